From an optimization exercise on the open Yosys and OpenROAD flow, aimed at small area, a short achievable clock period and few clock cycles per item; shortcuts taken in it are not production practice. Where RTL was checked, it was by simulation tests only, not by an equivalence proof against the original. Order is by start time. A run may have started before the one above it ended, and the first run may already hold edits. Not every run is shown, and edits may drop behaviour that the tests do not exercise. The RTL of runs 8, 9 and 12 to 15 was laid out without a check of its function. Power and IR drop assume default switching activity.

--- config.mk ---
export PLATFORM = sky130hd
export DESIGN_NAME = boothsalgo
export DESIGN_NICKNAME = boothsalgo
export VERILOG_FILES = /design/flow/design.v
export SDC_FILE = /design/flow/constraint.sdc
export NUM_CORES = 4
export LEC_CHECK = 0
export CAP_MARGIN = 20
export CORE_MARGIN = 2
export CORE_UTILIZATION = 40
export SLEW_MARGIN = 20
--- constraint.sdc ---
create_clock -name core_clock -period 6.5 [get_ports {clock}]
set_input_delay 1.3000 -clock core_clock [delete_from_list [all_inputs] [get_ports {clock}]]
set_output_delay 1.3000 -clock core_clock [all_outputs]
set_load 0.01 [all_outputs]
--- design.v ---
module boothsalgo(clock, reset, signal_in, mcand, mplier, product, done_signal, addOP, subOP);
    input clock, reset, signal_in;
    input signed [31:0] mcand;   
    input signed [31:0] mplier;  
    output reg signed [63:0] product;   
    output reg done_signal;             
    output reg [4:0] addOP;             
    output reg [4:0] subOP;             
    reg signed [31:0] mcand_q;        
    reg signed [31:0] mplier_q;       
    reg busy;                         
    reg [4:0] current_index;          
    reg previous_mplier_bit;          
    wire current_mplier_bit = mplier_q[current_index];                
    wire signed [63:0] mcand_ext = {{32{mcand_q[31]}}, mcand_q};
    wire signed [63:0] shifted_mcand = mcand_ext << current_index;     
    wire signed [32:0] temp_mplier = $signed({mplier_q[31], mplier_q}) >>> current_index;  
    wire rest_equal = current_mplier_bit ? (temp_mplier[32:1] == -32'sd1) : (temp_mplier[32:1] == 32'sd0);
    always @(posedge clock) begin
        if (reset) begin
            busy <= 1'b0;
            done_signal <= 1'b0;
        end
        else if (signal_in) begin
            mcand_q <= mcand;
            mplier_q <= mplier;
            busy <= 1'b1;
            done_signal <= 1'b0;        
            addOP <= 5'd0;              
            subOP <= 5'd0;              
            product <= 64'sd0;          
            previous_mplier_bit <= 1'b0;  
            current_index <= 5'd0;      
        end
        else if (busy) begin
            if (previous_mplier_bit != current_mplier_bit) begin
                if (current_mplier_bit != 1'b1) begin
                    product <= product + shifted_mcand;
                    addOP <= addOP + 5'd1;
                end
                else begin
                    product <= product - shifted_mcand;
                    subOP <= subOP + 5'd1;
                end
            end
            if (current_index == 5'd31 || rest_equal) begin
                done_signal <= 1'b1;
                busy <= 1'b0;
            end
            current_index <= current_index + 5'd1;
            previous_mplier_bit <= current_mplier_bit;
        end
    end
endmodule
--- run.sh ---
#!/bin/bash
# synth_recipe.tcl (not shown) runs the flow's synth.tcl, then flattens the netlist and writes it again
# the make line also repeats each setting of config.mk as NAME=value (left out here)
make -C /OpenROAD-flow-scripts/flow DESIGN_CONFIG=/design/flow/config.mk WORK_HOME=/design/flow/orfs CLKGATE_MAP_FILE= SYNTH_SCRIPT=/design/flow/synth_recipe.tcl finish
==> summary.txt, run 1 <==
worst hold path depth 2; antenna cells 0; via count 15.1k; Hold Startpoint done_signal; number of distinct standard cells referenced by the synthesized netlist between 80 and 90; number of antenna violations at the first check in global routing 0; overflow left after global routing 0; synthesized cell area 16000 um2; depth of the worst register-to-register path 21; last weighted congestion value of the routability-driven placer between 0.9 and 1; delay contributed by the slowest stage of the critical path between 600 and 700 ps; Worst Path Class, Setup reg2reg; Buffers on Ports about 140; first-pass GRT wire length ~81 mm; length of the first detailed-routing pass in iterations 5; die height slightly above 200 um; drt via density between 6 and 7; element type at the critical path start register; Achievable Freq approximately 160 MHz; portion of the post-synthesis area used by sequential elements 0.272; power per unit of standard cell area approximately 300 nW/um2; maximum vdd drop roughly 0.00022 V; WHS roughly 520 ps; warnings from Yosys 1; Lkg Pwr approximately 7.2 nW; r2r setup slk 240 ps; CP Capture Type register; DRC violation count after routing 0; final clock period utilization by the worst path 0.963; ports placed on the boundary ~140; Bufs on Longest Clock Path 2; Synth-to-Final Area Change 19.0%; overall routed net length 52.0 mm; total net switching power 0.00250 W; arrival time of the worst setup path approximately 6500 ps; number of buffers created by CTS 17; Clock Skew between 15 and 20 ps; CTS H-tree depth 4; number of hold buffers added after cts 0; via count of the first global-routing pass 14.4k; hold path endpoint done_signal; synthesized instance count approximately 1.8k; placed wire-length estimate between 40 and 50 mm; row count 73; run status timing/DRC/antenna clean; most common flop cell mapped by yosys sky130_fd_sc_hd__edfxtp_1; Hold/Removal Path Class reg2reg; area of the placeable core between 30000 and 40000 um2; most frequent standard cell in the layout excluding fill and tap cells sky130_fd_sc_hd__nor2_1; switch share 0.433; Max Slew Vio Count 0; time the final worst path needs with I/O delays and setup between 6000 and 7000 ps; critical path data required time 6720 ps; CTS tree yes; worst path setup slack after routing between 200 and 250 ps; number of sinks handled by clock tree synthesis 146; slowest stage cell on the critical path sky130_fd_sc_hd__or4_4; clock insertion delay at the later pin of the skew report between 400 and 500 ps; setup repair after global routing missed its margin no; CTS Root Cell sky130_fd_sc_hd__clkbuf_16; Final TNS setup 0 ps; number of enable-type register cells in the synthesized netlist 144; final net count between 2k and 2.5k; Clock transition at path regs roughly 70 ps; total chip power 0.00577 W; Final Setup Violations 0; initial cell density of the core 0.404; commonest cells after routing, fill and taps aside 181 x sky130_fd_sc_hd__nor2_1, 167 x sky130_fd_sc_hd__nand2_1, 144 x sky130_fd_sc_hd__edfxtp_1; proportion of layout cells with a drive suffix above 1 0.149; combined global-route utilization of all metal layers 0.249; Die Footprint 41700 um2; endpoint of the worst-slack reg-to-reg timing path product[63]; worst slew slack as a fraction of its limit 0.324; Horiz. Die Dim between 200 and 250 um; part of the total power dissipated in sequential elements 0.234; First DRT Iteration DRCs about 1.5k; flip-flop and latch count after synthesis about 150; internal portion of total power roughly 0.0033 W; cells along the critical path clkbuf_16 -> mux4_2 -> mux2i_1 -> o22ai_1 -> a311oi_1 -> and3_1 -> nand2_1 -> or4_4 -> o21ai_1 -> xor2_1 -> ha_1 -> a21o_1 -> a21o_1 -> a21o_1 -> a21oi_1 -> o21bai_1 -> a311o_1 -> a211oi_1 -> o21ai_0 -> and2_1 -> mux2_2; share of synthesized registers carrying an async set or reset 0; remaining antenna violation count 0; most common cell type on the critical path sky130_fd_sc_hd__a21o_1; post-synthesis area per instance 8.93 um2; syn_nets around 1.9k; Reg-to-Reg Start current_index[0]; top fanout value on the critical path 28; worst slack after detailed placement roughly 78 ps; number of maximum-capacitance constraint violations 0; Final Hold Violating Endpoints 0; transition at the pin with the smallest max-transition slack 1010 ps; relative contribution of combinational cells to total power 0.596; average detailed-routed wire length per instance 21.1 um; largest net degree at the start of global routing just over 80; portion of total power attributed to the clock network 0.169
metal layers:
metal	vias up	track usage	wire [um]
li1	7117	-	-
met4	0	0.0753	976
met1	7315	0.354	24000
met5	-	0	0
met3	65	0.0423	3460
met2	604	0.388	23500
per-stage QoR:
stage	util	area, um2	std cells
2_1_floorplan	-	16000	1795
3_3_place_gp	0.463	18300	2430
3_5_place_dp	0.463	18300	2430
4_1_cts	0.477	18900	2462
5_1_grt	0.481	19100	2471
6_report	0.481	19100	2471
synth_stat cells (6+ instances only):
master / n / area share
sky130_fd_sc_hd__nor2_1: 183 / 0.043
sky130_fd_sc_hd__nand2_1: 167 / 0.039
sky130_fd_sc_hd__edfxtp_1: 144 / 0.27
sky130_fd_sc_hd__a21oi_1: 127 / 0.040
sky130_fd_sc_hd__o21ai_0: 104 / 0.032
sky130_fd_sc_hd__clkbuf_1: 74 / 0.017
sky130_fd_sc_hd__ha_1: 68 / 0.053
sky130_fd_sc_hd__xnor2_1: 63 / 0.034
sky130_fd_sc_hd__mux4_2: 60 / 0.084
sky130_fd_sc_hd__xor2_1: 59 / 0.032
sky130_fd_sc_hd__a21o_1: 58 / 0.027
sky130_fd_sc_hd__mux2i_1: 55 / 0.034
sky130_fd_sc_hd__nand3_1: 48 / 0.015
sky130_fd_sc_hd__mux2_2: 46 / 0.032
sky130_fd_sc_hd__nor3_1: 42 / 0.013
sky130_fd_sc_hd__nor2b_1: 34 / 0.013
sky130_fd_sc_hd__a31oi_1: 32 / 0.012
sky130_fd_sc_hd__inv_1: 32 / 0.0075
sky130_fd_sc_hd__nand2b_1: 25 / 0.0098
sky130_fd_sc_hd__a211oi_1: 24 / 0.011
sky130_fd_sc_hd__nand4_1: 24 / 0.0094
sky130_fd_sc_hd__buf_1: 22 / 0.0052
sky130_fd_sc_hd__buf_2: 22 / 0.0069
sky130_fd_sc_hd__and2_1: 17 / 0.0066
sky130_fd_sc_hd__o211ai_1: 17 / 0.0080
sky130_fd_sc_hd__a211o_1: 15 / 0.0082
sky130_fd_sc_hd__nor4_1: 14 / 0.0055
sky130_fd_sc_hd__o31ai_1: 14 / 0.0066
sky130_fd_sc_hd__o21bai_1: 13 / 0.0061
sky130_fd_sc_hd__and3_1: 12 / 0.0047
sky130_fd_sc_hd__or3_1: 12 / 0.0047
sky130_fd_sc_hd__a31o_2: 9 / 0.0049
sky130_fd_sc_hd__a41oi_1: 9 / 0.0049
sky130_fd_sc_hd__mux4_1: 9 / 0.015
sky130_fd_sc_hd__o21a_1: 9 / 0.0042
sky130_fd_sc_hd__a2111oi_0: 8 / 0.0044
sky130_fd_sc_hd__a22oi_1: 8 / 0.0037
sky130_fd_sc_hd__or2_2: 8 / 0.0031
sky130_fd_sc_hd__buf_6: 7 / 0.0049
sky130_fd_sc_hd__o221ai_1: 6 / 0.0033
sky130_fd_sc_hd__o22ai_1: 6 / 0.0023
worst max path at each step:
stage | from | end
detailed placement | current_index[0] | product[62]
global route | current_index[0] | product[63]
finish | current_index[0] | product[63]
floorplan | current_index[2] | product[56]
global placement | current_index[2] | product[62]
CTS | current_index[0] | product[62]
area by class of cell:
type	instances	area, um2
multi-input cells	1489	11100
flip-flops and latches	146	4360
fillers	3856	20600
well taps	525	657
inverters	33	124
clock inverters	15	144
repair buffers	246	2300
clock buffers	17	425
critical path, delay by kind of cell, from the launching register on:
| kind | cells | cell delay [ps] |
|---|---|---|
| fa+ha+maj | 1 | 270 |
| xor+xnor | 1 | 200 |
| simple gates | 4 | 1240 |
| mux | 3 | 1210 |
| flops | 1 | 500 |
| compound gates | 11 | 2280 |
| buf+inv | 1 | 300 |
power by group through the flow:
stage	Sequential (W)	Clock (W)	Combinational, W
global route	0.00137	0.00104	0.00378
floorplan	0.00137	0	0.00231
CTS	0.00135	0.00101	0.00338
global placement	0.00137	0	0.00336
detailed placement	0.00137	0	0.00336
finish	0.00135	0.000977	0.00344
state kept, by name, indices dropped and copies added (netlist names):
signal / count
mplier_q: 32
subOP: 5
addOP: 5
product: 64
done_signal: 1
mcand_q: 32
previous_mplier_bit: 1
current_index: 5
busy: 1
kinds of logic after synthesis:
kind of cell | Yosys count | synth area share
simple gates | 611 | 0.181
compound gates | 514 | 0.213
mux | 173 | 0.169
buf+inv | 160 | 0.0437
flops | 146 | 0.272
xor+xnor | 122 | 0.0667
fa+ha+maj | 69 | 0.0543
repair_timing:
action                     4_1_cts  5_1_grt
setup endpoints to repair        0       16
gates resized for setup          0       22
setup buffers                    0        7
Testbench counts, summed over its fixed seeds: cycles 54,726, mults 3,200.
==> inputs of run 2 (changes only) <==
==> design.v (replaced) <==
module boothsalgo(clock, reset, signal_in, mcand, mplier, product, done_signal, addOP, subOP);
    input clock, reset, signal_in;
    input signed [31:0] mcand;
    input signed [31:0] mplier;
    output reg signed [63:0] product;
    output reg done_signal;
    output reg [4:0] addOP;
    reg m31;              
    output reg [4:0] subOP;
    reg [31:0] X;         
    reg [31:0] L;         
    reg [31:0] H;         
    reg        p;         
    reg        busy;
    reg [1:0] nch;   
    reg [1:0] idx;   
    wire mcand_fit1 = (~|mcand[31:7]) | (&mcand[31:7]);
    wire mcand_fit2 = (~|mcand[31:15]) | (&mcand[31:15]);
    wire mcand_fit3 = (~|mcand[31:23]) | (&mcand[31:23]);
    wire [1:0] n_mcand = mcand_fit1 ? 2'd0 : (mcand_fit2 ? 2'd1 : (mcand_fit3 ? 2'd2 : (3)));
    wire mplier_fit1 = (~|mplier[31:7]) | (&mplier[31:7]);
    wire mplier_fit2 = (~|mplier[31:15]) | (&mplier[31:15]);
    wire mplier_fit3 = (~|mplier[31:23]) | (&mplier[31:23]);
    wire [1:0] n_mplier = mplier_fit1 ? 2'd0 : (mplier_fit2 ? 2'd1 : (mplier_fit3 ? 2'd2 : (3)));
    wire swap = n_mcand < n_mplier;
    wire [8:0] yb = {L[7:0], p};
    wire [33:0] xe = {{2{X[31]}}, X};
    wire [33:0] x2 = {X[31], X, 1'b0};
    wire one0 = yb[0] ^ yb[1];
    wire two0 = (yb[2] & ~yb[1] & ~yb[0]) | (~yb[2] & yb[1] & yb[0]);
    wire neg0 = yb[2];
    wire [33:0] pp0 = (({34{one0}} & xe) | ({34{two0}} & x2)) ^ {34{neg0}};
    wire one1 = yb[2] ^ yb[3];
    wire two1 = (yb[4] & ~yb[3] & ~yb[2]) | (~yb[4] & yb[3] & yb[2]);
    wire neg1 = yb[4];
    wire [33:0] pp1 = (({34{one1}} & xe) | ({34{two1}} & x2)) ^ {34{neg1}};
    wire one2 = yb[4] ^ yb[5];
    wire two2 = (yb[6] & ~yb[5] & ~yb[4]) | (~yb[6] & yb[5] & yb[4]);
    wire neg2 = yb[6];
    wire [33:0] pp2 = (({34{one2}} & xe) | ({34{two2}} & x2)) ^ {34{neg2}};
    wire one3 = yb[6] ^ yb[7];
    wire two3 = (yb[8] & ~yb[7] & ~yb[6]) | (~yb[8] & yb[7] & yb[6]);
    wire neg3 = yb[8];
    wire [33:0] pp3 = (({34{one3}} & xe) | ({34{two3}} & x2)) ^ {34{neg3}};
    wire cs1;
    wire cs2;
    wire cs3;
    wire cs4;
    wire cs5;
    wire cs6;
    wire cs7;
    wire cs8;
    wire cs9;
    wire cs10;
    wire cs11;
    wire cs12;
    wire cs13;
    wire cs14;
    wire cs15;
    wire cs16;
    wire cs17;
    wire cs18;
    wire cs19;
    wire cs20;
    wire cs21;
    wire cs22;
    wire cs23;
    wire cs24;
    wire cs25;
    wire cs26;
    wire cs27;
    wire cs28;
    wire cs29;
    wire cs30;
    wire cs31;
    wire cs32;
    wire cs33;
    wire cs34;
    wire cs35;
    wire cs36;
    wire cs37;
    wire cs38;
    wire cs39;
    wire cs40;
    wire cs41;
    wire cs42;
    wire cs43;
    wire cs44;
    wire cs45;
    wire cs46;
    wire cs47;
    wire cs48;
    wire cs49;
    wire cs50;
    wire cs51;
    wire cs52;
    wire cs53;
    wire cs54;
    wire cs55;
    wire cs56;
    wire cs57;
    wire cs58;
    wire cs59;
    wire cs60;
    wire cs61;
    wire cs62;
    wire cs63;
    wire cs64;
    wire cs65;
    wire cs66;
    wire cs67;
    wire cs68;
    wire cs69;
    wire cs70;
    wire cs71;
    wire cs72;
    wire cs73;
    wire cs74;
    wire cs75;
    wire cs76;
    wire cs77;
    wire cs78;
    wire cs79;
    wire cs80;
    wire cs81;
    wire cs82;
    wire cs83;
    wire cs84;
    wire cs85;
    wire cs86;
    wire cs87;
    wire cs88;
    wire cs89;
    wire cs90;
    wire cs91;
    wire cs92;
    wire cs93;
    wire cs94;
    wire cs95;
    wire cs96;
    wire cs97;
    wire cs98;
    wire cs99;
    wire cs100;
    wire cs101;
    wire cs102;
    wire cs103;
    wire cs104;
    wire cs105;
    wire cs106;
    wire cs107;
    wire cs108;
    wire cs109;
    wire cs110;
    wire cs111;
    wire cs112;
    wire cs113;
    wire cs114;
    wire cs115;
    wire cs116;
    wire cs117;
    wire cs118;
    wire cs119;
    wire cs120;
    wire cs121;
    wire cs122;
    wire cs123;
    wire cs124;
    wire cs125;
    wire cs126;
    wire cs127;
    wire cs128;
    wire cs129;
    wire cs130;
    wire cs131;
    wire cs132;
    wire cs133;
    wire cs134;
    wire cs135;
    wire cs136;
    wire cs137;
    wire cs138;
    wire cs139;
    wire cs140;
    wire cs141;
    wire cs142;
    wire cs143;
    wire cs144;
    wire cs145;
    wire cs146;
    wire cs147;
    wire cs148;
    wire cs149;
    wire cs150;
    wire cs151;
    wire cs152;
    wire cs153;
    wire cs154;
    wire cs155;
    wire cs156;
    wire cs157;
    wire cs158;
    wire cs159;
    wire cs160;
    wire cs161;
    wire cs162;
    wire cs163;
    wire cs164;
    wire cs165;
    wire cs166;
    wire cs167;
    wire cs168;
    wire cs169;
    wire cs170;
    wire cs171;
    wire cs172;
    wire cs173;
    wire cs174;
    wire cs175;
    wire cs176;
    wire cs177;
    wire cs178;
    wire cs179;
    wire cs180;
    wire cs181;
    wire cs182;
    wire cs183;
    wire cs184;
    wire cs185;
    wire cs186;
    wire cs187;
    wire cs188;
    wire cs189;
    wire cs190;
    wire cs191;
    wire cs192;
    wire cs193;
    wire cs194;
    wire cs195;
    wire cs196;
    wire cs197;
    wire cs198;
    wire cs199;
    wire cs200;
    wire cs201;
    wire cs202;
    wire cs203;
    wire cs204;
    wire cs205;
    wire cs206;
    wire cs207;
    wire cs208;
    wire cs209;
    wire cs210;
    wire cs211;
    wire cs212;
    wire cs213;
    wire cs214;
    wire cs215;
    wire cs216;
    wire cs217;
    wire cs218;
    wire cs219;
    wire cs220;
    wire cs221;
    wire cs222;
    wire cs223;
    wire cs224;
    wire cs225;
    wire cs226;
    wire cs227;
    wire cs228;
    wire cs229;
    wire cs230;
    wire cs231;
    wire cs232;
    wire cs233;
    wire cs234;
    wire cs235;
    wire cs236;
    wire cs237;
    wire cs238;
    wire cs239;
    wire cs240;
    wire cs241;
    wire cs242;
    wire cs243;
    wire cs244;
    wire cs245;
    wire cs246;
    wire cs247;
    wire cs248;
    wire cs249;
    wire cs250;
    wire cs251;
    wire cs252;
    wire cs253;
    wire cs254;
    wire cs255;
    wire cs256;
    wire cs257;
    wire cs258;
    wire cs259;
    wire cs260;
    wire cs261;
    wire cs262;
    wire cs263;
    wire cs264;
    assign cs1 = H[4] ^ pp0[4];
    assign cs2 = H[4] & pp0[4];
    assign cs3 = H[5] ^ pp0[5];
    assign cs4 = H[5] & pp0[5];
    assign cs5 = H[6] ^ pp0[6] ^ pp1[4];
    assign cs6 = (H[6] & pp0[6]) | (H[6] & pp1[4]) | (pp0[6] & pp1[4]);
    assign cs7 = pp2[2] ^ pp3[0];
    assign cs8 = pp2[2] & pp3[0];
    assign cs9 = H[7] ^ pp0[7] ^ pp1[5];
    assign cs10 = (H[7] & pp0[7]) | (H[7] & pp1[5]) | (pp0[7] & pp1[5]);
    assign cs11 = pp2[3] ^ pp3[1];
    assign cs12 = pp2[3] & pp3[1];
    assign cs13 = H[8] ^ pp0[8] ^ pp1[6];
    assign cs14 = (H[8] & pp0[8]) | (H[8] & pp1[6]) | (pp0[8] & pp1[6]);
    assign cs15 = pp2[4] ^ pp3[2];
    assign cs16 = pp2[4] & pp3[2];
    assign cs17 = H[9] ^ pp0[9] ^ pp1[7];
    assign cs18 = (H[9] & pp0[9]) | (H[9] & pp1[7]) | (pp0[9] & pp1[7]);
    assign cs19 = pp2[5] ^ pp3[3];
    assign cs20 = pp2[5] & pp3[3];
    assign cs21 = H[10] ^ pp0[10] ^ pp1[8];
    assign cs22 = (H[10] & pp0[10]) | (H[10] & pp1[8]) | (pp0[10] & pp1[8]);
    assign cs23 = pp2[6] ^ pp3[4];
    assign cs24 = pp2[6] & pp3[4];
    assign cs25 = H[11] ^ pp0[11] ^ pp1[9];
    assign cs26 = (H[11] & pp0[11]) | (H[11] & pp1[9]) | (pp0[11] & pp1[9]);
    assign cs27 = pp2[7] ^ pp3[5];
    assign cs28 = pp2[7] & pp3[5];
    assign cs29 = H[12] ^ pp0[12] ^ pp1[10];
    assign cs30 = (H[12] & pp0[12]) | (H[12] & pp1[10]) | (pp0[12] & pp1[10]);
    assign cs31 = pp2[8] ^ pp3[6];
    assign cs32 = pp2[8] & pp3[6];
    assign cs33 = H[13] ^ pp0[13] ^ pp1[11];
    assign cs34 = (H[13] & pp0[13]) | (H[13] & pp1[11]) | (pp0[13] & pp1[11]);
    assign cs35 = pp2[9] ^ pp3[7];
    assign cs36 = pp2[9] & pp3[7];
    assign cs37 = H[14] ^ pp0[14] ^ pp1[12];
    assign cs38 = (H[14] & pp0[14]) | (H[14] & pp1[12]) | (pp0[14] & pp1[12]);
    assign cs39 = pp2[10] ^ pp3[8];
    assign cs40 = pp2[10] & pp3[8];
    assign cs41 = H[15] ^ pp0[15] ^ pp1[13];
    assign cs42 = (H[15] & pp0[15]) | (H[15] & pp1[13]) | (pp0[15] & pp1[13]);
    assign cs43 = pp2[11] ^ pp3[9];
    assign cs44 = pp2[11] & pp3[9];
    assign cs45 = H[16] ^ pp0[16] ^ pp1[14];
    assign cs46 = (H[16] & pp0[16]) | (H[16] & pp1[14]) | (pp0[16] & pp1[14]);
    assign cs47 = pp2[12] ^ pp3[10];
    assign cs48 = pp2[12] & pp3[10];
    assign cs49 = H[17] ^ pp0[17] ^ pp1[15];
    assign cs50 = (H[17] & pp0[17]) | (H[17] & pp1[15]) | (pp0[17] & pp1[15]);
    assign cs51 = pp2[13] ^ pp3[11];
    assign cs52 = pp2[13] & pp3[11];
    assign cs53 = H[18] ^ pp0[18] ^ pp1[16];
    assign cs54 = (H[18] & pp0[18]) | (H[18] & pp1[16]) | (pp0[18] & pp1[16]);
    assign cs55 = pp2[14] ^ pp3[12];
    assign cs56 = pp2[14] & pp3[12];
    assign cs57 = H[19] ^ pp0[19] ^ pp1[17];
    assign cs58 = (H[19] & pp0[19]) | (H[19] & pp1[17]) | (pp0[19] & pp1[17]);
    assign cs59 = pp2[15] ^ pp3[13];
    assign cs60 = pp2[15] & pp3[13];
    assign cs61 = H[20] ^ pp0[20] ^ pp1[18];
    assign cs62 = (H[20] & pp0[20]) | (H[20] & pp1[18]) | (pp0[20] & pp1[18]);
    assign cs63 = pp2[16] ^ pp3[14];
    assign cs64 = pp2[16] & pp3[14];
    assign cs65 = H[21] ^ pp0[21] ^ pp1[19];
    assign cs66 = (H[21] & pp0[21]) | (H[21] & pp1[19]) | (pp0[21] & pp1[19]);
    assign cs67 = pp2[17] ^ pp3[15];
    assign cs68 = pp2[17] & pp3[15];
    assign cs69 = H[22] ^ pp0[22] ^ pp1[20];
    assign cs70 = (H[22] & pp0[22]) | (H[22] & pp1[20]) | (pp0[22] & pp1[20]);
    assign cs71 = pp2[18] ^ pp3[16];
    assign cs72 = pp2[18] & pp3[16];
    assign cs73 = H[23] ^ pp0[23] ^ pp1[21];
    assign cs74 = (H[23] & pp0[23]) | (H[23] & pp1[21]) | (pp0[23] & pp1[21]);
    assign cs75 = pp2[19] ^ pp3[17];
    assign cs76 = pp2[19] & pp3[17];
    assign cs77 = H[24] ^ pp0[24] ^ pp1[22];
    assign cs78 = (H[24] & pp0[24]) | (H[24] & pp1[22]) | (pp0[24] & pp1[22]);
    assign cs79 = pp2[20] ^ pp3[18];
    assign cs80 = pp2[20] & pp3[18];
    assign cs81 = H[25] ^ pp0[25] ^ pp1[23];
    assign cs82 = (H[25] & pp0[25]) | (H[25] & pp1[23]) | (pp0[25] & pp1[23]);
    assign cs83 = pp2[21] ^ pp3[19];
    assign cs84 = pp2[21] & pp3[19];
    assign cs85 = H[26] ^ pp0[26] ^ pp1[24];
    assign cs86 = (H[26] & pp0[26]) | (H[26] & pp1[24]) | (pp0[26] & pp1[24]);
    assign cs87 = pp2[22] ^ pp3[20];
    assign cs88 = pp2[22] & pp3[20];
    assign cs89 = H[27] ^ pp0[27] ^ pp1[25];
    assign cs90 = (H[27] & pp0[27]) | (H[27] & pp1[25]) | (pp0[27] & pp1[25]);
    assign cs91 = pp2[23] ^ pp3[21];
    assign cs92 = pp2[23] & pp3[21];
    assign cs93 = H[28] ^ pp0[28] ^ pp1[26];
    assign cs94 = (H[28] & pp0[28]) | (H[28] & pp1[26]) | (pp0[28] & pp1[26]);
    assign cs95 = pp2[24] ^ pp3[22];
    assign cs96 = pp2[24] & pp3[22];
    assign cs97 = H[29] ^ pp0[29] ^ pp1[27];
    assign cs98 = (H[29] & pp0[29]) | (H[29] & pp1[27]) | (pp0[29] & pp1[27]);
    assign cs99 = pp2[25] ^ pp3[23];
    assign cs100 = pp2[25] & pp3[23];
    assign cs101 = H[30] ^ pp0[30] ^ pp1[28];
    assign cs102 = (H[30] & pp0[30]) | (H[30] & pp1[28]) | (pp0[30] & pp1[28]);
    assign cs103 = pp2[26] ^ pp3[24];
    assign cs104 = pp2[26] & pp3[24];
    assign cs105 = ~H[31] ^ pp0[31] ^ pp1[29];
    assign cs106 = (~H[31] & pp0[31]) | (~H[31] & pp1[29]) | (pp0[31] & pp1[29]);
    assign cs107 = pp2[27] ^ pp3[25] ^ 1'b1;
    assign cs108 = (pp2[27] & pp3[25]) | (pp2[27] & 1'b1) | (pp3[25] & 1'b1);
    assign cs109 = pp0[32] ^ pp1[30] ^ pp2[28];
    assign cs110 = (pp0[32] & pp1[30]) | (pp0[32] & pp2[28]) | (pp1[30] & pp2[28]);
    assign cs111 = pp3[26] ^ 1'b1;
    assign cs112 = pp3[26] & 1'b1;
    assign cs113 = ~pp0[33] ^ pp1[31] ^ pp2[29];
    assign cs114 = (~pp0[33] & pp1[31]) | (~pp0[33] & pp2[29]) | (pp1[31] & pp2[29]);
    assign cs115 = pp1[32] ^ pp2[30];
    assign cs116 = pp1[32] & pp2[30];
    assign cs117 = H[2] ^ pp0[2];
    assign cs118 = H[2] & pp0[2];
    assign cs119 = H[3] ^ pp0[3];
    assign cs120 = H[3] & pp0[3];
    assign cs121 = cs1 ^ pp1[2] ^ pp2[0];
    assign cs122 = (cs1 & pp1[2]) | (cs1 & pp2[0]) | (pp1[2] & pp2[0]);
    assign cs123 = cs2 ^ cs3 ^ pp1[3];
    assign cs124 = (cs2 & cs3) | (cs2 & pp1[3]) | (cs3 & pp1[3]);
    assign cs125 = cs4 ^ cs5 ^ cs7;
    assign cs126 = (cs4 & cs5) | (cs4 & cs7) | (cs5 & cs7);
    assign cs127 = cs6 ^ cs8 ^ cs9;
    assign cs128 = (cs6 & cs8) | (cs6 & cs9) | (cs8 & cs9);
    assign cs129 = cs10 ^ cs12 ^ cs13;
    assign cs130 = (cs10 & cs12) | (cs10 & cs13) | (cs12 & cs13);
    assign cs131 = cs14 ^ cs16 ^ cs17;
    assign cs132 = (cs14 & cs16) | (cs14 & cs17) | (cs16 & cs17);
    assign cs133 = cs18 ^ cs20 ^ cs21;
    assign cs134 = (cs18 & cs20) | (cs18 & cs21) | (cs20 & cs21);
    assign cs135 = cs22 ^ cs24 ^ cs25;
    assign cs136 = (cs22 & cs24) | (cs22 & cs25) | (cs24 & cs25);
    assign cs137 = cs26 ^ cs28 ^ cs29;
    assign cs138 = (cs26 & cs28) | (cs26 & cs29) | (cs28 & cs29);
    assign cs139 = cs30 ^ cs32 ^ cs33;
    assign cs140 = (cs30 & cs32) | (cs30 & cs33) | (cs32 & cs33);
    assign cs141 = cs34 ^ cs36 ^ cs37;
    assign cs142 = (cs34 & cs36) | (cs34 & cs37) | (cs36 & cs37);
    assign cs143 = cs38 ^ cs40 ^ cs41;
    assign cs144 = (cs38 & cs40) | (cs38 & cs41) | (cs40 & cs41);
    assign cs145 = cs42 ^ cs44 ^ cs45;
    assign cs146 = (cs42 & cs44) | (cs42 & cs45) | (cs44 & cs45);
    assign cs147 = cs46 ^ cs48 ^ cs49;
    assign cs148 = (cs46 & cs48) | (cs46 & cs49) | (cs48 & cs49);
    assign cs149 = cs50 ^ cs52 ^ cs53;
    assign cs150 = (cs50 & cs52) | (cs50 & cs53) | (cs52 & cs53);
    assign cs151 = cs54 ^ cs56 ^ cs57;
    assign cs152 = (cs54 & cs56) | (cs54 & cs57) | (cs56 & cs57);
    assign cs153 = cs58 ^ cs60 ^ cs61;
    assign cs154 = (cs58 & cs60) | (cs58 & cs61) | (cs60 & cs61);
    assign cs155 = cs62 ^ cs64 ^ cs65;
    assign cs156 = (cs62 & cs64) | (cs62 & cs65) | (cs64 & cs65);
    assign cs157 = cs66 ^ cs68 ^ cs69;
    assign cs158 = (cs66 & cs68) | (cs66 & cs69) | (cs68 & cs69);
    assign cs159 = cs70 ^ cs72 ^ cs73;
    assign cs160 = (cs70 & cs72) | (cs70 & cs73) | (cs72 & cs73);
    assign cs161 = cs74 ^ cs76 ^ cs77;
    assign cs162 = (cs74 & cs76) | (cs74 & cs77) | (cs76 & cs77);
    assign cs163 = cs78 ^ cs80 ^ cs81;
    assign cs164 = (cs78 & cs80) | (cs78 & cs81) | (cs80 & cs81);
    assign cs165 = cs82 ^ cs84 ^ cs85;
    assign cs166 = (cs82 & cs84) | (cs82 & cs85) | (cs84 & cs85);
    assign cs167 = cs86 ^ cs88 ^ cs89;
    assign cs168 = (cs86 & cs88) | (cs86 & cs89) | (cs88 & cs89);
    assign cs169 = cs90 ^ cs92 ^ cs93;
    assign cs170 = (cs90 & cs92) | (cs90 & cs93) | (cs92 & cs93);
    assign cs171 = cs94 ^ cs96 ^ cs97;
    assign cs172 = (cs94 & cs96) | (cs94 & cs97) | (cs96 & cs97);
    assign cs173 = cs98 ^ cs100 ^ cs101;
    assign cs174 = (cs98 & cs100) | (cs98 & cs101) | (cs100 & cs101);
    assign cs175 = cs102 ^ cs104 ^ cs105;
    assign cs176 = (cs102 & cs104) | (cs102 & cs105) | (cs104 & cs105);
    assign cs177 = cs106 ^ cs108 ^ cs109;
    assign cs178 = (cs106 & cs108) | (cs106 & cs109) | (cs108 & cs109);
    assign cs179 = cs110 ^ cs112 ^ cs113;
    assign cs180 = (cs110 & cs112) | (cs110 & cs113) | (cs112 & cs113);
    assign cs181 = cs114 ^ cs115 ^ pp3[28];
    assign cs182 = (cs114 & cs115) | (cs114 & pp3[28]) | (cs115 & pp3[28]);
    assign cs183 = cs116 ^ ~pp1[33] ^ pp2[31];
    assign cs184 = (cs116 & ~pp1[33]) | (cs116 & pp2[31]) | (~pp1[33] & pp2[31]);
    assign cs185 = pp2[32] ^ pp3[30];
    assign cs186 = pp2[32] & pp3[30];
    assign cs187 = H[0] ^ pp0[0];
    assign cs188 = H[0] & pp0[0];
    assign cs189 = H[1] ^ pp0[1];
    assign cs190 = H[1] & pp0[1];
    assign cs191 = cs117 ^ pp1[0] ^ neg1;
    assign cs192 = (cs117 & pp1[0]) | (cs117 & neg1) | (pp1[0] & neg1);
    assign cs193 = cs118 ^ cs119 ^ pp1[1];
    assign cs194 = (cs118 & cs119) | (cs118 & pp1[1]) | (cs119 & pp1[1]);
    assign cs195 = cs120 ^ cs121 ^ neg2;
    assign cs196 = (cs120 & cs121) | (cs120 & neg2) | (cs121 & neg2);
    assign cs197 = cs122 ^ cs123 ^ pp2[1];
    assign cs198 = (cs122 & cs123) | (cs122 & pp2[1]) | (cs123 & pp2[1]);
    assign cs199 = cs124 ^ cs125 ^ neg3;
    assign cs200 = (cs124 & cs125) | (cs124 & neg3) | (cs125 & neg3);
    assign cs201 = cs126 ^ cs127 ^ cs11;
    assign cs202 = (cs126 & cs127) | (cs126 & cs11) | (cs127 & cs11);
    assign cs203 = cs128 ^ cs129 ^ cs15;
    assign cs204 = (cs128 & cs129) | (cs128 & cs15) | (cs129 & cs15);
    assign cs205 = cs130 ^ cs131 ^ cs19;
    assign cs206 = (cs130 & cs131) | (cs130 & cs19) | (cs131 & cs19);
    assign cs207 = cs132 ^ cs133 ^ cs23;
    assign cs208 = (cs132 & cs133) | (cs132 & cs23) | (cs133 & cs23);
    assign cs209 = cs134 ^ cs135 ^ cs27;
    assign cs210 = (cs134 & cs135) | (cs134 & cs27) | (cs135 & cs27);
    assign cs211 = cs136 ^ cs137 ^ cs31;
    assign cs212 = (cs136 & cs137) | (cs136 & cs31) | (cs137 & cs31);
    assign cs213 = cs138 ^ cs139 ^ cs35;
    assign cs214 = (cs138 & cs139) | (cs138 & cs35) | (cs139 & cs35);
    assign cs215 = cs140 ^ cs141 ^ cs39;
    assign cs216 = (cs140 & cs141) | (cs140 & cs39) | (cs141 & cs39);
    assign cs217 = cs142 ^ cs143 ^ cs43;
    assign cs218 = (cs142 & cs143) | (cs142 & cs43) | (cs143 & cs43);
    assign cs219 = cs144 ^ cs145 ^ cs47;
    assign cs220 = (cs144 & cs145) | (cs144 & cs47) | (cs145 & cs47);
    assign cs221 = cs146 ^ cs147 ^ cs51;
    assign cs222 = (cs146 & cs147) | (cs146 & cs51) | (cs147 & cs51);
    assign cs223 = cs148 ^ cs149 ^ cs55;
    assign cs224 = (cs148 & cs149) | (cs148 & cs55) | (cs149 & cs55);
    assign cs225 = cs150 ^ cs151 ^ cs59;
    assign cs226 = (cs150 & cs151) | (cs150 & cs59) | (cs151 & cs59);
    assign cs227 = cs152 ^ cs153 ^ cs63;
    assign cs228 = (cs152 & cs153) | (cs152 & cs63) | (cs153 & cs63);
    assign cs229 = cs154 ^ cs155 ^ cs67;
    assign cs230 = (cs154 & cs155) | (cs154 & cs67) | (cs155 & cs67);
    assign cs231 = cs156 ^ cs157 ^ cs71;
    assign cs232 = (cs156 & cs157) | (cs156 & cs71) | (cs157 & cs71);
    assign cs233 = cs158 ^ cs159 ^ cs75;
    assign cs234 = (cs158 & cs159) | (cs158 & cs75) | (cs159 & cs75);
    assign cs235 = cs160 ^ cs161 ^ cs79;
    assign cs236 = (cs160 & cs161) | (cs160 & cs79) | (cs161 & cs79);
    assign cs237 = cs162 ^ cs163 ^ cs83;
    assign cs238 = (cs162 & cs163) | (cs162 & cs83) | (cs163 & cs83);
    assign cs239 = cs164 ^ cs165 ^ cs87;
    assign cs240 = (cs164 & cs165) | (cs164 & cs87) | (cs165 & cs87);
    assign cs241 = cs166 ^ cs167 ^ cs91;
    assign cs242 = (cs166 & cs167) | (cs166 & cs91) | (cs167 & cs91);
    assign cs243 = cs168 ^ cs169 ^ cs95;
    assign cs244 = (cs168 & cs169) | (cs168 & cs95) | (cs169 & cs95);
    assign cs245 = cs170 ^ cs171 ^ cs99;
    assign cs246 = (cs170 & cs171) | (cs170 & cs99) | (cs171 & cs99);
    assign cs247 = cs172 ^ cs173 ^ cs103;
    assign cs248 = (cs172 & cs173) | (cs172 & cs103) | (cs173 & cs103);
    assign cs249 = cs174 ^ cs175 ^ cs107;
    assign cs250 = (cs174 & cs175) | (cs174 & cs107) | (cs175 & cs107);
    assign cs251 = cs176 ^ cs177 ^ cs111;
    assign cs252 = (cs176 & cs177) | (cs176 & cs111) | (cs177 & cs111);
    assign cs253 = cs178 ^ cs179 ^ pp3[27];
    assign cs254 = (cs178 & cs179) | (cs178 & pp3[27]) | (cs179 & pp3[27]);
    assign cs255 = cs180 ^ cs181 ^ 1'b1;
    assign cs256 = (cs180 & cs181) | (cs180 & 1'b1) | (cs181 & 1'b1);
    assign cs257 = cs182 ^ cs183 ^ pp3[29];
    assign cs258 = (cs182 & cs183) | (cs182 & pp3[29]) | (cs183 & pp3[29]);
    assign cs259 = cs184 ^ cs185 ^ 1'b1;
    assign cs260 = (cs184 & cs185) | (cs184 & 1'b1) | (cs185 & 1'b1);
    assign cs261 = cs186 ^ ~pp2[33] ^ pp3[31];
    assign cs262 = (cs186 & ~pp2[33]) | (cs186 & pp3[31]) | (~pp2[33] & pp3[31]);
    assign cs263 = pp3[32] ^ 1'b1;
    assign cs264 = pp3[32] & 1'b1;
    wire [39:0] sum = {cs264, cs262, cs260, cs258, cs256, cs254, cs252, cs250, cs248, cs246, cs244, cs242, cs240, cs238, cs236, cs234, cs232, cs230, cs228, cs226, cs224, cs222, cs220, cs218, cs216, cs214, cs212, cs210, cs208, cs206, cs204, cs202, cs200, cs198, cs196, cs194, cs192, cs190, cs188, cs187} + {~pp3[33], cs263, cs261, cs259, cs257, cs255, cs253, cs251, cs249, cs247, cs245, cs243, cs241, cs239, cs237, cs235, cs233, cs231, cs229, cs227, cs225, cs223, cs221, cs219, cs217, cs215, cs213, cs211, cs209, cs207, cs205, cs203, cs201, cs199, cs197, cs195, cs193, cs191, cs189, neg0};
    wire [31:0] rises = mplier & ~{mplier[30:0], 1'b0};
    wire gp0a = rises[0] | rises[1];
    wire gp0b = rises[2] | rises[3];
    wire gs0 = gp0a ^ gp0b;
    wire gc0 = gp0a & gp0b;
    wire gp1a = rises[4] | rises[5];
    wire gp1b = rises[6] | rises[7];
    wire gs1 = gp1a ^ gp1b;
    wire gc1 = gp1a & gp1b;
    wire gp2a = rises[8] | rises[9];
    wire gp2b = rises[10] | rises[11];
    wire gs2 = gp2a ^ gp2b;
    wire gc2 = gp2a & gp2b;
    wire gp3a = rises[12] | rises[13];
    wire gp3b = rises[14] | rises[15];
    wire gs3 = gp3a ^ gp3b;
    wire gc3 = gp3a & gp3b;
    wire gp4a = rises[16] | rises[17];
    wire gp4b = rises[18] | rises[19];
    wire gs4 = gp4a ^ gp4b;
    wire gc4 = gp4a & gp4b;
    wire gp5a = rises[20] | rises[21];
    wire gp5b = rises[22] | rises[23];
    wire gs5 = gp5a ^ gp5b;
    wire gc5 = gp5a & gp5b;
    wire gp6a = rises[24] | rises[25];
    wire gp6b = rises[26] | rises[27];
    wire gs6 = gp6a ^ gp6b;
    wire gc6 = gp6a & gp6b;
    wire gp7a = rises[28] | rises[29];
    wire gp7b = rises[30] | rises[31];
    wire gs7 = gp7a ^ gp7b;
    wire gc7 = gp7a & gp7b;
    wire pc1;
    wire pc2;
    wire pc3;
    wire pc4;
    wire pc5;
    wire pc6;
    wire pc7;
    wire pc8;
    wire pc9;
    wire pc10;
    wire pc11;
    wire pc12;
    wire pc13;
    wire pc14;
    wire pc15;
    wire pc16;
    wire pc17;
    wire pc18;
    wire pc19;
    wire pc20;
    wire pc21;
    wire pc22;
    wire pc23;
    wire pc24;
    assign pc1 = gs0 ^ gs1 ^ gs2;
    assign pc2 = (gs0 & gs1) | (gs0 & gs2) | (gs1 & gs2);
    assign pc3 = gc0 ^ gc1 ^ gc2;
    assign pc4 = (gc0 & gc1) | (gc0 & gc2) | (gc1 & gc2);
    assign pc5 = gc3 ^ gc4;
    assign pc6 = gc3 & gc4;
    assign pc7 = pc1 ^ gs3 ^ gs4;
    assign pc8 = (pc1 & gs3) | (pc1 & gs4) | (gs3 & gs4);
    assign pc9 = pc2 ^ pc3 ^ pc5;
    assign pc10 = (pc2 & pc3) | (pc2 & pc5) | (pc3 & pc5);
    assign pc11 = gc5 ^ gc6;
    assign pc12 = gc5 & gc6;
    assign pc13 = pc7 ^ gs5;
    assign pc14 = pc7 & gs5;
    assign pc15 = pc8 ^ pc9 ^ pc11;
    assign pc16 = (pc8 & pc9) | (pc8 & pc11) | (pc9 & pc11);
    assign pc17 = pc10 ^ pc12 ^ pc4;
    assign pc18 = (pc10 & pc12) | (pc10 & pc4) | (pc12 & pc4);
    assign pc19 = pc13 ^ gs6;
    assign pc20 = pc13 & gs6;
    assign pc21 = pc14 ^ pc15 ^ gc7;
    assign pc22 = (pc14 & pc15) | (pc14 & gc7) | (pc15 & gc7);
    assign pc23 = pc16 ^ pc17 ^ pc6;
    assign pc24 = (pc16 & pc17) | (pc16 & pc6) | (pc17 & pc6);
    wire [4:0] nsub = {1'b0, pc24, pc22, pc20, pc19} + {1'b0, pc18, pc23, pc21, gs7};
    always @(posedge clock) begin
        if (reset) begin
            busy <= 1'b0;
            done_signal <= 1'b0;
        end else if (signal_in) begin
            X <= swap ? mplier : mcand;
            L <= swap ? mcand : mplier;
            nch <= swap ? n_mcand : n_mplier;
            H <= 32'd0;
            p <= 1'b0;
            idx <= 2'd0;
            busy <= 1'b1;
            done_signal <= 1'b0;
            subOP <= nsub;
            m31 <= mplier[31];
        end else if (busy) begin
            H <= sum[39:8];
            L <= {sum[7:0], L[31:8]};
            p <= L[7];
            idx <= idx + 1'b1;
            if (idx == nch) begin
                busy <= 1'b0;
                done_signal <= 1'b1;
            end
        end
    end
    always @(*) begin
        addOP = subOP - {4'd0, m31};
        case (nch)
            2'd0: product = $signed({H, L}) >>> 24;
            2'd1: product = $signed({H, L}) >>> 16;
            2'd2: product = $signed({H, L}) >>> 8;
            2'd3: product = $signed({H, L}) >>> 0;
            default: product = 64'sd0;
        endcase
    end
endmodule
--- a/config.mk
+++ b/config.mk
@@ -5,6 +5,7 @@
 export SDC_FILE = /design/flow/constraint.sdc
 export NUM_CORES = 4
 export LEC_CHECK = 0
+export ABC_AREA = 1
 export CAP_MARGIN = 20
 export CORE_MARGIN = 2
 export CORE_UTILIZATION = 40
==> run 2 against run 1 <==
Net effect:
- register-to-register slack got worse by 50 ps
- clock skew shrank 1.9 ps
- flip-flop and latch count decreased by 37
- sequential share of layout area decreased by 3.9 points
- via count is 0.71% lower
- non-clock buffer count down 78
- utilization down 1.4 points
- critical path depth decreased by 1
- hold slack got worse by 58 ps
- design area decreased by 10%
- maximum frequency shrank 0.79%
- synthesized cell count rose by 14%
- critical path type unchanged
- largest cell class unchanged
==> summary.txt, run 2 <==
run status timing/DRC/antenna clean; overflow left after global routing 0; last weighted congestion value of the routability-driven placer between 1 and 1.5; DRC violation count after routing 0; Max Slew Vio Count 0; number of buffers created by CTS 9; count leader, synth sky130_fd_sc_hd__inv_1; CTS tree yes; remaining antenna violation count 0; element type at the critical path start register; Final TNS setup 0 ps; top fanout value on the critical path 19; critical path data required time between 6000 and 7000 ps; Buffers on Ports about 140; worst slew slack as a fraction of its limit 0.242; Bufs and invs on worst path 4; flip-flop and latch count after synthesis between 100 and 150; via count of the first global-routing pass 14.6k; Achievable Freq about 160 MHz; Worst Path Class, Setup reg2reg; number of sinks handled by clock tree synthesis 109; row count 70; Horiz. Die Dim 197 um; first-pass GRT wire length around 90 mm; worst slack after detailed placement between 200 and 300 ps; number of maximum-capacitance constraint violations 0; Clock Skew 16.3 ps; commonest cells in the netlist 405 x sky130_fd_sc_hd__inv_1, 386 x sky130_fd_sc_hd__nand2_1, 136 x sky130_fd_sc_hd__nor2_1, 134 x sky130_fd_sc_hd__xor2_1, 129 x sky130_fd_sc_hd__o22ai_1; area of the placeable core between 30000 and 40000 um2; initial cell density of the core 0.408; average detailed-routed wire length per instance between 20 and 25 um; area fraction of the dominant cell type after synthesis 0.215; commonest cells after routing, fill and taps aside 405 x sky130_fd_sc_hd__inv_1, 386 x sky130_fd_sc_hd__nand2_1, 141 x sky130_fd_sc_hd__clkdlybuf4s50_1; final clock period utilization by the worst path 0.970; post-synth top area cell sky130_fd_sc_hd__edfxtp_1; placed instance count 2602; antenna cells 0; CTS Root Cell sky130_fd_sc_hd__clkbuf_16; cells along the critical path nor2_1 -> o21ai_2 -> buf_4 -> o22ai_1 -> xor2_1 -> fa_1 -> inv_1 -> fa_1 -> inv_1 -> fa_1 -> inv_1 -> ha_1 -> a21oi_1 -> o21ai_0 -> a21oi_1 -> nand3_1 -> a21boi_0 -> nand2_1 -> nand2_1 -> nor2_1; number of enable-type register cells in the synthesized netlist between 100 and 150; CTS H-tree depth 3; Final Setup Violations 0; synthesized cell area 15000 um2; Largest regs H (32), L (32), X (32); CP Capture Type register; warnings from Yosys 1; length of the first detailed-routing pass in iterations 6; share of synthesized registers carrying an async set or reset 0; Die Footprint between 30000 and 40000 um2; combined global-route utilization of all metal layers 0.309; syn_nets between 2k and 2.5k; arrival time of the worst setup path about 6500 ps; final net count roughly 2.4k; count of non-filler cells in the finished layout approximately 2.6k; synthesized instance count between 2k and 2.5k; drt via density 5.73; Hold/Removal Path Class reg2reg; First DRT Iteration DRCs about 1.7k; Clock transition at path regs around 90 ps; number of distinct standard cells referenced by the synthesized netlist 45; overall routed net length 59.1 mm; post-CTS setup buffer count 0; portion of the post-synthesis area used by sequential elements 0.217; transition at the pin with the smallest max-transition slack 1140 ps; number of antenna violations at the first check in global routing 1; most common flop cell mapped by yosys sky130_fd_sc_hd__edfxtp_1; most frequent standard cell in the layout excluding fill and tap cells sky130_fd_sc_hd__inv_1; final core utilization 0.468; Final Hold Violating Endpoints 0; delay contributed by the slowest stage of the critical path just under 800 ps; worst path setup slack after routing approximately 190 ps; time the final worst path needs with I/O delays and setup around 6300 ps; via count about 15k; setup repair after global routing missed its margin yes; placed wire-length estimate approximately 49 mm; top post-synthesis cells by area sky130_fd_sc_hd__edfxtp_1 21%, sky130_fd_sc_hd__fa_1 14%, sky130_fd_sc_hd__inv_1 10%; Bufs on Longest Clock Path 2; clock insertion delay at the later pin of the skew report 400 ps; die height just under 200 um; largest net degree at the start of global routing 67; Synth-to-Final Area Change 14.7%; ports placed on the boundary about 140; post-synthesis area per instance ~7.3 um2; slowest stage cell on the critical path sky130_fd_sc_hd__o21ai_2; proportion of layout cells with a drive suffix above 1 0.0307; Crit path max-delay family compound AO/OA/AOI/OAI gates
-- run 2: changes by cell type after synthesis, moves of 54 or more --
| cell | previous run | this run |
|---|---|---|
| sky130_fd_sc_hd__inv_1 | 32 | 405 |
| sky130_fd_sc_hd__nand2_1 | 167 | 386 |
| sky130_fd_sc_hd__o22ai_1 | 6 | 129 |
| sky130_fd_sc_hd__fa_1 | 1 | 101 |
| sky130_fd_sc_hd__xor2_1 | 59 | 134 |
| sky130_fd_sc_hd__nand3_1 | 48 | 113 |
| sky130_fd_sc_hd__mux4_2 | 60 | 0 |
| sky130_fd_sc_hd__xnor2_1 | 63 | 5 |
| sky130_fd_sc_hd__mux2i_1 | 55 | 0 |
| sky130_fd_sc_hd__a21o_1 | 58 | 4 |
-- run 2: layout make-up --
type,instances,area [um2]
repair buffers,168,1640
clock inverters,7,73.8
flip-flops and latches,109,3250
multi-input cells,1446,9840
fillers,3736,19500
well taps,468,586
inverters,411,1540
clock buffers,9,225
-- run 2: worst min-delay path: cells and delay by family (launching register included) --
kind / cells / cell delay (ps)
flip-flops: 1 / 320
buffers and inverters: 1 / 50
AO/OA/AOI/OAI: 1 / 50
-- run 2: logic make-up after synthesis --
group,Yosys count,synth area share
fa+ha+maj,200,0.218
compound gates,438,0.173
buf+inv,496,0.128
xor+xnor,139,0.0813
flops,109,0.217
simple gates,669,0.183
-- run 2: timing repair --
| action | CTS | global route |
|---|---|---|
| gates resized for setup | 0 | 0 |
| endpoints found under the setup margin | 0 | 1 |
| endpoints found under the hold margin | 0 | 0 |
| hold buffers | 0 | 0 |
-- run 2: final timing paths --
kind,startpoint,slack (ps),endpoint,cells after the start
worst min-delay path,done_signal,460,done_signal,2
worst min register to register,done_signal,460,done_signal,2
worst max register to register,L[1],190,H[20],20
worst max-delay path,L[1],190,H[20],20
-- run 2: metal layers --
| layer | part of all wire | up-vias | GRT usage |
|---|---|---|---|
| met2 | 0.44 | 818 | 0.482 |
| met3 | 0.091 | 161 | 0.0606 |
| li1 | - | 6910 | - |
| met5 | 0.00022 | - | 0 |
| met1 | 0.42 | 7103 | 0.412 |
| met4 | 0.050 | 2 | 0.147 |
-- run 2: per-stage QoR --
stage	instance area [um2]	hold WS, ps
5_1_grt	17200	505
4_1_cts	17200	470
3_5_place_dp	16900	456
3_3_place_gp	16900	453
6_report	17200	464
2_1_floorplan	15000	457
Testbench counts for the RTL of run 2, summed over its fixed seeds: cycles 8,914, mults 3,200.
Power of run 2 is left out: the tool's default activity adds up to more than one toggle a clock period on the data nets, which glitch-free logic cannot reach.
==> inputs of run 3 (changes only) <==
--- a/config.mk
+++ b/config.mk
@@ -5,8 +5,9 @@
 export SDC_FILE = /design/flow/constraint.sdc
 export NUM_CORES = 4
 export LEC_CHECK = 0
-export ABC_AREA = 1
+export ABC_AREA = 0
 export CAP_MARGIN = 20
 export CORE_MARGIN = 2
 export CORE_UTILIZATION = 40
+export SETUP_SLACK_MARGIN = 2.0
 export SLEW_MARGIN = 20
==> run 3 against run 2 <==
Net effect:
- utilization up 4.6 points
- non-clock buffer count up 147
- design area up 22%
- clock-buffer cell count unchanged
- worst setup slack better by 920 ps
- die area up 11%
- via count up 12%
- area after synthesis up 11%
- critical endpoint is now H[22]
==> summary.txt, run 3 <==
run status timing/DRC/antenna clean; number of buffers created by CTS 9; average detailed-routed wire length per instance about 25 um; Die Footprint 43200 um2; Achievable Freq roughly 190 MHz; most common cell type on the critical path sky130_fd_sc_hd__buf_6; row count 74; area of the placeable core about 41000 um2; Final TNS setup 0 ps; CTS H-tree depth 3; commonest cells in the netlist 262 x sky130_fd_sc_hd__inv_1, 260 x sky130_fd_sc_hd__nor2_1, 213 x sky130_fd_sc_hd__a21oi_1, 170 x sky130_fd_sc_hd__clkbuf_1, 110 x sky130_fd_sc_hd__nand2_1; Horiz. Die Dim between 200 and 250 um; number of distinct standard cells referenced by the synthesized netlist 68; die height 208 um; critical path data required time approximately 6600 ps; final standard cell area without fillers around 21000 um2; post-synthesis area per instance about 8.1 um2; warnings from Yosys 1; CTS tree yes; number of antenna violations at the first check in global routing 0; synthesized instance count 2053; first-pass GRT wire length around 100 mm; Synth-to-Final Area Change 26.5%; count leader, synth sky130_fd_sc_hd__inv_1; Clock Skew around 14 ps; remaining antenna violation count 0; Buffers on Ports 141; area fraction of the dominant cell type after synthesis 0.193; placed inst area 18400 um2; drt via density 6.20; top post-synthesis cells by area sky130_fd_sc_hd__edfxtp_1 19%, sky130_fd_sc_hd__fa_1 12%, sky130_fd_sc_hd__ha_1 7.3%; Hold/Removal Path Class reg2reg; clock insertion delay at the later pin of the skew report about 400 ps; delay contributed by the slowest stage of the critical path 550 ps; largest net degree at the start of global routing just over 80; setup repair after global routing missed its margin yes; First DRT Iteration DRCs between 2k and 2.5k; final clock period utilization by the worst path 0.829; post-synth top area cell sky130_fd_sc_hd__edfxtp_1; time the final worst path needs with I/O delays and setup ~5400 ps; cells along the critical path buf_6 -> buf_6 -> buf_6 -> nor2_4 -> buf_12 -> a22oi_2 -> o21ai_2 -> fa_1 -> inv_2 -> fa_1 -> inv_1 -> fa_1 -> inv_2 -> ha_4 -> o2111ai_4 -> or2_4 -> o211ai_1 -> buf_4 -> o41a_1 -> buf_6 -> o211ai_1 -> a21oi_2 -> o21a_1 -> nor3_2; Final Hold Violating Endpoints 0; via count between 15k and 20k; WHS approximately 530 ps; syn_nets roughly 2.3k; number of sinks handled by clock tree synthesis 109; portion of the post-synthesis area used by sequential elements 0.196; length of the first detailed-routing pass in iterations 8; Worst setup startpoint L[1]; share of synthesized registers carrying an async set or reset 0; Worst Path Class, Setup reg2reg; Largest regs H (32), L (32), X (32); flip-flop and latch count after synthesis 109; synthesized cell area around 17000 um2; DRC violation count after routing 0; Bufs and invs on worst path 9; via count of the first global-routing pass about 16k; slowest stage cell on the critical path sky130_fd_sc_hd__fa_1; worst slew slack as a fraction of its limit 0.371; number of enable-type register cells in the synthesized netlist between 100 and 150; CP Capture Type register; Hold Startpoint done_signal; number of maximum-capacitance constraint violations 0; Crit path max-delay family adder cells; most frequent standard cell in the layout excluding fill and tap cells sky130_fd_sc_hd__nor2_1; element type at the critical path start register; Max Slew Vio Count 0; most common flop cell mapped by yosys sky130_fd_sc_hd__edfxtp_1; combined global-route utilization of all metal layers 0.304; commonest cells after routing, fill and taps aside 248 x sky130_fd_sc_hd__nor2_1, 243 x sky130_fd_sc_hd__inv_1, 193 x sky130_fd_sc_hd__a21oi_1; top fanout value on the critical path 5; arrival time of the worst setup path around 5500 ps; Bufs on Longest Clock Path 2; CTS Root Cell sky130_fd_sc_hd__clkbuf_16; number of hold buffers added after cts 0; overflow left after global routing 0; overall routed net length around 68 mm; ports placed on the boundary about 140; Clock transition at path regs 90 ps; Final Setup Violations 0; last weighted congestion value of the routability-driven placer 0.970; proportion of layout cells with a drive suffix above 1 0.217; initial cell density of the core 0.406; Reg-to-Reg Start L[1]; final net count around 2.4k; transition at the pin with the smallest max-transition slack about 940 ps; placed wire-length estimate roughly 48 mm
==> run 3: cell types whose count changed after synthesis, moves of 31 or more <==
cell,delta
sky130_fd_sc_hd__a221oi_1,+62
sky130_fd_sc_hd__clkbuf_1,+121
sky130_fd_sc_hd__nand2_1,-276
sky130_fd_sc_hd__inv_1,-143
sky130_fd_sc_hd__nor2_1,+124
sky130_fd_sc_hd__mux4_2,+31
sky130_fd_sc_hd__o22ai_1,-35
sky130_fd_sc_hd__nand3_1,-93
sky130_fd_sc_hd__a22oi_1,+57
sky130_fd_sc_hd__a21oi_1,+103
sky130_fd_sc_hd__xor2_1,-113
sky130_fd_sc_hd__mux2i_1,+80
==> run 3: layout make-up <==
type	count	area, um2
antenna	1	2.50
timing repair buffer	315	3130
fill	3812	19900
clock buffer	9	225
inverter	263	987
sequential	109	3250
clock inverter	7	78.8
tap	532	666
multi-input combinational	1478	12700
==> run 3: layer usage <==
metal / wire length, um / vias to the layer above / track usage
met5: 0 / - / 0
met4: 3330 / 0 / 0.126
met3: 7160 / 204 / 0.0687
met2: 30000 / 993 / 0.467
met1: 27700 / 8144 / 0.413
li1: - / 7488 / -
==> run 3: repair_timing <==
action / CTS / global route
gates resized for setup: 210 / 142
buffers inserted: 73 / 44
cloned: 5 / 5
pin swaps: 56 / 90
endpoints found under the setup margin: 45 / 34
==> run 3: worst paths after layout <==
check | to | slack [ps] | cells past startpoint
worst max-delay path | H[22] | 1110 | 24
worst min-delay path | done_signal | 530 | 2
worst max register to register | H[22] | 1110 | 24
worst min register to register | done_signal | 530 | 2
==> run 3: cells by family (layout without fill, tap and decap cells) <==
logic type	after synthesis	count (layout)	share of synthesized area
compound gates	616	616	0.233
xor+xnor	41	41	0.0216
fa+ha+maj	199	199	0.195
buf+inv	468	594	0.113
flops	109	109	0.196
mux	149	149	0.121
other cells	0	1	0
simple gates	471	473	0.120
==> run 3: metrics by stage <==
| stage | std cells | utilization | worst slack [ps] |
|---|---|---|---|
| floorplan | 2053 | - | 1350 |
| global placement | 2570 | 0.450 | 721 |
| detailed placement | 2570 | 0.450 | 653 |
| CTS | 2664 | 0.490 | 1230 |
| global route | 2713 | 0.513 | 949 |
| finish | 2714 | 0.513 | 1110 |
==> run 3: worst register-to-register path: stages (launching register included) <==
cell and delay, ps:
sky130_fd_sc_hd__edfxtp_1 450, sky130_fd_sc_hd__buf_6 130, sky130_fd_sc_hd__buf_6 100, sky130_fd_sc_hd__buf_6 100, sky130_fd_sc_hd__nor2_4 50, sky130_fd_sc_hd__buf_12 130, sky130_fd_sc_hd__a22oi_2 200, sky130_fd_sc_hd__o21ai_2 140
sky130_fd_sc_hd__fa_1 550, sky130_fd_sc_hd__inv_2 40, sky130_fd_sc_hd__fa_1 470, sky130_fd_sc_hd__inv_1 50, sky130_fd_sc_hd__fa_1 530, sky130_fd_sc_hd__inv_2 60, sky130_fd_sc_hd__ha_4 300, sky130_fd_sc_hd__o2111ai_4 130
sky130_fd_sc_hd__or2_4 260, sky130_fd_sc_hd__o211ai_1 320, sky130_fd_sc_hd__buf_4 190, sky130_fd_sc_hd__o41a_1 150, sky130_fd_sc_hd__buf_6 140, sky130_fd_sc_hd__o211ai_1 160, sky130_fd_sc_hd__a21oi_2 270, sky130_fd_sc_hd__o21a_1 180
sky130_fd_sc_hd__nor3_2 40
Power of run 3 is not shown: the default activity estimate is doubtful for this run.
==> inputs of run 4 (changes only) <==
--- a/config.mk
+++ b/config.mk
@@ -5,7 +5,7 @@
 export SDC_FILE = /design/flow/constraint.sdc
 export NUM_CORES = 4
 export LEC_CHECK = 0
-export ABC_AREA = 0
+export ABC_AREA = 1
 export CAP_MARGIN = 20
 export CORE_MARGIN = 2
 export CORE_UTILIZATION = 40
==> run 4 against run 3 <==
Net effect:
- still clean
- clock skew grew 7.2 ps
- via count shrank 6.9%
- clock-buffer cell count is the same
- global-route usage grew 2.7 points
- area after synthesis shrank 9.9%
- sequential share of layout area grew 0.98 points
- hold slack lost 60 ps
- die area shrank 9.7%
==> summary.txt, run 4 <==
most frequent standard cell in the layout excluding fill and tap cells sky130_fd_sc_hd__inv_1; element type at the critical path start register; number of hold buffers added after cts 0; number of enable-type register cells in the synthesized netlist 107; length of the first detailed-routing pass in iterations 19; number of sinks handled by clock tree synthesis 109; flip-flop and latch count after synthesis ~110; met3 usage 0.0721; time the final worst path needs with I/O delays and setup 4860 ps; post-synthesis area per instance 7.30 um2; final clock period utilization by the worst path 0.748; clock insertion delay at the later pin of the skew report around 400 ps; last weighted congestion value of the routability-driven placer slightly below 1; average detailed-routed wire length per instance between 20 and 25 um; transition at the pin with the smallest max-transition slack 1010 ps; Largest regs H (32), L (32), X (32); Achievable Freq approximately 210 MHz; Die Footprint about 40000 um2; Final Hold Violating Endpoints 0; commonest cells in the netlist 405 x sky130_fd_sc_hd__inv_1, 386 x sky130_fd_sc_hd__nand2_1, 136 x sky130_fd_sc_hd__nor2_1, 134 x sky130_fd_sc_hd__xor2_1, 129 x sky130_fd_sc_hd__o22ai_1; Bufs on Longest Clock Path 2; Horiz. Die Dim ~200 um; remaining antenna violation count 0; die height between 150 and 200 um; arrival time of the worst setup path 5020 ps; share of synthesized registers carrying an async set or reset 0; fill cell instance count of the final layout 3517; proportion of layout cells with a drive suffix above 1 0.207; Worst Path Class, Setup reg2reg; Buffers on Ports around 140; largest net degree at the start of global routing 66; area of the placeable core around 37000 um2; count leader, synth sky130_fd_sc_hd__inv_1; Synth-to-Final Area Change 32.0%; CTS Root Cell sky130_fd_sc_hd__clkbuf_16; synthesized instance count 2051; number of buffers created by CTS 9; CTS tree yes; run status timing/DRC/antenna clean; WHS about 470 ps; Final TNS setup 0 ps; number of antenna violations at the first check in global routing 1; top fanout value on the critical path 8; Clock Skew roughly 21 ps; first-pass GRT wire length roughly 95 mm; Max Slew Vio Count 0; worst slew slack as a fraction of its limit 0.327; post-synth top area cell sky130_fd_sc_hd__edfxtp_1; Hold/Removal Path Class reg2reg; drt via density between 5 and 6; overall routed net length around 64 mm; First DRT Iteration DRCs approximately 1.6k; setup repair after global routing missed its margin yes; Clock transition at path regs 90 ps; portion of the post-synthesis area used by sequential elements 0.217; commonest cells after routing, fill and taps aside 366 x sky130_fd_sc_hd__inv_1, 330 x sky130_fd_sc_hd__nand2_1, 126 x sky130_fd_sc_hd__xor2_1; number of distinct standard cells referenced by the synthesized netlist 45; total area of multi-input combinational cells ~12000 um2; synthesized cell area 15000 um2; most common flop cell mapped by yosys sky130_fd_sc_hd__edfxtp_1; via count of the first global-routing pass roughly 16k; number of maximum-capacitance constraint violations 0; GRT busiest layer met2; GR Layer Usage met1 0.419; warnings from Yosys 1; Final Setup Violations 0; final net count 2501; top post-synthesis cells by area sky130_fd_sc_hd__edfxtp_1 21%, sky130_fd_sc_hd__fa_1 14%, sky130_fd_sc_hd__inv_1 10%; area taken by flip-flops and latches ~3300 um2; DRC violation count after routing 0; CP Capture Type register; ports placed on the boundary 142; placed wire-length estimate slightly below 50 mm; via count 15.7k; initial cell density of the core 0.408; area fraction of the dominant cell type after synthesis 0.215; CTS H-tree depth 3; row count 70; syn_nets around 2.3k; combined global-route utilization of all metal layers 0.331; met2 track demand over resource in global routing 0.546; critical path data required time 6660 ps; overflow left after global routing 0
## run 4: cell types whose count changed in the layout (fill, tap and decap cells not counted), moves of 31 or more
cell | before | now
sky130_fd_sc_hd__mux4_2 | 31 | 0
sky130_fd_sc_hd__a221oi_1 | 56 | 5
sky130_fd_sc_hd__nand2_1 | 100 | 330
sky130_fd_sc_hd__xor2_1 | 19 | 126
sky130_fd_sc_hd__nor2_1 | 248 | 94
sky130_fd_sc_hd__nand3_1 | 16 | 102
sky130_fd_sc_hd__a22oi_1 | 48 | 0
sky130_fd_sc_hd__a21oi_1 | 193 | 58
sky130_fd_sc_hd__inv_1 | 243 | 366
sky130_fd_sc_hd__mux2i_1 | 76 | 0
sky130_fd_sc_hd__o2111ai_1 | 0 | 31
## run 4: through the flow
step	worst slack [ps]	std cells	cell area (um2)	util
after global routing	1480	2709	19800	0.538
final	1640	2711	19800	0.538
after floorplan	2000	2051	15000	-
after detailed placement	818	2604	16900	0.461
after CTS	1740	2682	19300	0.525
after global placement	860	2603	16900	0.460
## run 4: path summary, 6_finish.rpt
path,endpoint,from,cells past startpoint,slack [ps]
worst max-delay path,H[26],L[1],24,1640
worst min-delay path,done_signal,done_signal,2,470
worst max register to register,H[26],L[1],24,1640
worst min register to register,done_signal,done_signal,2,470
## run 4: final cells by class
cell class | count | area share
multi-input combinational | 1449 | 0.588
sequential | 109 | 0.165
timing repair buffer | 255 | 0.123
inverter | 411 | 0.0791
tap | 468 | 0.0296
clock buffer | 9 | 0.0114
clock inverter | 7 | 0.00456
timing repair inverter | 1 | 0.000253
antenna | 2 | 0.000253
## run 4: per-layer routing
metal  routed length [um]  up-vias
met5                    0        -
met4                 2650        0
met3                 6020      135
met2                29900      775
met1                25200     7653
li1                     -     7112
## run 4: cell families (layout without fill, tap and decap cells)
kind of cell,count (synthesis),count (layout),synth area share
simple gates,669,669,0.183
buf+inv,496,683,0.128
compound gates,438,441,0.173
fa+ha+maj,200,200,0.218
xor+xnor,139,139,0.0813
flops,109,109,0.217
other cells,0,2,0
## run 4: worst max-delay path, stage by stage, from the launching register on
cell,delay [ps]
sky130_fd_sc_hd__edfxtp_1,440
sky130_fd_sc_hd__buf_12,160
sky130_fd_sc_hd__nand2_4,60
sky130_fd_sc_hd__inv_4,40
sky130_fd_sc_hd__nor2_4,160
sky130_fd_sc_hd__clkinv_4,170
sky130_fd_sc_hd__buf_16,200
sky130_fd_sc_hd__o22ai_4,190
sky130_fd_sc_hd__xor2_2,100
sky130_fd_sc_hd__fa_1,550
sky130_fd_sc_hd__inv_2,50
sky130_fd_sc_hd__fa_1,540
sky130_fd_sc_hd__inv_1,50
sky130_fd_sc_hd__fa_1,490
sky130_fd_sc_hd__inv_2,50
sky130_fd_sc_hd__ha_4,320
sky130_fd_sc_hd__nand2_4,80
sky130_fd_sc_hd__nor2_4,130
sky130_fd_sc_hd__nand4_1,240
sky130_fd_sc_hd__nor2_2,190
sky130_fd_sc_hd__nand3_2,120
sky130_fd_sc_hd__nand3_2,90
sky130_fd_sc_hd__nand2_1,60
sky130_fd_sc_hd__nand2_1,60
sky130_fd_sc_hd__nor2_1,50
## run 4: repair_timing
item	in CTS	in global routing
pin swaps	82	74
gates cloned	7	0
resized for setup	391	106
setup buffers	55	27
endpoints found under the setup margin	49	43
Power of run 4 is not shown: default switching activity piles up to over one toggle a cycle in this logic, so the estimate is an artifact.
==> inputs of run 5 (changes only) <==
--- a/design.v
+++ b/design.v
@@ -10,7 +10,6 @@
     reg [31:0] X;         
     reg [31:0] L;         
     reg [31:0] H;         
-    reg        p;         
     reg        busy;
     reg [1:0] nch;   
     reg [1:0] idx;   
@@ -23,25 +22,48 @@
     wire mplier_fit3 = (~|mplier[31:23]) | (&mplier[31:23]);
     wire [1:0] n_mplier = mplier_fit1 ? 2'd0 : (mplier_fit2 ? 2'd1 : (mplier_fit3 ? 2'd2 : (3)));
     wire swap = n_mcand < n_mplier;
-    wire [8:0] yb = {L[7:0], p};
+    wire [8:0] ys = {swap ? mcand[7:0] : mplier[7:0], 1'b0};
+    wire [8:0] yn = L[15:7];
     wire [33:0] xe = {{2{X[31]}}, X};
     wire [33:0] x2 = {X[31], X, 1'b0};
-    wire one0 = yb[0] ^ yb[1];
-    wire two0 = (yb[2] & ~yb[1] & ~yb[0]) | (~yb[2] & yb[1] & yb[0]);
-    wire neg0 = yb[2];
+    reg one0, two0, neg0;
+    wire ones0 = ys[0] ^ ys[1];
+    wire twos0 = (ys[2] & ~ys[1] & ~ys[0]) | (~ys[2] & ys[1] & ys[0]);
+    wire onen0 = yn[0] ^ yn[1];
+    wire twon0 = (yn[2] & ~yn[1] & ~yn[0]) | (~yn[2] & yn[1] & yn[0]);
     wire [33:0] pp0 = (({34{one0}} & xe) | ({34{two0}} & x2)) ^ {34{neg0}};
-    wire one1 = yb[2] ^ yb[3];
-    wire two1 = (yb[4] & ~yb[3] & ~yb[2]) | (~yb[4] & yb[3] & yb[2]);
-    wire neg1 = yb[4];
+    reg one1, two1, neg1;
+    wire ones1 = ys[2] ^ ys[3];
+    wire twos1 = (ys[4] & ~ys[3] & ~ys[2]) | (~ys[4] & ys[3] & ys[2]);
+    wire onen1 = yn[2] ^ yn[3];
+    wire twon1 = (yn[4] & ~yn[3] & ~yn[2]) | (~yn[4] & yn[3] & yn[2]);
     wire [33:0] pp1 = (({34{one1}} & xe) | ({34{two1}} & x2)) ^ {34{neg1}};
-    wire one2 = yb[4] ^ yb[5];
-    wire two2 = (yb[6] & ~yb[5] & ~yb[4]) | (~yb[6] & yb[5] & yb[4]);
-    wire neg2 = yb[6];
+    reg one2, two2, neg2;
+    wire ones2 = ys[4] ^ ys[5];
+    wire twos2 = (ys[6] & ~ys[5] & ~ys[4]) | (~ys[6] & ys[5] & ys[4]);
+    wire onen2 = yn[4] ^ yn[5];
+    wire twon2 = (yn[6] & ~yn[5] & ~yn[4]) | (~yn[6] & yn[5] & yn[4]);
     wire [33:0] pp2 = (({34{one2}} & xe) | ({34{two2}} & x2)) ^ {34{neg2}};
-    wire one3 = yb[6] ^ yb[7];
-    wire two3 = (yb[8] & ~yb[7] & ~yb[6]) | (~yb[8] & yb[7] & yb[6]);
-    wire neg3 = yb[8];
+    reg one3, two3, neg3;
+    wire ones3 = ys[6] ^ ys[7];
+    wire twos3 = (ys[8] & ~ys[7] & ~ys[6]) | (~ys[8] & ys[7] & ys[6]);
+    wire onen3 = yn[6] ^ yn[7];
+    wire twon3 = (yn[8] & ~yn[7] & ~yn[6]) | (~yn[8] & yn[7] & yn[6]);
     wire [33:0] pp3 = (({34{one3}} & xe) | ({34{two3}} & x2)) ^ {34{neg3}};
+    always @(posedge clock) begin
+        one0 <= signal_in ? ones0 : onen0;
+        two0 <= signal_in ? twos0 : twon0;
+        neg0 <= signal_in ? ys[2] : yn[2];
+        one1 <= signal_in ? ones1 : onen1;
+        two1 <= signal_in ? twos1 : twon1;
+        neg1 <= signal_in ? ys[4] : yn[4];
+        one2 <= signal_in ? ones2 : onen2;
+        two2 <= signal_in ? twos2 : twon2;
+        neg2 <= signal_in ? ys[6] : yn[6];
+        one3 <= signal_in ? ones3 : onen3;
+        two3 <= signal_in ? twos3 : twon3;
+        neg3 <= signal_in ? ys[8] : yn[8];
+    end
     wire cs1;
     wire cs2;
     wire cs3;
@@ -572,38 +594,48 @@
     assign cs264 = pp3[32] & 1'b1;
     wire [39:0] sum = {cs264, cs262, cs260, cs258, cs256, cs254, cs252, cs250, cs248, cs246, cs244, cs242, cs240, cs238, cs236, cs234, cs232, cs230, cs228, cs226, cs224, cs222, cs220, cs218, cs216, cs214, cs212, cs210, cs208, cs206, cs204, cs202, cs200, cs198, cs196, cs194, cs192, cs190, cs188, cs187} + {~pp3[33], cs263, cs261, cs259, cs257, cs255, cs253, cs251, cs249, cs247, cs245, cs243, cs241, cs239, cs237, cs235, cs233, cs231, cs229, cs227, cs225, cs223, cs221, cs219, cs217, cs215, cs213, cs211, cs209, cs207, cs205, cs203, cs201, cs199, cs197, cs195, cs193, cs191, cs189, neg0};
     wire [31:0] rises = mplier & ~{mplier[30:0], 1'b0};
-    wire gp0a = rises[0] | rises[1];
-    wire gp0b = rises[2] | rises[3];
-    wire gs0 = gp0a ^ gp0b;
-    wire gc0 = gp0a & gp0b;
-    wire gp1a = rises[4] | rises[5];
-    wire gp1b = rises[6] | rises[7];
-    wire gs1 = gp1a ^ gp1b;
-    wire gc1 = gp1a & gp1b;
-    wire gp2a = rises[8] | rises[9];
-    wire gp2b = rises[10] | rises[11];
-    wire gs2 = gp2a ^ gp2b;
-    wire gc2 = gp2a & gp2b;
-    wire gp3a = rises[12] | rises[13];
-    wire gp3b = rises[14] | rises[15];
-    wire gs3 = gp3a ^ gp3b;
-    wire gc3 = gp3a & gp3b;
-    wire gp4a = rises[16] | rises[17];
-    wire gp4b = rises[18] | rises[19];
-    wire gs4 = gp4a ^ gp4b;
-    wire gc4 = gp4a & gp4b;
-    wire gp5a = rises[20] | rises[21];
-    wire gp5b = rises[22] | rises[23];
-    wire gs5 = gp5a ^ gp5b;
-    wire gc5 = gp5a & gp5b;
-    wire gp6a = rises[24] | rises[25];
-    wire gp6b = rises[26] | rises[27];
-    wire gs6 = gp6a ^ gp6b;
-    wire gc6 = gp6a & gp6b;
-    wire gp7a = rises[28] | rises[29];
-    wire gp7b = rises[30] | rises[31];
-    wire gs7 = gp7a ^ gp7b;
-    wire gc7 = gp7a & gp7b;
+    reg [11:0] gcnt;      
+    wire [2:0] gn0;
+    wire [2:0] gn1;
+    wire [2:0] gn2;
+    wire [2:0] gn3;
+    wire gq1;
+    wire gq2;
+    wire gq3;
+    wire gq4;
+    wire gq5;
+    wire gq6;
+    wire gq7;
+    wire gq8;
+    wire gq9;
+    wire gq10;
+    wire gq11;
+    wire gq12;
+    wire gq13;
+    wire gq14;
+    wire gq15;
+    wire gq16;
+    assign gq1 = (rises[0] | rises[1]) ^ (rises[2] | rises[3]);
+    assign gq2 = (rises[0] | rises[1]) & (rises[2] | rises[3]);
+    assign gq3 = gq1 ^ (rises[4] | rises[5]);
+    assign gq4 = gq1 & (rises[4] | rises[5]);
+    assign gn0 = {1'b0, gq4, gq3} + {1'b0, gq2, (rises[6] | rises[7])};
+    assign gq5 = (rises[8] | rises[9]) ^ (rises[10] | rises[11]);
+    assign gq6 = (rises[8] | rises[9]) & (rises[10] | rises[11]);
+    assign gq7 = gq5 ^ (rises[12] | rises[13]);
+    assign gq8 = gq5 & (rises[12] | rises[13]);
+    assign gn1 = {1'b0, gq8, gq7} + {1'b0, gq6, (rises[14] | rises[15])};
+    assign gq9 = (rises[16] | rises[17]) ^ (rises[18] | rises[19]);
+    assign gq10 = (rises[16] | rises[17]) & (rises[18] | rises[19]);
+    assign gq11 = gq9 ^ (rises[20] | rises[21]);
+    assign gq12 = gq9 & (rises[20] | rises[21]);
+    assign gn2 = {1'b0, gq12, gq11} + {1'b0, gq10, (rises[22] | rises[23])};
+    assign gq13 = (rises[24] | rises[25]) ^ (rises[26] | rises[27]);
+    assign gq14 = (rises[24] | rises[25]) & (rises[26] | rises[27]);
+    assign gq15 = gq13 ^ (rises[28] | rises[29]);
+    assign gq16 = gq13 & (rises[28] | rises[29]);
+    assign gn3 = {1'b0, gq16, gq15} + {1'b0, gq14, (rises[30] | rises[31])};
+    always @(posedge clock) gcnt <= {gn3, gn2, gn1, gn0};
     wire pc1;
     wire pc2;
     wire pc3;
@@ -616,43 +648,19 @@
     wire pc10;
     wire pc11;
     wire pc12;
-    wire pc13;
-    wire pc14;
-    wire pc15;
-    wire pc16;
-    wire pc17;
-    wire pc18;
-    wire pc19;
-    wire pc20;
-    wire pc21;
-    wire pc22;
-    wire pc23;
-    wire pc24;
-    assign pc1 = gs0 ^ gs1 ^ gs2;
-    assign pc2 = (gs0 & gs1) | (gs0 & gs2) | (gs1 & gs2);
-    assign pc3 = gc0 ^ gc1 ^ gc2;
-    assign pc4 = (gc0 & gc1) | (gc0 & gc2) | (gc1 & gc2);
-    assign pc5 = gc3 ^ gc4;
-    assign pc6 = gc3 & gc4;
-    assign pc7 = pc1 ^ gs3 ^ gs4;
-    assign pc8 = (pc1 & gs3) | (pc1 & gs4) | (gs3 & gs4);
-    assign pc9 = pc2 ^ pc3 ^ pc5;
-    assign pc10 = (pc2 & pc3) | (pc2 & pc5) | (pc3 & pc5);
-    assign pc11 = gc5 ^ gc6;
-    assign pc12 = gc5 & gc6;
-    assign pc13 = pc7 ^ gs5;
-    assign pc14 = pc7 & gs5;
-    assign pc15 = pc8 ^ pc9 ^ pc11;
-    assign pc16 = (pc8 & pc9) | (pc8 & pc11) | (pc9 & pc11);
-    assign pc17 = pc10 ^ pc12 ^ pc4;
-    assign pc18 = (pc10 & pc12) | (pc10 & pc4) | (pc12 & pc4);
-    assign pc19 = pc13 ^ gs6;
-    assign pc20 = pc13 & gs6;
-    assign pc21 = pc14 ^ pc15 ^ gc7;
-    assign pc22 = (pc14 & pc15) | (pc14 & gc7) | (pc15 & gc7);
-    assign pc23 = pc16 ^ pc17 ^ pc6;
-    assign pc24 = (pc16 & pc17) | (pc16 & pc6) | (pc17 & pc6);
-    wire [4:0] nsub = {1'b0, pc24, pc22, pc20, pc19} + {1'b0, pc18, pc23, pc21, gs7};
+    assign pc1 = gcnt[0] ^ gcnt[3];
+    assign pc2 = gcnt[0] & gcnt[3];
+    assign pc3 = gcnt[1] ^ gcnt[4] ^ gcnt[7];
+    assign pc4 = (gcnt[1] & gcnt[4]) | (gcnt[1] & gcnt[7]) | (gcnt[4] & gcnt[7]);
+    assign pc5 = gcnt[2] ^ gcnt[5] ^ gcnt[8];
+    assign pc6 = (gcnt[2] & gcnt[5]) | (gcnt[2] & gcnt[8]) | (gcnt[5] & gcnt[8]);
+    assign pc7 = pc1 ^ gcnt[6];
+    assign pc8 = pc1 & gcnt[6];
+    assign pc9 = pc2 ^ pc3 ^ gcnt[10];
+    assign pc10 = (pc2 & pc3) | (pc2 & gcnt[10]) | (pc3 & gcnt[10]);
+    assign pc11 = pc4 ^ pc5 ^ gcnt[11];
+    assign pc12 = (pc4 & pc5) | (pc4 & gcnt[11]) | (pc5 & gcnt[11]);
+    wire [4:0] nsub = {1'b0, pc12, pc10, pc8, pc7} + {1'b0, pc6, pc11, pc9, gcnt[9]};
     always @(posedge clock) begin
         if (reset) begin
             busy <= 1'b0;
@@ -662,16 +670,14 @@
             L <= swap ? mcand : mplier;
             nch <= swap ? n_mcand : n_mplier;
             H <= 32'd0;
-            p <= 1'b0;
             idx <= 2'd0;
             busy <= 1'b1;
             done_signal <= 1'b0;
-            subOP <= nsub;
             m31 <= mplier[31];
         end else if (busy) begin
+            if (idx == 2'd0) subOP <= nsub;
             H <= sum[39:8];
             L <= {sum[7:0], L[31:8]};
-            p <= L[7];
             idx <= idx + 1'b1;
             if (idx == nch) begin
                 busy <= 1'b0;
--- a/config.mk
+++ b/config.mk
@@ -9,5 +9,5 @@
 export CAP_MARGIN = 20
 export CORE_MARGIN = 2
 export CORE_UTILIZATION = 40
-export SETUP_SLACK_MARGIN = 2.0
+export SETUP_SLACK_MARGIN = 3.0
 export SLEW_MARGIN = 20
==> run 5 against run 4 <==
Net effect:
- still clean
- area after synthesis rose by 5.2%
- worst setup slack improved by 290 ps
- global-route usage rose by 0.76 points
- non-clock buffer count rose by 90
- sequential share of layout area rose by 0.076 points
- first-iteration DRC count rose by 32%
- design area rose by 14%
- critical path depth fell by 4
- clock-buffer cell count rose by 8
- clock skew fell by 6.1 ps
- via count rose by 11%
- hold slack improved by 51 ps
- critical endpoint is now H[16]
==> summary.txt, run 5 <==
largest family of logic cells by synthesized area adder cells; initial cell density of the core 0.407; depth of the worst register-to-register path 20; final net count approximately 2.7k; r2r setup slk a little under 2000 ps; ports placed on the boundary 142; number of buffers created by CTS 17; synthesized cell area roughly 16000 um2; First DRT Iteration DRCs 2139; area fraction of the dominant cell type after synthesis 0.202; top fanout value on the critical path 6; run status timing/DRC/antenna clean; most common flop cell mapped by yosys sky130_fd_sc_hd__edfxtp_1; DRC violation count after routing 0; first-pass GRT wire length around 100 mm; combined global-route utilization of all metal layers 0.339; last weighted congestion value of the routability-driven placer between 1 and 1.5; largest net degree at the start of global routing between 60 and 70; Final TNS setup 0 ps; remaining antenna violation count 0; xor and xnor fraction of the mapped netlist area 0.0790; number of sinks handled by clock tree synthesis about 130; post-synthesis area per instance between 7 and 8 um2; Largest regs H (32), L (32), X (32); element type at the critical path start register; post-synth top area cell sky130_fd_sc_hd__edfxtp_1; Achievable Freq around 220 MHz; top post-synthesis cells by area sky130_fd_sc_hd__edfxtp_1 20%, sky130_fd_sc_hd__fa_1 13%, sky130_fd_sc_hd__inv_1 9.9%; CTS tree yes; proportion of layout cells with a drive suffix above 1 0.322; CTS H-tree depth 4; via count of the first global-routing pass ~16k; syn_nets about 2.4k; time the final worst path needs with I/O delays and setup 4570 ps; CP Capture Type register; worst hold path depth 2; Hold/Removal Path Class reg2reg; Die Footprint between 40000 and 50000 um2; antenna cells 0; share of synthesized registers carrying an async set or reset 0; Hold Startpoint done_signal; drt via density between 5 and 6; overflow left after global routing 0; clock insertion delay at the later pin of the skew report roughly 440 ps; arrival time of the worst setup path between 4000 and 5000 ps; Worst Path Class, Setup reg2reg; Clock Skew ~15 ps; overall routed net length about 72 mm; simple-gate share of the synthesized area 0.154; area of the placeable core roughly 39000 um2; Final Hold Violating Endpoints 0; Bufs on Longest Clock Path 2; placed wire-length estimate 51.8 mm; Compound-Gate Fraction of Synth Area 0.194; share of synthesized cell area in full adder, half adder and majority cells 0.214; synthesized instance count 2114; commonest cells after routing, fill and taps aside 326 x sky130_fd_sc_hd__inv_1, 300 x sky130_fd_sc_hd__nand2_1, 152 x sky130_fd_sc_hd__buf_4; Final Setup Violations 0; critical path data required time 6750 ps; Reg-to-Reg Start two0; transition at the pin with the smallest max-transition slack ~1000 ps; number of maximum-capacitance constraint violations 0; count leader, synth sky130_fd_sc_hd__inv_1; via count around 17k; Clock transition at path regs approximately 70 ps; Horiz. Die Dim roughly 200 um; number of distinct standard cells referenced by the synthesized netlist 47; portion of the post-synthesis area used by sequential elements 0.235; setup repair after global routing missed its margin yes; hold path endpoint done_signal; final clock period utilization by the worst path 0.704; worst slew slack as a fraction of its limit 0.322; post-synthesis mux area share 0; number of enable-type register cells in the synthesized netlist around 110; endpoint of the worst-slack reg-to-reg timing path H[16]; number of antenna violations at the first check in global routing 0; die height ~200 um; row count 72; most frequent standard cell in the layout excluding fill and tap cells sky130_fd_sc_hd__inv_1; number of hold buffers added after cts 0; commonest cells in the netlist 416 x sky130_fd_sc_hd__inv_1, 360 x sky130_fd_sc_hd__nand2_1, 160 x sky130_fd_sc_hd__nor2_1, 157 x sky130_fd_sc_hd__o21ai_0, 140 x sky130_fd_sc_hd__xor2_1; CTS Root Cell sky130_fd_sc_hd__clkbuf_16; flip-flop and latch count after synthesis around 130; warnings from Yosys 1; average detailed-routed wire length per instance approximately 25 um; Synth-to-Final Area Change 43.3%; length of the first detailed-routing pass in iterations 6; Buffers on Ports 141; Max Slew Vio Count 0
==> run 5: cell families (layout without fill, tap and decap cells) <==
logic type	count (synthesis)	count (layout)
AO/OA/AOI/OAI	524	524
AND/OR/NAND/NOR	604	607
flip-flops	132	132
buffers and inverters	506	811
adder cells (fa/ha/maj)	206	206
XOR/XNOR	142	142
==> run 5: final cells by class <==
type                    instances  area, um2
clock buffers                  17        425
clock inverters                15        175
fillers                      3509      16200
inverters                     422       1750
multi-input cells            1479      12600
flip-flops and latches        132       3730
well taps                     518        648
repair buffers                345       3160
repair inverters               12       98.8
==> run 5: how the worst max path moves through the flow <==
stage | start | end | slack (ps)
5_1_grt | two0 | H[20] | 1860
3_3_place_gp | two0 | H[22] | 1310
3_5_place_dp | two0 | H[22] | 1390
2_1_floorplan | neg1 | H[24] | 2610
4_1_cts | two0 | H[26] | 2060
6_report | two0 | H[16] | 1930
==> run 5: metrics by stage <==
step           instance area (um2)  utilization  setup slack (ps)  std cells  hold slack, ps
5_1_grt                      22600        0.583              1860       2940             582
6_report                     22600        0.583              1930       2940             521
4_1_cts                      21100        0.544              2060       2875             529
3_3_place_gp                 18300        0.472              1310       2707             502
2_1_floorplan                16600            -              2610       2114             503
3_5_place_dp                 18300        0.472              1390       2707             507
==> run 5: critical path, cell delays in order, from the launching register on <==
cell and delay, ps:
sky130_fd_sc_hd__dfxtp_4 380, sky130_fd_sc_hd__clkinvlp_4 230, sky130_fd_sc_hd__buf_4 210, sky130_fd_sc_hd__o22ai_2 120
sky130_fd_sc_hd__xor2_1 100, sky130_fd_sc_hd__fa_1 490, sky130_fd_sc_hd__inv_1 50, sky130_fd_sc_hd__fa_1 550
sky130_fd_sc_hd__inv_1 50, sky130_fd_sc_hd__fa_1 510, sky130_fd_sc_hd__inv_2 60, sky130_fd_sc_hd__ha_4 250
sky130_fd_sc_hd__inv_2 120, sky130_fd_sc_hd__o21bai_4 90, sky130_fd_sc_hd__nor2_2 140, sky130_fd_sc_hd__nand2_1 110
sky130_fd_sc_hd__a21oi_2 220, sky130_fd_sc_hd__o21ai_2 110, sky130_fd_sc_hd__a21oi_2 220, sky130_fd_sc_hd__o21ai_1 100
sky130_fd_sc_hd__a21oi_2 270
==> run 5: metal layers <==
| layer | up-vias | GRT usage | share of wire |
|---|---|---|---|
| li1 | 7543 | - | - |
| met1 | 8316 | 0.493 | 0.42 |
| met2 | 1260 | 0.501 | 0.42 |
| met3 | 233 | 0.0677 | 0.11 |
| met4 | 0 | 0.113 | 0.046 |
| met5 | - | 0 | 0 |
==> run 5: repair_timing <==
item	in CTS	in global routing
buffers inserted	122	57
setup endpoints to repair	165	162
pin swaps	115	89
gates resized for setup	514	330
cloned	14	7
Testbench counts for the RTL of run 5, summed over its fixed seeds: cycles 8,914, mults 3,200.
Power of run 5 is left out for the same reason.
==> inputs of run 6 (changes only) <==
--- a/config.mk
+++ b/config.mk
@@ -9,5 +9,5 @@
 export CAP_MARGIN = 20
 export CORE_MARGIN = 2
 export CORE_UTILIZATION = 40
-export SETUP_SLACK_MARGIN = 3.0
+export SETUP_SLACK_MARGIN = 2.0
 export SLEW_MARGIN = 20
==> run 6 against run 5 <==
Net effect:
- still clean on timing, DRC and antenna
- flip-flop and latch count did not move
- sequential share of layout area rose by 1.2 points
- first-iteration DRC count fell by 8.1%
- design area fell by 7.0%
- via count fell by 5.0%
- global-route usage fell by 0.57 points
- maximum frequency fell by 0.52%
- highest routed layer unchanged
==> summary.txt, run 6 <==
arrival time of the worst setup path between 4000 and 5000 ps; cells along the critical path clkinvlp_4 -> buf_6 -> o22ai_2 -> xor2_1 -> fa_1 -> inv_1 -> fa_1 -> inv_1 -> fa_1 -> inv_1 -> ha_4 -> nand2_4 -> nor2_4 -> inv_4 -> nor4_4 -> nand4_1 -> nand4_1 -> o21ai_1 -> a21oi_2; Final Hold Violating Endpoints 0; flip-flop and latch count after synthesis approximately 130; number of antenna violations at the first check in global routing 4; portion of the post-synthesis area used by sequential elements 0.235; via count 16.5k; Synth-to-Final Area Change 33.3%; Buffers on Ports approximately 140; CP Capture Type register; total met3 wirelength after detailed routing 6.93 mm; syn_nets approximately 2.4k; Worst Path Class, Setup reg2reg; Final TNS setup 0 ps; average detailed-routed wire length per instance about 24 um; Achievable Freq between 200 and 250 MHz; synthesized instance count between 2k and 2.5k; top fanout value on the critical path 5; slowest stage cell on the critical path sky130_fd_sc_hd__fa_1; post-synthesis area per instance around 7.5 um2; final clock period utilization by the worst path 0.707; synthesized cell area 15800 um2; CTS Root Cell sky130_fd_sc_hd__clkbuf_16; delay contributed by the slowest stage of the critical path around 530 ps; first-pass GRT wire length just over 100 mm; area fraction of the dominant cell type after synthesis 0.202; overflow left after global routing 0; count leader, synth sky130_fd_sc_hd__inv_1; Max Slew Vio Count 0; Reg-to-Reg Start two1; fill cell instance count of the final layout around 3.7k; proportion of layout cells with a drive suffix above 1 0.210; met2 routed WL 28.9 mm; largest net degree at the start of global routing 72; CTS H-tree depth 4; top post-synthesis cells by area sky130_fd_sc_hd__edfxtp_1 20%, sky130_fd_sc_hd__fa_1 13%, sky130_fd_sc_hd__inv_1 9.9%; die height roughly 200 um; element type at the critical path start register; drt via density about 5.8; Bufs and invs on worst path 6; First DRT Iteration DRCs 1965; Hold/Removal Path Class reg2reg; number of sinks handled by clock tree synthesis ~130; length of the first detailed-routing pass in iterations 8; last weighted congestion value of the routability-driven placer 0.988; DRC violation count after routing 0; Bufs on Longest Clock Path 2; Largest regs H (32), L (32), X (32); time the final worst path needs with I/O delays and setup 4600 ps; run status timing/DRC/antenna clean; share of synthesized registers carrying an async set or reset 0; overall routed net length 68.9 mm; critical path data required time roughly 6800 ps; number of buffers created by CTS 17; Hold Startpoint done_signal; Crit path max-delay family adder cells; warnings from Yosys 1; final net count 2583; Clock transition at path regs about 70 ps; commonest cells in the netlist 416 x sky130_fd_sc_hd__inv_1, 360 x sky130_fd_sc_hd__nand2_1, 160 x sky130_fd_sc_hd__nor2_1, 157 x sky130_fd_sc_hd__o21ai_0, 140 x sky130_fd_sc_hd__xor2_1; most frequent standard cell in the layout excluding fill and tap cells sky130_fd_sc_hd__inv_1; top layer in use met4; CTS tree yes; Horiz. Die Dim about 200 um; post-synth top area cell sky130_fd_sc_hd__edfxtp_1; number of hold buffers added after cts 0; worst slew slack as a fraction of its limit 0.303; endpoint of the worst-slack reg-to-reg timing path H[26]; remaining antenna violation count 0; combined global-route utilization of all metal layers 0.333; commonest cells after routing, fill and taps aside 365 x sky130_fd_sc_hd__inv_1, 325 x sky130_fd_sc_hd__nand2_1, 140 x sky130_fd_sc_hd__clkdlybuf4s50_1; number of distinct standard cells referenced by the synthesized netlist 47; wl on met1 ~31 mm; ports placed on the boundary between 100 and 150; clock insertion delay at the later pin of the skew report approximately 450 ps; Clock Skew 16.6 ps; antenna cells 0; transition at the pin with the smallest max-transition slack around 1000 ps; Die Footprint between 40000 and 50000 um2; depth of the worst register-to-register path 19; row count between 70 and 80; hold path endpoint done_signal; initial cell density of the core 0.407; number of enable-type register cells in the synthesized netlist approximately 110; placed wire-length estimate between 50 and 60 mm; Final Setup Violations 0; setup repair after global routing missed its margin yes; area of the placeable core just under 40000 um2; via count of the first global-routing pass approximately 16k; worst hold path depth 2; number of maximum-capacitance constraint violations 0; r2r setup slk approximately 1900 ps; most common flop cell mapped by yosys sky130_fd_sc_hd__edfxtp_1
==> run 6: cell count changes in the layout (fill, tap and decap cells not counted), moves of 25 or more <==
cell | previous run | this run
sky130_fd_sc_hd__inv_1 | 326 | 365
sky130_fd_sc_hd__buf_4 | 152 | 95
sky130_fd_sc_hd__nand2_1 | 300 | 325
sky130_fd_sc_hd__o21ai_1 | 78 | 45
sky130_fd_sc_hd__o21ai_0 | 74 | 126
sky130_fd_sc_hd__clkdlybuf4s50_1 | 58 | 140
sky130_fd_sc_hd__inv_2 | 63 | 26
sky130_fd_sc_hd__buf_2 | 34 | 1
==> run 6: through the flow <==
stage | cell area, um2 | util | setup slack, ps | instances | hold WS, ps
global route | 21000 | 0.542 | 1770 | 2842 | 571
detailed placement | 17600 | 0.455 | 726 | 2712 | 516
CTS | 20000 | 0.515 | 1940 | 2805 | 550
global placement | 17600 | 0.455 | 624 | 2712 | 503
floorplan | 15800 | - | 2070 | 2114 | 503
finish | 21000 | 0.542 | 1900 | 2842 | 543
==> run 6: cell families (layout without fill, tap and decap cells) <==
| family | Yosys count | in the layout | share of synthesized area |
|---|---|---|---|
| xor gates and xnor gates | 142 | 142 | 0.0790 |
| and+or+nand+nor | 604 | 604 | 0.154 |
| DFF | 132 | 132 | 0.235 |
| AOI/OAI and AO/OA | 524 | 524 | 0.194 |
| adders and majority gates | 206 | 206 | 0.214 |
| buffers and inverters | 506 | 716 | 0.124 |
==> run 6: worst max path at each step <==
| stage | from | endpoint | cells after the start |
|---|---|---|---|
| 3_3_place_gp | two0 | H[16] | 19 |
| 4_1_cts | two0 | H[22] | 22 |
| 6_report | two1 | H[26] | 19 |
| 5_1_grt | two1 | H[26] | 21 |
| 3_5_place_dp | one0 | H[16] | 20 |
| 2_1_floorplan | neg0 | H[19] | 18 |
==> run 6: area by class of cell <==
class                   instances  area (um2)  area share
repair inverters               11        75.1     0.00358
repair buffers                251        2310       0.110
inverters                     422        1690      0.0803
clock buffers                  17         425      0.0203
well taps                     518         648      0.0309
clock inverters                15         139     0.00662
multi-input cells            1476       12000       0.571
flip-flops and latches        132        3730       0.178
==> run 6: per-layer routing <==
| layer | GRT usage | vias up |
|---|---|---|
| met5 | 0 | - |
| li1 | - | 7339 |
| met2 | 0.483 | 1002 |
| met1 | 0.496 | 7990 |
| met4 | 0.113 | 0 |
| met3 | 0.0595 | 152 |
==> run 6: timing repair <==
action	in CTS	in global routing
setup buffers	52	35
resized for setup	310	182
endpoints found under the setup margin	62	42
cloned	9	2
pin swaps	68	66
==> run 6: worst register-to-register path, cell delays in order (launching register included) <==
cell                         delay (ps)
sky130_fd_sc_hd__dfxtp_4            390
sky130_fd_sc_hd__clkinvlp_4         180
sky130_fd_sc_hd__buf_6              190
sky130_fd_sc_hd__o22ai_2            200
sky130_fd_sc_hd__xor2_1             120
sky130_fd_sc_hd__fa_1               530
sky130_fd_sc_hd__inv_1               70
sky130_fd_sc_hd__fa_1               540
sky130_fd_sc_hd__inv_1               50
sky130_fd_sc_hd__fa_1               520
sky130_fd_sc_hd__inv_1               70
sky130_fd_sc_hd__ha_4               330
sky130_fd_sc_hd__nand2_4             90
sky130_fd_sc_hd__nor2_4             150
sky130_fd_sc_hd__inv_4               80
sky130_fd_sc_hd__nor4_4             300
sky130_fd_sc_hd__nand4_1            180
sky130_fd_sc_hd__nand4_1            150
sky130_fd_sc_hd__o21ai_1             80
sky130_fd_sc_hd__a21oi_2            210
Power of run 6 is left out for the same reason.
==> inputs of run 7 (changes only) <==
--- a/config.mk
+++ b/config.mk
@@ -9,5 +9,5 @@
 export CAP_MARGIN = 20
 export CORE_MARGIN = 2
 export CORE_UTILIZATION = 40
-export SETUP_SLACK_MARGIN = 2.0
+export SETUP_SLACK_MARGIN = 1.3
 export SLEW_MARGIN = 20
==> run 7 against run 6 <==
Net effect:
- sequential share of layout area rose by 2.2 points
- area after synthesis did not move
- non-clock buffer count fell by 74
- die area did not move
- highest routed layer is now met5
==> summary.txt, run 7 <==
commonest cells in the netlist 416 x sky130_fd_sc_hd__inv_1, 360 x sky130_fd_sc_hd__nand2_1, 160 x sky130_fd_sc_hd__nor2_1, 157 x sky130_fd_sc_hd__o21ai_0, 140 x sky130_fd_sc_hd__xor2_1; Final Setup Violations 0; syn_nets between 2k and 2.5k; critical path data required time between 6000 and 7000 ps; Largest regs H (32), L (32), X (32); largest family of logic cells by synthesized area adder cells; most common flop cell mapped by yosys sky130_fd_sc_hd__edfxtp_1; CTS Root Cell sky130_fd_sc_hd__clkbuf_16; Clock transition at path regs roughly 80 ps; commonest cells after routing, fill and taps aside 409 x sky130_fd_sc_hd__inv_1, 360 x sky130_fd_sc_hd__nand2_1, 152 x sky130_fd_sc_hd__nor2_1; Compound-Gate Fraction of Synth Area 0.194; Reg-to-Reg Start two0; Final TNS setup 0 ps; overall routed net length 65.7 mm; placed wire-length estimate roughly 53 mm; warnings from Yosys 1; Synth-to-Final Area Change 17.9%; via count 15.8k; length of the first detailed-routing pass in iterations 7; clock insertion delay at the later pin of the skew report approximately 460 ps; top fanout value on the critical path 7; total area of multi-input combinational cells approximately 10000 um2; overflow left after global routing 0; worst slew slack as a fraction of its limit 0.270; Hold Startpoint done_signal; last weighted congestion value of the routability-driven placer roughly 1.0; Clock Skew approximately 21 ps; Final Hold Violating Endpoints 0; Max Slew Vio Count 0; number of buffers created by CTS 17; simple-gate share of the synthesized area 0.154; Worst setup startpoint two0; synthesized instance count approximately 2.1k; First DRT Iteration DRCs a little over 2k; Bufs on Longest Clock Path 2; number of enable-type register cells in the synthesized netlist approximately 110; final clock period utilization by the worst path 0.797; post-synthesis mux area share 0; largest net degree at the start of global routing 59; Achievable Freq slightly below 200 MHz; post-synthesis area per instance 7.45 um2; Worst Path Class, Setup reg2reg; DRC violation count after routing 0; drt via density ~5.7; hold path endpoint done_signal; combined global-route utilization of all metal layers 0.320; share of synthesized registers carrying an async set or reset 0; initial cell density of the core 0.407; endpoint of the worst-slack reg-to-reg timing path H[15]; worst hold path depth 2; average detailed-routed wire length per instance about 24 um; transition at the pin with the smallest max-transition slack between 1000 and 1500 ps; placed instance count around 2.7k; die height just over 200 um; final net count between 2k and 3k; setup repair after global routing missed its margin yes; fill cell instance count of the final layout 3898; CTS tree yes; xor and xnor fraction of the mapped netlist area 0.0790; synthesized cell area between 15000 and 20000 um2; depth of the worst register-to-register path 18; top post-synthesis cells by area sky130_fd_sc_hd__edfxtp_1 20%, sky130_fd_sc_hd__fa_1 13%, sky130_fd_sc_hd__inv_1 9.9%; final core utilization 0.480; via count of the first global-routing pass around 15k; number of sinks handled by clock tree synthesis roughly 130; CP Capture Type register; portion of the post-synthesis area used by sequential elements 0.235; Hold/Removal Path Class reg2reg; Horiz. Die Dim between 200 and 250 um; share of synthesized cell area in full adder, half adder and majority cells 0.214; area taken by flip-flops and latches between 3000 and 4000 um2; number of distinct standard cells referenced by the synthesized netlist 47; post-synth top area cell sky130_fd_sc_hd__edfxtp_1; time the final worst path needs with I/O delays and setup 5180 ps; ports placed on the boundary roughly 140; most frequent standard cell in the layout excluding fill and tap cells sky130_fd_sc_hd__inv_1; count leader, synth sky130_fd_sc_hd__inv_1; proportion of layout cells with a drive suffix above 1 0.0593; number of hold buffers added after cts 0; area fraction of the dominant cell type after synthesis 0.202; Die Footprint slightly above 40000 um2; number of antenna violations at the first check in global routing 4; CTS H-tree depth 4; first-pass GRT wire length 96.6 mm; flip-flop and latch count after synthesis 132; count of non-filler cells in the finished layout roughly 2.8k; row count ~70; remaining antenna violation count 0; number of maximum-capacitance constraint violations 0; r2r setup slk ~1300 ps; area of the placeable core roughly 39000 um2; element type at the critical path start register; arrival time of the worst setup path roughly 5400 ps; Buffers on Ports between 100 and 150; run status timing/DRC/antenna clean
## run 7: cell types whose count changed in the layout (fill, tap and decap cells not counted), moves of 28 or more
| cell | delta |
|---|---|
| sky130_fd_sc_hd__inv_1 | +44 |
| sky130_fd_sc_hd__o22ai_1 | +41 |
| sky130_fd_sc_hd__buf_4 | -61 |
| sky130_fd_sc_hd__ha_4 | -30 |
| sky130_fd_sc_hd__nor2_1 | +41 |
| sky130_fd_sc_hd__a21oi_1 | +32 |
| sky130_fd_sc_hd__o22ai_2 | -29 |
| sky130_fd_sc_hd__ha_1 | +28 |
| sky130_fd_sc_hd__nand2_1 | +35 |
## run 7: worst max path at each step
stage | end | slack (ps)
after global placement | H[17] | 590
after detailed placement | H[17] | 700
after CTS | H[22] | 1310
final | H[15] | 1320
after floorplan | H[19] | 2000
after global routing | H[27] | 1240
## run 7: routing by layer
metal	share of wire	wire [um]	track usage	up-vias
met2	0.42	27300	0.470	904
met5	0.00011	7	0	-
met3	0.10	6890	0.0724	111
li1	-	-	-	7164
met1	0.45	29400	0.466	7625
met4	0.032	2100	0.0991	2
## run 7: cell families (layout without fill, tap and decap cells)
group / after synthesis / after routing
AO/OA/AOI/OAI: 524 / 524
XOR/XNOR: 142 / 142
adder cells (fa/ha/maj): 206 / 206
buffers and inverters: 506 / 634
flip-flops: 132 / 132
other: 0 / 1
AND/OR/NAND/NOR: 604 / 604
## run 7: final cells by class
| type | count | area share |
|---|---|---|
| Timing Repair Buffer | 177 | 0.0911 |
| Multi-Input combinational cell | 1476 | 0.553 |
| Timing Repair inverter | 3 | 0.00121 |
| Sequential cell | 132 | 0.200 |
| Clock inverter | 13 | 0.00802 |
| Tap cell | 518 | 0.0349 |
| Antenna cell | 1 | 0.000135 |
| Clock buffer | 19 | 0.0256 |
| Inverter | 422 | 0.0868 |
## run 7: metrics by stage
stage,hold slack (ps),area (um2),setup WS [ps]
finish,528,18600,1320
global route,599,18600,1240
CTS,525,18400,1310
detailed placement,503,17700,700
global placement,506,17700,590
floorplan,503,15800,2000
## run 7: timing repair
item                       4_1_cts  5_1_grt
cloned                           2        1
setup buffers                    6        2
setup endpoints to repair       17       23
pin swaps                        1        1
resized for setup               26       36
## run 7: worst max-delay path: stages (launching register included)
cell                         delay (ps)
sky130_fd_sc_hd__dfxtp_2            410
sky130_fd_sc_hd__clkinvlp_4         200
sky130_fd_sc_hd__buf_4              190
sky130_fd_sc_hd__o22ai_1            170
sky130_fd_sc_hd__xor2_1             220
sky130_fd_sc_hd__fa_1               470
sky130_fd_sc_hd__fa_1               510
sky130_fd_sc_hd__fa_1               530
sky130_fd_sc_hd__ha_1               400
sky130_fd_sc_hd__nand2_1            210
sky130_fd_sc_hd__nor2_1              80
sky130_fd_sc_hd__nor2_1             270
sky130_fd_sc_hd__nand2_1            210
sky130_fd_sc_hd__nand2_1            110
sky130_fd_sc_hd__nand2_1            140
sky130_fd_sc_hd__a21oi_1            290
sky130_fd_sc_hd__inv_1              120
sky130_fd_sc_hd__o21ai_0            220
sky130_fd_sc_hd__a21oi_2            130
Power of run 7 is left out for the same reason.
==> inputs of run 8 (changes only) <==
--- a/design.v
+++ b/design.v
@@ -27,42 +27,62 @@
     wire [33:0] xe = {{2{X[31]}}, X};
     wire [33:0] x2 = {X[31], X, 1'b0};
     reg one0, two0, neg0;
+    reg one0_n, two0_n, neg0_n;    
     wire ones0 = ys[0] ^ ys[1];
     wire twos0 = (ys[2] & ~ys[1] & ~ys[0]) | (~ys[2] & ys[1] & ys[0]);
     wire onen0 = yn[0] ^ yn[1];
     wire twon0 = (yn[2] & ~yn[1] & ~yn[0]) | (~yn[2] & yn[1] & yn[0]);
-    wire [33:0] pp0 = (({34{one0}} & xe) | ({34{two0}} & x2)) ^ {34{neg0}};
+    wire [33:0] pp0 = {(({17{~one0_n}} & xe[33:17]) | ({17{~two0_n}} & x2[33:17])) ^ {17{~neg0_n}},
+                         (({17{one0}} & xe[16:0]) | ({17{two0}} & x2[16:0])) ^ {17{neg0}}};
     reg one1, two1, neg1;
+    reg one1_n, two1_n, neg1_n;    
     wire ones1 = ys[2] ^ ys[3];
     wire twos1 = (ys[4] & ~ys[3] & ~ys[2]) | (~ys[4] & ys[3] & ys[2]);
     wire onen1 = yn[2] ^ yn[3];
     wire twon1 = (yn[4] & ~yn[3] & ~yn[2]) | (~yn[4] & yn[3] & yn[2]);
-    wire [33:0] pp1 = (({34{one1}} & xe) | ({34{two1}} & x2)) ^ {34{neg1}};
+    wire [33:0] pp1 = {(({17{~one1_n}} & xe[33:17]) | ({17{~two1_n}} & x2[33:17])) ^ {17{~neg1_n}},
+                         (({17{one1}} & xe[16:0]) | ({17{two1}} & x2[16:0])) ^ {17{neg1}}};
     reg one2, two2, neg2;
+    reg one2_n, two2_n, neg2_n;    
     wire ones2 = ys[4] ^ ys[5];
     wire twos2 = (ys[6] & ~ys[5] & ~ys[4]) | (~ys[6] & ys[5] & ys[4]);
     wire onen2 = yn[4] ^ yn[5];
     wire twon2 = (yn[6] & ~yn[5] & ~yn[4]) | (~yn[6] & yn[5] & yn[4]);
-    wire [33:0] pp2 = (({34{one2}} & xe) | ({34{two2}} & x2)) ^ {34{neg2}};
+    wire [33:0] pp2 = {(({17{~one2_n}} & xe[33:17]) | ({17{~two2_n}} & x2[33:17])) ^ {17{~neg2_n}},
+                         (({17{one2}} & xe[16:0]) | ({17{two2}} & x2[16:0])) ^ {17{neg2}}};
     reg one3, two3, neg3;
+    reg one3_n, two3_n, neg3_n;    
     wire ones3 = ys[6] ^ ys[7];
     wire twos3 = (ys[8] & ~ys[7] & ~ys[6]) | (~ys[8] & ys[7] & ys[6]);
     wire onen3 = yn[6] ^ yn[7];
     wire twon3 = (yn[8] & ~yn[7] & ~yn[6]) | (~yn[8] & yn[7] & yn[6]);
-    wire [33:0] pp3 = (({34{one3}} & xe) | ({34{two3}} & x2)) ^ {34{neg3}};
+    wire [33:0] pp3 = {(({17{~one3_n}} & xe[33:17]) | ({17{~two3_n}} & x2[33:17])) ^ {17{~neg3_n}},
+                         (({17{one3}} & xe[16:0]) | ({17{two3}} & x2[16:0])) ^ {17{neg3}}};
     always @(posedge clock) begin
         one0 <= signal_in ? ones0 : onen0;
         two0 <= signal_in ? twos0 : twon0;
         neg0 <= signal_in ? ys[2] : yn[2];
+        one0_n <= ~(signal_in ? ones0 : onen0);
+        two0_n <= ~(signal_in ? twos0 : twon0);
+        neg0_n <= ~(signal_in ? ys[2] : yn[2]);
         one1 <= signal_in ? ones1 : onen1;
         two1 <= signal_in ? twos1 : twon1;
         neg1 <= signal_in ? ys[4] : yn[4];
+        one1_n <= ~(signal_in ? ones1 : onen1);
+        two1_n <= ~(signal_in ? twos1 : twon1);
+        neg1_n <= ~(signal_in ? ys[4] : yn[4]);
         one2 <= signal_in ? ones2 : onen2;
         two2 <= signal_in ? twos2 : twon2;
         neg2 <= signal_in ? ys[6] : yn[6];
+        one2_n <= ~(signal_in ? ones2 : onen2);
+        two2_n <= ~(signal_in ? twos2 : twon2);
+        neg2_n <= ~(signal_in ? ys[6] : yn[6]);
         one3 <= signal_in ? ones3 : onen3;
         two3 <= signal_in ? twos3 : twon3;
         neg3 <= signal_in ? ys[8] : yn[8];
+        one3_n <= ~(signal_in ? ones3 : onen3);
+        two3_n <= ~(signal_in ? twos3 : twon3);
+        neg3_n <= ~(signal_in ? ys[8] : yn[8]);
     end
     wire cs1;
     wire cs2;
--- a/config.mk
+++ b/config.mk
@@ -9,5 +9,5 @@
 export CAP_MARGIN = 20
 export CORE_MARGIN = 2
 export CORE_UTILIZATION = 40
-export SETUP_SLACK_MARGIN = 1.3
+export SETUP_SLACK_MARGIN = 2.0
 export SLEW_MARGIN = 20
==> run 8 against run 7 <==
Net effect:
- critical endpoint is now product[32]
- still clean
- first-iteration DRC count is 17% lower
- critical path type is now reg2out
- design area up 7.7%
- global-route usage fell by 1.8 points
- largest cell class unchanged
- register-to-register slack gained 690 ps
- via count decreased by 1.9%
==> summary.txt, run 8 <==
element type at the critical path start register; via count of the first global-routing pass 15.1k; Die Footprint between 40000 and 50000 um2; number of buffers created by CTS 17; warnings from Yosys 1; remaining antenna violation count 0; Final TNS setup 0 ps; antenna cells 0; post-synthesis area per instance between 7 and 8 um2; First DRT Iteration DRCs roughly 1.7k; average detailed-routed wire length per instance around 23 um; most common flop cell mapped by yosys sky130_fd_sc_hd__edfxtp_1; area fraction of the dominant cell type after synthesis 0.198; Final Hold Violating Endpoints 0; proportion of layout cells with a drive suffix above 1 0.149; DRC violation count after routing 0; overall routed net length 63.1 mm; length of the first detailed-routing pass in iterations 6; overflow left after global routing 0; number of enable-type register cells in the synthesized netlist around 110; number of hold buffers added after cts 0; synthesized instance count 2136; placed inst area between 15000 and 20000 um2; arrival time of the worst setup path 3200 ps; time the final worst path needs with I/O delays and setup approximately 4500 ps; post-synth top area cell sky130_fd_sc_hd__edfxtp_1; final standard cell area without fillers ~20000 um2; drt via density 5.55; cells along the critical path buf_4 -> nor2_1 -> buf_4 -> inv_1 -> o21ai_0 -> clkdlybuf4s50_1; Bufs on Longest Clock Path 2; number of antenna violations at the first check in global routing 1; Max Slew Vio Count 0; CTS tree yes; initial cell density of the core 0.405; fill cell instance count of the final layout about 4k; CTS H-tree depth 4; top fanout value on the critical path 29; CP Capture Type output pin; Largest regs H (32), L (32), X (32); final clock period utilization by the worst path 0.693; Buffers on Ports 141; placed instance count about 2.7k; critical path data required time ~5200 ps; Achievable Freq roughly 220 MHz; Horiz. Die Dim around 200 um; Final Setup Violations 0; worst slew slack as a fraction of its limit 0.262; Clock transition at path regs around 60 ps; top post-synthesis cells by area sky130_fd_sc_hd__edfxtp_1 20%, sky130_fd_sc_hd__fa_1 13%, sky130_fd_sc_hd__inv_1 10%; run status timing/DRC/antenna clean; area of the placeable core approximately 40000 um2; CTS Root Cell sky130_fd_sc_hd__clkbuf_16; final net count around 2.5k; Worst Path Class, Setup reg2out; number of sinks handled by clock tree synthesis about 140; commonest cells after routing, fill and taps aside 402 x sky130_fd_sc_hd__inv_1, 306 x sky130_fd_sc_hd__nand2_1, 140 x sky130_fd_sc_hd__clkdlybuf4s50_1; number of maximum-capacitance constraint violations 0; largest net degree at the start of global routing 110; delay contributed by the slowest stage of the critical path between 600 and 700 ps; last weighted congestion value of the routability-driven placer 1.01; transition at the pin with the smallest max-transition slack 1110 ps; Clock Skew roughly 12 ps; combined global-route utilization of all metal layers 0.302; commonest cells in the netlist 446 x sky130_fd_sc_hd__inv_1, 327 x sky130_fd_sc_hd__nand2_1, 155 x sky130_fd_sc_hd__nor2_1, 150 x sky130_fd_sc_hd__o21ai_0, 135 x sky130_fd_sc_hd__xor2_1; clock insertion delay at the later pin of the skew report approximately 450 ps; row count 73; portion of the post-synthesis area used by sequential elements 0.246; setup repair after global routing missed its margin yes; share of synthesized registers carrying an async set or reset 0; count of non-filler cells in the finished layout around 2.8k; ports placed on the boundary ~140; syn_nets 2408; most frequent standard cell in the layout excluding fill and tap cells sky130_fd_sc_hd__inv_1; Hold/Removal Path Class reg2reg; most common cell type on the critical path sky130_fd_sc_hd__buf_4; via count 15.5k; Synth-to-Final Area Change 24.6%; number of distinct standard cells referenced by the synthesized netlist between 40 and 50; slowest stage cell on the critical path sky130_fd_sc_hd__o21ai_0; synthesized cell area approximately 16000 um2; WHS between 500 and 600 ps; die height 204 um; placed wire-length estimate a little under 50 mm; count leader, synth sky130_fd_sc_hd__inv_1; flip-flop and latch count after synthesis roughly 140; first-pass GRT wire length 93.4 mm
-- run 8: layout make-up --
class                      count  area [um2]  area share
clock buffer                  20         489      0.0244
clock inverter                11         138     0.00688
inverter                     455        1760      0.0879
multi-input combinational   1454       11200       0.558
sequential                   144        3980       0.199
tap                          525         657      0.0328
timing repair buffer         186        1820      0.0909
timing repair inverter         1        7.51    0.000375
-- run 8: timing repair --
| action | 4_1_cts | 5_1_grt |
|---|---|---|
| resized for setup | 96 | 235 |
| endpoints found under the setup margin | 58 | 58 |
| pin swaps | 5 | 44 |
| buffers inserted | 14 | 17 |
| cloned | 2 | 0 |
-- run 8: cell families after synthesis --
logic type / share of synthesized area
AOI/OAI and AO/OA: 0.191
xor gates and xnor gates: 0.0758
adders and majority gates: 0.210
buffers and inverters: 0.129
DFF: 0.246
and+or+nand+nor: 0.149
-- run 8: critical path, delay by kind of cell, from the launching register on --
kind                   cells  cell delay (ps)
AOI/OAI and AO/OA          1              640
buffers and inverters      4             1590
DFF                        1              420
and+or+nand+nor            1               80
-- run 8: path summary, 6_finish.rpt --
check | from | slack [ps] | to | depth (start not counted)
worst min register to register | gcnt[9] | 540 | subOP[0] | 1
worst max register to register | one0 | 2010 | H[20] | 21
worst max-delay path | nch[1] | 2000 | product[32] | 6
worst min-delay path | gcnt[9] | 540 | subOP[0] | 1
-- run 8: metrics by stage --
step                      worst slack (ps)  utilization
after floorplan                       2030            -
after global placement                1290        0.451
after detailed placement              1350        0.451
after CTS                             1870        0.479
after global routing                  1820        0.505
final                                 2000        0.505
-- run 8: metal layers --
layer,vias up,share of wire,GRT usage
li1,7232,-,-
met1,7394,0.43,0.411
met2,753,0.45,0.476
met3,123,0.076,0.0478
met4,2,0.046,0.131
met5,-,0.00029,0
Power of run 8 is left out for the same reason.
==> inputs of run 9 (changes only) <==
==> flow/run.sh (new file) <==
#!/bin/bash
set -e
cp standard.sh standard_sh_copy.log
export ADDER_MAP_FILE=
bash standard.sh > standard.log 2>&1
==> standard.sh (new file) <==
#!/bin/bash
# synth_recipe.tcl (not shown) runs the flow's synth.tcl, then flattens the netlist and writes it again
# the make line also repeats each setting of config.mk as NAME=value (left out here)
make -C /OpenROAD-flow-scripts/flow DESIGN_CONFIG=/design/flow/config.mk WORK_HOME=/design/flow/orfs CLKGATE_MAP_FILE= SYNTH_SCRIPT=/design/flow/synth_recipe.tcl "${@:-finish}"
removed: run.sh
==> run 9 against run 8 <==
Net effect:
- utilization decreased by 5.0 points
- clock skew increased by 4.9 ps
- non-clock buffer count decreased by 33
- largest cell class unchanged
==> summary.txt, run 9 <==
Achievable Freq around 220 MHz; synthesized instance count about 3.5k; Die Footprint 48800 um2; top fanout value on the critical path 24; Synth-to-Final Area Change 12.2%; Clock transition at path regs 80 ps; post-synth top area cell sky130_fd_sc_hd__nand2_1; combined global-route utilization of all metal layers 0.304; largest net degree at the start of global routing 74; syn_nets 3582; number of buffers created by CTS 17; Final TNS setup 0 ps; number of distinct standard cells referenced by the synthesized netlist 48; share of synthesized registers carrying an async set or reset 0; most common flop cell mapped by yosys sky130_fd_sc_hd__edfxtp_1; First DRT Iteration DRCs roughly 2.4k; clock insertion delay at the later pin of the skew report a little under 500 ps; number of sinks handled by clock tree synthesis around 140; Bufs on Longest Clock Path 2; die height 221 um; final net count approximately 3.6k; post-synthesis area per instance approximately 5.4 um2; arrival time of the worst setup path around 3200 ps; Clock Skew 16.6 ps; remaining antenna violation count 0; Worst Path Class, Setup reg2out; setup repair after global routing missed its margin yes; Worst setup startpoint nch[0]; placed wire-length estimate 60.2 mm; run status timing/DRC/antenna clean; number of hold buffers added after cts 0; transition at the pin with the smallest max-transition slack roughly 850 ps; synthesized cell area roughly 19000 um2; DRC violation count after routing 0; commonest cells after routing, fill and taps aside 1657 x sky130_fd_sc_hd__nand2_1, 412 x sky130_fd_sc_hd__inv_1, 386 x sky130_fd_sc_hd__nand3_1; time the final worst path needs with I/O delays and setup ~4500 ps; CTS Root Cell sky130_fd_sc_hd__clkbuf_16; number of maximum-capacitance constraint violations 0; proportion of layout cells with a drive suffix above 1 0.0396; critical path data required time around 5200 ps; worst slew slack as a fraction of its limit 0.434; drt via density between 5 and 6; Max Slew Vio Count 0; area fraction of the dominant cell type after synthesis 0.331; average detailed-routed wire length per instance 17.9 um; final clock period utilization by the worst path 0.693; length of the first detailed-routing pass in iterations 6; count leader, synth sky130_fd_sc_hd__nand2_1; row count 79; number of antenna violations at the first check in global routing 1; area of the placeable core roughly 46000 um2; Final Setup Violations 0; overflow left after global routing 0; overall routed net length roughly 75 mm; CTS H-tree depth 4; top post-synthesis cells by area sky130_fd_sc_hd__nand2_1 33%, sky130_fd_sc_hd__edfxtp_1 17%, sky130_fd_sc_hd__nand3_1 10%; commonest cells in the netlist 1661 x sky130_fd_sc_hd__nand2_1, 414 x sky130_fd_sc_hd__inv_1, 386 x sky130_fd_sc_hd__nand3_1, 183 x sky130_fd_sc_hd__nor2_1, 150 x sky130_fd_sc_hd__o21ai_0; Horiz. Die Dim ~220 um; number of enable-type register cells in the synthesized netlist 106; ports placed on the boundary between 100 and 150; element type at the critical path start register; CTS tree yes; most frequent standard cell in the layout excluding fill and tap cells sky130_fd_sc_hd__nand2_1; last weighted congestion value of the routability-driven placer between 0.9 and 1; portion of the post-synthesis area used by sequential elements 0.210; Hold/Removal Path Class reg2reg; Buffers on Ports 141; via count between 20k and 25k; Largest regs H (32), L (32), X (32); CP Capture Type output pin; flip-flop and latch count after synthesis 144; via count of the first global-routing pass approximately 20k; Hold Startpoint busy; initial cell density of the core 0.405; warnings from Yosys 1; Final Hold Violating Endpoints 0; first-pass GRT wire length roughly 110 mm; Reg-to-Reg Start two0
==> run 9: cell types whose count changed in the layout (fill, tap and decap cells not counted), moves of 17 or more <==
cell | before | now
sky130_fd_sc_hd__a21oi_2 | 35 | 2
sky130_fd_sc_hd__buf_4 | 39 | 12
sky130_fd_sc_hd__fa_1 | 105 | 0
sky130_fd_sc_hd__ha_1 | 74 | 0
sky130_fd_sc_hd__ha_4 | 17 | 0
sky130_fd_sc_hd__nand2_1 | 306 | 1657
sky130_fd_sc_hd__nand3_1 | 45 | 386
sky130_fd_sc_hd__nor2_1 | 130 | 179
sky130_fd_sc_hd__o211ai_1 | 0 | 18
sky130_fd_sc_hd__o21ai_0 | 113 | 147
sky130_fd_sc_hd__o21ai_1 | 49 | 18
sky130_fd_sc_hd__o22ai_1 | 113 | 29
sky130_fd_sc_hd__o22ai_2 | 18 | 1
sky130_fd_sc_hd__xor2_1 | 130 | 69
==> run 9: final timing paths <==
| check | to | slack, ps | cells past startpoint |
|---|---|---|---|
| max | product[49] | 2000 | 5 |
| min | done_signal | 490 | 2 |
| max reg2reg | H[30] | 2440 | 25 |
| min reg2reg | done_signal | 490 | 2 |
==> run 9: layout make-up <==
cell class	count	area (um2)
Multi-Input combinational cell	2810	12600
Tap cell	607	759
Clock inverter	15	189
Timing Repair inverter	1	7.51
Fill cell	5126	25300
Clock buffer	17	425
Inverter	448	1690
Timing Repair Buffer	153	1500
Sequential cell	144	3950
Antenna cell	1	2.50
==> run 9: logic make-up after synthesis <==
group,share of synthesized area
AOI/OAI and AO/OA,0.114
xor gates and xnor gates,0.0409
adders and majority gates,0.000532
buffers and inverters,0.124
DFF,0.210
and+or+nand+nor,0.510
==> run 9: metrics by stage <==
| stage | hold slack [ps] | util | instance area [um2] | cells | worst slack (ps) |
|---|---|---|---|---|---|
| after global routing | 509 | 0.454 | 21100 | 4195 | 1950 |
| after floorplan | 453 | - | 18800 | 3515 | 2550 |
| final | 494 | 0.454 | 21100 | 4196 | 2000 |
| after CTS | 493 | 0.453 | 21100 | 4192 | 1880 |
| after global placement | 475 | 0.440 | 20400 | 4160 | 1480 |
| after detailed placement | 473 | 0.440 | 20400 | 4160 | 1450 |
==> run 9: critical path, stage by stage, from the launching register on <==
cell and delay, ps:
sky130_fd_sc_hd__edfxtp_1 550, sky130_fd_sc_hd__inv_1 130, sky130_fd_sc_hd__nor2_4 510, sky130_fd_sc_hd__nand2_1 450, sky130_fd_sc_hd__o2111ai_1 410, sky130_fd_sc_hd__clkdlybuf4s50_1 650
==> run 9: what timing repair did <==
action | in CTS | in global routing
gates resized for setup | 7 | 13
buffers inserted | 0 | 2
setup endpoints to repair | 46 | 102
cloned | 0 | 1
==> run 9: metal layers <==
metal	global-route usage	vias to the layer above	part of all wire
met2	0.469	889	0.43
met3	0.0644	148	0.090
met5	0	-	0.000093
li1	-	11270	-
met1	0.413	9919	0.44
met4	0.123	2	0.042
Power of run 9 is not shown: the default activity estimate is doubtful for this run.
==> inputs of run 10 (changes only) <==
--- a/design.v
+++ b/design.v
@@ -11,7 +11,8 @@
     reg [31:0] L;         
     reg [31:0] H;         
     reg        busy;
-    reg [1:0] nch;   
+    reg [3:0] sel;    
+    reg [3:0] sel_n;  
     reg [1:0] idx;   
     wire mcand_fit1 = (~|mcand[31:7]) | (&mcand[31:7]);
     wire mcand_fit2 = (~|mcand[31:15]) | (&mcand[31:15]);
@@ -681,6 +682,10 @@
     assign pc11 = pc4 ^ pc5 ^ gcnt[11];
     assign pc12 = (pc4 & pc5) | (pc4 & gcnt[11]) | (pc5 & gcnt[11]);
     wire [4:0] nsub = {1'b0, pc12, pc10, pc8, pc7} + {1'b0, pc6, pc11, pc9, gcnt[9]};
+    wire [63:0] al0 = $signed({H, L}) >>> 24;
+    wire [63:0] al1 = $signed({H, L}) >>> 16;
+    wire [63:0] al2 = $signed({H, L}) >>> 8;
+    wire [63:0] al3 = $signed({H, L}) >>> 0;
     always @(posedge clock) begin
         if (reset) begin
             busy <= 1'b0;
@@ -688,7 +693,8 @@
         end else if (signal_in) begin
             X <= swap ? mplier : mcand;
             L <= swap ? mcand : mplier;
-            nch <= swap ? n_mcand : n_mplier;
+            sel <= 4'd1 << (swap ? n_mcand : n_mplier);
+            sel_n <= ~(4'd1 << (swap ? n_mcand : n_mplier));
             H <= 32'd0;
             idx <= 2'd0;
             busy <= 1'b1;
@@ -699,7 +705,7 @@
             H <= sum[39:8];
             L <= {sum[7:0], L[31:8]};
             idx <= idx + 1'b1;
-            if (idx == nch) begin
+            if (sel[idx]) begin
                 busy <= 1'b0;
                 done_signal <= 1'b1;
             end
@@ -707,12 +713,14 @@
     end
     always @(*) begin
         addOP = subOP - {4'd0, m31};
-        case (nch)
-            2'd0: product = $signed({H, L}) >>> 24;
-            2'd1: product = $signed({H, L}) >>> 16;
-            2'd2: product = $signed({H, L}) >>> 8;
-            2'd3: product = $signed({H, L}) >>> 0;
-            default: product = 64'sd0;
-        endcase
+        product = 64'd0;
+        product[31:0] = product[31:0] | ({32{sel[0]}} & al0[31:0]);
+        product[63:32] = product[63:32] | ({32{~sel_n[0]}} & al0[63:32]);
+        product[31:0] = product[31:0] | ({32{sel[1]}} & al1[31:0]);
+        product[63:32] = product[63:32] | ({32{~sel_n[1]}} & al1[63:32]);
+        product[31:0] = product[31:0] | ({32{sel[2]}} & al2[31:0]);
+        product[63:32] = product[63:32] | ({32{~sel_n[2]}} & al2[63:32]);
+        product[31:0] = product[31:0] | ({32{sel[3]}} & al3[31:0]);
+        product[63:32] = product[63:32] | ({32{~sel_n[3]}} & al3[63:32]);
     end
 endmodule
==> run.sh (new file) <==
#!/bin/bash
# synth_recipe.tcl (not shown) runs the flow's synth.tcl, then flattens the netlist and writes it again
# the make line also repeats each setting of config.mk as NAME=value (left out here)
make -C /OpenROAD-flow-scripts/flow DESIGN_CONFIG=/design/flow/config.mk WORK_HOME=/design/flow/orfs CLKGATE_MAP_FILE= SYNTH_SCRIPT=/design/flow/synth_recipe.tcl finish
--- a/config.mk
+++ b/config.mk
@@ -9,5 +9,6 @@
 export CAP_MARGIN = 20
 export CORE_MARGIN = 2
 export CORE_UTILIZATION = 40
+export PLACE_DENSITY = 0.75
 export SETUP_SLACK_MARGIN = 2.0
 export SLEW_MARGIN = 20
removed: flow/run.sh
removed: standard.sh
==> run 10 against run 9 <==
Net effect:
- hold slack gained 52 ps
- clock skew grew 5.3 ps
- first-iteration DRC count shrank 26%
- critical endpoint is now H[23]
- wire length shrank 20%
- design area shrank 8.7%
- non-clock buffer count grew 20
- via count shrank 29%
==> summary.txt, run 10 <==
Achievable Freq ~220 MHz; area taken by flip-flops and latches between 4000 and 5000 um2; Bufs and invs on worst path 5; syn_nets 2358; delay contributed by the slowest stage of the critical path roughly 530 ps; post-synth top area cell sky130_fd_sc_hd__edfxtp_1; total area of multi-input combinational cells 10500 um2; Bufs on Longest Clock Path 2; last weighted congestion value of the routability-driven placer between 1 and 1.5; count of non-filler cells in the finished layout ~2.7k; area fraction of the dominant cell type after synthesis 0.211; CP Capture Type register; Clock Skew 21.9 ps; overflow left after global routing 0; number of sinks handled by clock tree synthesis 150; ports placed on the boundary about 140; number of maximum-capacitance constraint violations 0; die height around 200 um; Final Hold Violating Endpoints 0; number of hold buffers added after cts 0; initial cell density of the core 0.403; CTS H-tree depth 4; Max Slew Vio Count 0; transition at the pin with the smallest max-transition slack ~1100 ps; First DRT Iteration DRCs ~1.8k; most common flop cell mapped by yosys sky130_fd_sc_hd__edfxtp_1; slowest stage cell on the critical path sky130_fd_sc_hd__fa_1; element type at the critical path start register; number of antenna violations at the first check in global routing 1; commonest cells in the netlist 428 x sky130_fd_sc_hd__inv_1, 264 x sky130_fd_sc_hd__nand2_1, 167 x sky130_fd_sc_hd__o22ai_1, 158 x sky130_fd_sc_hd__a21oi_1, 153 x sky130_fd_sc_hd__o21ai_0; DRC violation count after routing 0; Clock transition at path regs ~90 ps; synthesized instance count between 2k and 2.5k; run status timing/DRC/antenna clean; flip-flop and latch count after synthesis 150; synthesized cell area ~16000 um2; portion of the post-synthesis area used by sequential elements 0.258; Buffers on Ports between 100 and 150; arrival time of the worst setup path between 4000 and 5000 ps; remaining antenna violation count 0; top post-synthesis cells by area sky130_fd_sc_hd__edfxtp_1 21%, sky130_fd_sc_hd__fa_1 13%, sky130_fd_sc_hd__inv_1 10%; row count 73; Die Footprint slightly above 40000 um2; length of the first detailed-routing pass in iterations 6; proportion of layout cells with a drive suffix above 1 0.104; cells along the critical path clkinvlp_4 -> buf_6 -> o22ai_2 -> xor2_2 -> fa_1 -> inv_1 -> fa_1 -> inv_1 -> fa_1 -> inv_1 -> ha_4 -> a21o_1 -> a21oi_4 -> nor2_1 -> nor2_1 -> nand2_2 -> a21oi_4 -> o21bai_1 -> o21ai_1 -> a21oi_2; count leader, synth sky130_fd_sc_hd__inv_1; clock insertion delay at the later pin of the skew report around 460 ps; final clock period utilization by the worst path 0.692; Horiz. Die Dim 204 um; via count of the first global-routing pass 15.3k; commonest cells after routing, fill and taps aside 398 x sky130_fd_sc_hd__inv_1, 250 x sky130_fd_sc_hd__nand2_1, 157 x sky130_fd_sc_hd__o22ai_1; Hold/Removal Path Class reg2reg; CTS Root Cell sky130_fd_sc_hd__clkbuf_16; Final Setup Violations 0; combined global-route utilization of all metal layers 0.286; top fanout value on the critical path 7; Worst Path Class, Setup reg2reg; Final TNS setup 0 ps; via count around 16k; antenna cells 0; Synth-to-Final Area Change 20.8%; warnings from Yosys 1; worst slew slack as a fraction of its limit 0.296; largest net degree at the start of global routing 66; first-pass GRT wire length ~90 mm; Crit path max-delay family adder cells; setup repair after global routing missed its margin yes; number of distinct standard cells referenced by the synthesized netlist between 40 and 50; final net count between 2k and 2.5k; Largest regs H (32), L (32), X (32); post-synthesis area per instance between 7 and 8 um2; area of the placeable core approximately 40000 um2; CTS tree yes; time the final worst path needs with I/O delays and setup between 4000 and 5000 ps; drt via density 5.77; average detailed-routed wire length per instance 21.9 um; placed instance count about 2.7k; fill cell instance count of the final layout 3741; number of enable-type register cells in the synthesized netlist roughly 110; most frequent standard cell in the layout excluding fill and tap cells sky130_fd_sc_hd__inv_1; overall routed net length around 60 mm; share of synthesized registers carrying an async set or reset 0; critical path data required time ~6700 ps; placed wire-length estimate between 40 and 50 mm; number of buffers created by CTS 17
## run 10: cell types whose count changed after synthesis, moves of 66 or more
cell                      before  now
sky130_fd_sc_hd__o22ai_1      30  167
sky130_fd_sc_hd__nand2_1    1661  264
sky130_fd_sc_hd__ha_1          0  100
sky130_fd_sc_hd__fa_1          0  105
sky130_fd_sc_hd__nand3_1     386   43
sky130_fd_sc_hd__xor2_1       69  135
## run 10: worst reg2reg max path: cells and delay by family, from the launching register on
kind / cells / cell delay, ps
compound gates: 7 / 1190
buf+inv: 5 / 530
simple gates: 3 / 280
xor+xnor: 1 / 120
flops: 1 / 370
fa+ha+maj: 4 / 1770
## run 10: cell type report
class	instances	share of cell area
multi-input cells	1417	0.544
flip-flops and latches	150	0.216
inverters	434	0.0863
repair buffers	173	0.0859
well taps	525	0.0341
clock buffers	21	0.0256
clock inverters	11	0.00695
repair inverters	2	0.000649
## run 10: logic make-up after synthesis
kind of cell,after synthesis,share of synthesized area
buffers and inverters,519,0.124
flip-flops,150,0.258
AND/OR/NAND/NOR,492,0.125
AO/OA/AOI/OAI,577,0.204
adder cells (fa/ha/maj),207,0.211
XOR/XNOR,141,0.0774
## run 10: metrics by stage
| stage | util | area [um2] | setup slack [ps] | hold WS [ps] |
|---|---|---|---|---|
| 3_3_place_gp | 0.449 | 17800 | 1170 | 528 |
| 5_1_grt | 0.487 | 19300 | 1850 | 606 |
| 4_1_cts | 0.475 | 18800 | 2000 | 568 |
| 2_1_floorplan | - | 16000 | 2040 | 491 |
| 6_report | 0.487 | 19300 | 2000 | 545 |
| 3_5_place_dp | 0.449 | 17800 | 1170 | 546 |
## run 10: timing repair
item / in CTS / in global routing
gates cloned: 2 / 0
setup endpoints to repair: 32 / 54
gates resized for setup: 87 / 116
endpoints found under the hold margin: 0 / 0
pin swaps: 4 / 14
buffers inserted: 16 / 8
## run 10: routing by layer
layer,up-vias,track usage,wire [um],part of all wire
met5,-,0,0,0
met4,0,0.119,2830,0.047
met3,160,0.0505,6230,0.10
met2,1036,0.454,26900,0.45
met1,7469,0.385,24000,0.40
li1,7102,-,-,-
## run 10: path summary, 6_finish.rpt
kind	slack, ps	end	depth (start not counted)	startpoint
max	2000	H[23]	20	one0
min	550	done_signal	2	done_signal
max reg2reg	2000	H[23]	20	one0
min reg2reg	550	done_signal	2	done_signal
Testbench counts for the RTL of run 10, summed over its fixed seeds: cycles 8,914, mults 3,200.
Power of run 10 is left out: the tool's default activity adds up to more than one toggle a clock period on the data nets, which glitch-free logic cannot reach.
==> inputs of run 11 (changes only) <==
--- a/config.mk
+++ b/config.mk
@@ -9,6 +9,5 @@
 export CAP_MARGIN = 20
 export CORE_MARGIN = 2
 export CORE_UTILIZATION = 40
-export PLACE_DENSITY = 0.75
 export SETUP_SLACK_MARGIN = 2.0
 export SLEW_MARGIN = 20
==> run 11 against run 10 <==
Net effect:
- clock-buffer cell count down 3
- non-clock buffer count is 13 higher
- global-route usage grew 0.35 points
- first-iteration DRC count fell by 11%
- worst setup slack gained 110 ps
- critical path depth fell by 1
- maximum frequency increased by 2.6%
- sequential share of layout area is 0.55 points lower
- area after synthesis stayed put
- hold slack got worse by 29 ps
- synthesized cell count stayed put
- utilization rose by 1.2 points
- critical path type unchanged
- critical endpoint unchanged
==> summary.txt, run 11 <==
Synth-to-Final Area Change 23.8%; syn_nets around 2.4k; met2 track demand over resource in global routing 0.459; Bufs on Longest Clock Path 2; via count approximately 16k; area of the placeable core between 30000 and 40000 um2; warnings from Yosys 1; Clock Skew between 30 and 40 ps; most common flop cell mapped by yosys sky130_fd_sc_hd__edfxtp_1; ports placed on the boundary roughly 140; placed inst area about 18000 um2; drt via density approximately 5.7; synthesized cell area between 15000 and 20000 um2; Final Setup Violations 0; clock insertion delay at the later pin of the skew report around 480 ps; worst slew slack as a fraction of its limit 0.276; row count 73; element type at the critical path start register; average detailed-routed wire length per instance ~22 um; commonest cells after routing, fill and taps aside 386 x sky130_fd_sc_hd__inv_1, 242 x sky130_fd_sc_hd__nand2_1, 143 x sky130_fd_sc_hd__o22ai_1; remaining antenna violation count 0; final clock period utilization by the worst path 0.674; combined global-route utilization of all metal layers 0.290; First DRT Iteration DRCs approximately 1.6k; count leader, synth sky130_fd_sc_hd__inv_1; number of distinct standard cells referenced by the synthesized netlist 41; final net count 2484; Final TNS setup 0 ps; time the final worst path needs with I/O delays and setup roughly 4400 ps; Final Hold Violating Endpoints 0; number of maximum-capacitance constraint violations 0; fill cell instance count of the final layout around 3.8k; placed instance count 2676; proportion of layout cells with a drive suffix above 1 0.134; Buffers on Ports 141; critical path data required time 6700 ps; via count of the first global-routing pass roughly 15k; number of enable-type register cells in the synthesized netlist around 110; number of antenna violations at the first check in global routing 0; r2r setup slk around 2100 ps; top post-synthesis cells by area sky130_fd_sc_hd__edfxtp_1 21%, sky130_fd_sc_hd__fa_1 13%, sky130_fd_sc_hd__inv_1 10%; Achievable Freq ~230 MHz; Die Footprint 41500 um2; initial cell density of the core 0.403; length of the first detailed-routing pass in iterations 6; die height between 200 and 250 um; placed wire-length estimate between 40 and 50 mm; final standard cell area without fillers around 20000 um2; portion of the post-synthesis area used by sequential elements 0.258; count of non-filler cells in the finished layout ~2.8k; Hold/Removal Path Class reg2reg; largest net degree at the start of global routing 87; CTS H-tree depth 4; post-synth top area cell sky130_fd_sc_hd__edfxtp_1; DRC violation count after routing 0; number of sinks handled by clock tree synthesis 150; commonest cells in the netlist 428 x sky130_fd_sc_hd__inv_1, 264 x sky130_fd_sc_hd__nand2_1, 167 x sky130_fd_sc_hd__o22ai_1, 158 x sky130_fd_sc_hd__a21oi_1, 153 x sky130_fd_sc_hd__o21ai_0; Max Slew Vio Count 0; number of buffers created by CTS 17; CP Capture Type register; share of synthesized registers carrying an async set or reset 0; post-synthesis area per instance about 7.6 um2; overall routed net length 61.4 mm; run status timing/DRC/antenna clean; area fraction of the dominant cell type after synthesis 0.211; top fanout value on the critical path 8; Clock transition at path regs 100 ps; transition at the pin with the smallest max-transition slack about 1100 ps; GRT busiest layer met2; met3 usage 0.0355; most frequent standard cell in the layout excluding fill and tap cells sky130_fd_sc_hd__inv_1; Largest regs H (32), L (32), X (32); Horiz. Die Dim 204 um; synthesized instance count 2086; CTS Root Cell sky130_fd_sc_hd__clkbuf_16; flip-flop and latch count after synthesis 150; last weighted congestion value of the routability-driven placer 0.993; CTS tree yes; GR Layer Usage met1 0.404; number of hold buffers added after cts 0; setup repair after global routing missed its margin yes; overflow left after global routing 0; Worst Path Class, Setup reg2reg; arrival time of the worst setup path 4580 ps; first-pass GRT wire length between 80 and 90 mm
## run 11: final cells by class
class / count / area (um2) / area share
Sequential cell: 150 / 4170 / 0.211
Inverter: 434 / 1720 / 0.0871
Multi-Input combinational cell: 1418 / 10800 / 0.544
Clock buffer: 18 / 439 / 0.0222
Clock inverter: 14 / 161 / 0.00817
Timing Repair Buffer: 186 / 1820 / 0.0921
Timing Repair inverter: 5 / 35.0 / 0.00177
Tap cell: 525 / 657 / 0.0333
Antenna cell: 2 / 5.00 / 0.000253
## run 11: cell families (layout without fill, tap and decap cells)
family                     after synthesis  in the layout  share of synthesized area
AOI/OAI and AO/OA                      577            577                      0.204
xor gates and xnor gates               141            141                     0.0774
adders and majority gates              207            207                      0.211
buffers and inverters                  519            657                      0.124
DFF                                    150            150                      0.258
other                                    0              2                          0
and+or+nand+nor                        492            493                      0.125
## run 11: repair_timing
action                                  in CTS  in global routing
setup buffers                                5                 31
endpoints found under the setup margin      46                 33
gates cloned                                 4                  2
resized for setup                           94                195
pin swaps                                    4                 39
## run 11: metrics by stage
stage | setup slack [ps] | hold slack [ps] | util
floorplan | 2040 | 491 | -
CTS | 1990 | 537 | 0.472
global placement | 1200 | 501 | 0.449
finish | 2120 | 517 | 0.500
detailed placement | 1190 | 520 | 0.449
global route | 1950 | 556 | 0.499
## run 11: routing by layer
| layer | up-vias | part of all wire |
|---|---|---|
| met4 | 0 | 0.039 |
| met5 | - | 0 |
| met2 | 804 | 0.45 |
| met3 | 119 | 0.082 |
| li1 | 7140 | - |
| met1 | 7513 | 0.43 |
## run 11: worst max-delay path: stages (launching register included)
cell and delay (ps):
sky130_fd_sc_hd__dfxtp_4 400, sky130_fd_sc_hd__clkinvlp_4 240, sky130_fd_sc_hd__o22ai_2 240, sky130_fd_sc_hd__xor2_1 110, sky130_fd_sc_hd__fa_1 500, sky130_fd_sc_hd__inv_1 60, sky130_fd_sc_hd__fa_1 530, sky130_fd_sc_hd__inv_1 50
sky130_fd_sc_hd__fa_1 490, sky130_fd_sc_hd__inv_1 60, sky130_fd_sc_hd__ha_4 240, sky130_fd_sc_hd__a21o_1 200, sky130_fd_sc_hd__a21oi_2 180, sky130_fd_sc_hd__nor2_1 60, sky130_fd_sc_hd__nor2_1 110, sky130_fd_sc_hd__nand2_2 110
sky130_fd_sc_hd__a21oi_4 190, sky130_fd_sc_hd__o21bai_1 110, sky130_fd_sc_hd__o21ai_1 130, sky130_fd_sc_hd__a21oi_1 60
## run 11: final timing paths
path / startpoint / to / cells past startpoint
setup / recovery: two0 / H[23] / 19
hold / removal: done_signal / done_signal / 2
setup reg to reg: two0 / H[23] / 19
hold reg to reg: done_signal / done_signal / 2
Power of run 11 is left out for the same reason.
==> inputs of run 12 (changes only) <==
--- a/design.v
+++ b/design.v
@@ -85,6 +85,7 @@
         two3_n <= ~(signal_in ? twos3 : twon3);
         neg3_n <= ~(signal_in ? ys[8] : yn[8]);
     end
+    wire [31:0] Hg = H & {32{idx != 2'd0}};    
     wire cs1;
     wire cs2;
     wire cs3;
@@ -349,112 +350,112 @@
     wire cs262;
     wire cs263;
     wire cs264;
-    assign cs1 = H[4] ^ pp0[4];
-    assign cs2 = H[4] & pp0[4];
-    assign cs3 = H[5] ^ pp0[5];
-    assign cs4 = H[5] & pp0[5];
-    assign cs5 = H[6] ^ pp0[6] ^ pp1[4];
-    assign cs6 = (H[6] & pp0[6]) | (H[6] & pp1[4]) | (pp0[6] & pp1[4]);
+    assign cs1 = Hg[4] ^ pp0[4];
+    assign cs2 = Hg[4] & pp0[4];
+    assign cs3 = Hg[5] ^ pp0[5];
+    assign cs4 = Hg[5] & pp0[5];
+    assign cs5 = Hg[6] ^ pp0[6] ^ pp1[4];
+    assign cs6 = (Hg[6] & pp0[6]) | (Hg[6] & pp1[4]) | (pp0[6] & pp1[4]);
     assign cs7 = pp2[2] ^ pp3[0];
     assign cs8 = pp2[2] & pp3[0];
-    assign cs9 = H[7] ^ pp0[7] ^ pp1[5];
-    assign cs10 = (H[7] & pp0[7]) | (H[7] & pp1[5]) | (pp0[7] & pp1[5]);
+    assign cs9 = Hg[7] ^ pp0[7] ^ pp1[5];
+    assign cs10 = (Hg[7] & pp0[7]) | (Hg[7] & pp1[5]) | (pp0[7] & pp1[5]);
     assign cs11 = pp2[3] ^ pp3[1];
     assign cs12 = pp2[3] & pp3[1];
-    assign cs13 = H[8] ^ pp0[8] ^ pp1[6];
-    assign cs14 = (H[8] & pp0[8]) | (H[8] & pp1[6]) | (pp0[8] & pp1[6]);
+    assign cs13 = Hg[8] ^ pp0[8] ^ pp1[6];
+    assign cs14 = (Hg[8] & pp0[8]) | (Hg[8] & pp1[6]) | (pp0[8] & pp1[6]);
     assign cs15 = pp2[4] ^ pp3[2];
     assign cs16 = pp2[4] & pp3[2];
-    assign cs17 = H[9] ^ pp0[9] ^ pp1[7];
-    assign cs18 = (H[9] & pp0[9]) | (H[9] & pp1[7]) | (pp0[9] & pp1[7]);
+    assign cs17 = Hg[9] ^ pp0[9] ^ pp1[7];
+    assign cs18 = (Hg[9] & pp0[9]) | (Hg[9] & pp1[7]) | (pp0[9] & pp1[7]);
     assign cs19 = pp2[5] ^ pp3[3];
     assign cs20 = pp2[5] & pp3[3];
-    assign cs21 = H[10] ^ pp0[10] ^ pp1[8];
-    assign cs22 = (H[10] & pp0[10]) | (H[10] & pp1[8]) | (pp0[10] & pp1[8]);
+    assign cs21 = Hg[10] ^ pp0[10] ^ pp1[8];
+    assign cs22 = (Hg[10] & pp0[10]) | (Hg[10] & pp1[8]) | (pp0[10] & pp1[8]);
     assign cs23 = pp2[6] ^ pp3[4];
     assign cs24 = pp2[6] & pp3[4];
-    assign cs25 = H[11] ^ pp0[11] ^ pp1[9];
-    assign cs26 = (H[11] & pp0[11]) | (H[11] & pp1[9]) | (pp0[11] & pp1[9]);
+    assign cs25 = Hg[11] ^ pp0[11] ^ pp1[9];
+    assign cs26 = (Hg[11] & pp0[11]) | (Hg[11] & pp1[9]) | (pp0[11] & pp1[9]);
     assign cs27 = pp2[7] ^ pp3[5];
     assign cs28 = pp2[7] & pp3[5];
-    assign cs29 = H[12] ^ pp0[12] ^ pp1[10];
-    assign cs30 = (H[12] & pp0[12]) | (H[12] & pp1[10]) | (pp0[12] & pp1[10]);
+    assign cs29 = Hg[12] ^ pp0[12] ^ pp1[10];
+    assign cs30 = (Hg[12] & pp0[12]) | (Hg[12] & pp1[10]) | (pp0[12] & pp1[10]);
     assign cs31 = pp2[8] ^ pp3[6];
     assign cs32 = pp2[8] & pp3[6];
-    assign cs33 = H[13] ^ pp0[13] ^ pp1[11];
-    assign cs34 = (H[13] & pp0[13]) | (H[13] & pp1[11]) | (pp0[13] & pp1[11]);
+    assign cs33 = Hg[13] ^ pp0[13] ^ pp1[11];
+    assign cs34 = (Hg[13] & pp0[13]) | (Hg[13] & pp1[11]) | (pp0[13] & pp1[11]);
     assign cs35 = pp2[9] ^ pp3[7];
     assign cs36 = pp2[9] & pp3[7];
-    assign cs37 = H[14] ^ pp0[14] ^ pp1[12];
-    assign cs38 = (H[14] & pp0[14]) | (H[14] & pp1[12]) | (pp0[14] & pp1[12]);
+    assign cs37 = Hg[14] ^ pp0[14] ^ pp1[12];
+    assign cs38 = (Hg[14] & pp0[14]) | (Hg[14] & pp1[12]) | (pp0[14] & pp1[12]);
     assign cs39 = pp2[10] ^ pp3[8];
     assign cs40 = pp2[10] & pp3[8];
-    assign cs41 = H[15] ^ pp0[15] ^ pp1[13];
-    assign cs42 = (H[15] & pp0[15]) | (H[15] & pp1[13]) | (pp0[15] & pp1[13]);
+    assign cs41 = Hg[15] ^ pp0[15] ^ pp1[13];
+    assign cs42 = (Hg[15] & pp0[15]) | (Hg[15] & pp1[13]) | (pp0[15] & pp1[13]);
     assign cs43 = pp2[11] ^ pp3[9];
     assign cs44 = pp2[11] & pp3[9];
-    assign cs45 = H[16] ^ pp0[16] ^ pp1[14];
-    assign cs46 = (H[16] & pp0[16]) | (H[16] & pp1[14]) | (pp0[16] & pp1[14]);
+    assign cs45 = Hg[16] ^ pp0[16] ^ pp1[14];
+    assign cs46 = (Hg[16] & pp0[16]) | (Hg[16] & pp1[14]) | (pp0[16] & pp1[14]);
     assign cs47 = pp2[12] ^ pp3[10];
     assign cs48 = pp2[12] & pp3[10];
-    assign cs49 = H[17] ^ pp0[17] ^ pp1[15];
-    assign cs50 = (H[17] & pp0[17]) | (H[17] & pp1[15]) | (pp0[17] & pp1[15]);
+    assign cs49 = Hg[17] ^ pp0[17] ^ pp1[15];
+    assign cs50 = (Hg[17] & pp0[17]) | (Hg[17] & pp1[15]) | (pp0[17] & pp1[15]);
     assign cs51 = pp2[13] ^ pp3[11];
     assign cs52 = pp2[13] & pp3[11];
-    assign cs53 = H[18] ^ pp0[18] ^ pp1[16];
-    assign cs54 = (H[18] & pp0[18]) | (H[18] & pp1[16]) | (pp0[18] & pp1[16]);
+    assign cs53 = Hg[18] ^ pp0[18] ^ pp1[16];
+    assign cs54 = (Hg[18] & pp0[18]) | (Hg[18] & pp1[16]) | (pp0[18] & pp1[16]);
     assign cs55 = pp2[14] ^ pp3[12];
     assign cs56 = pp2[14] & pp3[12];
-    assign cs57 = H[19] ^ pp0[19] ^ pp1[17];
-    assign cs58 = (H[19] & pp0[19]) | (H[19] & pp1[17]) | (pp0[19] & pp1[17]);
+    assign cs57 = Hg[19] ^ pp0[19] ^ pp1[17];
+    assign cs58 = (Hg[19] & pp0[19]) | (Hg[19] & pp1[17]) | (pp0[19] & pp1[17]);
     assign cs59 = pp2[15] ^ pp3[13];
     assign cs60 = pp2[15] & pp3[13];
-    assign cs61 = H[20] ^ pp0[20] ^ pp1[18];
-    assign cs62 = (H[20] & pp0[20]) | (H[20] & pp1[18]) | (pp0[20] & pp1[18]);
+    assign cs61 = Hg[20] ^ pp0[20] ^ pp1[18];
+    assign cs62 = (Hg[20] & pp0[20]) | (Hg[20] & pp1[18]) | (pp0[20] & pp1[18]);
     assign cs63 = pp2[16] ^ pp3[14];
     assign cs64 = pp2[16] & pp3[14];
-    assign cs65 = H[21] ^ pp0[21] ^ pp1[19];
-    assign cs66 = (H[21] & pp0[21]) | (H[21] & pp1[19]) | (pp0[21] & pp1[19]);
+    assign cs65 = Hg[21] ^ pp0[21] ^ pp1[19];
+    assign cs66 = (Hg[21] & pp0[21]) | (Hg[21] & pp1[19]) | (pp0[21] & pp1[19]);
     assign cs67 = pp2[17] ^ pp3[15];
     assign cs68 = pp2[17] & pp3[15];
-    assign cs69 = H[22] ^ pp0[22] ^ pp1[20];
-    assign cs70 = (H[22] & pp0[22]) | (H[22] & pp1[20]) | (pp0[22] & pp1[20]);
+    assign cs69 = Hg[22] ^ pp0[22] ^ pp1[20];
+    assign cs70 = (Hg[22] & pp0[22]) | (Hg[22] & pp1[20]) | (pp0[22] & pp1[20]);
     assign cs71 = pp2[18] ^ pp3[16];
     assign cs72 = pp2[18] & pp3[16];
-    assign cs73 = H[23] ^ pp0[23] ^ pp1[21];
-    assign cs74 = (H[23] & pp0[23]) | (H[23] & pp1[21]) | (pp0[23] & pp1[21]);
+    assign cs73 = Hg[23] ^ pp0[23] ^ pp1[21];
+    assign cs74 = (Hg[23] & pp0[23]) | (Hg[23] & pp1[21]) | (pp0[23] & pp1[21]);
     assign cs75 = pp2[19] ^ pp3[17];
     assign cs76 = pp2[19] & pp3[17];
-    assign cs77 = H[24] ^ pp0[24] ^ pp1[22];
-    assign cs78 = (H[24] & pp0[24]) | (H[24] & pp1[22]) | (pp0[24] & pp1[22]);
+    assign cs77 = Hg[24] ^ pp0[24] ^ pp1[22];
+    assign cs78 = (Hg[24] & pp0[24]) | (Hg[24] & pp1[22]) | (pp0[24] & pp1[22]);
     assign cs79 = pp2[20] ^ pp3[18];
     assign cs80 = pp2[20] & pp3[18];
-    assign cs81 = H[25] ^ pp0[25] ^ pp1[23];
-    assign cs82 = (H[25] & pp0[25]) | (H[25] & pp1[23]) | (pp0[25] & pp1[23]);
+    assign cs81 = Hg[25] ^ pp0[25] ^ pp1[23];
+    assign cs82 = (Hg[25] & pp0[25]) | (Hg[25] & pp1[23]) | (pp0[25] & pp1[23]);
     assign cs83 = pp2[21] ^ pp3[19];
     assign cs84 = pp2[21] & pp3[19];
-    assign cs85 = H[26] ^ pp0[26] ^ pp1[24];
-    assign cs86 = (H[26] & pp0[26]) | (H[26] & pp1[24]) | (pp0[26] & pp1[24]);
+    assign cs85 = Hg[26] ^ pp0[26] ^ pp1[24];
+    assign cs86 = (Hg[26] & pp0[26]) | (Hg[26] & pp1[24]) | (pp0[26] & pp1[24]);
     assign cs87 = pp2[22] ^ pp3[20];
     assign cs88 = pp2[22] & pp3[20];
-    assign cs89 = H[27] ^ pp0[27] ^ pp1[25];
-    assign cs90 = (H[27] & pp0[27]) | (H[27] & pp1[25]) | (pp0[27] & pp1[25]);
+    assign cs89 = Hg[27] ^ pp0[27] ^ pp1[25];
+    assign cs90 = (Hg[27] & pp0[27]) | (Hg[27] & pp1[25]) | (pp0[27] & pp1[25]);
     assign cs91 = pp2[23] ^ pp3[21];
     assign cs92 = pp2[23] & pp3[21];
-    assign cs93 = H[28] ^ pp0[28] ^ pp1[26];
-    assign cs94 = (H[28] & pp0[28]) | (H[28] & pp1[26]) | (pp0[28] & pp1[26]);
+    assign cs93 = Hg[28] ^ pp0[28] ^ pp1[26];
+    assign cs94 = (Hg[28] & pp0[28]) | (Hg[28] & pp1[26]) | (pp0[28] & pp1[26]);
     assign cs95 = pp2[24] ^ pp3[22];
     assign cs96 = pp2[24] & pp3[22];
-    assign cs97 = H[29] ^ pp0[29] ^ pp1[27];
-    assign cs98 = (H[29] & pp0[29]) | (H[29] & pp1[27]) | (pp0[29] & pp1[27]);
+    assign cs97 = Hg[29] ^ pp0[29] ^ pp1[27];
+    assign cs98 = (Hg[29] & pp0[29]) | (Hg[29] & pp1[27]) | (pp0[29] & pp1[27]);
     assign cs99 = pp2[25] ^ pp3[23];
     assign cs100 = pp2[25] & pp3[23];
-    assign cs101 = H[30] ^ pp0[30] ^ pp1[28];
-    assign cs102 = (H[30] & pp0[30]) | (H[30] & pp1[28]) | (pp0[30] & pp1[28]);
+    assign cs101 = Hg[30] ^ pp0[30] ^ pp1[28];
+    assign cs102 = (Hg[30] & pp0[30]) | (Hg[30] & pp1[28]) | (pp0[30] & pp1[28]);
     assign cs103 = pp2[26] ^ pp3[24];
     assign cs104 = pp2[26] & pp3[24];
-    assign cs105 = ~H[31] ^ pp0[31] ^ pp1[29];
-    assign cs106 = (~H[31] & pp0[31]) | (~H[31] & pp1[29]) | (pp0[31] & pp1[29]);
+    assign cs105 = ~Hg[31] ^ pp0[31] ^ pp1[29];
+    assign cs106 = (~Hg[31] & pp0[31]) | (~Hg[31] & pp1[29]) | (pp0[31] & pp1[29]);
     assign cs107 = pp2[27] ^ pp3[25] ^ 1'b1;
     assign cs108 = (pp2[27] & pp3[25]) | (pp2[27] & 1'b1) | (pp3[25] & 1'b1);
     assign cs109 = pp0[32] ^ pp1[30] ^ pp2[28];
@@ -465,10 +466,10 @@
     assign cs114 = (~pp0[33] & pp1[31]) | (~pp0[33] & pp2[29]) | (pp1[31] & pp2[29]);
     assign cs115 = pp1[32] ^ pp2[30];
     assign cs116 = pp1[32] & pp2[30];
-    assign cs117 = H[2] ^ pp0[2];
-    assign cs118 = H[2] & pp0[2];
-    assign cs119 = H[3] ^ pp0[3];
-    assign cs120 = H[3] & pp0[3];
+    assign cs117 = Hg[2] ^ pp0[2];
+    assign cs118 = Hg[2] & pp0[2];
+    assign cs119 = Hg[3] ^ pp0[3];
+    assign cs120 = Hg[3] & pp0[3];
     assign cs121 = cs1 ^ pp1[2] ^ pp2[0];
     assign cs122 = (cs1 & pp1[2]) | (cs1 & pp2[0]) | (pp1[2] & pp2[0]);
     assign cs123 = cs2 ^ cs3 ^ pp1[3];
@@ -535,10 +536,10 @@
     assign cs184 = (cs116 & ~pp1[33]) | (cs116 & pp2[31]) | (~pp1[33] & pp2[31]);
     assign cs185 = pp2[32] ^ pp3[30];
     assign cs186 = pp2[32] & pp3[30];
-    assign cs187 = H[0] ^ pp0[0];
-    assign cs188 = H[0] & pp0[0];
-    assign cs189 = H[1] ^ pp0[1];
-    assign cs190 = H[1] & pp0[1];
+    assign cs187 = Hg[0] ^ pp0[0];
+    assign cs188 = Hg[0] & pp0[0];
+    assign cs189 = Hg[1] ^ pp0[1];
+    assign cs190 = Hg[1] & pp0[1];
     assign cs191 = cs117 ^ pp1[0] ^ neg1;
     assign cs192 = (cs117 & pp1[0]) | (cs117 & neg1) | (pp1[0] & neg1);
     assign cs193 = cs118 ^ cs119 ^ pp1[1];
@@ -695,7 +696,6 @@
             L <= swap ? mcand : mplier;
             sel <= 4'd1 << (swap ? n_mcand : n_mplier);
             sel_n <= ~(4'd1 << (swap ? n_mcand : n_mplier));
-            H <= 32'd0;
             idx <= 2'd0;
             busy <= 1'b1;
             done_signal <= 1'b0;
==> run 12 against run 11 <==
Net effect:
- worst setup slack lost 120 ps
- wire length up 0.65%
- still clean
- utilization is 0.22 points higher
- critical path depth decreased by 5
==> summary.txt, run 12 <==
run status timing/DRC/antenna clean; syn_nets 2355; Worst Path Class, Setup reg2reg; final net count 2493; largest family of logic cells by synthesized area adder cells; Clock transition at path regs 80 ps; CTS Root Cell sky130_fd_sc_hd__clkbuf_16; Clock Skew around 28 ps; post-synthesis area per instance 7.71 um2; count leader, synth sky130_fd_sc_hd__inv_1; area of the placeable core ~40000 um2; average detailed-routed wire length per instance 22.4 um; fill cell instance count of the final layout between 3k and 4k; Max Slew Vio Count 0; endpoint of the worst-slack reg-to-reg timing path H[5]; most common flop cell mapped by yosys sky130_fd_sc_hd__edfxtp_1; die height slightly above 200 um; commonest cells after routing, fill and taps aside 374 x sky130_fd_sc_hd__inv_1, 272 x sky130_fd_sc_hd__nand2_1, 154 x sky130_fd_sc_hd__o22ai_1; combined global-route utilization of all metal layers 0.295; number of distinct standard cells referenced by the synthesized netlist 45; via count 15.5k; row count 73; first-pass GRT wire length 91.0 mm; setup repair after global routing missed its margin yes; clock insertion delay at the later pin of the skew report 470 ps; WHS approximately 550 ps; number of antenna violations at the first check in global routing 1; warnings from Yosys 1; number of maximum-capacitance constraint violations 0; CP Capture Type register; Largest regs H (32), L (32), X (32); post-synthesis mux area share 0; DRC violation count after routing 0; length of the first detailed-routing pass in iterations 10; post-synth top area cell sky130_fd_sc_hd__edfxtp_1; placed wire-length estimate between 40 and 50 mm; arrival time of the worst setup path approximately 4700 ps; Reg-to-Reg Start two1; top fanout value on the critical path 7; overflow left after global routing 0; Final TNS setup 0 ps; Worst setup startpoint two1; CTS tree yes; Final Setup Violations 0; Achievable Freq 222 MHz; last weighted congestion value of the routability-driven placer 0.988; flip-flop and latch count after synthesis 150; transition at the pin with the smallest max-transition slack 1050 ps; Horiz. Die Dim 204 um; time the final worst path needs with I/O delays and setup around 4500 ps; Die Footprint approximately 42000 um2; ports placed on the boundary between 100 and 150; First DRT Iteration DRCs 1664; CTS H-tree depth 4; synthesized cell area 16100 um2; Bufs on Longest Clock Path 2; Synth-to-Final Area Change 23.9%; via count of the first global-routing pass between 10k and 15k; Final Hold Violating Endpoints 0; most frequent standard cell in the layout excluding fill and tap cells sky130_fd_sc_hd__inv_1; depth of the worst register-to-register path 14; element type at the critical path start register; number of enable-type register cells in the synthesized netlist between 100 and 150; xor and xnor fraction of the mapped netlist area 0.0928; synthesized instance count 2083; worst slew slack as a fraction of its limit 0.296; proportion of layout cells with a drive suffix above 1 0.131; critical path capture point H[5]; top post-synthesis cells by area sky130_fd_sc_hd__edfxtp_1 21%, sky130_fd_sc_hd__fa_1 13%, sky130_fd_sc_hd__inv_1 9.8%; commonest cells in the netlist 418 x sky130_fd_sc_hd__inv_1, 296 x sky130_fd_sc_hd__nand2_1, 165 x sky130_fd_sc_hd__o22ai_1, 153 x sky130_fd_sc_hd__xor2_1, 147 x sky130_fd_sc_hd__o21ai_0; largest net degree at the start of global routing 84; Hold/Removal Path Class reg2reg; remaining antenna violation count 0; area fraction of the dominant cell type after synthesis 0.210; r2r setup slk 2000 ps; final clock period utilization by the worst path 0.692; number of hold buffers added after cts 0; critical path data required time approximately 6700 ps; share of synthesized cell area in full adder, half adder and majority cells 0.210; simple-gate share of the synthesized area 0.132; portion of the post-synthesis area used by sequential elements 0.257; number of sinks handled by clock tree synthesis 150; overall routed net length 61.8 mm; share of synthesized registers carrying an async set or reset 0; Buffers on Ports approximately 140; drt via density ~5.6; number of buffers created by CTS 17; initial cell density of the core 0.405; Compound-Gate Fraction of Synth Area 0.187
## run 12: cell count changes after synthesis, moves of 3 or more
cell	change
sky130_fd_sc_hd__a21boi_0	-3
sky130_fd_sc_hd__a21oi_1	-32
sky130_fd_sc_hd__a31oi_1	+3
sky130_fd_sc_hd__inv_1	-10
sky130_fd_sc_hd__nand2_1	+32
sky130_fd_sc_hd__nand3_1	+3
sky130_fd_sc_hd__nand4_1	+3
sky130_fd_sc_hd__nor2_1	-6
sky130_fd_sc_hd__o21ai_0	-6
sky130_fd_sc_hd__o21ai_1	-19
sky130_fd_sc_hd__xnor2_1	+11
sky130_fd_sc_hd__xor2_1	+18
## run 12: kinds of logic after synthesis
logic type / after synthesis
buffers and inverters: 508
DFF: 150
adders and majority gates: 207
and+or+nand+nor: 523
xor gates and xnor gates: 170
AOI/OAI and AO/OA: 525
## run 12: area by class of cell
| type | instances | area, um2 | area share |
|---|---|---|---|
| clock inverter | 14 | 176 | 0.00887 |
| timing repair buffer | 201 | 1920 | 0.0963 |
| tap | 525 | 657 | 0.0330 |
| inverter | 423 | 1630 | 0.0818 |
| multi-input combinational | 1425 | 10900 | 0.547 |
| antenna | 1 | 2.50 | 0.000126 |
| clock buffer | 18 | 450 | 0.0226 |
| sequential | 150 | 4160 | 0.209 |
| timing repair inverter | 3 | 22.5 | 0.00113 |
## run 12: timing repair
item / CTS / global route
pin swaps: 8 / 28
cloned: 2 / 1
setup buffers: 24 / 26
gates resized for setup: 97 / 174
endpoints found under the setup margin: 33 / 60
## run 12: critical path, cell delays in order, from the launching register on
cell and delay, ps:
sky130_fd_sc_hd__dfxtp_4 380, sky130_fd_sc_hd__clkinvlp_4 210, sky130_fd_sc_hd__o22ai_1 280, sky130_fd_sc_hd__xor2_1 250
sky130_fd_sc_hd__fa_1 490, sky130_fd_sc_hd__fa_1 520, sky130_fd_sc_hd__fa_1 430, sky130_fd_sc_hd__ha_2 390
sky130_fd_sc_hd__nand2_2 100, sky130_fd_sc_hd__buf_4 160, sky130_fd_sc_hd__nor2_1 180, sky130_fd_sc_hd__nand2_1 110
sky130_fd_sc_hd__nand3_1 70, sky130_fd_sc_hd__o21ai_0 170, sky130_fd_sc_hd__xnor2_1 490
## run 12: how the worst min path moves through the flow
stage | slack, ps | to | depth (start not counted) | from
finish | 550 | subOP[0] | 1 | gcnt[9]
global route | 560 | subOP[0] | 1 | gcnt[9]
CTS | 550 | subOP[0] | 1 | gcnt[9]
global placement | 540 | subOP[0] | 1 | gcnt[9]
floorplan | 490 | neg3_n | 1 | L[15]
detailed placement | 520 | subOP[0] | 1 | gcnt[9]
## run 12: layer usage
layer / GRT usage / wire length (um) / vias to the layer above
met4: 0.112 / 2710 / 0
met3: 0.0501 / 5220 / 127
met5: 0 / 0 / -
met2: 0.474 / 28200 / 805
li1: - / - / 7125
met1: 0.396 / 25700 / 7421
## run 12: per-stage QoR
step                      instance area (um2)   util  setup WS [ps]  std cells
after detailed placement                17900  0.451            716       2673
after CTS                               19000  0.480           1960       2731
after global routing                    19900  0.502           1910       2759
after global placement                  17900  0.451            677       2673
after floorplan                         16100      -           1940       2083
final                                   19900  0.502           2000       2760
Power of run 12 is left out for the same reason.
==> inputs of run 13 (changes only) <==
==> design.v (replaced) <==
module boothsalgo(clock, reset, signal_in, mcand, mplier, product, done_signal, addOP, subOP);
    input clock, reset, signal_in;
    input signed [31:0] mcand;
    input signed [31:0] mplier;
    output reg signed [63:0] product;
    output reg done_signal;
    output reg [4:0] addOP;
    reg m31;              
    output reg [4:0] subOP;
    reg [31:0] X;         
    reg [31:0] L;         
    reg [31:0] H;         
    reg [3:0] cp;        
    reg        busy;
    reg [3:0] sel;    
    reg [3:0] sel_n;  
    reg [1:0] idx;   
    wire mcand_fit1 = (~|mcand[31:7]) | (&mcand[31:7]);
    wire mcand_fit2 = (~|mcand[31:15]) | (&mcand[31:15]);
    wire mcand_fit3 = (~|mcand[31:23]) | (&mcand[31:23]);
    wire [1:0] n_mcand = mcand_fit1 ? 2'd0 : (mcand_fit2 ? 2'd1 : (mcand_fit3 ? 2'd2 : (3)));
    wire mplier_fit1 = (~|mplier[31:7]) | (&mplier[31:7]);
    wire mplier_fit2 = (~|mplier[31:15]) | (&mplier[31:15]);
    wire mplier_fit3 = (~|mplier[31:23]) | (&mplier[31:23]);
    wire [1:0] n_mplier = mplier_fit1 ? 2'd0 : (mplier_fit2 ? 2'd1 : (mplier_fit3 ? 2'd2 : (3)));
    wire swap = n_mcand < n_mplier;
    wire [8:0] ys = {swap ? mcand[7:0] : mplier[7:0], 1'b0};
    wire [8:0] yn = L[15:7];
    wire [33:0] xe = {{2{X[31]}}, X};
    wire [33:0] x2 = {X[31], X, 1'b0};
    reg one0, two0, neg0;
    reg one0_n, two0_n, neg0_n;    
    wire ones0 = ys[0] ^ ys[1];
    wire twos0 = (ys[2] & ~ys[1] & ~ys[0]) | (~ys[2] & ys[1] & ys[0]);
    wire onen0 = yn[0] ^ yn[1];
    wire twon0 = (yn[2] & ~yn[1] & ~yn[0]) | (~yn[2] & yn[1] & yn[0]);
    wire [33:0] pp0 = {(({17{~one0_n}} & xe[33:17]) | ({17{~two0_n}} & x2[33:17])) ^ {17{~neg0_n}},
                         (({17{one0}} & xe[16:0]) | ({17{two0}} & x2[16:0])) ^ {17{neg0}}};
    reg one1, two1, neg1;
    reg one1_n, two1_n, neg1_n;    
    wire ones1 = ys[2] ^ ys[3];
    wire twos1 = (ys[4] & ~ys[3] & ~ys[2]) | (~ys[4] & ys[3] & ys[2]);
    wire onen1 = yn[2] ^ yn[3];
    wire twon1 = (yn[4] & ~yn[3] & ~yn[2]) | (~yn[4] & yn[3] & yn[2]);
    wire [33:0] pp1 = {(({17{~one1_n}} & xe[33:17]) | ({17{~two1_n}} & x2[33:17])) ^ {17{~neg1_n}},
                         (({17{one1}} & xe[16:0]) | ({17{two1}} & x2[16:0])) ^ {17{neg1}}};
    reg one2, two2, neg2;
    reg one2_n, two2_n, neg2_n;    
    wire ones2 = ys[4] ^ ys[5];
    wire twos2 = (ys[6] & ~ys[5] & ~ys[4]) | (~ys[6] & ys[5] & ys[4]);
    wire onen2 = yn[4] ^ yn[5];
    wire twon2 = (yn[6] & ~yn[5] & ~yn[4]) | (~yn[6] & yn[5] & yn[4]);
    wire [33:0] pp2 = {(({17{~one2_n}} & xe[33:17]) | ({17{~two2_n}} & x2[33:17])) ^ {17{~neg2_n}},
                         (({17{one2}} & xe[16:0]) | ({17{two2}} & x2[16:0])) ^ {17{neg2}}};
    reg one3, two3, neg3;
    reg one3_n, two3_n, neg3_n;    
    wire ones3 = ys[6] ^ ys[7];
    wire twos3 = (ys[8] & ~ys[7] & ~ys[6]) | (~ys[8] & ys[7] & ys[6]);
    wire onen3 = yn[6] ^ yn[7];
    wire twon3 = (yn[8] & ~yn[7] & ~yn[6]) | (~yn[8] & yn[7] & yn[6]);
    wire [33:0] pp3 = {(({17{~one3_n}} & xe[33:17]) | ({17{~two3_n}} & x2[33:17])) ^ {17{~neg3_n}},
                         (({17{one3}} & xe[16:0]) | ({17{two3}} & x2[16:0])) ^ {17{neg3}}};
    always @(posedge clock) begin
        one0 <= signal_in ? ones0 : onen0;
        two0 <= signal_in ? twos0 : twon0;
        neg0 <= signal_in ? ys[2] : yn[2];
        one0_n <= ~(signal_in ? ones0 : onen0);
        two0_n <= ~(signal_in ? twos0 : twon0);
        neg0_n <= ~(signal_in ? ys[2] : yn[2]);
        one1 <= signal_in ? ones1 : onen1;
        two1 <= signal_in ? twos1 : twon1;
        neg1 <= signal_in ? ys[4] : yn[4];
        one1_n <= ~(signal_in ? ones1 : onen1);
        two1_n <= ~(signal_in ? twos1 : twon1);
        neg1_n <= ~(signal_in ? ys[4] : yn[4]);
        one2 <= signal_in ? ones2 : onen2;
        two2 <= signal_in ? twos2 : twon2;
        neg2 <= signal_in ? ys[6] : yn[6];
        one2_n <= ~(signal_in ? ones2 : onen2);
        two2_n <= ~(signal_in ? twos2 : twon2);
        neg2_n <= ~(signal_in ? ys[6] : yn[6]);
        one3 <= signal_in ? ones3 : onen3;
        two3 <= signal_in ? twos3 : twon3;
        neg3 <= signal_in ? ys[8] : yn[8];
        one3_n <= ~(signal_in ? ones3 : onen3);
        two3_n <= ~(signal_in ? twos3 : twon3);
        neg3_n <= ~(signal_in ? ys[8] : yn[8]);
    end
    wire cs1;
    wire cs2;
    wire cs3;
    wire cs4;
    wire cs5;
    wire cs6;
    wire cs7;
    wire cs8;
    wire cs9;
    wire cs10;
    wire cs11;
    wire cs12;
    wire cs13;
    wire cs14;
    wire cs15;
    wire cs16;
    wire cs17;
    wire cs18;
    wire cs19;
    wire cs20;
    wire cs21;
    wire cs22;
    wire cs23;
    wire cs24;
    wire cs25;
    wire cs26;
    wire cs27;
    wire cs28;
    wire cs29;
    wire cs30;
    wire cs31;
    wire cs32;
    wire cs33;
    wire cs34;
    wire cs35;
    wire cs36;
    wire cs37;
    wire cs38;
    wire cs39;
    wire cs40;
    wire cs41;
    wire cs42;
    wire cs43;
    wire cs44;
    wire cs45;
    wire cs46;
    wire cs47;
    wire cs48;
    wire cs49;
    wire cs50;
    wire cs51;
    wire cs52;
    wire cs53;
    wire cs54;
    wire cs55;
    wire cs56;
    wire cs57;
    wire cs58;
    wire cs59;
    wire cs60;
    wire cs61;
    wire cs62;
    wire cs63;
    wire cs64;
    wire cs65;
    wire cs66;
    wire cs67;
    wire cs68;
    wire cs69;
    wire cs70;
    wire cs71;
    wire cs72;
    wire cs73;
    wire cs74;
    wire cs75;
    wire cs76;
    wire cs77;
    wire cs78;
    wire cs79;
    wire cs80;
    wire cs81;
    wire cs82;
    wire cs83;
    wire cs84;
    wire cs85;
    wire cs86;
    wire cs87;
    wire cs88;
    wire cs89;
    wire cs90;
    wire cs91;
    wire cs92;
    wire cs93;
    wire cs94;
    wire cs95;
    wire cs96;
    wire cs97;
    wire cs98;
    wire cs99;
    wire cs100;
    wire cs101;
    wire cs102;
    wire cs103;
    wire cs104;
    wire cs105;
    wire cs106;
    wire cs107;
    wire cs108;
    wire cs109;
    wire cs110;
    wire cs111;
    wire cs112;
    wire cs113;
    wire cs114;
    wire cs115;
    wire cs116;
    wire cs117;
    wire cs118;
    wire cs119;
    wire cs120;
    wire cs121;
    wire cs122;
    wire cs123;
    wire cs124;
    wire cs125;
    wire cs126;
    wire cs127;
    wire cs128;
    wire cs129;
    wire cs130;
    wire cs131;
    wire cs132;
    wire cs133;
    wire cs134;
    wire cs135;
    wire cs136;
    wire cs137;
    wire cs138;
    wire cs139;
    wire cs140;
    wire cs141;
    wire cs142;
    wire cs143;
    wire cs144;
    wire cs145;
    wire cs146;
    wire cs147;
    wire cs148;
    wire cs149;
    wire cs150;
    wire cs151;
    wire cs152;
    wire cs153;
    wire cs154;
    wire cs155;
    wire cs156;
    wire cs157;
    wire cs158;
    wire cs159;
    wire cs160;
    wire cs161;
    wire cs162;
    wire cs163;
    wire cs164;
    wire cs165;
    wire cs166;
    wire cs167;
    wire cs168;
    wire cs169;
    wire cs170;
    wire cs171;
    wire cs172;
    wire cs173;
    wire cs174;
    wire cs175;
    wire cs176;
    wire cs177;
    wire cs178;
    wire cs179;
    wire cs180;
    wire cs181;
    wire cs182;
    wire cs183;
    wire cs184;
    wire cs185;
    wire cs186;
    wire cs187;
    wire cs188;
    wire cs189;
    wire cs190;
    wire cs191;
    wire cs192;
    wire cs193;
    wire cs194;
    wire cs195;
    wire cs196;
    wire cs197;
    wire cs198;
    wire cs199;
    wire cs200;
    wire cs201;
    wire cs202;
    wire cs203;
    wire cs204;
    wire cs205;
    wire cs206;
    wire cs207;
    wire cs208;
    wire cs209;
    wire cs210;
    wire cs211;
    wire cs212;
    wire cs213;
    wire cs214;
    wire cs215;
    wire cs216;
    wire cs217;
    wire cs218;
    wire cs219;
    wire cs220;
    wire cs221;
    wire cs222;
    wire cs223;
    wire cs224;
    wire cs225;
    wire cs226;
    wire cs227;
    wire cs228;
    wire cs229;
    wire cs230;
    wire cs231;
    wire cs232;
    wire cs233;
    wire cs234;
    wire cs235;
    wire cs236;
    wire cs237;
    wire cs238;
    wire cs239;
    wire cs240;
    wire cs241;
    wire cs242;
    wire cs243;
    wire cs244;
    wire cs245;
    wire cs246;
    wire cs247;
    wire cs248;
    wire cs249;
    wire cs250;
    wire cs251;
    wire cs252;
    wire cs253;
    wire cs254;
    wire cs255;
    wire cs256;
    wire cs257;
    wire cs258;
    wire cs259;
    wire cs260;
    wire cs261;
    wire cs262;
    wire cs263;
    wire cs264;
    wire cs265;
    wire cs266;
    assign cs1 = H[4] ^ pp0[4];
    assign cs2 = H[4] & pp0[4];
    assign cs3 = H[5] ^ pp0[5];
    assign cs4 = H[5] & pp0[5];
    assign cs5 = H[6] ^ pp0[6] ^ pp1[4];
    assign cs6 = (H[6] & pp0[6]) | (H[6] & pp1[4]) | (pp0[6] & pp1[4]);
    assign cs7 = pp2[2] ^ pp3[0];
    assign cs8 = pp2[2] & pp3[0];
    assign cs9 = H[7] ^ pp0[7] ^ pp1[5];
    assign cs10 = (H[7] & pp0[7]) | (H[7] & pp1[5]) | (pp0[7] & pp1[5]);
    assign cs11 = pp2[3] ^ pp3[1];
    assign cs12 = pp2[3] & pp3[1];
    assign cs13 = H[8] ^ cp[1] ^ pp0[8];
    assign cs14 = (H[8] & cp[1]) | (H[8] & pp0[8]) | (cp[1] & pp0[8]);
    assign cs15 = pp1[6] ^ pp2[4] ^ pp3[2];
    assign cs16 = (pp1[6] & pp2[4]) | (pp1[6] & pp3[2]) | (pp2[4] & pp3[2]);
    assign cs17 = H[9] ^ pp0[9] ^ pp1[7];
    assign cs18 = (H[9] & pp0[9]) | (H[9] & pp1[7]) | (pp0[9] & pp1[7]);
    assign cs19 = pp2[5] ^ pp3[3];
    assign cs20 = pp2[5] & pp3[3];
    assign cs21 = H[10] ^ pp0[10] ^ pp1[8];
    assign cs22 = (H[10] & pp0[10]) | (H[10] & pp1[8]) | (pp0[10] & pp1[8]);
    assign cs23 = pp2[6] ^ pp3[4];
    assign cs24 = pp2[6] & pp3[4];
    assign cs25 = H[11] ^ pp0[11] ^ pp1[9];
    assign cs26 = (H[11] & pp0[11]) | (H[11] & pp1[9]) | (pp0[11] & pp1[9]);
    assign cs27 = pp2[7] ^ pp3[5];
    assign cs28 = pp2[7] & pp3[5];
    assign cs29 = H[12] ^ pp0[12] ^ pp1[10];
    assign cs30 = (H[12] & pp0[12]) | (H[12] & pp1[10]) | (pp0[12] & pp1[10]);
    assign cs31 = pp2[8] ^ pp3[6];
    assign cs32 = pp2[8] & pp3[6];
    assign cs33 = H[13] ^ pp0[13] ^ pp1[11];
    assign cs34 = (H[13] & pp0[13]) | (H[13] & pp1[11]) | (pp0[13] & pp1[11]);
    assign cs35 = pp2[9] ^ pp3[7];
    assign cs36 = pp2[9] & pp3[7];
    assign cs37 = H[14] ^ pp0[14] ^ pp1[12];
    assign cs38 = (H[14] & pp0[14]) | (H[14] & pp1[12]) | (pp0[14] & pp1[12]);
    assign cs39 = pp2[10] ^ pp3[8];
    assign cs40 = pp2[10] & pp3[8];
    assign cs41 = H[15] ^ pp0[15] ^ pp1[13];
    assign cs42 = (H[15] & pp0[15]) | (H[15] & pp1[13]) | (pp0[15] & pp1[13]);
    assign cs43 = pp2[11] ^ pp3[9];
    assign cs44 = pp2[11] & pp3[9];
    assign cs45 = H[16] ^ cp[2] ^ pp0[16];
    assign cs46 = (H[16] & cp[2]) | (H[16] & pp0[16]) | (cp[2] & pp0[16]);
    assign cs47 = pp1[14] ^ pp2[12] ^ pp3[10];
    assign cs48 = (pp1[14] & pp2[12]) | (pp1[14] & pp3[10]) | (pp2[12] & pp3[10]);
    assign cs49 = H[17] ^ pp0[17] ^ pp1[15];
    assign cs50 = (H[17] & pp0[17]) | (H[17] & pp1[15]) | (pp0[17] & pp1[15]);
    assign cs51 = pp2[13] ^ pp3[11];
    assign cs52 = pp2[13] & pp3[11];
    assign cs53 = H[18] ^ pp0[18] ^ pp1[16];
    assign cs54 = (H[18] & pp0[18]) | (H[18] & pp1[16]) | (pp0[18] & pp1[16]);
    assign cs55 = pp2[14] ^ pp3[12];
    assign cs56 = pp2[14] & pp3[12];
    assign cs57 = H[19] ^ pp0[19] ^ pp1[17];
    assign cs58 = (H[19] & pp0[19]) | (H[19] & pp1[17]) | (pp0[19] & pp1[17]);
    assign cs59 = pp2[15] ^ pp3[13];
    assign cs60 = pp2[15] & pp3[13];
    assign cs61 = H[20] ^ pp0[20] ^ pp1[18];
    assign cs62 = (H[20] & pp0[20]) | (H[20] & pp1[18]) | (pp0[20] & pp1[18]);
    assign cs63 = pp2[16] ^ pp3[14];
    assign cs64 = pp2[16] & pp3[14];
    assign cs65 = H[21] ^ pp0[21] ^ pp1[19];
    assign cs66 = (H[21] & pp0[21]) | (H[21] & pp1[19]) | (pp0[21] & pp1[19]);
    assign cs67 = pp2[17] ^ pp3[15];
    assign cs68 = pp2[17] & pp3[15];
    assign cs69 = H[22] ^ pp0[22] ^ pp1[20];
    assign cs70 = (H[22] & pp0[22]) | (H[22] & pp1[20]) | (pp0[22] & pp1[20]);
    assign cs71 = pp2[18] ^ pp3[16];
    assign cs72 = pp2[18] & pp3[16];
    assign cs73 = H[23] ^ pp0[23] ^ pp1[21];
    assign cs74 = (H[23] & pp0[23]) | (H[23] & pp1[21]) | (pp0[23] & pp1[21]);
    assign cs75 = pp2[19] ^ pp3[17];
    assign cs76 = pp2[19] & pp3[17];
    assign cs77 = H[24] ^ cp[3] ^ pp0[24];
    assign cs78 = (H[24] & cp[3]) | (H[24] & pp0[24]) | (cp[3] & pp0[24]);
    assign cs79 = pp1[22] ^ pp2[20] ^ pp3[18];
    assign cs80 = (pp1[22] & pp2[20]) | (pp1[22] & pp3[18]) | (pp2[20] & pp3[18]);
    assign cs81 = H[25] ^ pp0[25] ^ pp1[23];
    assign cs82 = (H[25] & pp0[25]) | (H[25] & pp1[23]) | (pp0[25] & pp1[23]);
    assign cs83 = pp2[21] ^ pp3[19];
    assign cs84 = pp2[21] & pp3[19];
    assign cs85 = H[26] ^ pp0[26] ^ pp1[24];
    assign cs86 = (H[26] & pp0[26]) | (H[26] & pp1[24]) | (pp0[26] & pp1[24]);
    assign cs87 = pp2[22] ^ pp3[20];
    assign cs88 = pp2[22] & pp3[20];
    assign cs89 = H[27] ^ pp0[27] ^ pp1[25];
    assign cs90 = (H[27] & pp0[27]) | (H[27] & pp1[25]) | (pp0[27] & pp1[25]);
    assign cs91 = pp2[23] ^ pp3[21];
    assign cs92 = pp2[23] & pp3[21];
    assign cs93 = H[28] ^ pp0[28] ^ pp1[26];
    assign cs94 = (H[28] & pp0[28]) | (H[28] & pp1[26]) | (pp0[28] & pp1[26]);
    assign cs95 = pp2[24] ^ pp3[22];
    assign cs96 = pp2[24] & pp3[22];
    assign cs97 = H[29] ^ pp0[29] ^ pp1[27];
    assign cs98 = (H[29] & pp0[29]) | (H[29] & pp1[27]) | (pp0[29] & pp1[27]);
    assign cs99 = pp2[25] ^ pp3[23];
    assign cs100 = pp2[25] & pp3[23];
    assign cs101 = H[30] ^ pp0[30] ^ pp1[28];
    assign cs102 = (H[30] & pp0[30]) | (H[30] & pp1[28]) | (pp0[30] & pp1[28]);
    assign cs103 = pp2[26] ^ pp3[24];
    assign cs104 = pp2[26] & pp3[24];
    assign cs105 = ~H[31] ^ pp0[31] ^ pp1[29];
    assign cs106 = (~H[31] & pp0[31]) | (~H[31] & pp1[29]) | (pp0[31] & pp1[29]);
    assign cs107 = pp2[27] ^ pp3[25] ^ 1'b1;
    assign cs108 = (pp2[27] & pp3[25]) | (pp2[27] & 1'b1) | (pp3[25] & 1'b1);
    assign cs109 = pp0[32] ^ pp1[30] ^ pp2[28];
    assign cs110 = (pp0[32] & pp1[30]) | (pp0[32] & pp2[28]) | (pp1[30] & pp2[28]);
    assign cs111 = pp3[26] ^ 1'b1;
    assign cs112 = pp3[26] & 1'b1;
    assign cs113 = ~pp0[33] ^ pp1[31] ^ pp2[29];
    assign cs114 = (~pp0[33] & pp1[31]) | (~pp0[33] & pp2[29]) | (pp1[31] & pp2[29]);
    assign cs115 = pp1[32] ^ pp2[30];
    assign cs116 = pp1[32] & pp2[30];
    assign cs117 = H[0] ^ cp[0];
    assign cs118 = H[0] & cp[0];
    assign cs119 = H[2] ^ pp0[2];
    assign cs120 = H[2] & pp0[2];
    assign cs121 = H[3] ^ pp0[3];
    assign cs122 = H[3] & pp0[3];
    assign cs123 = cs1 ^ pp1[2] ^ pp2[0];
    assign cs124 = (cs1 & pp1[2]) | (cs1 & pp2[0]) | (pp1[2] & pp2[0]);
    assign cs125 = cs2 ^ cs3 ^ pp1[3];
    assign cs126 = (cs2 & cs3) | (cs2 & pp1[3]) | (cs3 & pp1[3]);
    assign cs127 = cs4 ^ cs5 ^ cs7;
    assign cs128 = (cs4 & cs5) | (cs4 & cs7) | (cs5 & cs7);
    assign cs129 = cs6 ^ cs8 ^ cs9;
    assign cs130 = (cs6 & cs8) | (cs6 & cs9) | (cs8 & cs9);
    assign cs131 = cs10 ^ cs12 ^ cs13;
    assign cs132 = (cs10 & cs12) | (cs10 & cs13) | (cs12 & cs13);
    assign cs133 = cs14 ^ cs16 ^ cs17;
    assign cs134 = (cs14 & cs16) | (cs14 & cs17) | (cs16 & cs17);
    assign cs135 = cs18 ^ cs20 ^ cs21;
    assign cs136 = (cs18 & cs20) | (cs18 & cs21) | (cs20 & cs21);
    assign cs137 = cs22 ^ cs24 ^ cs25;
    assign cs138 = (cs22 & cs24) | (cs22 & cs25) | (cs24 & cs25);
    assign cs139 = cs26 ^ cs28 ^ cs29;
    assign cs140 = (cs26 & cs28) | (cs26 & cs29) | (cs28 & cs29);
    assign cs141 = cs30 ^ cs32 ^ cs33;
    assign cs142 = (cs30 & cs32) | (cs30 & cs33) | (cs32 & cs33);
    assign cs143 = cs34 ^ cs36 ^ cs37;
    assign cs144 = (cs34 & cs36) | (cs34 & cs37) | (cs36 & cs37);
    assign cs145 = cs38 ^ cs40 ^ cs41;
    assign cs146 = (cs38 & cs40) | (cs38 & cs41) | (cs40 & cs41);
    assign cs147 = cs42 ^ cs44 ^ cs45;
    assign cs148 = (cs42 & cs44) | (cs42 & cs45) | (cs44 & cs45);
    assign cs149 = cs46 ^ cs48 ^ cs49;
    assign cs150 = (cs46 & cs48) | (cs46 & cs49) | (cs48 & cs49);
    assign cs151 = cs50 ^ cs52 ^ cs53;
    assign cs152 = (cs50 & cs52) | (cs50 & cs53) | (cs52 & cs53);
    assign cs153 = cs54 ^ cs56 ^ cs57;
    assign cs154 = (cs54 & cs56) | (cs54 & cs57) | (cs56 & cs57);
    assign cs155 = cs58 ^ cs60 ^ cs61;
    assign cs156 = (cs58 & cs60) | (cs58 & cs61) | (cs60 & cs61);
    assign cs157 = cs62 ^ cs64 ^ cs65;
    assign cs158 = (cs62 & cs64) | (cs62 & cs65) | (cs64 & cs65);
    assign cs159 = cs66 ^ cs68 ^ cs69;
    assign cs160 = (cs66 & cs68) | (cs66 & cs69) | (cs68 & cs69);
    assign cs161 = cs70 ^ cs72 ^ cs73;
    assign cs162 = (cs70 & cs72) | (cs70 & cs73) | (cs72 & cs73);
    assign cs163 = cs74 ^ cs76 ^ cs77;
    assign cs164 = (cs74 & cs76) | (cs74 & cs77) | (cs76 & cs77);
    assign cs165 = cs78 ^ cs80 ^ cs81;
    assign cs166 = (cs78 & cs80) | (cs78 & cs81) | (cs80 & cs81);
    assign cs167 = cs82 ^ cs84 ^ cs85;
    assign cs168 = (cs82 & cs84) | (cs82 & cs85) | (cs84 & cs85);
    assign cs169 = cs86 ^ cs88 ^ cs89;
    assign cs170 = (cs86 & cs88) | (cs86 & cs89) | (cs88 & cs89);
    assign cs171 = cs90 ^ cs92 ^ cs93;
    assign cs172 = (cs90 & cs92) | (cs90 & cs93) | (cs92 & cs93);
    assign cs173 = cs94 ^ cs96 ^ cs97;
    assign cs174 = (cs94 & cs96) | (cs94 & cs97) | (cs96 & cs97);
    assign cs175 = cs98 ^ cs100 ^ cs101;
    assign cs176 = (cs98 & cs100) | (cs98 & cs101) | (cs100 & cs101);
    assign cs177 = cs102 ^ cs104 ^ cs105;
    assign cs178 = (cs102 & cs104) | (cs102 & cs105) | (cs104 & cs105);
    assign cs179 = cs106 ^ cs108 ^ cs109;
    assign cs180 = (cs106 & cs108) | (cs106 & cs109) | (cs108 & cs109);
    assign cs181 = cs110 ^ cs112 ^ cs113;
    assign cs182 = (cs110 & cs112) | (cs110 & cs113) | (cs112 & cs113);
    assign cs183 = cs114 ^ cs115 ^ pp3[28];
    assign cs184 = (cs114 & cs115) | (cs114 & pp3[28]) | (cs115 & pp3[28]);
    assign cs185 = cs116 ^ ~pp1[33] ^ pp2[31];
    assign cs186 = (cs116 & ~pp1[33]) | (cs116 & pp2[31]) | (~pp1[33] & pp2[31]);
    assign cs187 = pp2[32] ^ pp3[30];
    assign cs188 = pp2[32] & pp3[30];
    assign cs189 = cs117 ^ pp0[0];
    assign cs190 = cs117 & pp0[0];
    assign cs191 = cs118 ^ H[1] ^ pp0[1];
    assign cs192 = (cs118 & H[1]) | (cs118 & pp0[1]) | (H[1] & pp0[1]);
    assign cs193 = cs119 ^ pp1[0] ^ neg1;
    assign cs194 = (cs119 & pp1[0]) | (cs119 & neg1) | (pp1[0] & neg1);
    assign cs195 = cs120 ^ cs121 ^ pp1[1];
    assign cs196 = (cs120 & cs121) | (cs120 & pp1[1]) | (cs121 & pp1[1]);
    assign cs197 = cs122 ^ cs123 ^ neg2;
    assign cs198 = (cs122 & cs123) | (cs122 & neg2) | (cs123 & neg2);
    assign cs199 = cs124 ^ cs125 ^ pp2[1];
    assign cs200 = (cs124 & cs125) | (cs124 & pp2[1]) | (cs125 & pp2[1]);
    assign cs201 = cs126 ^ cs127 ^ neg3;
    assign cs202 = (cs126 & cs127) | (cs126 & neg3) | (cs127 & neg3);
    assign cs203 = cs128 ^ cs129 ^ cs11;
    assign cs204 = (cs128 & cs129) | (cs128 & cs11) | (cs129 & cs11);
    assign cs205 = cs130 ^ cs131 ^ cs15;
    assign cs206 = (cs130 & cs131) | (cs130 & cs15) | (cs131 & cs15);
    assign cs207 = cs132 ^ cs133 ^ cs19;
    assign cs208 = (cs132 & cs133) | (cs132 & cs19) | (cs133 & cs19);
    assign cs209 = cs134 ^ cs135 ^ cs23;
    assign cs210 = (cs134 & cs135) | (cs134 & cs23) | (cs135 & cs23);
    assign cs211 = cs136 ^ cs137 ^ cs27;
    assign cs212 = (cs136 & cs137) | (cs136 & cs27) | (cs137 & cs27);
    assign cs213 = cs138 ^ cs139 ^ cs31;
    assign cs214 = (cs138 & cs139) | (cs138 & cs31) | (cs139 & cs31);
    assign cs215 = cs140 ^ cs141 ^ cs35;
    assign cs216 = (cs140 & cs141) | (cs140 & cs35) | (cs141 & cs35);
    assign cs217 = cs142 ^ cs143 ^ cs39;
    assign cs218 = (cs142 & cs143) | (cs142 & cs39) | (cs143 & cs39);
    assign cs219 = cs144 ^ cs145 ^ cs43;
    assign cs220 = (cs144 & cs145) | (cs144 & cs43) | (cs145 & cs43);
    assign cs221 = cs146 ^ cs147 ^ cs47;
    assign cs222 = (cs146 & cs147) | (cs146 & cs47) | (cs147 & cs47);
    assign cs223 = cs148 ^ cs149 ^ cs51;
    assign cs224 = (cs148 & cs149) | (cs148 & cs51) | (cs149 & cs51);
    assign cs225 = cs150 ^ cs151 ^ cs55;
    assign cs226 = (cs150 & cs151) | (cs150 & cs55) | (cs151 & cs55);
    assign cs227 = cs152 ^ cs153 ^ cs59;
    assign cs228 = (cs152 & cs153) | (cs152 & cs59) | (cs153 & cs59);
    assign cs229 = cs154 ^ cs155 ^ cs63;
    assign cs230 = (cs154 & cs155) | (cs154 & cs63) | (cs155 & cs63);
    assign cs231 = cs156 ^ cs157 ^ cs67;
    assign cs232 = (cs156 & cs157) | (cs156 & cs67) | (cs157 & cs67);
    assign cs233 = cs158 ^ cs159 ^ cs71;
    assign cs234 = (cs158 & cs159) | (cs158 & cs71) | (cs159 & cs71);
    assign cs235 = cs160 ^ cs161 ^ cs75;
    assign cs236 = (cs160 & cs161) | (cs160 & cs75) | (cs161 & cs75);
    assign cs237 = cs162 ^ cs163 ^ cs79;
    assign cs238 = (cs162 & cs163) | (cs162 & cs79) | (cs163 & cs79);
    assign cs239 = cs164 ^ cs165 ^ cs83;
    assign cs240 = (cs164 & cs165) | (cs164 & cs83) | (cs165 & cs83);
    assign cs241 = cs166 ^ cs167 ^ cs87;
    assign cs242 = (cs166 & cs167) | (cs166 & cs87) | (cs167 & cs87);
    assign cs243 = cs168 ^ cs169 ^ cs91;
    assign cs244 = (cs168 & cs169) | (cs168 & cs91) | (cs169 & cs91);
    assign cs245 = cs170 ^ cs171 ^ cs95;
    assign cs246 = (cs170 & cs171) | (cs170 & cs95) | (cs171 & cs95);
    assign cs247 = cs172 ^ cs173 ^ cs99;
    assign cs248 = (cs172 & cs173) | (cs172 & cs99) | (cs173 & cs99);
    assign cs249 = cs174 ^ cs175 ^ cs103;
    assign cs250 = (cs174 & cs175) | (cs174 & cs103) | (cs175 & cs103);
    assign cs251 = cs176 ^ cs177 ^ cs107;
    assign cs252 = (cs176 & cs177) | (cs176 & cs107) | (cs177 & cs107);
    assign cs253 = cs178 ^ cs179 ^ cs111;
    assign cs254 = (cs178 & cs179) | (cs178 & cs111) | (cs179 & cs111);
    assign cs255 = cs180 ^ cs181 ^ pp3[27];
    assign cs256 = (cs180 & cs181) | (cs180 & pp3[27]) | (cs181 & pp3[27]);
    assign cs257 = cs182 ^ cs183 ^ 1'b1;
    assign cs258 = (cs182 & cs183) | (cs182 & 1'b1) | (cs183 & 1'b1);
    assign cs259 = cs184 ^ cs185 ^ pp3[29];
    assign cs260 = (cs184 & cs185) | (cs184 & pp3[29]) | (cs185 & pp3[29]);
    assign cs261 = cs186 ^ cs187 ^ 1'b1;
    assign cs262 = (cs186 & cs187) | (cs186 & 1'b1) | (cs187 & 1'b1);
    assign cs263 = cs188 ^ ~pp2[33] ^ pp3[31];
    assign cs264 = (cs188 & ~pp2[33]) | (cs188 & pp3[31]) | (~pp2[33] & pp3[31]);
    assign cs265 = pp3[32] ^ 1'b1;
    assign cs266 = pp3[32] & 1'b1;
    wire [39:0] r0 = {cs266, cs264, cs262, cs260, cs258, cs256, cs254, cs252, cs250, cs248, cs246, cs244, cs242, cs240, cs238, cs236, cs234, cs232, cs230, cs228, cs226, cs224, cs222, cs220, cs218, cs216, cs214, cs212, cs210, cs208, cs206, cs204, cs202, cs200, cs198, cs196, cs194, cs192, cs190, cs189};
    wire [39:0] r1 = {~pp3[33], cs265, cs263, cs261, cs259, cs257, cs255, cs253, cs251, cs249, cs247, cs245, cs243, cs241, cs239, cs237, cs235, cs233, cs231, cs229, cs227, cs225, cs223, cs221, cs219, cs217, cs215, cs213, cs211, cs209, cs207, cs205, cs203, cs201, cs199, cs197, cs195, cs193, cs191, neg0};
    wire [8:0] bs0 = r0[7:0] + r1[7:0];
    wire [8:0] bs1 = r0[15:8] + r1[15:8];
    wire [8:0] bs2 = r0[23:16] + r1[23:16];
    wire [8:0] bs3 = r0[31:24] + r1[31:24];
    wire [8:0] bs4 = r0[39:32] + r1[39:32];
    wire [31:0] Hn = {bs4[7:0], bs3[7:0], bs2[7:0], bs1[7:0]};
    wire [3:0] cpn = {bs3[8], bs2[8], bs1[8], bs0[8]};
    wire [31:0] Hr = H + {cp[3], 7'd0, cp[2], 7'd0, cp[1], 7'd0, cp[0]};
    wire [31:0] rises = mplier & ~{mplier[30:0], 1'b0};
    reg [11:0] gcnt;      
    wire [2:0] gn0;
    wire [2:0] gn1;
    wire [2:0] gn2;
    wire [2:0] gn3;
    wire gq1;
    wire gq2;
    wire gq3;
    wire gq4;
    wire gq5;
    wire gq6;
    wire gq7;
    wire gq8;
    wire gq9;
    wire gq10;
    wire gq11;
    wire gq12;
    wire gq13;
    wire gq14;
    wire gq15;
    wire gq16;
    assign gq1 = (rises[0] | rises[1]) ^ (rises[2] | rises[3]);
    assign gq2 = (rises[0] | rises[1]) & (rises[2] | rises[3]);
    assign gq3 = gq1 ^ (rises[4] | rises[5]);
    assign gq4 = gq1 & (rises[4] | rises[5]);
    assign gn0 = {1'b0, gq4, gq3} + {1'b0, gq2, (rises[6] | rises[7])};
    assign gq5 = (rises[8] | rises[9]) ^ (rises[10] | rises[11]);
    assign gq6 = (rises[8] | rises[9]) & (rises[10] | rises[11]);
    assign gq7 = gq5 ^ (rises[12] | rises[13]);
    assign gq8 = gq5 & (rises[12] | rises[13]);
    assign gn1 = {1'b0, gq8, gq7} + {1'b0, gq6, (rises[14] | rises[15])};
    assign gq9 = (rises[16] | rises[17]) ^ (rises[18] | rises[19]);
    assign gq10 = (rises[16] | rises[17]) & (rises[18] | rises[19]);
    assign gq11 = gq9 ^ (rises[20] | rises[21]);
    assign gq12 = gq9 & (rises[20] | rises[21]);
    assign gn2 = {1'b0, gq12, gq11} + {1'b0, gq10, (rises[22] | rises[23])};
    assign gq13 = (rises[24] | rises[25]) ^ (rises[26] | rises[27]);
    assign gq14 = (rises[24] | rises[25]) & (rises[26] | rises[27]);
    assign gq15 = gq13 ^ (rises[28] | rises[29]);
    assign gq16 = gq13 & (rises[28] | rises[29]);
    assign gn3 = {1'b0, gq16, gq15} + {1'b0, gq14, (rises[30] | rises[31])};
    always @(posedge clock) gcnt <= {gn3, gn2, gn1, gn0};
    wire pc1;
    wire pc2;
    wire pc3;
    wire pc4;
    wire pc5;
    wire pc6;
    wire pc7;
    wire pc8;
    wire pc9;
    wire pc10;
    wire pc11;
    wire pc12;
    assign pc1 = gcnt[0] ^ gcnt[3];
    assign pc2 = gcnt[0] & gcnt[3];
    assign pc3 = gcnt[1] ^ gcnt[4] ^ gcnt[7];
    assign pc4 = (gcnt[1] & gcnt[4]) | (gcnt[1] & gcnt[7]) | (gcnt[4] & gcnt[7]);
    assign pc5 = gcnt[2] ^ gcnt[5] ^ gcnt[8];
    assign pc6 = (gcnt[2] & gcnt[5]) | (gcnt[2] & gcnt[8]) | (gcnt[5] & gcnt[8]);
    assign pc7 = pc1 ^ gcnt[6];
    assign pc8 = pc1 & gcnt[6];
    assign pc9 = pc2 ^ pc3 ^ gcnt[10];
    assign pc10 = (pc2 & pc3) | (pc2 & gcnt[10]) | (pc3 & gcnt[10]);
    assign pc11 = pc4 ^ pc5 ^ gcnt[11];
    assign pc12 = (pc4 & pc5) | (pc4 & gcnt[11]) | (pc5 & gcnt[11]);
    wire [4:0] nsub = {1'b0, pc12, pc10, pc8, pc7} + {1'b0, pc6, pc11, pc9, gcnt[9]};
    wire [63:0] al0 = $signed({Hr, L}) >>> 24;
    wire [63:0] al1 = $signed({Hr, L}) >>> 16;
    wire [63:0] al2 = $signed({Hr, L}) >>> 8;
    wire [63:0] al3 = $signed({Hr, L}) >>> 0;
    always @(posedge clock) begin
        if (reset) begin
            busy <= 1'b0;
            done_signal <= 1'b0;
        end else if (signal_in) begin
            X <= swap ? mplier : mcand;
            L <= swap ? mcand : mplier;
            sel <= 4'd1 << (swap ? n_mcand : n_mplier);
            sel_n <= ~(4'd1 << (swap ? n_mcand : n_mplier));
            H <= 32'd0;
            cp <= 4'd0;
            idx <= 2'd0;
            busy <= 1'b1;
            done_signal <= 1'b0;
            m31 <= mplier[31];
        end else if (busy) begin
            if (idx == 2'd0) subOP <= nsub;
            H <= Hn;
            cp <= cpn;
            L <= {bs0[7:0], L[31:8]};
            idx <= idx + 1'b1;
            if (sel[idx]) begin
                busy <= 1'b0;
                done_signal <= 1'b1;
            end
        end
    end
    always @(*) begin
        addOP = subOP - {4'd0, m31};
        product = 64'd0;
        product[31:0] = product[31:0] | ({32{sel[0]}} & al0[31:0]);
        product[63:32] = product[63:32] | ({32{~sel_n[0]}} & al0[63:32]);
        product[31:0] = product[31:0] | ({32{sel[1]}} & al1[31:0]);
        product[63:32] = product[63:32] | ({32{~sel_n[1]}} & al1[63:32]);
        product[31:0] = product[31:0] | ({32{sel[2]}} & al2[31:0]);
        product[63:32] = product[63:32] | ({32{~sel_n[2]}} & al2[63:32]);
        product[31:0] = product[31:0] | ({32{sel[3]}} & al3[31:0]);
        product[63:32] = product[63:32] | ({32{~sel_n[3]}} & al3[63:32]);
    end
endmodule
==> run 13 against run 12 <==
Net effect:
- critical path depth down 4
- highest routed layer unchanged
- still clean
- via count decreased by 4.7%
- cell count fell by 2.2%
- clock skew decreased by 18 ps
- worst setup slack got worse by 120 ps
- design area decreased by 2.8%
==> summary.txt, run 13 <==
via count of the first global-routing pass roughly 14k; remaining antenna violation count 0; Max Slew Vio Count 0; Worst Path Class, Setup reg2out; final net count 2443; top post-synthesis cells by area sky130_fd_sc_hd__edfxtp_1 22%, sky130_fd_sc_hd__fa_1 14%, sky130_fd_sc_hd__xor2_1 8.4%; area of the placeable core roughly 40000 um2; arrival time of the worst setup path between 3000 and 4000 ps; Die Footprint a little over 40000 um2; row count 73; Largest regs H (32), L (32), X (32); post-synthesis mux area share 0; critical path data required time between 5000 and 6000 ps; Clock Skew 10.3 ps; syn_nets about 2.3k; top fanout value on the critical path 4; number of distinct standard cells referenced by the synthesized netlist 51; largest family of logic cells by synthesized area adder cells; number of antenna violations at the first check in global routing 2; transition at the pin with the smallest max-transition slack 1090 ps; number of sinks handled by clock tree synthesis approximately 150; flip-flop and latch count after synthesis 154; Hold/Removal Path Class reg2reg; count leader, synth sky130_fd_sc_hd__inv_1; placed wire-length estimate around 44 mm; commonest cells in the netlist 350 x sky130_fd_sc_hd__inv_1, 345 x sky130_fd_sc_hd__nand2_1, 153 x sky130_fd_sc_hd__xor2_1, 134 x sky130_fd_sc_hd__o22ai_1, 132 x sky130_fd_sc_hd__nor2_1; CTS tree yes; first-pass GRT wire length 85.1 mm; clock insertion delay at the later pin of the skew report around 450 ps; CTS H-tree depth 4; synthesized instance count approximately 2.0k; element type at the critical path start register; Achievable Freq 216 MHz; most common flop cell mapped by yosys sky130_fd_sc_hd__edfxtp_1; share of synthesized registers carrying an async set or reset 0; overall routed net length around 56 mm; Crit path max-delay family compound AO/OA/AOI/OAI gates; proportion of layout cells with a drive suffix above 1 0.122; ports placed on the boundary about 140; setup repair after global routing missed its margin yes; via count approximately 15k; initial cell density of the core 0.403; Final Setup Violations 0; Horiz. Die Dim between 200 and 250 um; Buffers on Ports roughly 140; synthesized cell area around 16000 um2; Bufs on Longest Clock Path 2; Final Hold Violating Endpoints 0; time the final worst path needs with I/O delays and setup roughly 4600 ps; area fraction of the dominant cell type after synthesis 0.218; placed inst area approximately 18000 um2; number of hold buffers added after cts 0; Bufs and invs on worst path 1; number of buffers created by CTS 17; First DRT Iteration DRCs approximately 1.5k; most frequent standard cell in the layout excluding fill and tap cells sky130_fd_sc_hd__nand2_1; Clock transition at path regs around 70 ps; antenna cells 0; number of enable-type register cells in the synthesized netlist between 100 and 150; share of synthesized cell area in full adder, half adder and majority cells 0.221; CP Capture Type output pin; worst slew slack as a fraction of its limit 0.274; run status timing/DRC/antenna clean; portion of the post-synthesis area used by sequential elements 0.266; Compound-Gate Fraction of Synth Area 0.153; combined global-route utilization of all metal layers 0.272; post-synth top area cell sky130_fd_sc_hd__edfxtp_1; last weighted congestion value of the routability-driven placer slightly above 0.9; die height slightly above 200 um; Synth-to-Final Area Change 21.3%; average detailed-routed wire length per instance slightly above 20 um; largest net degree at the start of global routing about 110; cells along the critical path ha_1 -> nand2_1 -> nor3_4 -> a21oi_2 -> xor2_1 -> nand2_1 -> o21ai_0 -> a21oi_1 -> o21ai_0 -> clkdlybuf4s50_1; overflow left after global routing 0; commonest cells after routing, fill and taps aside 336 x sky130_fd_sc_hd__nand2_1, 330 x sky130_fd_sc_hd__inv_1, 135 x sky130_fd_sc_hd__xor2_1; final standard cell area without fillers ~19000 um2; final clock period utilization by the worst path 0.711; xor and xnor fraction of the mapped netlist area 0.0894; length of the first detailed-routing pass in iterations 5; slowest stage cell on the critical path sky130_fd_sc_hd__clkdlybuf4s50_1; simple-gate share of the synthesized area 0.161; delay contributed by the slowest stage of the critical path about 670 ps; post-synthesis area per instance 7.91 um2; warnings from Yosys 1; number of maximum-capacitance constraint violations 0; Final TNS setup 0 ps; DRC violation count after routing 0; drt via density between 5 and 6; CTS Root Cell sky130_fd_sc_hd__clkbuf_16
## run 13: layer usage
layer,vias to the layer above,global-route usage,routed length (um)
met3,69,0.0473,4670
li1,6904,-,-
met5,-,0,0
met2,669,0.443,26000
met1,7103,0.364,23700
met4,0,0.0923,1690
## run 13: per-stage QoR
stage | setup WS, ps | std cells | hold slack (ps) | util
6_report | 1880 | 2700 | 540 | 0.489
5_1_grt | 1750 | 2700 | 546 | 0.489
4_1_cts | 1830 | 2671 | 542 | 0.475
3_5_place_dp | 1560 | 2609 | 520 | 0.448
3_3_place_gp | 1600 | 2609 | 502 | 0.448
2_1_floorplan | 2090 | 2017 | 480 | -
## run 13: logic make-up after synthesis
family	count (synthesis)
DFF	154
and+or+nand+nor	616
buffers and inverters	449
xor gates and xnor gates	162
AOI/OAI and AO/OA	420
adders and majority gates	216
## run 13: path summary, 6_finish.rpt
check | depth (start not counted) | end | slack (ps) | startpoint
worst max register to register | 24 | cp[1] | 2110 | X[7]
worst min register to register | 1 | subOP[0] | 540 | gcnt[9]
worst min-delay path | 1 | subOP[0] | 540 | gcnt[9]
worst max-delay path | 10 | product[17] | 1880 | cp[1]
## run 13: cell type report
type | count | area [um2]
Clock inverter | 14 | 129
Timing Repair Buffer | 204 | 1860
Clock buffer | 18 | 450
Timing Repair inverter | 1 | 5.00
Multi-Input combinational cell | 1416 | 10600
Tap cell | 525 | 657
Sequential cell | 154 | 4280
Fill cell | 3837 | 20200
Inverter | 368 | 1410
## run 13: what timing repair did
| item | in CTS | in global routing |
|---|---|---|
| buffers inserted | 29 | 27 |
| gates cloned | 1 | 2 |
| setup endpoints to repair | 59 | 78 |
| hold endpoints to repair | 0 | 0 |
| pin swaps | 12 | 34 |
| resized for setup | 94 | 128 |
Power of run 13 is not shown: the default activity estimate is doubtful for this run.
==> inputs of run 14 (changes only) <==
==> design.v (replaced) <==
module boothsalgo(clock, reset, signal_in, mcand, mplier, product, done_signal, addOP, subOP);
    input clock, reset, signal_in;
    input signed [31:0] mcand;
    input signed [31:0] mplier;
    output reg signed [63:0] product;
    output reg done_signal;
    output reg [4:0] addOP;
    reg m31;              
    output reg [4:0] subOP;
    reg [31:0] X;         
    reg [31:0] L;         
    reg [31:0] H;         
    reg        busy;
    reg [3:0] sel;    
    reg [3:0] sel_n;  
    reg [1:0] idx;   
    wire mcand_fit1 = (~|mcand[31:7]) | (&mcand[31:7]);
    wire mcand_fit2 = (~|mcand[31:15]) | (&mcand[31:15]);
    wire mcand_fit3 = (~|mcand[31:23]) | (&mcand[31:23]);
    wire [1:0] n_mcand = mcand_fit1 ? 2'd0 : (mcand_fit2 ? 2'd1 : (mcand_fit3 ? 2'd2 : (3)));
    wire mplier_fit1 = (~|mplier[31:7]) | (&mplier[31:7]);
    wire mplier_fit2 = (~|mplier[31:15]) | (&mplier[31:15]);
    wire mplier_fit3 = (~|mplier[31:23]) | (&mplier[31:23]);
    wire [1:0] n_mplier = mplier_fit1 ? 2'd0 : (mplier_fit2 ? 2'd1 : (mplier_fit3 ? 2'd2 : (3)));
    wire swap = n_mcand < n_mplier;
    wire [8:0] ys = {swap ? mcand[7:0] : mplier[7:0], 1'b0};
    wire [8:0] yn = L[15:7];
    wire [33:0] xe = {{2{X[31]}}, X};
    wire [33:0] x2 = {X[31], X, 1'b0};
    reg one0_a, two0_a, one0_b, two0_b;    
    reg neg0, neg0_n;
    wire ones0 = ys[0] ^ ys[1];
    wire twos0 = (ys[2] & ~ys[1] & ~ys[0]) | (~ys[2] & ys[1] & ys[0]);
    wire onen0 = yn[0] ^ yn[1];
    wire twon0 = (yn[2] & ~yn[1] & ~yn[0]) | (~yn[2] & yn[1] & yn[0]);
    wire [33:0] pp0 = {(({17{~one0_b}} & xe[33:17]) | ({17{~two0_b}} & x2[33:17])) ^ {17{~neg0_n}},
                         (({17{~one0_a}} & xe[16:0]) | ({17{~two0_a}} & x2[16:0])) ^ {17{neg0}}};
    reg one1_a, two1_a, one1_b, two1_b;    
    reg neg1, neg1_n;
    wire ones1 = ys[2] ^ ys[3];
    wire twos1 = (ys[4] & ~ys[3] & ~ys[2]) | (~ys[4] & ys[3] & ys[2]);
    wire onen1 = yn[2] ^ yn[3];
    wire twon1 = (yn[4] & ~yn[3] & ~yn[2]) | (~yn[4] & yn[3] & yn[2]);
    wire [33:0] pp1 = {(({17{~one1_b}} & xe[33:17]) | ({17{~two1_b}} & x2[33:17])) ^ {17{~neg1_n}},
                         (({17{~one1_a}} & xe[16:0]) | ({17{~two1_a}} & x2[16:0])) ^ {17{neg1}}};
    reg one2_a, two2_a, one2_b, two2_b;    
    reg neg2, neg2_n;
    wire ones2 = ys[4] ^ ys[5];
    wire twos2 = (ys[6] & ~ys[5] & ~ys[4]) | (~ys[6] & ys[5] & ys[4]);
    wire onen2 = yn[4] ^ yn[5];
    wire twon2 = (yn[6] & ~yn[5] & ~yn[4]) | (~yn[6] & yn[5] & yn[4]);
    wire [33:0] pp2 = {(({17{~one2_b}} & xe[33:17]) | ({17{~two2_b}} & x2[33:17])) ^ {17{~neg2_n}},
                         (({17{~one2_a}} & xe[16:0]) | ({17{~two2_a}} & x2[16:0])) ^ {17{neg2}}};
    reg one3_a, two3_a, one3_b, two3_b;    
    reg neg3, neg3_n;
    wire ones3 = ys[6] ^ ys[7];
    wire twos3 = (ys[8] & ~ys[7] & ~ys[6]) | (~ys[8] & ys[7] & ys[6]);
    wire onen3 = yn[6] ^ yn[7];
    wire twon3 = (yn[8] & ~yn[7] & ~yn[6]) | (~yn[8] & yn[7] & yn[6]);
    wire [33:0] pp3 = {(({17{~one3_b}} & xe[33:17]) | ({17{~two3_b}} & x2[33:17])) ^ {17{~neg3_n}},
                         (({17{~one3_a}} & xe[16:0]) | ({17{~two3_a}} & x2[16:0])) ^ {17{neg3}}};
    always @(posedge clock) begin
        neg0 <= signal_in ? ys[2] : yn[2];
        neg0_n <= ~(signal_in ? ys[2] : yn[2]);
        one0_b <= ~(signal_in ? ones0 : onen0);
        two0_b <= ~(signal_in ? twos0 : twon0);
        if (signal_in | busy) begin
            one0_a <= ~(signal_in ? ones0 : onen0);
            two0_a <= ~(signal_in ? twos0 : twon0);
        end
        neg1 <= signal_in ? ys[4] : yn[4];
        neg1_n <= ~(signal_in ? ys[4] : yn[4]);
        one1_b <= ~(signal_in ? ones1 : onen1);
        two1_b <= ~(signal_in ? twos1 : twon1);
        if (signal_in | busy) begin
            one1_a <= ~(signal_in ? ones1 : onen1);
            two1_a <= ~(signal_in ? twos1 : twon1);
        end
        neg2 <= signal_in ? ys[6] : yn[6];
        neg2_n <= ~(signal_in ? ys[6] : yn[6]);
        one2_b <= ~(signal_in ? ones2 : onen2);
        two2_b <= ~(signal_in ? twos2 : twon2);
        if (signal_in | busy) begin
            one2_a <= ~(signal_in ? ones2 : onen2);
            two2_a <= ~(signal_in ? twos2 : twon2);
        end
        neg3 <= signal_in ? ys[8] : yn[8];
        neg3_n <= ~(signal_in ? ys[8] : yn[8]);
        one3_b <= ~(signal_in ? ones3 : onen3);
        two3_b <= ~(signal_in ? twos3 : twon3);
        if (signal_in | busy) begin
            one3_a <= ~(signal_in ? ones3 : onen3);
            two3_a <= ~(signal_in ? twos3 : twon3);
        end
    end
    wire cs1;
    wire cs2;
    wire cs3;
    wire cs4;
    wire cs5;
    wire cs6;
    wire cs7;
    wire cs8;
    wire cs9;
    wire cs10;
    wire cs11;
    wire cs12;
    wire cs13;
    wire cs14;
    wire cs15;
    wire cs16;
    wire cs17;
    wire cs18;
    wire cs19;
    wire cs20;
    wire cs21;
    wire cs22;
    wire cs23;
    wire cs24;
    wire cs25;
    wire cs26;
    wire cs27;
    wire cs28;
    wire cs29;
    wire cs30;
    wire cs31;
    wire cs32;
    wire cs33;
    wire cs34;
    wire cs35;
    wire cs36;
    wire cs37;
    wire cs38;
    wire cs39;
    wire cs40;
    wire cs41;
    wire cs42;
    wire cs43;
    wire cs44;
    wire cs45;
    wire cs46;
    wire cs47;
    wire cs48;
    wire cs49;
    wire cs50;
    wire cs51;
    wire cs52;
    wire cs53;
    wire cs54;
    wire cs55;
    wire cs56;
    wire cs57;
    wire cs58;
    wire cs59;
    wire cs60;
    wire cs61;
    wire cs62;
    wire cs63;
    wire cs64;
    wire cs65;
    wire cs66;
    wire cs67;
    wire cs68;
    wire cs69;
    wire cs70;
    wire cs71;
    wire cs72;
    wire cs73;
    wire cs74;
    wire cs75;
    wire cs76;
    wire cs77;
    wire cs78;
    wire cs79;
    wire cs80;
    wire cs81;
    wire cs82;
    wire cs83;
    wire cs84;
    wire cs85;
    wire cs86;
    wire cs87;
    wire cs88;
    wire cs89;
    wire cs90;
    wire cs91;
    wire cs92;
    wire cs93;
    wire cs94;
    wire cs95;
    wire cs96;
    wire cs97;
    wire cs98;
    wire cs99;
    wire cs100;
    wire cs101;
    wire cs102;
    wire cs103;
    wire cs104;
    wire cs105;
    wire cs106;
    wire cs107;
    wire cs108;
    wire cs109;
    wire cs110;
    wire cs111;
    wire cs112;
    wire cs113;
    wire cs114;
    wire cs115;
    wire cs116;
    wire cs117;
    wire cs118;
    wire cs119;
    wire cs120;
    wire cs121;
    wire cs122;
    wire cs123;
    wire cs124;
    wire cs125;
    wire cs126;
    wire cs127;
    wire cs128;
    wire cs129;
    wire cs130;
    wire cs131;
    wire cs132;
    wire cs133;
    wire cs134;
    wire cs135;
    wire cs136;
    wire cs137;
    wire cs138;
    wire cs139;
    wire cs140;
    wire cs141;
    wire cs142;
    wire cs143;
    wire cs144;
    wire cs145;
    wire cs146;
    wire cs147;
    wire cs148;
    wire cs149;
    wire cs150;
    wire cs151;
    wire cs152;
    wire cs153;
    wire cs154;
    wire cs155;
    wire cs156;
    wire cs157;
    wire cs158;
    wire cs159;
    wire cs160;
    wire cs161;
    wire cs162;
    wire cs163;
    wire cs164;
    wire cs165;
    wire cs166;
    wire cs167;
    wire cs168;
    wire cs169;
    wire cs170;
    wire cs171;
    wire cs172;
    wire cs173;
    wire cs174;
    wire cs175;
    wire cs176;
    wire cs177;
    wire cs178;
    wire cs179;
    wire cs180;
    wire cs181;
    wire cs182;
    wire cs183;
    wire cs184;
    wire cs185;
    wire cs186;
    wire cs187;
    wire cs188;
    wire cs189;
    wire cs190;
    wire cs191;
    wire cs192;
    wire cs193;
    wire cs194;
    wire cs195;
    wire cs196;
    wire cs197;
    wire cs198;
    wire cs199;
    wire cs200;
    wire cs201;
    wire cs202;
    wire cs203;
    wire cs204;
    wire cs205;
    wire cs206;
    wire cs207;
    wire cs208;
    wire cs209;
    wire cs210;
    wire cs211;
    wire cs212;
    wire cs213;
    wire cs214;
    wire cs215;
    wire cs216;
    wire cs217;
    wire cs218;
    wire cs219;
    wire cs220;
    wire cs221;
    wire cs222;
    wire cs223;
    wire cs224;
    wire cs225;
    wire cs226;
    wire cs227;
    wire cs228;
    wire cs229;
    wire cs230;
    wire cs231;
    wire cs232;
    wire cs233;
    wire cs234;
    wire cs235;
    wire cs236;
    wire cs237;
    wire cs238;
    wire cs239;
    wire cs240;
    wire cs241;
    wire cs242;
    wire cs243;
    wire cs244;
    wire cs245;
    wire cs246;
    wire cs247;
    wire cs248;
    wire cs249;
    wire cs250;
    wire cs251;
    wire cs252;
    wire cs253;
    wire cs254;
    wire cs255;
    wire cs256;
    wire cs257;
    wire cs258;
    wire cs259;
    wire cs260;
    wire cs261;
    wire cs262;
    wire cs263;
    wire cs264;
    assign cs1 = H[4] ^ pp0[4];
    assign cs2 = H[4] & pp0[4];
    assign cs3 = H[5] ^ pp0[5];
    assign cs4 = H[5] & pp0[5];
    assign cs5 = H[6] ^ pp0[6] ^ pp1[4];
    assign cs6 = (H[6] & pp0[6]) | (H[6] & pp1[4]) | (pp0[6] & pp1[4]);
    assign cs7 = pp2[2] ^ pp3[0];
    assign cs8 = pp2[2] & pp3[0];
    assign cs9 = H[7] ^ pp0[7] ^ pp1[5];
    assign cs10 = (H[7] & pp0[7]) | (H[7] & pp1[5]) | (pp0[7] & pp1[5]);
    assign cs11 = pp2[3] ^ pp3[1];
    assign cs12 = pp2[3] & pp3[1];
    assign cs13 = H[8] ^ pp0[8] ^ pp1[6];
    assign cs14 = (H[8] & pp0[8]) | (H[8] & pp1[6]) | (pp0[8] & pp1[6]);
    assign cs15 = pp2[4] ^ pp3[2];
    assign cs16 = pp2[4] & pp3[2];
    assign cs17 = H[9] ^ pp0[9] ^ pp1[7];
    assign cs18 = (H[9] & pp0[9]) | (H[9] & pp1[7]) | (pp0[9] & pp1[7]);
    assign cs19 = pp2[5] ^ pp3[3];
    assign cs20 = pp2[5] & pp3[3];
    assign cs21 = H[10] ^ pp0[10] ^ pp1[8];
    assign cs22 = (H[10] & pp0[10]) | (H[10] & pp1[8]) | (pp0[10] & pp1[8]);
    assign cs23 = pp2[6] ^ pp3[4];
    assign cs24 = pp2[6] & pp3[4];
    assign cs25 = H[11] ^ pp0[11] ^ pp1[9];
    assign cs26 = (H[11] & pp0[11]) | (H[11] & pp1[9]) | (pp0[11] & pp1[9]);
    assign cs27 = pp2[7] ^ pp3[5];
    assign cs28 = pp2[7] & pp3[5];
    assign cs29 = H[12] ^ pp0[12] ^ pp1[10];
    assign cs30 = (H[12] & pp0[12]) | (H[12] & pp1[10]) | (pp0[12] & pp1[10]);
    assign cs31 = pp2[8] ^ pp3[6];
    assign cs32 = pp2[8] & pp3[6];
    assign cs33 = H[13] ^ pp0[13] ^ pp1[11];
    assign cs34 = (H[13] & pp0[13]) | (H[13] & pp1[11]) | (pp0[13] & pp1[11]);
    assign cs35 = pp2[9] ^ pp3[7];
    assign cs36 = pp2[9] & pp3[7];
    assign cs37 = H[14] ^ pp0[14] ^ pp1[12];
    assign cs38 = (H[14] & pp0[14]) | (H[14] & pp1[12]) | (pp0[14] & pp1[12]);
    assign cs39 = pp2[10] ^ pp3[8];
    assign cs40 = pp2[10] & pp3[8];
    assign cs41 = H[15] ^ pp0[15] ^ pp1[13];
    assign cs42 = (H[15] & pp0[15]) | (H[15] & pp1[13]) | (pp0[15] & pp1[13]);
    assign cs43 = pp2[11] ^ pp3[9];
    assign cs44 = pp2[11] & pp3[9];
    assign cs45 = H[16] ^ pp0[16] ^ pp1[14];
    assign cs46 = (H[16] & pp0[16]) | (H[16] & pp1[14]) | (pp0[16] & pp1[14]);
    assign cs47 = pp2[12] ^ pp3[10];
    assign cs48 = pp2[12] & pp3[10];
    assign cs49 = H[17] ^ pp0[17] ^ pp1[15];
    assign cs50 = (H[17] & pp0[17]) | (H[17] & pp1[15]) | (pp0[17] & pp1[15]);
    assign cs51 = pp2[13] ^ pp3[11];
    assign cs52 = pp2[13] & pp3[11];
    assign cs53 = H[18] ^ pp0[18] ^ pp1[16];
    assign cs54 = (H[18] & pp0[18]) | (H[18] & pp1[16]) | (pp0[18] & pp1[16]);
    assign cs55 = pp2[14] ^ pp3[12];
    assign cs56 = pp2[14] & pp3[12];
    assign cs57 = H[19] ^ pp0[19] ^ pp1[17];
    assign cs58 = (H[19] & pp0[19]) | (H[19] & pp1[17]) | (pp0[19] & pp1[17]);
    assign cs59 = pp2[15] ^ pp3[13];
    assign cs60 = pp2[15] & pp3[13];
    assign cs61 = H[20] ^ pp0[20] ^ pp1[18];
    assign cs62 = (H[20] & pp0[20]) | (H[20] & pp1[18]) | (pp0[20] & pp1[18]);
    assign cs63 = pp2[16] ^ pp3[14];
    assign cs64 = pp2[16] & pp3[14];
    assign cs65 = H[21] ^ pp0[21] ^ pp1[19];
    assign cs66 = (H[21] & pp0[21]) | (H[21] & pp1[19]) | (pp0[21] & pp1[19]);
    assign cs67 = pp2[17] ^ pp3[15];
    assign cs68 = pp2[17] & pp3[15];
    assign cs69 = H[22] ^ pp0[22] ^ pp1[20];
    assign cs70 = (H[22] & pp0[22]) | (H[22] & pp1[20]) | (pp0[22] & pp1[20]);
    assign cs71 = pp2[18] ^ pp3[16];
    assign cs72 = pp2[18] & pp3[16];
    assign cs73 = H[23] ^ pp0[23] ^ pp1[21];
    assign cs74 = (H[23] & pp0[23]) | (H[23] & pp1[21]) | (pp0[23] & pp1[21]);
    assign cs75 = pp2[19] ^ pp3[17];
    assign cs76 = pp2[19] & pp3[17];
    assign cs77 = H[24] ^ pp0[24] ^ pp1[22];
    assign cs78 = (H[24] & pp0[24]) | (H[24] & pp1[22]) | (pp0[24] & pp1[22]);
    assign cs79 = pp2[20] ^ pp3[18];
    assign cs80 = pp2[20] & pp3[18];
    assign cs81 = H[25] ^ pp0[25] ^ pp1[23];
    assign cs82 = (H[25] & pp0[25]) | (H[25] & pp1[23]) | (pp0[25] & pp1[23]);
    assign cs83 = pp2[21] ^ pp3[19];
    assign cs84 = pp2[21] & pp3[19];
    assign cs85 = H[26] ^ pp0[26] ^ pp1[24];
    assign cs86 = (H[26] & pp0[26]) | (H[26] & pp1[24]) | (pp0[26] & pp1[24]);
    assign cs87 = pp2[22] ^ pp3[20];
    assign cs88 = pp2[22] & pp3[20];
    assign cs89 = H[27] ^ pp0[27] ^ pp1[25];
    assign cs90 = (H[27] & pp0[27]) | (H[27] & pp1[25]) | (pp0[27] & pp1[25]);
    assign cs91 = pp2[23] ^ pp3[21];
    assign cs92 = pp2[23] & pp3[21];
    assign cs93 = H[28] ^ pp0[28] ^ pp1[26];
    assign cs94 = (H[28] & pp0[28]) | (H[28] & pp1[26]) | (pp0[28] & pp1[26]);
    assign cs95 = pp2[24] ^ pp3[22];
    assign cs96 = pp2[24] & pp3[22];
    assign cs97 = H[29] ^ pp0[29] ^ pp1[27];
    assign cs98 = (H[29] & pp0[29]) | (H[29] & pp1[27]) | (pp0[29] & pp1[27]);
    assign cs99 = pp2[25] ^ pp3[23];
    assign cs100 = pp2[25] & pp3[23];
    assign cs101 = H[30] ^ pp0[30] ^ pp1[28];
    assign cs102 = (H[30] & pp0[30]) | (H[30] & pp1[28]) | (pp0[30] & pp1[28]);
    assign cs103 = pp2[26] ^ pp3[24];
    assign cs104 = pp2[26] & pp3[24];
    assign cs105 = ~H[31] ^ pp0[31] ^ pp1[29];
    assign cs106 = (~H[31] & pp0[31]) | (~H[31] & pp1[29]) | (pp0[31] & pp1[29]);
    assign cs107 = pp2[27] ^ pp3[25] ^ 1'b1;
    assign cs108 = (pp2[27] & pp3[25]) | (pp2[27] & 1'b1) | (pp3[25] & 1'b1);
    assign cs109 = pp0[32] ^ pp1[30] ^ pp2[28];
    assign cs110 = (pp0[32] & pp1[30]) | (pp0[32] & pp2[28]) | (pp1[30] & pp2[28]);
    assign cs111 = pp3[26] ^ 1'b1;
    assign cs112 = pp3[26] & 1'b1;
    assign cs113 = ~pp0[33] ^ pp1[31] ^ pp2[29];
    assign cs114 = (~pp0[33] & pp1[31]) | (~pp0[33] & pp2[29]) | (pp1[31] & pp2[29]);
    assign cs115 = pp1[32] ^ pp2[30];
    assign cs116 = pp1[32] & pp2[30];
    assign cs117 = H[2] ^ pp0[2];
    assign cs118 = H[2] & pp0[2];
    assign cs119 = H[3] ^ pp0[3];
    assign cs120 = H[3] & pp0[3];
    assign cs121 = cs1 ^ pp1[2] ^ pp2[0];
    assign cs122 = (cs1 & pp1[2]) | (cs1 & pp2[0]) | (pp1[2] & pp2[0]);
    assign cs123 = cs2 ^ cs3 ^ pp1[3];
    assign cs124 = (cs2 & cs3) | (cs2 & pp1[3]) | (cs3 & pp1[3]);
    assign cs125 = cs4 ^ cs5 ^ cs7;
    assign cs126 = (cs4 & cs5) | (cs4 & cs7) | (cs5 & cs7);
    assign cs127 = cs6 ^ cs8 ^ cs9;
    assign cs128 = (cs6 & cs8) | (cs6 & cs9) | (cs8 & cs9);
    assign cs129 = cs10 ^ cs12 ^ cs13;
    assign cs130 = (cs10 & cs12) | (cs10 & cs13) | (cs12 & cs13);
    assign cs131 = cs14 ^ cs16 ^ cs17;
    assign cs132 = (cs14 & cs16) | (cs14 & cs17) | (cs16 & cs17);
    assign cs133 = cs18 ^ cs20 ^ cs21;
    assign cs134 = (cs18 & cs20) | (cs18 & cs21) | (cs20 & cs21);
    assign cs135 = cs22 ^ cs24 ^ cs25;
    assign cs136 = (cs22 & cs24) | (cs22 & cs25) | (cs24 & cs25);
    assign cs137 = cs26 ^ cs28 ^ cs29;
    assign cs138 = (cs26 & cs28) | (cs26 & cs29) | (cs28 & cs29);
    assign cs139 = cs30 ^ cs32 ^ cs33;
    assign cs140 = (cs30 & cs32) | (cs30 & cs33) | (cs32 & cs33);
    assign cs141 = cs34 ^ cs36 ^ cs37;
    assign cs142 = (cs34 & cs36) | (cs34 & cs37) | (cs36 & cs37);
    assign cs143 = cs38 ^ cs40 ^ cs41;
    assign cs144 = (cs38 & cs40) | (cs38 & cs41) | (cs40 & cs41);
    assign cs145 = cs42 ^ cs44 ^ cs45;
    assign cs146 = (cs42 & cs44) | (cs42 & cs45) | (cs44 & cs45);
    assign cs147 = cs46 ^ cs48 ^ cs49;
    assign cs148 = (cs46 & cs48) | (cs46 & cs49) | (cs48 & cs49);
    assign cs149 = cs50 ^ cs52 ^ cs53;
    assign cs150 = (cs50 & cs52) | (cs50 & cs53) | (cs52 & cs53);
    assign cs151 = cs54 ^ cs56 ^ cs57;
    assign cs152 = (cs54 & cs56) | (cs54 & cs57) | (cs56 & cs57);
    assign cs153 = cs58 ^ cs60 ^ cs61;
    assign cs154 = (cs58 & cs60) | (cs58 & cs61) | (cs60 & cs61);
    assign cs155 = cs62 ^ cs64 ^ cs65;
    assign cs156 = (cs62 & cs64) | (cs62 & cs65) | (cs64 & cs65);
    assign cs157 = cs66 ^ cs68 ^ cs69;
    assign cs158 = (cs66 & cs68) | (cs66 & cs69) | (cs68 & cs69);
    assign cs159 = cs70 ^ cs72 ^ cs73;
    assign cs160 = (cs70 & cs72) | (cs70 & cs73) | (cs72 & cs73);
    assign cs161 = cs74 ^ cs76 ^ cs77;
    assign cs162 = (cs74 & cs76) | (cs74 & cs77) | (cs76 & cs77);
    assign cs163 = cs78 ^ cs80 ^ cs81;
    assign cs164 = (cs78 & cs80) | (cs78 & cs81) | (cs80 & cs81);
    assign cs165 = cs82 ^ cs84 ^ cs85;
    assign cs166 = (cs82 & cs84) | (cs82 & cs85) | (cs84 & cs85);
    assign cs167 = cs86 ^ cs88 ^ cs89;
    assign cs168 = (cs86 & cs88) | (cs86 & cs89) | (cs88 & cs89);
    assign cs169 = cs90 ^ cs92 ^ cs93;
    assign cs170 = (cs90 & cs92) | (cs90 & cs93) | (cs92 & cs93);
    assign cs171 = cs94 ^ cs96 ^ cs97;
    assign cs172 = (cs94 & cs96) | (cs94 & cs97) | (cs96 & cs97);
    assign cs173 = cs98 ^ cs100 ^ cs101;
    assign cs174 = (cs98 & cs100) | (cs98 & cs101) | (cs100 & cs101);
    assign cs175 = cs102 ^ cs104 ^ cs105;
    assign cs176 = (cs102 & cs104) | (cs102 & cs105) | (cs104 & cs105);
    assign cs177 = cs106 ^ cs108 ^ cs109;
    assign cs178 = (cs106 & cs108) | (cs106 & cs109) | (cs108 & cs109);
    assign cs179 = cs110 ^ cs112 ^ cs113;
    assign cs180 = (cs110 & cs112) | (cs110 & cs113) | (cs112 & cs113);
    assign cs181 = cs114 ^ cs115 ^ pp3[28];
    assign cs182 = (cs114 & cs115) | (cs114 & pp3[28]) | (cs115 & pp3[28]);
    assign cs183 = cs116 ^ ~pp1[33] ^ pp2[31];
    assign cs184 = (cs116 & ~pp1[33]) | (cs116 & pp2[31]) | (~pp1[33] & pp2[31]);
    assign cs185 = pp2[32] ^ pp3[30];
    assign cs186 = pp2[32] & pp3[30];
    assign cs187 = H[0] ^ pp0[0];
    assign cs188 = H[0] & pp0[0];
    assign cs189 = H[1] ^ pp0[1];
    assign cs190 = H[1] & pp0[1];
    assign cs191 = cs117 ^ pp1[0] ^ neg1;
    assign cs192 = (cs117 & pp1[0]) | (cs117 & neg1) | (pp1[0] & neg1);
    assign cs193 = cs118 ^ cs119 ^ pp1[1];
    assign cs194 = (cs118 & cs119) | (cs118 & pp1[1]) | (cs119 & pp1[1]);
    assign cs195 = cs120 ^ cs121 ^ neg2;
    assign cs196 = (cs120 & cs121) | (cs120 & neg2) | (cs121 & neg2);
    assign cs197 = cs122 ^ cs123 ^ pp2[1];
    assign cs198 = (cs122 & cs123) | (cs122 & pp2[1]) | (cs123 & pp2[1]);
    assign cs199 = cs124 ^ cs125 ^ neg3;
    assign cs200 = (cs124 & cs125) | (cs124 & neg3) | (cs125 & neg3);
    assign cs201 = cs126 ^ cs127 ^ cs11;
    assign cs202 = (cs126 & cs127) | (cs126 & cs11) | (cs127 & cs11);
    assign cs203 = cs128 ^ cs129 ^ cs15;
    assign cs204 = (cs128 & cs129) | (cs128 & cs15) | (cs129 & cs15);
    assign cs205 = cs130 ^ cs131 ^ cs19;
    assign cs206 = (cs130 & cs131) | (cs130 & cs19) | (cs131 & cs19);
    assign cs207 = cs132 ^ cs133 ^ cs23;
    assign cs208 = (cs132 & cs133) | (cs132 & cs23) | (cs133 & cs23);
    assign cs209 = cs134 ^ cs135 ^ cs27;
    assign cs210 = (cs134 & cs135) | (cs134 & cs27) | (cs135 & cs27);
    assign cs211 = cs136 ^ cs137 ^ cs31;
    assign cs212 = (cs136 & cs137) | (cs136 & cs31) | (cs137 & cs31);
    assign cs213 = cs138 ^ cs139 ^ cs35;
    assign cs214 = (cs138 & cs139) | (cs138 & cs35) | (cs139 & cs35);
    assign cs215 = cs140 ^ cs141 ^ cs39;
    assign cs216 = (cs140 & cs141) | (cs140 & cs39) | (cs141 & cs39);
    assign cs217 = cs142 ^ cs143 ^ cs43;
    assign cs218 = (cs142 & cs143) | (cs142 & cs43) | (cs143 & cs43);
    assign cs219 = cs144 ^ cs145 ^ cs47;
    assign cs220 = (cs144 & cs145) | (cs144 & cs47) | (cs145 & cs47);
    assign cs221 = cs146 ^ cs147 ^ cs51;
    assign cs222 = (cs146 & cs147) | (cs146 & cs51) | (cs147 & cs51);
    assign cs223 = cs148 ^ cs149 ^ cs55;
    assign cs224 = (cs148 & cs149) | (cs148 & cs55) | (cs149 & cs55);
    assign cs225 = cs150 ^ cs151 ^ cs59;
    assign cs226 = (cs150 & cs151) | (cs150 & cs59) | (cs151 & cs59);
    assign cs227 = cs152 ^ cs153 ^ cs63;
    assign cs228 = (cs152 & cs153) | (cs152 & cs63) | (cs153 & cs63);
    assign cs229 = cs154 ^ cs155 ^ cs67;
    assign cs230 = (cs154 & cs155) | (cs154 & cs67) | (cs155 & cs67);
    assign cs231 = cs156 ^ cs157 ^ cs71;
    assign cs232 = (cs156 & cs157) | (cs156 & cs71) | (cs157 & cs71);
    assign cs233 = cs158 ^ cs159 ^ cs75;
    assign cs234 = (cs158 & cs159) | (cs158 & cs75) | (cs159 & cs75);
    assign cs235 = cs160 ^ cs161 ^ cs79;
    assign cs236 = (cs160 & cs161) | (cs160 & cs79) | (cs161 & cs79);
    assign cs237 = cs162 ^ cs163 ^ cs83;
    assign cs238 = (cs162 & cs163) | (cs162 & cs83) | (cs163 & cs83);
    assign cs239 = cs164 ^ cs165 ^ cs87;
    assign cs240 = (cs164 & cs165) | (cs164 & cs87) | (cs165 & cs87);
    assign cs241 = cs166 ^ cs167 ^ cs91;
    assign cs242 = (cs166 & cs167) | (cs166 & cs91) | (cs167 & cs91);
    assign cs243 = cs168 ^ cs169 ^ cs95;
    assign cs244 = (cs168 & cs169) | (cs168 & cs95) | (cs169 & cs95);
    assign cs245 = cs170 ^ cs171 ^ cs99;
    assign cs246 = (cs170 & cs171) | (cs170 & cs99) | (cs171 & cs99);
    assign cs247 = cs172 ^ cs173 ^ cs103;
    assign cs248 = (cs172 & cs173) | (cs172 & cs103) | (cs173 & cs103);
    assign cs249 = cs174 ^ cs175 ^ cs107;
    assign cs250 = (cs174 & cs175) | (cs174 & cs107) | (cs175 & cs107);
    assign cs251 = cs176 ^ cs177 ^ cs111;
    assign cs252 = (cs176 & cs177) | (cs176 & cs111) | (cs177 & cs111);
    assign cs253 = cs178 ^ cs179 ^ pp3[27];
    assign cs254 = (cs178 & cs179) | (cs178 & pp3[27]) | (cs179 & pp3[27]);
    assign cs255 = cs180 ^ cs181 ^ 1'b1;
    assign cs256 = (cs180 & cs181) | (cs180 & 1'b1) | (cs181 & 1'b1);
    assign cs257 = cs182 ^ cs183 ^ pp3[29];
    assign cs258 = (cs182 & cs183) | (cs182 & pp3[29]) | (cs183 & pp3[29]);
    assign cs259 = cs184 ^ cs185 ^ 1'b1;
    assign cs260 = (cs184 & cs185) | (cs184 & 1'b1) | (cs185 & 1'b1);
    assign cs261 = cs186 ^ ~pp2[33] ^ pp3[31];
    assign cs262 = (cs186 & ~pp2[33]) | (cs186 & pp3[31]) | (~pp2[33] & pp3[31]);
    assign cs263 = pp3[32] ^ 1'b1;
    assign cs264 = pp3[32] & 1'b1;
    wire [39:0] sum = {cs264, cs262, cs260, cs258, cs256, cs254, cs252, cs250, cs248, cs246, cs244, cs242, cs240, cs238, cs236, cs234, cs232, cs230, cs228, cs226, cs224, cs222, cs220, cs218, cs216, cs214, cs212, cs210, cs208, cs206, cs204, cs202, cs200, cs198, cs196, cs194, cs192, cs190, cs188, cs187} + {~pp3[33], cs263, cs261, cs259, cs257, cs255, cs253, cs251, cs249, cs247, cs245, cs243, cs241, cs239, cs237, cs235, cs233, cs231, cs229, cs227, cs225, cs223, cs221, cs219, cs217, cs215, cs213, cs211, cs209, cs207, cs205, cs203, cs201, cs199, cs197, cs195, cs193, cs191, cs189, neg0};
    wire [31:0] rises = mplier & ~{mplier[30:0], 1'b0};
    reg [11:0] gcnt;      
    wire [2:0] gn0;
    wire [2:0] gn1;
    wire [2:0] gn2;
    wire [2:0] gn3;
    wire gq1;
    wire gq2;
    wire gq3;
    wire gq4;
    wire gq5;
    wire gq6;
    wire gq7;
    wire gq8;
    wire gq9;
    wire gq10;
    wire gq11;
    wire gq12;
    wire gq13;
    wire gq14;
    wire gq15;
    wire gq16;
    assign gq1 = (rises[0] | rises[1]) ^ (rises[2] | rises[3]);
    assign gq2 = (rises[0] | rises[1]) & (rises[2] | rises[3]);
    assign gq3 = gq1 ^ (rises[4] | rises[5]);
    assign gq4 = gq1 & (rises[4] | rises[5]);
    assign gn0 = {1'b0, gq4, gq3} + {1'b0, gq2, (rises[6] | rises[7])};
    assign gq5 = (rises[8] | rises[9]) ^ (rises[10] | rises[11]);
    assign gq6 = (rises[8] | rises[9]) & (rises[10] | rises[11]);
    assign gq7 = gq5 ^ (rises[12] | rises[13]);
    assign gq8 = gq5 & (rises[12] | rises[13]);
    assign gn1 = {1'b0, gq8, gq7} + {1'b0, gq6, (rises[14] | rises[15])};
    assign gq9 = (rises[16] | rises[17]) ^ (rises[18] | rises[19]);
    assign gq10 = (rises[16] | rises[17]) & (rises[18] | rises[19]);
    assign gq11 = gq9 ^ (rises[20] | rises[21]);
    assign gq12 = gq9 & (rises[20] | rises[21]);
    assign gn2 = {1'b0, gq12, gq11} + {1'b0, gq10, (rises[22] | rises[23])};
    assign gq13 = (rises[24] | rises[25]) ^ (rises[26] | rises[27]);
    assign gq14 = (rises[24] | rises[25]) & (rises[26] | rises[27]);
    assign gq15 = gq13 ^ (rises[28] | rises[29]);
    assign gq16 = gq13 & (rises[28] | rises[29]);
    assign gn3 = {1'b0, gq16, gq15} + {1'b0, gq14, (rises[30] | rises[31])};
    always @(posedge clock) gcnt <= {gn3, gn2, gn1, gn0};
    wire pc1;
    wire pc2;
    wire pc3;
    wire pc4;
    wire pc5;
    wire pc6;
    wire pc7;
    wire pc8;
    wire pc9;
    wire pc10;
    wire pc11;
    wire pc12;
    assign pc1 = gcnt[0] ^ gcnt[3];
    assign pc2 = gcnt[0] & gcnt[3];
    assign pc3 = gcnt[1] ^ gcnt[4] ^ gcnt[7];
    assign pc4 = (gcnt[1] & gcnt[4]) | (gcnt[1] & gcnt[7]) | (gcnt[4] & gcnt[7]);
    assign pc5 = gcnt[2] ^ gcnt[5] ^ gcnt[8];
    assign pc6 = (gcnt[2] & gcnt[5]) | (gcnt[2] & gcnt[8]) | (gcnt[5] & gcnt[8]);
    assign pc7 = pc1 ^ gcnt[6];
    assign pc8 = pc1 & gcnt[6];
    assign pc9 = pc2 ^ pc3 ^ gcnt[10];
    assign pc10 = (pc2 & pc3) | (pc2 & gcnt[10]) | (pc3 & gcnt[10]);
    assign pc11 = pc4 ^ pc5 ^ gcnt[11];
    assign pc12 = (pc4 & pc5) | (pc4 & gcnt[11]) | (pc5 & gcnt[11]);
    wire [4:0] nsub = {1'b0, pc12, pc10, pc8, pc7} + {1'b0, pc6, pc11, pc9, gcnt[9]};
    wire [63:0] al0 = $signed({H, L}) >>> 24;
    wire [63:0] al1 = $signed({H, L}) >>> 16;
    wire [63:0] al2 = $signed({H, L}) >>> 8;
    wire [63:0] al3 = $signed({H, L}) >>> 0;
    always @(posedge clock) begin
        if (reset) begin
            busy <= 1'b0;
            done_signal <= 1'b0;
        end else if (signal_in) begin
            X <= swap ? mplier : mcand;
            L <= swap ? mcand : mplier;
            sel <= 4'd1 << (swap ? n_mcand : n_mplier);
            sel_n <= ~(4'd1 << (swap ? n_mcand : n_mplier));
            H <= 32'd0;
            idx <= 2'd0;
            busy <= 1'b1;
            done_signal <= 1'b0;
            m31 <= mplier[31];
        end else if (busy) begin
            if (idx == 2'd0) subOP <= nsub;
            H <= sum[39:8];
            L <= {sum[7:0], L[31:8]};
            idx <= idx + 1'b1;
            if (sel[idx]) begin
                busy <= 1'b0;
                done_signal <= 1'b1;
            end
        end
    end
    always @(*) begin
        addOP = subOP - {4'd0, m31};
        product = 64'd0;
        product[31:0] = product[31:0] | ({32{sel[0]}} & al0[31:0]);
        product[63:32] = product[63:32] | ({32{~sel_n[0]}} & al0[63:32]);
        product[31:0] = product[31:0] | ({32{sel[1]}} & al1[31:0]);
        product[63:32] = product[63:32] | ({32{~sel_n[1]}} & al1[63:32]);
        product[31:0] = product[31:0] | ({32{sel[2]}} & al2[31:0]);
        product[63:32] = product[63:32] | ({32{~sel_n[2]}} & al2[63:32]);
        product[31:0] = product[31:0] | ({32{sel[3]}} & al3[31:0]);
        product[63:32] = product[63:32] | ({32{~sel_n[3]}} & al3[63:32]);
    end
endmodule
==> run 14 against run 13 <==
Net effect:
- register-to-register slack about the same
- area after synthesis grew 0.36%
- clock-buffer cell count fell by 1
- via count grew 3.5%
- critical path type unchanged
- hold slack lost 72 ps
- first-iteration DRC count grew 4.8%
- utilization grew 0.52 points
==> summary.txt, run 14 <==
Synth-to-Final Area Change 22.4%; synthesized instance count 2061; post-synth top area cell sky130_fd_sc_hd__edfxtp_1; CTS Root Cell sky130_fd_sc_hd__clkbuf_16; share of synthesized registers carrying an async set or reset 0; top fanout value on the critical path 25; Die Footprint ~42000 um2; commonest cells in the netlist 392 x sky130_fd_sc_hd__inv_1, 253 x sky130_fd_sc_hd__nand2_1, 196 x sky130_fd_sc_hd__o21ai_0, 164 x sky130_fd_sc_hd__o22ai_1, 158 x sky130_fd_sc_hd__a21oi_1; time the final worst path needs with I/O delays and setup approximately 4500 ps; number of buffers created by CTS 17; Buffers on Ports about 140; setup repair after global routing missed its margin yes; Final Setup Violations 0; synthesized cell area approximately 16000 um2; final net count 2447; Max Slew Vio Count 0; Largest regs H (32), L (32), X (32); first-pass GRT wire length between 90 and 100 mm; Worst Path Class, Setup reg2out; Achievable Freq 224 MHz; length of the first detailed-routing pass in iterations 5; warnings from Yosys 1; WHS about 470 ps; number of enable-type register cells in the synthesized netlist 120; Final Hold Violating Endpoints 0; average detailed-routed wire length per instance between 20 and 25 um; element type at the critical path start register; r2r setup slk 2110 ps; overflow left after global routing 0; placed instance count between 2k and 3k; worst slack after detailed placement ~1300 ps; worst path setup slack after routing around 2000 ps; area fraction of the dominant cell type after synthesis 0.225; number of maximum-capacitance constraint violations 0; GRT busiest layer met2; portion of the post-synthesis area used by sequential elements 0.263; count of non-filler cells in the finished layout 2713; area of the placeable core ~40000 um2; Clock transition at path regs approximately 70 ps; placed wire-length estimate between 40 and 50 mm; proportion of layout cells with a drive suffix above 1 0.126; most common flop cell mapped by yosys sky130_fd_sc_hd__edfxtp_1; count leader, synth sky130_fd_sc_hd__inv_1; ports placed on the boundary between 100 and 150; number of distinct standard cells referenced by the synthesized netlist 46; commonest cells after routing, fill and taps aside 359 x sky130_fd_sc_hd__inv_1, 232 x sky130_fd_sc_hd__nand2_1, 174 x sky130_fd_sc_hd__o21ai_0; number of antenna violations at the first check in global routing 0; Hold/Removal Path Class reg2reg; flip-flop and latch count after synthesis 150; Clock Skew 10.8 ps; combined global-route utilization of all metal layers 0.291; row count 73; overall routed net length between 60 and 70 mm; via count of the first global-routing pass ~15k; most frequent standard cell in the layout excluding fill and tap cells sky130_fd_sc_hd__inv_1; transition at the pin with the smallest max-transition slack about 1000 ps; run status timing/DRC/antenna clean; arrival time of the worst setup path ~3200 ps; via count 15.3k; met2 track demand over resource in global routing 0.474; Bufs on Longest Clock Path 2; last weighted congestion value of the routability-driven placer approximately 1; GR Layer Usage met1 0.398; met3 usage 0.0360; number of sinks handled by clock tree synthesis 150; CTS H-tree depth 4; syn_nets 2333; drt via density approximately 5.6; post-synthesis area per instance 7.77 um2; clock insertion delay at the later pin of the skew report 460 ps; remaining antenna violation count 0; initial cell density of the core 0.404; die height between 200 and 250 um; CTS tree yes; top post-synthesis cells by area sky130_fd_sc_hd__edfxtp_1 23%, sky130_fd_sc_hd__fa_1 13%, sky130_fd_sc_hd__inv_1 9.2%; fill cell instance count of the final layout around 3.9k; critical path data required time between 5000 and 6000 ps; Final TNS setup 0 ps; final clock period utilization by the worst path 0.686; CP Capture Type output pin; Horiz. Die Dim around 200 um; worst slew slack as a fraction of its limit 0.295; First DRT Iteration DRCs ~1.6k; antenna cells 0; DRC violation count after routing 0; largest net degree at the start of global routing 68
[run 14: cell count changes in the layout (fill, tap and decap cells not counted), sizes merged, moves of 29 or more]
cell | previous run | this run
clkdlybuf4s50 | 97 | 141
inv | 370 | 399
o22ai | 134 | 164
nand2 | 353 | 257
o21ai | 144 | 209
a21oi | 97 | 158
[run 14: final timing paths]
check | depth (start not counted) | from | end
max reg2reg | 19 | two1_a | H[17]
min reg2reg | 2 | done_signal | done_signal
min | 2 | done_signal | done_signal
max | 5 | sel[2] | product[24]
[run 14: what timing repair did]
action                     4_1_cts  5_1_grt
setup endpoints to repair       34       36
gates cloned                     0        1
gates resized for setup         73      187
hold buffers                     0        0
buffers inserted                15       23
pin swaps                        4       33
[run 14: logic make-up after synthesis]
kind of cell,after synthesis,synth area share
AOI/OAI and AO/OA,591,0.208
buffers and inverters,495,0.119
and+or+nand+nor,476,0.122
adders and majority gates,207,0.211
DFF,150,0.263
xor gates and xnor gates,142,0.0777
[run 14: worst max-delay path, cell delays in order (launching register included)]
cell and delay (ps):
sky130_fd_sc_hd__edfxtp_1 570, sky130_fd_sc_hd__inv_1 810, sky130_fd_sc_hd__o22ai_1 290, sky130_fd_sc_hd__a21oi_1 210, sky130_fd_sc_hd__o21ai_0 230, sky130_fd_sc_hd__clkdlybuf4s50_1 570
[run 14: metrics by stage]
step           cell area [um2]   util
6_report                 19600  0.494
5_1_grt                  19600  0.494
4_1_cts                  18700  0.471
3_5_place_dp             17800  0.448
3_3_place_gp             17800  0.448
2_1_floorplan            16000      -
[run 14: final cells by class]
cell class / instances / area (um2) / share of cell area
clock inverters: 15 / 189 / 0.00964
well taps: 525 / 657 / 0.0335
inverters: 400 / 1550 / 0.0789
repair inverters: 1 / 7.51 / 0.000383
clock buffers: 17 / 425 / 0.0217
flip-flops and latches: 150 / 4240 / 0.216
repair buffers: 189 / 1840 / 0.0940
multi-input cells: 1416 / 10700 / 0.546
[run 14: layer usage]
metal,vias up,part of all wire
met4,0,0.036
met1,7323,0.43
li1,7087,-
met3,111,0.075
met2,741,0.46
met5,-,0
Power of run 14 is left out: the tool's default activity adds up to more than one toggle a clock period on the data nets, which glitch-free logic cannot reach.
==> inputs of run 15 (changes only) <==
--- a/design.v
+++ b/design.v
@@ -7,7 +7,8 @@
     output reg [4:0] addOP;
     reg m31;              
     output reg [4:0] subOP;
-    reg [31:0] X;         
+    reg [31:0] Xn;        
+    wire [31:0] X = ~Xn;
     reg [31:0] L;         
     reg [31:0] H;         
     reg        busy;
@@ -699,7 +700,7 @@
             busy <= 1'b0;
             done_signal <= 1'b0;
         end else if (signal_in) begin
-            X <= swap ? mplier : mcand;
+            Xn <= ~(swap ? mplier : mcand);
             L <= swap ? mcand : mplier;
             sel <= 4'd1 << (swap ? n_mcand : n_mplier);
             sel_n <= ~(4'd1 << (swap ? n_mcand : n_mplier));
==> run 15 against run 14 <==
Net effect:
- critical path depth shrank 2
- largest cell class unchanged
- maximum frequency shrank 0.43%
- area after synthesis is essentially flat
- non-clock buffer count grew 50
- wire length grew 2.4%
- die area is essentially flat
- via count grew 0.77%
- synthesized cell count shrank 1.2%
- design area grew 1.4%
- clock-buffer cell count is the same
- worst setup slack lost 19 ps
- utilization grew 0.68 points
- critical path type unchanged
==> summary.txt, run 15 <==
Bufs on Longest Clock Path 2; critical path data required time roughly 5200 ps; Final Setup Violations 0; number of buffers created by CTS 17; met3 usage 0.0437; largest net degree at the start of global routing 87; Largest regs H (32), L (32), Xn (32); portion of the post-synthesis area used by sequential elements 0.263; Die Footprint roughly 42000 um2; length of the first detailed-routing pass in iterations 5; transition at the pin with the smallest max-transition slack 1100 ps; final net count 2442; ports placed on the boundary between 100 and 150; remaining antenna violation count 0; initial cell density of the core 0.404; antenna cells 0; die height slightly above 200 um; proportion of layout cells with a drive suffix above 1 0.150; most common flop cell mapped by yosys sky130_fd_sc_hd__edfxtp_1; Final Hold Violating Endpoints 0; Final TNS setup 0 ps; average detailed-routed wire length per instance roughly 23 um; row count 73; count leader, synth sky130_fd_sc_hd__inv_1; Hold/Removal Path Class reg2reg; number of enable-type register cells in the synthesized netlist 120; number of antenna violations at the first check in global routing 0; most frequent standard cell in the layout excluding fill and tap cells sky130_fd_sc_hd__inv_1; combined global-route utilization of all metal layers 0.293; share of synthesized registers carrying an async set or reset 0; time the final worst path needs with I/O delays and setup between 4000 and 5000 ps; Clock Skew roughly 22 ps; Max Slew Vio Count 0; commonest cells after routing, fill and taps aside 341 x sky130_fd_sc_hd__inv_1, 209 x sky130_fd_sc_hd__nand2_1, 160 x sky130_fd_sc_hd__o22ai_1; drt via density approximately 5.7; post-synth top area cell sky130_fd_sc_hd__edfxtp_1; met2 track demand over resource in global routing 0.472; GR Layer Usage met1 0.398; CTS H-tree depth 4; run status timing/DRC/antenna clean; first-pass GRT wire length 90.2 mm; synthesized cell area around 16000 um2; number of sinks handled by clock tree synthesis 150; post-synthesis area per instance just under 8 um2; via count approximately 15k; top fanout value on the critical path 20; top post-synthesis cells by area sky130_fd_sc_hd__edfxtp_1 23%, sky130_fd_sc_hd__fa_1 13%, sky130_fd_sc_hd__inv_1 8.3%; final clock period utilization by the worst path 0.689; First DRT Iteration DRCs 1515; worst slew slack as a fraction of its limit 0.264; warnings from Yosys 1; number of maximum-capacitance constraint violations 0; CP Capture Type output pin; Achievable Freq between 200 and 250 MHz; via count of the first global-routing pass around 15k; commonest cells in the netlist 354 x sky130_fd_sc_hd__inv_1, 236 x sky130_fd_sc_hd__nand2_1, 182 x sky130_fd_sc_hd__o22ai_1, 166 x sky130_fd_sc_hd__o21ai_0, 164 x sky130_fd_sc_hd__nor2_1; element type at the critical path start register; GRT busiest layer met2; area fraction of the dominant cell type after synthesis 0.225; Synth-to-Final Area Change 24.1%; setup repair after global routing missed its margin yes; area of the placeable core 39600 um2; placed wire-length estimate 48.6 mm; syn_nets around 2.3k; clock insertion delay at the later pin of the skew report 460 ps; overflow left after global routing 0; number of hold buffers added after cts 0; CTS tree yes; Buffers on Ports roughly 140; number of distinct standard cells referenced by the synthesized netlist 49; last weighted congestion value of the routability-driven placer ~0.96; DRC violation count after routing 0; arrival time of the worst setup path approximately 3200 ps; CTS Root Cell sky130_fd_sc_hd__clkbuf_16; flip-flop and latch count after synthesis 150; Clock transition at path regs 70 ps; overall routed net length between 60 and 70 mm; fill cell instance count of the final layout 3840; Horiz. Die Dim 204 um; Worst Path Class, Setup reg2out; synthesized instance count a little over 2k
run 15: worst paths after layout:
| path | startpoint | end | slack [ps] | cells after the start |
|---|---|---|---|---|
| setup / recovery | sel[0] | product[17] | 2020 | 3 |
| hold / removal | done_signal | done_signal | 450 | 2 |
| hold reg to reg | done_signal | done_signal | 450 | 2 |
| setup reg to reg | one0_a | H[23] | 2030 | 21 |
run 15: repair_timing:
action / in CTS / in global routing
pin swaps: 4 / 40
endpoints found under the setup margin: 37 / 33
buffers inserted: 21 / 70
gates resized for setup: 59 / 193
run 15: cell type report:
type	count	area, um2	share of cell area
Tap cell	525	657	0.0331
Inverter	358	1370	0.0689
Multi-Input combinational cell	1404	10900	0.546
Sequential cell	150	4240	0.213
Clock buffer	17	425	0.0214
Timing Repair Buffer	239	2170	0.109
Clock inverter	15	155	0.00781
run 15: layer usage:
metal | wire length (um) | vias to the layer above | part of all wire
met5 | 0 | - | 0
met4 | 2480 | 0 | 0.040
met3 | 5240 | 115 | 0.084
met2 | 28700 | 754 | 0.46
met1 | 25800 | 7468 | 0.41
li1 | - | 7043 | -
run 15: through the flow:
| stage | hold slack (ps) | cells | setup slack (ps) | utilization | area, um2 |
|---|---|---|---|---|---|
| floorplan | 466 | 2036 | 2110 | - | 16000 |
| global placement | 453 | 2585 | 1370 | 0.444 | 17600 |
| detailed placement | 441 | 2585 | 1320 | 0.444 | 17600 |
| CTS | 452 | 2638 | 1930 | 0.467 | 18500 |
| global route | 474 | 2708 | 1900 | 0.501 | 19900 |
| finish | 447 | 2708 | 2020 | 0.501 | 19900 |
run 15: critical path, cell delays in order (launching register included):
cell,delay [ps]
sky130_fd_sc_hd__edfxtp_1,780
sky130_fd_sc_hd__inv_1,580
sky130_fd_sc_hd__o21ai_0,690
sky130_fd_sc_hd__clkdlybuf4s50_1,660
run 15: kinds of logic after synthesis:
group                      share of synthesized area
buffers and inverters                          0.117
DFF                                            0.263
muxes                                        0.00876
AOI/OAI and AO/OA                              0.200
xor gates and xnor gates                      0.0777
and+or+nand+nor                                0.124
adders and majority gates                      0.210
Power of run 15 is left out for the same reason.
==> inputs of run 16 (changes only) <==
==> design.v: back to that of run 10 <==
--- a/config.mk
+++ b/config.mk
@@ -9,5 +9,5 @@
 export CAP_MARGIN = 20
 export CORE_MARGIN = 2
 export CORE_UTILIZATION = 40
-export SETUP_SLACK_MARGIN = 2.0
+export SETUP_SLACK_MARGIN = 2.4
 export SLEW_MARGIN = 20
==> run 16 against run 15 <==
Net effect:
- still clean on timing, DRC and antenna
- critical path depth rose by 18
- utilization up 2.9 points
- wire length grew 6.8%
- hold slack improved by 71 ps
- flip-flop and latch count did not move
- worst setup slack improved by 59 ps
- non-clock buffer count grew 21
- largest cell class unchanged
- via count is 4.4% higher
- design area grew 5.6%
==> summary.txt, run 16 <==
syn_nets ~2.4k; Hold/Removal Path Class reg2reg; run status timing/DRC/antenna clean; Largest regs H (32), L (32), X (32); area of the placeable core 39500 um2; flip-flop and latch count after synthesis 150; met3 usage 0.0551; drt via density ~5.7; number of distinct standard cells referenced by the synthesized netlist a little over 40; commonest cells in the netlist 428 x sky130_fd_sc_hd__inv_1, 264 x sky130_fd_sc_hd__nand2_1, 167 x sky130_fd_sc_hd__o22ai_1, 158 x sky130_fd_sc_hd__a21oi_1, 153 x sky130_fd_sc_hd__o21ai_0; share of synthesized registers carrying an async set or reset 0; CTS Root Cell sky130_fd_sc_hd__clkbuf_16; warnings from Yosys 1; CTS tree yes; number of sinks handled by clock tree synthesis 150; clock insertion delay at the later pin of the skew report between 400 and 500 ps; Clock transition at path regs ~80 ps; CP Capture Type register; top fanout value on the critical path 5; Max Slew Vio Count 0; worst path setup slack after routing about 2100 ps; final clock period utilization by the worst path 0.680; last weighted congestion value of the routability-driven placer slightly below 1; die height ~200 um; Die Footprint 41500 um2; placed wire-length estimate 50.2 mm; placed instance count around 2.7k; length of the first detailed-routing pass in iterations 6; Final Setup Violations 0; worst slew slack as a fraction of its limit 0.302; most common flop cell mapped by yosys sky130_fd_sc_hd__edfxtp_1; Final TNS setup 0 ps; Clock Skew about 14 ps; worst slack after detailed placement 1040 ps; fill cell instance count of the final layout about 3.8k; via count roughly 16k; overall routed net length 66.5 mm; number of enable-type register cells in the synthesized netlist around 110; element type at the critical path start register; Achievable Freq between 200 and 250 MHz; top post-synthesis cells by area sky130_fd_sc_hd__edfxtp_1 21%, sky130_fd_sc_hd__fa_1 13%, sky130_fd_sc_hd__inv_1 10%; First DRT Iteration DRCs 1602; antenna cells 0; count of non-filler cells in the finished layout about 2.8k; Bufs on Longest Clock Path 2; most frequent standard cell in the layout excluding fill and tap cells sky130_fd_sc_hd__inv_1; ports placed on the boundary about 140; number of maximum-capacitance constraint violations 0; time the final worst path needs with I/O delays and setup 4420 ps; GRT busiest layer met2; proportion of layout cells with a drive suffix above 1 0.210; transition at the pin with the smallest max-transition slack about 1000 ps; portion of the post-synthesis area used by sequential elements 0.258; first-pass GRT wire length between 90 and 100 mm; number of buffers created by CTS 17; average detailed-routed wire length per instance ~24 um; largest net degree at the start of global routing between 60 and 70; critical path data required time 6680 ps; GR Layer Usage met1 0.418; synthesized instance count ~2.1k; post-synth top area cell sky130_fd_sc_hd__edfxtp_1; overflow left after global routing 0; Worst Path Class, Setup reg2reg; via count of the first global-routing pass roughly 16k; CTS H-tree depth 4; remaining antenna violation count 0; met2 track demand over resource in global routing 0.508; Horiz. Die Dim 204 um; setup repair after global routing missed its margin yes; combined global-route utilization of all metal layers 0.313; final net count roughly 2.6k; post-synthesis area per instance between 7 and 8 um2; arrival time of the worst setup path roughly 4600 ps; Synth-to-Final Area Change 31.4%; synthesized cell area between 15000 and 20000 um2; Final Hold Violating Endpoints 0; commonest cells after routing, fill and taps aside 349 x sky130_fd_sc_hd__inv_1, 225 x sky130_fd_sc_hd__nand2_1, 146 x sky130_fd_sc_hd__o22ai_1; Buffers on Ports ~140; area fraction of the dominant cell type after synthesis 0.211; count leader, synth sky130_fd_sc_hd__inv_1; number of antenna violations at the first check in global routing 1; initial cell density of the core 0.403; DRC violation count after routing 0; WHS between 500 and 600 ps; row count 73
==> run 16: cell types whose count changed in the layout (fill, tap and decap cells not counted), sizes merged, moves of 14 or more <==
cell | previous run | this run
a21oi | 141 | 158
buf | 98 | 120
clkinvlp | 4 | 24
inv | 364 | 422
mux2i | 14 | 0
nand2 | 240 | 266
nor2 | 170 | 149
o21ai | 169 | 197
o22ai | 182 | 167
==> run 16: timing repair <==
item	in CTS	in global routing
hold buffers	0	0
setup buffers	75	35
gates cloned	9	0
resized for setup	319	145
pin swaps	91	94
setup endpoints to repair	143	69
endpoints found under the hold margin	0	0
==> run 16: layer usage <==
layer	vias to the layer above	wire length, um	share of wire
li1	7285	-	-
met1	7741	27400	0.41
met2	887	30400	0.46
met3	145	6030	0.091
met4	2	2660	0.040
met5	-	11	0.00017
==> run 16: worst paths after layout <==
check / from / endpoint / slack [ps] / cells after the start
worst max-delay path: one0 / H[27] / 2080 / 21
worst max register to register: one0 / H[27] / 2080 / 21
worst min-delay path: done_signal / done_signal / 520 / 2
worst min register to register: done_signal / done_signal / 520 / 2
==> run 16: logic make-up (layout without fill, tap and decap cells) <==
family	after synthesis	in the layout	share of synthesized area
AND/OR/NAND/NOR	492	493	0.125
buffers and inverters	519	734	0.124
AO/OA/AOI/OAI	577	577	0.204
adder cells (fa/ha/maj)	207	207	0.211
flip-flops	150	150	0.258
XOR/XNOR	141	141	0.0774
==> run 16: final cells by class <==
| type | count | area, um2 | area share |
|---|---|---|---|
| Inverter | 434 | 1740 | 0.0829 |
| Timing Repair Buffer | 260 | 2400 | 0.114 |
| Sequential cell | 150 | 4170 | 0.199 |
| Multi-Input combinational cell | 1418 | 11300 | 0.541 |
| Tap cell | 525 | 657 | 0.0313 |
| Timing Repair inverter | 8 | 57.6 | 0.00274 |
| Clock buffer | 18 | 450 | 0.0215 |
| Clock inverter | 14 | 156 | 0.00746 |
==> run 16: metrics by stage <==
step | area (um2) | utilization
6_report | 21000 | 0.530
5_1_grt | 21000 | 0.530
4_1_cts | 20100 | 0.508
3_5_place_dp | 17800 | 0.449
3_3_place_gp | 17800 | 0.449
2_1_floorplan | 16000 | -
==> run 16: worst max-delay path, cell delays in order (launching register included) <==
cell                         delay, ps
sky130_fd_sc_hd__dfxtp_4           390
sky130_fd_sc_hd__clkinvlp_4        180
sky130_fd_sc_hd__buf_6             190
sky130_fd_sc_hd__o22ai_4           100
sky130_fd_sc_hd__xor2_1            120
sky130_fd_sc_hd__fa_1              530
sky130_fd_sc_hd__inv_1              70
sky130_fd_sc_hd__fa_1              530
sky130_fd_sc_hd__inv_1              50
sky130_fd_sc_hd__fa_1              500
sky130_fd_sc_hd__inv_1              60
sky130_fd_sc_hd__ha_4              280
sky130_fd_sc_hd__nand2_4           110
sky130_fd_sc_hd__nor2_4             40
sky130_fd_sc_hd__buf_4             130
sky130_fd_sc_hd__a21oi_2           180
sky130_fd_sc_hd__nand2_1           120
sky130_fd_sc_hd__nand2_1            90
sky130_fd_sc_hd__nand3_2            90
sky130_fd_sc_hd__buf_4             150
sky130_fd_sc_hd__o21ai_0           160
sky130_fd_sc_hd__a21oi_1            60
Testbench counts for the RTL of run 16, summed over its fixed seeds: cycles 8,914, mults 3,200.
Power of run 16 is left out for the same reason.
==> inputs of run 17 (changes only) <==
--- a/config.mk
+++ b/config.mk
@@ -9,5 +9,5 @@
 export CAP_MARGIN = 20
 export CORE_MARGIN = 2
 export CORE_UTILIZATION = 40
-export SETUP_SLACK_MARGIN = 2.4
+export SETUP_SLACK_MARGIN = 2.8
 export SLEW_MARGIN = 20
==> run 17 against run 16 <==
Net effect:
- die area unchanged
- flip-flop and latch count unchanged
- cell count up 1.3%
- critical endpoint is now H[26]
- wire length shrank 0.54%
==> summary.txt, run 17 <==
run status timing/DRC/antenna clean; number of hold buffers added after cts 0; slowest stage cell on the critical path sky130_fd_sc_hd__nor4_1; met2 track demand over resource in global routing 0.488; most common cell type on the critical path sky130_fd_sc_hd__fa_1; Horiz. Die Dim 204 um; first-pass GRT wire length around 96 mm; setup repair after global routing missed its margin yes; worst path setup slack after routing around 2200 ps; syn_nets approximately 2.4k; number of enable-type register cells in the synthesized netlist approximately 110; portion of the post-synthesis area used by sequential elements 0.258; time the final worst path needs with I/O delays and setup between 4000 and 5000 ps; via count 16.2k; CTS Root Cell sky130_fd_sc_hd__clkbuf_16; total area of multi-input combinational cells approximately 12000 um2; combined global-route utilization of all metal layers 0.314; DRC violation count after routing 0; GRT busiest layer met2; length of the first detailed-routing pass in iterations 6; CP Capture Type register; most common flop cell mapped by yosys sky130_fd_sc_hd__edfxtp_1; Final Setup Violations 0; Clock transition at path regs approximately 70 ps; final net count between 2k and 3k; die height slightly above 200 um; top fanout value on the critical path 5; arrival time of the worst setup path around 4600 ps; worst slew slack as a fraction of its limit 0.283; number of maximum-capacitance constraint violations 0; met3 usage 0.0644; Worst setup startpoint X[6]; most frequent standard cell in the layout excluding fill and tap cells sky130_fd_sc_hd__inv_1; synthesized cell area roughly 16000 um2; post-synth top area cell sky130_fd_sc_hd__edfxtp_1; cells along the critical path inv_4 -> buf_6 -> o22ai_2 -> xor2_1 -> fa_1 -> inv_1 -> fa_1 -> inv_1 -> fa_1 -> inv_2 -> ha_4 -> nand2_4 -> nor4_1 -> nand4_1 -> nand3_2 -> o21ai_1 -> a21oi_1; Hold/Removal Path Class reg2reg; commonest cells in the netlist 428 x sky130_fd_sc_hd__inv_1, 264 x sky130_fd_sc_hd__nand2_1, 167 x sky130_fd_sc_hd__o22ai_1, 158 x sky130_fd_sc_hd__a21oi_1, 153 x sky130_fd_sc_hd__o21ai_0; final clock period utilization by the worst path 0.659; CTS H-tree depth 4; Final TNS setup 0 ps; fill cell instance count of the final layout ~3.7k; number of sinks handled by clock tree synthesis 150; GR Layer Usage met1 0.417; critical path capture point H[26]; final standard cell area without fillers roughly 22000 um2; share of synthesized registers carrying an async set or reset 0; Bufs on Longest Clock Path 2; number of distinct standard cells referenced by the synthesized netlist 41; Worst Path Class, Setup reg2reg; top post-synthesis cells by area sky130_fd_sc_hd__edfxtp_1 21%, sky130_fd_sc_hd__fa_1 13%, sky130_fd_sc_hd__inv_1 10%; endpoint of the worst-slack reg-to-reg timing path H[26]; average detailed-routed wire length per instance between 20 and 25 um; Achievable Freq 234 MHz; row count 73; flip-flop and latch count after synthesis 150; ports placed on the boundary about 140; largest net degree at the start of global routing 68; Clock Skew 14.8 ps; depth of the worst register-to-register path 17; count leader, synth sky130_fd_sc_hd__inv_1; number of antenna violations at the first check in global routing 3; area taken by flip-flops and latches 4180 um2; Buffers on Ports roughly 140; Die Footprint ~42000 um2; transition at the pin with the smallest max-transition slack ~1100 ps; area fraction of the dominant cell type after synthesis 0.211; synthesized instance count 2086; placed inst area 18600 um2; remaining antenna violation count 0; number of buffers created by CTS 17; via count of the first global-routing pass 15.6k; Max Slew Vio Count 0; element type at the critical path start register; initial cell density of the core 0.403; Final Hold Violating Endpoints 0; CTS tree yes; worst slack after detailed placement roughly 1600 ps; overflow left after global routing 0; delay contributed by the slowest stage of the critical path ~590 ps; commonest cells after routing, fill and taps aside 338 x sky130_fd_sc_hd__inv_1, 224 x sky130_fd_sc_hd__nand2_1, 130 x sky130_fd_sc_hd__buf_4; First DRT Iteration DRCs 1705; post-synthesis area per instance around 7.6 um2; critical path data required time roughly 6800 ps; area of the placeable core ~40000 um2; antenna cells 0; Synth-to-Final Area Change 36.7%; drt via density 5.65; last weighted congestion value of the routability-driven placer slightly below 1; placed wire-length estimate roughly 51 mm; clock insertion delay at the later pin of the skew report 470 ps; Largest regs H (32), L (32), X (32); overall routed net length 66.1 mm; Reg-to-Reg Start X[6]; proportion of layout cells with a drive suffix above 1 0.257; warnings from Yosys 1; r2r setup slk 2220 ps
-- run 17: worst min-delay path by stage --
| stage | from | endpoint | slack [ps] | cells after the start |
|---|---|---|---|---|
| after global placement | done_signal | done_signal | 500 | 2 |
| after floorplan | L[15] | neg3_n | 490 | 1 |
| after global routing | gcnt[9] | subOP[0] | 570 | 1 |
| after detailed placement | done_signal | done_signal | 510 | 2 |
| after CTS | done_signal | done_signal | 530 | 2 |
| final | done_signal | done_signal | 520 | 2 |
-- run 17: critical path, delay by kind of cell (launching register included) --
kind / cells / cell delay (ps)
AO/OA/AOI/OAI: 3 / 300
XOR/XNOR: 1 / 180
flip-flops: 1 / 450
AND/OR/NAND/NOR: 4 / 1020
buffers and inverters: 5 / 380
adder cells (fa/ha/maj): 4 / 1800
-- run 17: metrics by stage --
| step | hold slack, ps | instances | util |
|---|---|---|---|
| finish | 518 | 2863 | 0.552 |
| global route | 573 | 2863 | 0.552 |
| CTS | 527 | 2811 | 0.529 |
| detailed placement | 512 | 2674 | 0.471 |
| global placement | 501 | 2674 | 0.471 |
| floorplan | 491 | 2086 | - |
-- run 17: cell type report --
class	count	share of cell area
clock buffer	18	0.0201
multi-input combinational	1419	0.544
clock inverter	14	0.00533
timing repair buffer	298	0.126
timing repair inverter	5	0.00172
sequential	150	0.191
inverter	434	0.0818
tap	525	0.0301
-- run 17: routing by layer --
| layer | vias to the layer above | part of all wire |
|---|---|---|
| met2 | 844 | 0.45 |
| met3 | 165 | 0.088 |
| met4 | 4 | 0.053 |
| li1 | 7380 | - |
| met5 | - | 0.00032 |
| met1 | 7770 | 0.41 |
-- run 17: kinds of logic (layout without fill, tap and decap cells) --
logic type | after synthesis | in the layout | share of synthesized area
fa+ha+maj | 207 | 207 | 0.211
simple gates | 492 | 494 | 0.125
flops | 150 | 150 | 0.258
buf+inv | 519 | 769 | 0.124
xor+xnor | 141 | 141 | 0.0774
compound gates | 577 | 577 | 0.204
-- run 17: repair_timing --
item / CTS / global route
gates cloned: 5 / 2
gates resized for setup: 273 / 123
setup endpoints to repair: 183 / 111
setup buffers: 100 / 50
pin swaps: 99 / 56
Power of run 17 is left out for the same reason.
==> inputs of run 18 (changes only) <==
--- a/config.mk
+++ b/config.mk
@@ -8,6 +8,6 @@
 export ABC_AREA = 1
 export CAP_MARGIN = 20
 export CORE_MARGIN = 2
-export CORE_UTILIZATION = 40
-export SETUP_SLACK_MARGIN = 2.8
+export CORE_UTILIZATION = 60
+export SETUP_SLACK_MARGIN = 2.0
 export SLEW_MARGIN = 20
==> run 18 against run 17 <==
Net effect:
- critical path depth is 4 higher
- maximum frequency is 6.6% lower
- sequential share of layout area is 2.3 points higher
- clock skew is 3.0 ps higher
- first-iteration DRC count is 62% higher
- still clean
- area after synthesis stayed put
- flip-flop and latch count stayed put
==> summary.txt, run 18 <==
number of distinct standard cells referenced by the synthesized netlist a little over 40; die height between 150 and 200 um; final net count around 2.5k; Final Hold Violating Endpoints 0; count of non-filler cells in the finished layout 2557; commonest cells in the netlist 428 x sky130_fd_sc_hd__inv_1, 264 x sky130_fd_sc_hd__nand2_1, 167 x sky130_fd_sc_hd__o22ai_1, 158 x sky130_fd_sc_hd__a21oi_1, 153 x sky130_fd_sc_hd__o21ai_0; Bufs and invs on worst path 7; Crit path max-delay family adder cells; drt via density around 6.4; DRC violation count after routing 0; critical path data required time 6680 ps; Synth-to-Final Area Change 21.8%; cells along the critical path clkinvlp_4 -> buf_4 -> o22ai_2 -> xor2_1 -> fa_1 -> inv_1 -> fa_1 -> inv_1 -> fa_1 -> inv_1 -> ha_4 -> a21oi_2 -> inv_1 -> a21oi_2 -> inv_1 -> a21oi_1 -> o21ai_0 -> nand2_1 -> nand3_1 -> o21ai_2 -> a21oi_1; length of the first detailed-routing pass in iterations 8; top post-synthesis cells by area sky130_fd_sc_hd__edfxtp_1 21%, sky130_fd_sc_hd__fa_1 13%, sky130_fd_sc_hd__inv_1 10%; Largest regs H (32), L (32), X (32); row count between 50 and 60; arrival time of the worst setup path around 4800 ps; clock insertion delay at the later pin of the skew report 450 ps; CTS Root Cell sky130_fd_sc_hd__clkbuf_16; post-synth top area cell sky130_fd_sc_hd__edfxtp_1; syn_nets approximately 2.4k; number of enable-type register cells in the synthesized netlist roughly 110; final clock period utilization by the worst path 0.705; commonest cells after routing, fill and taps aside 390 x sky130_fd_sc_hd__inv_1, 242 x sky130_fd_sc_hd__nand2_1, 152 x sky130_fd_sc_hd__o22ai_1; number of antenna violations at the first check in global routing 0; most common cell type on the critical path sky130_fd_sc_hd__inv_1; remaining antenna violation count 0; overall routed net length just over 60 mm; worst path setup slack after routing 1910 ps; number of buffers created by CTS 17; share of synthesized registers carrying an async set or reset 0; via count 16.4k; CTS tree yes; first-pass GRT wire length 89.0 mm; largest net degree at the start of global routing 71; Reg-to-Reg Start two0; placed wire-length estimate approximately 45 mm; final core utilization 0.746; Bufs on Longest Clock Path 2; area taken by flip-flops and latches 4160 um2; setup repair after global routing missed its margin yes; placed instance count approximately 2.5k; hold path endpoint subOP[0]; worst slew slack as a fraction of its limit 0.272; last weighted congestion value of the routability-driven placer between 1 and 1.5; worst slack after detailed placement about 1200 ps; run status timing/DRC/antenna clean; endpoint of the worst-slack reg-to-reg timing path H[30]; top fanout value on the critical path 5; CTS H-tree depth 4; combined global-route utilization of all metal layers 0.418; Worst Path Class, Setup reg2reg; First DRT Iteration DRCs 2765; number of maximum-capacitance constraint violations 0; number of sinks handled by clock tree synthesis 150; most common flop cell mapped by yosys sky130_fd_sc_hd__edfxtp_1; Final TNS setup 0 ps; count leader, synth sky130_fd_sc_hd__inv_1; area fraction of the dominant cell type after synthesis 0.211; delay contributed by the slowest stage of the critical path about 530 ps; warnings from Yosys 1; portion of the post-synthesis area used by sequential elements 0.258; Clock Skew about 18 ps; worst hold path depth 1; proportion of layout cells with a drive suffix above 1 0.128; flip-flop and latch count after synthesis 150; overflow left after global routing 0; Hold Startpoint gcnt[9]; Die Footprint about 28000 um2; Clock transition at path regs approximately 80 ps; area of the placeable core around 26000 um2; synthesized cell area roughly 16000 um2; initial cell density of the core 0.612; most frequent standard cell in the layout excluding fill and tap cells sky130_fd_sc_hd__inv_1; synthesized instance count 2086; Final Setup Violations 0; ports placed on the boundary 142; time the final worst path needs with I/O delays and setup around 4600 ps; fill cell instance count of the final layout approximately 1.9k; CP Capture Type register; Hold/Removal Path Class reg2reg; Max Slew Vio Count 0; element type at the critical path start register; r2r setup slk roughly 1900 ps; Achievable Freq roughly 220 MHz; slowest stage cell on the critical path sky130_fd_sc_hd__fa_1; transition at the pin with the smallest max-transition slack ~1100 ps; total area of multi-input combinational cells between 10000 and 15000 um2; via count of the first global-routing pass approximately 16k; Horiz. Die Dim 167 um; Buffers on Ports between 100 and 150; average detailed-routed wire length per instance around 24 um; post-synthesis area per instance ~7.6 um2; depth of the worst register-to-register path 21; antenna cells 0
## run 18: cell counts after synthesis
No cell type changed its count.
## run 18: how the worst max path moves through the flow
stage / from / endpoint / slack [ps] / depth (start not counted)
finish: two0 / H[30] / 1910 / 21
global route: two1 / H[30] / 1740 / 20
CTS: neg0_n / H[26] / 2000 / 16
detailed placement: neg1 / H[21] / 1210 / 18
global placement: neg1 / H[21] / 1240 / 18
floorplan: neg1 / H[21] / 2040 / 20
## run 18: logic make-up (layout without fill, tap and decap cells)
| group | after synthesis | in the layout | synth area share |
|---|---|---|---|
| compound gates | 577 | 577 | 0.204 |
| buf+inv | 519 | 655 | 0.124 |
| simple gates | 492 | 492 | 0.125 |
| fa+ha+maj | 207 | 207 | 0.211 |
| flops | 150 | 150 | 0.258 |
| xor+xnor | 141 | 141 | 0.0774 |
## run 18: per-layer routing
layer  global-route usage  share of wire  up-vias  wire [um]
li1                     -              -     7138          -
met1                0.540           0.36     7654      21800
met2                0.657           0.44     1335      26800
met3               0.0908           0.12      310       7370
met4                0.230          0.072        0       4360
met5                    0              0        -          0
## run 18: timing repair
action                     in CTS  in global routing
hold endpoints to repair        0                  0
cloned                          3                  0
resized for setup             108                165
pin swaps                       5                 22
setup buffers                  19                 15
setup endpoints to repair      54                 48
hold buffers                    0                  0
## run 18: per-stage QoR
stage	hold WS, ps	cell area [um2]
after detailed placement	524	17600
after floorplan	491	16000
after global routing	566	19400
after CTS	542	18700
final	539	19400
after global placement	525	17500
## run 18: area by class of cell
class                      instances  area share
inverter                         434      0.0870
multi-input combinational       1417       0.550
clock inverter                    15      0.0107
clock buffer                      17      0.0219
timing repair buffer             186      0.0934
tap                              335      0.0216
sequential                       150       0.214
timing repair inverter             3     0.00116
Power of run 18 is left out for the same reason.

[re-timing with driven ports]
The flow's constraints put no driver on any port. The routed layouts listed below were extracted and timed again, unchanged, in two steps. Step 1 sets driving cells, clkbuf_16 on the clock port and buf_2 on the other inputs (assumed; they add their load-dependent delay and slew). Step 2, shift: input delay + t, output delay - t, t = (earliest + latest rising clock arrival at the registers) / 2. This alone moves slack from input paths to output paths. Slacks: no drivers / after step 1 / after step 2; pairs: no drivers / after step 1.
run | shift t [ns] | setup WS [ns] | latest minus earliest clock arrival (ns)
run 1 | 0.521 | 0.242 / 0.242 / 0.242 | 0.018 / 0.018
run 2 | 0.441 | 0.193 / 0.193 / 0.193 | 0.017 / 0.016
run 3 | 0.441 | 1.112 / 1.112 / 1.112 | 0.014 / 0.014
run 4 | 0.449 | 1.640 / 1.640 / 1.640 | 0.021 / 0.021
run 5 | 0.492 | 1.927 / 1.927 / 1.927 | 0.015 / 0.016
run 6 | 0.500 | 1.903 / 1.903 / 1.648 | 0.017 / 0.017
run 7 | 0.508 | 1.320 / 1.320 / 1.320 | 0.024 / 0.024
run 8 | 0.497 | 1.998 / 1.945 / 1.812 | 0.013 / 0.013
run 9 | 0.548 | 1.995 / 1.935 / 1.837 | 0.018 / 0.017
run 10 | 0.499 | 2.004 / 1.958 / 1.778 | 0.022 / 0.022
run 11 | 0.519 | 2.117 / 2.089 / 1.695 | 0.038 / 0.038
run 12 | 0.509 | 2.001 / 2.001 / 1.981 | 0.028 / 0.028
run 13 | 0.502 | 1.881 / 1.826 / 1.899 | 0.011 / 0.011
run 14 | 0.508 | 2.040 / 1.987 / 1.803 | 0.012 / 0.011
run 15 | 0.506 | 2.020 / 1.966 / 1.719 | 0.023 / 0.023
run 16 | 0.500 | 2.080 / 2.080 / 2.058 | 0.014 / 0.014
run 17 | 0.516 | 2.219 / 2.219 / 2.219 | 0.015 / 0.015
run 18 | 0.498 | 1.915 / 1.915 / 1.766 | 0.018 / 0.018
After both steps every run listed still meets setup and hold. The setup slack of run 11, which loses most, moves by -0.028 ns with the drivers and by -0.422 ns with both steps.
